Source: an optimization exercise on an open RTL-to-GDS flow (aim: small area). Production flows keep margins and buffers that such runs may drop.
At most, simulation tests tie the RTL to the original design; equivalence was not proved.
Order is by start time. A run may have started before the one above it ended, and the first run may already hold edits.
Not every run is shown, and edits may drop behaviour that the tests do not exercise.
The RTL of run 1 was laid out without a check of its function.

==> design.v <==
`timescale 1ns/1ns
module LZA2(
    input [1:0] in,
    output valid, 
    output position
);
    assign valid = in[1]|in[0];
    assign position = ~in[1];
endmodule
`timescale 1ns/1ns
module LZA4(
    input [3:0] in,
    output valid,
    output [1:0] position
);
    wire u_valid;
    wire l_valid;
    wire u_position;
    wire l_position;
    LZA2 u1(in[3:2], u_valid, u_position);
    LZA2 u2(in[1:0], l_valid, l_position);
    assign valid = u_valid | l_valid;
    assign position[1] = ~u_valid;
    assign position[0] = u_valid ? u_position : l_position;
endmodule
`timescale 1ns/1ns
module LZA8(
    input [7:0] in,
    output valid,
    output [2:0] position
);
    wire u_valid;
    wire l_valid;
    wire[1:0] u_position;
    wire[1:0] l_position;
    LZA4 u1(in[7:4], u_valid, u_position);
    LZA4 u2(in[3:0], l_valid, l_position);
    assign valid = u_valid | l_valid;
    assign position[2] = ~u_valid;
    assign position[1:0] = u_valid ? u_position : l_position;
endmodule
`timescale 1ns/1ns
module LZA16(
    input [15:0] in,
    output valid,
    output [3:0] position
);
    wire u_valid;
    wire l_valid;
    wire[2:0] u_position;
    wire[2:0] l_position;
    LZA8 u1(in[15:8], u_valid, u_position);
    LZA8 u2(in[7:0], l_valid, l_position);
    assign valid = u_valid | l_valid;
    assign position[3] = ~u_valid;
    assign position[2:0] = u_valid ? u_position : l_position;
endmodule
`timescale 1ns/1ns
module FP_MUL(
    input [15:0] opA_i,
    input [15:0] opB_i,
    output [15:0] MUL_o
);
wire [4:0] a_exp = opA_i[14:10];
wire [9:0] a_mantissa = opA_i[9:0];
wire [4:0] b_exp = opB_i[14:10];
wire [9:0] b_mantissa = opB_i[9:0];
wire [5:0] r_exp = a_exp + b_exp;        
reg [21:0] r_mantissa;
wire [4:0] a_denorm_value;                    
wire [9:0] a_denorm_mantissa;
wire [4:0] b_denorm_value;        
wire [9:0] b_denorm_mantissa;
reg [4:0] o_exp;
reg [9:0] o_mantissa;
wire o_sign = opA_i[15] ^ opB_i[15];
wire a_valid;
wire[3:0] a_position;
wire b_valid;
wire[3:0] b_position;
always@(*) begin
    r_mantissa = 22'd0;
    o_exp = 5'd0;
    o_mantissa = 10'd0;
    if((a_exp == 5'b11111) || (b_exp == 5'b11111)) begin
        o_exp = 5'b11111;
        o_mantissa = 10'd0;
    end
    else if((a_exp == 5'd0) && (b_exp == 5'd0)) begin
        o_exp = 5'd0;
        o_mantissa = 10'd0;
    end
    else if((a_exp == 5'd0)) begin
        if(a_mantissa == 10'd0) begin
            o_exp = 5'd0;
            o_mantissa = 10'd0;
        end
        else begin
            r_mantissa = {1'b1, a_denorm_mantissa} * {1'b1, b_mantissa};    
            if((b_exp + r_mantissa[21] == a_denorm_value + 15) && r_mantissa[21]) begin
                o_exp = 1;    
                r_mantissa = r_mantissa >> 1;
            end
            else if(b_exp + r_mantissa[21] > a_denorm_value + 15) begin
                o_exp = b_exp + r_mantissa[21] - a_denorm_value - 14;    
                if(r_mantissa[21]) begin        
                    r_mantissa = r_mantissa >> 1;   
                end
                else                                                                         
                    r_mantissa = r_mantissa;
            end
            else begin
                o_exp = 5'd0;
                r_mantissa = (r_mantissa >> a_denorm_value - (b_exp) + 15);
            end   
            o_mantissa = r_mantissa[19:10];
        end
    end
    else if((b_exp == 5'd0)) begin
        if(b_mantissa == 10'd0) begin
            o_exp = 5'd0;
            o_mantissa = 10'd0;
        end
        else begin
            r_mantissa = {1'b1, b_denorm_mantissa} * {1'b1, a_mantissa};   
            if((a_exp + r_mantissa[21] == b_denorm_value + 15) && r_mantissa[21]) begin
                o_exp = 1;    
                r_mantissa = r_mantissa >> 1;
            end
            else if(a_exp + r_mantissa[21] > b_denorm_value + 15) begin
                o_exp = a_exp + r_mantissa[21] - b_denorm_value - 14;    
                if(r_mantissa[21]) begin       
                    r_mantissa = r_mantissa >> 1;   
                end
                else                                                                         
                    r_mantissa = r_mantissa;
            end
            else begin
                o_exp = 5'd0;
                r_mantissa = (r_mantissa >> b_denorm_value - (a_exp) + 15); 
            end   
            o_mantissa = r_mantissa[19:10];
        end
    end
    else begin
        r_mantissa = {1'b1, a_mantissa} * {1'b1, b_mantissa};
        if(r_exp < 15) begin
            if(r_exp == 14 && r_mantissa[21]) begin
                o_exp = 5'd0;
                r_mantissa = r_mantissa >> 2;
                o_mantissa = r_mantissa[19:10];
            end
            else begin
                o_exp = 5'd0;
                r_mantissa = r_mantissa >> (16-r_exp);    
                o_mantissa = r_mantissa[19:10];
            end
        end
        else if(r_exp == 15) begin
            if(r_mantissa[21]) begin  
                o_exp = 5'd1;
                r_mantissa = r_mantissa >> 1;
                o_mantissa = r_mantissa[19:10];
            end
            else begin
                o_exp = 5'd0;
                o_mantissa = r_mantissa[19:10];
            end
        end
        else if((r_exp + r_mantissa[21] >= 46) ) begin 
            o_exp = 5'b11111;
            o_mantissa = 10'd0;
        end
        else begin
            o_exp = a_exp + b_exp - 15;
            r_mantissa = {1'b1, a_mantissa} * {1'b1, b_mantissa};
            if(r_mantissa[21]) begin
                r_mantissa = r_mantissa >> 1;
                o_exp = o_exp + 1;
            end
            else 
                r_mantissa = r_mantissa;
            o_mantissa = r_mantissa[19:10];    
        end
    end
end
LZA16 u1(.in({a_mantissa,6'd0}), .valid(a_valid), .position(a_position));
LZA16 u2(.in({b_mantissa,6'd0}), .valid(b_valid), .position(b_position));
assign a_denorm_value = a_valid ? a_position + 1 : 0;
assign a_denorm_mantissa = a_valid ? (a_mantissa << (a_position + 1)) : a_mantissa;
assign b_denorm_value = b_valid ? b_position + 1 : 0;
assign b_denorm_mantissa = b_valid ? (b_mantissa << (b_position + 1)) : b_mantissa;
assign MUL_o = {o_sign,o_exp,o_mantissa};
endmodule
`timescale 1ns/1ns
module FP_ADD(opA_i, opB_i, ADD_o);
   input [15:0] opA_i;
   input [15:0] opB_i;
   output [15:0] ADD_o;
   reg   sign_A, sign_B, sign_out;
   reg   [4:0] exp_A, exp_B, exp_reg, exp_out;
   reg [20:0] man_A, man_B;  
   reg [21:0] man_reg, man_reg_2;    
   reg [19:0] man_out;  
   wire V_16, V_4;
   wire [3:0] P_16;
   wire [1:0] P_4;
   wire [4:0] norm_shift_num;
   always @(*) begin
      sign_out = 1'b0;
      exp_out = 5'd0;
      exp_reg = 5'd0;
      man_A = 21'd0;
      man_B = 21'd0;
      man_reg = 22'd0;
      man_reg_2 = 22'd0;
      man_out = 20'd0;
      sign_A = opA_i[15];
      sign_B = opB_i[15];
      exp_A = opA_i[14:10];
      exp_B = opB_i[14:10];
      if ((exp_A==5'b11111) || (exp_B==5'b11111)) begin
         exp_out = 5'b11111;
         man_out = 0;
         if ((exp_A==5'b11111) && (exp_B==5'b11111)) begin
            if (sign_A == sign_B)
               sign_out = sign_A;
            else 
               sign_out = 0;
         end
         else if (exp_A ==5'b11111)
            sign_out = sign_A;
         else if (exp_B==5'b11111)
            sign_out = sign_B;
      end
      else if ((exp_A==0 && opA_i[9:0]==0) && (exp_B==0 && opB_i[9:0]==0)) begin
         exp_out = 0;
         man_out = 0;
         sign_out = 0;
      end
      else if ((exp_A==0 && opA_i[9:0]==0)) begin
         exp_out = exp_B;
         man_out = {opB_i[9:0],{10{1'b0}}};
         sign_out = sign_B;
      end
      else if ((exp_B==0 && opB_i[9:0]==0)) begin
         exp_out = exp_A;
         man_out = {opA_i[9:0],{10{1'b0}}};
         sign_out = sign_A;
      end
      else if (exp_A == 0 && exp_B == 0) begin
         man_A = {1'b0, opA_i[9:0], {10{1'b0}}};   
         man_B = {1'b0, opB_i[9:0], {10{1'b0}}};     
         exp_reg = 0;
         if (sign_A == sign_B) begin
            man_reg = man_A + man_B;
            sign_out = sign_A;
         end
         else begin
            if (man_A > man_B) begin
               man_reg = man_A - man_B;
               sign_out = sign_A;
            end
            else if (man_A < man_B) begin
               man_reg = man_B - man_A;
               sign_out = sign_B;
            end
            else if (man_A == man_B) begin
               man_reg = 0;
               sign_out = sign_A;
            end
         end
         if (man_reg[20] == 1'b0) begin
            exp_out = 0;
            man_out = man_reg[19:0];
         end
         else if (man_reg[20] == 1'b1) begin
            exp_out = 1;
            man_out = man_reg[19:0];
         end
      end
      else if (exp_A == 0) begin
         man_A = {1'b0, opA_i[9:0], {10{1'b0}}};   
         man_B = {1'b1, opB_i[9:0], {10{1'b0}}};     
         man_A = man_A >> (exp_B - (exp_A + 1));
         if (sign_A == sign_B) begin
            man_reg = man_A + man_B;
				sign_out = sign_A;
				exp_reg = exp_B;
            if (man_reg[21] == 1) begin
               man_reg = man_reg >> 1;
               exp_reg = exp_reg + 1;
            end
            man_out = man_reg;
            exp_out = exp_reg;
         end
         else begin
            sign_out = sign_B;
            man_reg = man_B - man_A;
            if (man_reg[21:20] ==2'b01) begin
               exp_reg = exp_B;
               man_out = man_reg[19:0];
               exp_out = exp_reg;
            end
            else if (man_reg[21:20] ==2'b00) begin
               exp_reg = ((exp_B==5'b00001) ? 0 : exp_B);
               if (exp_reg < norm_shift_num) begin
               man_reg_2 = man_reg << (exp_reg);
               man_out = man_reg_2[19:0];
               exp_out = 0;
               end
               else if (exp_reg > norm_shift_num) begin
                  man_reg_2 = man_reg << (norm_shift_num);
                  man_out = man_reg_2[19:0];
                  exp_out = exp_reg - (norm_shift_num);
               end
               else if (exp_reg == norm_shift_num) begin
                  man_reg_2 = man_reg << (norm_shift_num);
                  man_out = man_reg_2[19:0];
                  exp_out = 1;
               end
            end   
         end
      end
      else if (exp_B == 0) begin
         man_A = {1'b1, opA_i[9:0], {10{1'b0}}};   
         man_B = {1'b0, opB_i[9:0], {10{1'b0}}};     
         man_B = man_B >> (exp_A - (exp_B + 1));
         if (sign_A == sign_B) begin
            man_reg = man_A + man_B;
            sign_out = sign_A;
            exp_reg = exp_A;
            if (man_reg[21] == 1) begin
               man_reg = man_reg >> 1;
               exp_reg = exp_reg + 1;
            end
            man_out = man_reg;
            exp_out = exp_reg;
         end
         else begin
            sign_out = sign_A;
            man_reg = man_A - man_B;
            if (man_reg[21:20] ==2'b01) begin
               exp_reg = exp_A;
               man_out = man_reg[19:0];
               exp_out = exp_reg;
            end
            else if (man_reg[21:20] ==2'b00) begin
               exp_reg = ((exp_A==5'b00001) ? 0 : exp_A);
               if (exp_reg < norm_shift_num) begin
               man_reg_2 = man_reg << (exp_reg);
               man_out = man_reg_2[19:0];
               exp_out = 0;
               end
               else if (exp_reg > norm_shift_num) begin
                  man_reg_2 = man_reg << (norm_shift_num);
                  man_out = man_reg_2[19:0];
                  exp_out = exp_reg - (norm_shift_num);
               end
               else if (exp_reg == norm_shift_num) begin
                  man_reg_2 = man_reg << (norm_shift_num);
                  man_out = man_reg_2[19:0];
                  exp_out = 1;
               end
            end   
         end
      end
      else begin
         man_A = {1'b1, opA_i[9:0], {10{1'b0}}};   
         man_B = {1'b1, opB_i[9:0], {10{1'b0}}};     
         if (exp_A > exp_B) begin
            man_B = man_B >> (exp_A - exp_B);
            exp_reg = exp_A;
         end
         else if (exp_A < exp_B) begin
            man_A = man_A >> (exp_B - exp_A);
            exp_reg = exp_B;
         end
         else if (exp_A == exp_B) begin
            exp_reg = exp_A;
         end
         if (sign_A == sign_B) begin
            man_reg = man_A + man_B;
            sign_out = sign_A;
            if (man_reg[21] == 1) begin
               man_reg = man_reg >> 1;
               exp_reg = exp_reg + 1;
            end   
            man_out = man_reg[19:0];
            exp_out = exp_reg;
            if (exp_reg ==5'b11111) begin
               exp_out = 5'b11111;
               man_out = 0;
            end
         end
         else begin
            if (man_A > man_B) begin
               man_reg = man_A - man_B;
               sign_out = sign_A;
            end
            else if (man_A < man_B) begin
               man_reg = man_B - man_A;
               sign_out = sign_B;
            end
            else begin 
               man_reg = 0;
               sign_out = 0;
            end
            if (man_reg[20] == 1'b1) begin  
               man_out = man_reg[19:0];
               exp_out = exp_reg;
            end
            else if ((exp_reg-1) > norm_shift_num) begin
               man_reg_2 = man_reg << (norm_shift_num);
               man_out = man_reg_2[19:0];
               exp_out = exp_reg - (norm_shift_num);
            end
            else if ((exp_reg-1) == norm_shift_num) begin
               man_reg_2 = man_reg << (norm_shift_num);
               man_out = man_reg_2[19:0];
               exp_out = 1;
            end
            else if ((exp_reg-1) < norm_shift_num) begin
               man_reg_2 = man_reg << (exp_reg - 1);
               man_out = man_reg_2[19:0];
               exp_out = 0;
            end
         end
      end
   end
   LZA16 u16 (man_reg[19:4], V_16, P_16);
   LZA4 u4 (man_reg[3:0], V_4, P_4);
   assign norm_shift_num = (V_16 ? P_16 : (V_4 ? (P_4 + 4'b1111) : 0)) + 1'b1;
   assign ADD_o = {sign_out, exp_out, man_out[19:10]};
endmodule
`timescale 1ns/1ns
module FP_MAC(
    input clk,
    input reset_n,
    input val_MAC,
    input enA,           
    input enB,           
    input [15:0] opA,   
    input [15:0] opB,
    input enADD,
    input [15:0] opADD,
    output [15:0] out_o
);
    reg[15:0] r_a, r_b;
    reg[15:0] r_add;
    reg[15:0] r_mul;
    wire[15:0] w_mul;
    reg [1:0] r_valid;
    always@(posedge clk, negedge reset_n) begin
        if(!reset_n) begin
            r_a <= 16'b0;
        end
        else if(enA)
            r_a <= opA;
        else
            r_a <= r_a;
    end
    always@(posedge clk, negedge reset_n) begin
        if(!reset_n) begin
            r_b <= 16'b0;
        end
        else if(enB)
            r_b <= opB;
        else
            r_b <= r_b;
    end
    always@(posedge clk, negedge reset_n) begin
        if(!reset_n) begin
            r_add <= 16'b0;
        end
        else if(enADD)
            r_add <= opADD;
        else
            r_add <= 16'b0;          
    end
    always@(posedge clk, negedge reset_n) begin
        if(!reset_n) begin
            r_mul <= 16'b0;
        end
        else
            r_mul <= w_mul;
    end
    always@(posedge clk, negedge reset_n) begin
        if(!reset_n)
            r_valid <= 2'b0;
        else begin
            r_valid <= {r_valid[0],val_MAC};
        end
    end
    FP_MUL u1(
        .opA_i(r_a),
        .opB_i(r_b),
        .MUL_o(w_mul)
    );
    FP_ADD u2(
        .opA_i(r_mul),
        .opB_i(r_add),
        .ADD_o(out_o)
    );
endmodule
`timescale 1ns/1ns
module macrow4(
    input clk,
    input reset_n,
    input enX,
    input[3:0] enW,
    input [15:0] X_i, 
    input [15:0] W_i,
    output valid_o,
    output [15:0] Y_o
);
reg [6:0] r_enX;
wire [15:0] w_out1, w_out2, w_out3;
reg [15:0] r_X_i;
    always@(posedge clk, negedge reset_n) begin
        if(!reset_n)
            r_enX <= 0;
        else
            r_enX <= {r_enX[5:0], enX};
    end
    always@(posedge clk, negedge reset_n) begin
        if(!reset_n)
            r_X_i <= 0;
        else
            r_X_i <= X_i;
    end
    FP_MAC mac_u1(
        .clk(clk),
        .reset_n(reset_n),
        .val_MAC(r_enX[0]),
        .enA(r_enX[0]),           
        .enB(enW[0]),           
        .opA(r_X_i),   
        .opB(W_i),
        .enADD(r_enX[1]),
        .opADD(16'b0),
        .out_o(w_out1)
    );
    FP_MAC mac_u2(
        .clk(clk),
        .reset_n(reset_n),
        .val_MAC(r_enX[1]),
        .enA(r_enX[1]),           
        .enB(enW[1]),           
        .opA(r_X_i),   
        .opB(W_i),
        .enADD(r_enX[2]),
        .opADD(w_out1),
        .out_o(w_out2)
    );
    FP_MAC mac_u3(
        .clk(clk),
        .reset_n(reset_n),
        .val_MAC(r_enX[2]),
        .enA(r_enX[2]),           
        .enB(enW[2]),           
        .opA(r_X_i),   
        .opB(W_i),
        .enADD(r_enX[3]),
        .opADD(w_out2),
        .out_o(w_out3)
    );
    FP_MAC mac_u4(
        .clk(clk),
        .reset_n(reset_n),
        .val_MAC(r_enX[3]),
        .enA(r_enX[3]),           
        .enB(enW[3]),           
        .opA(r_X_i),   
        .opB(W_i),
        .enADD(r_enX[4]),
        .opADD(w_out3),
        .out_o(Y_o)
    );
assign valid_o = enX ? r_enX[5] : r_enX[2];
endmodule
==> run.sh <==
#!/bin/bash
# synth_recipe.tcl (not shown) runs the flow's synth.tcl, then flattens the netlist and writes it again
# the make line also repeats each setting of config.mk as NAME=value (left out here)
make -C /OpenROAD-flow-scripts/flow DESIGN_CONFIG=/design/flow/config.mk WORK_HOME=/design/flow/orfs CLKGATE_MAP_FILE= SYNTH_SCRIPT=/design/flow/synth_recipe.tcl finish
==> config.mk <==
export PLATFORM = sky130hd
export DESIGN_NAME = macrow4
export DESIGN_NICKNAME = macrow4
export VERILOG_FILES = /design/flow/design.v
export SDC_FILE = /design/flow/constraint.sdc
export NUM_CORES = 4
export LEC_CHECK = 0
export CAP_MARGIN = 20
export CORE_MARGIN = 2
export CORE_UTILIZATION = 40
export SLEW_MARGIN = 20
==> constraint.sdc <==
create_clock -name core_clock -period 18.0 [get_ports {clk}]
set_input_delay 3.6000 -clock core_clock [delete_from_list [all_inputs] [get_ports {clk}]]
set_output_delay 3.6000 -clock core_clock [all_outputs]
set_load 0.01 [all_outputs]
==> results.sh, run 1 <==
export IMPL_status="complete, no violations"
export IMPL_max_slew_margin_pct=10.9
export IMPL_start_util_pct=40.1
export IMPL_track_usage_pct=33.8
export IMPL_grt_first_pass_wirelength_um=923000
export IMPL_num_fill_cells=36490
export IMPL_die_area_sq_um=354000
export IMPL_netlist_top_cells_area="fa_1 15%, ha_1 13%, nand2_1 5.8%"
export IMPL_reg2reg_slack_ns=2.53
export IMPL_die_w_um=595
export IMPL_yosys_area_top_type="fa_1"
export IMPL_insertion_delay_ns=0.69
export IMPL_worstHoldPathType="register to register"
export IMPL_drc=0
export IMPL_synth_warnings=4
export IMPL_cp_data_required_time_ns=14.40
export IMPL_hp_start="mac_u1.r_mul[15]"
export IMPL_final_util_pct=42.3
export IMPL_cts_tree="yes"
export IMPL_netlist_instances=19144
export IMPL_cts_buffer_depth=3
export IMPL_die_h_um=595
export IMPL_fin_tns_setup_ns=0
export IMPL_gp_congestion=1.07
export IMPL_syn2layout_area_growth_pct=5.58
export IMPL_row_count=217
export IMPL_rr_startpoint="mac_u3.r_mul[12]"
export IMPL_fin_crit_ns=16.94
export IMPL_syn_cell_area_sq_um=140000
export IMPL_crit_buf_inv=8
export IMPL_synth_most_common_cell="nand2_1"
export IMPL_synth_flop_cell="dfrtp_1"
export IMPL_grt_max_degree=68
export IMPL_dp_cells=23250
export IMPL_syn_area_per_cell_sq_um=7.30
export IMPL_synth_common_cells="2176 x nand2_1, 2004 x inv_1, 1722 x nor2_1"
export IMPL_cts_buffers_inserted=39
export IMPL_antenna_left=0
export IMPL_crit_start="mac_u4.r_add[10]"
export IMPL_htreeDepth=2
export IMPL_maxSlewViolCount=0
export IMPL_ys_seq_elements=262
export IMPL_start_kind="register"
export IMPL_first_iter_violations=18581
export IMPL_max_stage_delay_ns=0.79
export IMPL_rr_worst_depth=47
export IMPL_finalHoldViolCount=0
export IMPL_cap_violations=0
export IMPL_routedWlPerCell_um=26.7
export IMPL_io_buffers=55
export IMPL_rr_endpoint="mac_u4.r_add[13]"
export IMPL_synth_top_area_share_pct=14.6
export IMPL_first_global_vias=139489
export IMPL_path_delay_family="simple AND/OR/NAND/NOR gates"
export IMPL_antenna_found_initial=34
export IMPL_clockRootBuffer="clkbuf_16"
export IMPL_clk_pin_slew_ns=0.07
export IMPL_synth_distinct_cells=131
export IMPL_first_pass_iters=7
export IMPL_ios=56
export IMPL_yosysSeqAreaShare_pct=4.69
export IMPL_num_vias=148580
export IMPL_crit_arrival_ns=13.34
export IMPL_crit_path_top_delay_cell="ha_2"
export IMPL_seq_area_sq_um=6560
export IMPL_place_hpwl_um=495000
export IMPL_drt_total_wl_um=623000
export IMPL_path_depth=43
export IMPL_endpoint_kind="primary output"
export IMPL_worst_pin_slew_ns=1.33
export IMPL_cpMostUsedCell="a21oi_1"
export IMPL_synth_edff_count=0
export IMPL_endpoint="Y_o[9]"
export IMPL_crit_type="register to primary output"
export IMPL_core_area_sq_um=349000
export IMPL_finalCritPeriodShare_pct=94.1
export IMPL_worstPathMaxFanout=56
export IMPL_multi_input_area_sq_um=121000
export IMPL_fmax_ghz=0.0590
export IMPL_cts_hold_buffers_added=0
export IMPL_finalSetupViolCount=0
export IMPL_final_cells=23336
export IMPL_grt_ovfl_total=0
export IMPL_rsz0062_at_grt="no"
export IMPL_drive_gt1_share_pct=6.94
export IMPL_async_flop_share_pct=100
export IMPL_viasPerCell=6.37
export IMPL_nets=21194
export IMPL_post_cts_buffers=0
export IMPL_clock_skew_ns=0.0462
export IMPL_cts_repair_resized=0
export IMPL_final_hold_worst_slack_ns=0.446
export IMPL_cts_sinks=262
## stage by stage
step	setup WS, ns	cell area [sq um]
2_1_floorplan	2.61	140000
3_3_place_gp	2.21	146000
3_5_place_dp	2.15	146000
4_1_cts	1.33	147000
5_1_grt	0.343	147000
6_report	1.06	147000
## sequential cells by signal, summed over array words and instances (netlist names), 16 cells and up
| signal | cells |
|---|---|
| mac_u4.r_a | 16 |
| mac_u4.r_b | 16 |
| mac_u3.r_mul | 16 |
| mac_u4.r_add | 16 |
| mac_u1.r_b | 16 |
| mac_u3.r_a | 16 |
| mac_u2.r_a | 16 |
| mac_u2.r_b | 16 |
| r_X_i | 16 |
| mac_u4.r_mul | 16 |
| mac_u1.r_a | 16 |
| mac_u2.r_add | 16 |
| mac_u2.r_mul | 16 |
| mac_u3.r_add | 16 |
| mac_u3.r_b | 16 |
| mac_u1.r_mul | 16 |
## worst min path at each step
stage,endpoint,cells after the start
final,mac_u2.r_add[15],1
after global routing,mac_u3.r_mul[15],1
after CTS,mac_u2.r_add[15],1
after detailed placement,mac_u2.r_add[15],1
after global placement,mac_u2.r_add[15],1
after floorplan,r_enX[1],0
## per-layer routing
metal / part of all wire, % / track usage (%) / wire [um]
met5: 0.056 / 0 / 351
met4: 5.0 / 14.2 / 31200
met3: 10 / 7.51 / 65300
met2: 41 / 49.9 / 258000
met1: 43 / 47.3 / 268000
## logic make-up after synthesis
logic type	synth area share, %
multiplexers	8.77
AO/OA/AOI/OAI	25.0
flip-flops	4.69
buffers and inverters	8.70
AND/OR/NAND/NOR	21.1
XOR/XNOR	4.21
adder cells (fa/ha/maj)	27.5
other	0.00538
## area by class of cell
cell class                      instances  share of cell area (%)
Multi-Input combinational cell      15722                    82.2
Inverter                             2075                    5.28
Sequential cell                       262                    4.45
Tap cell                             4599                    3.90
Timing Repair Buffer                  595                    3.13
Clock buffer                           42                   0.676
Clock inverter                         26                   0.290
Antenna cell                           15                  0.0255
## placed cells by master (no fill, tap or decap), types with 117 or more instances in the layout
| cell type | netlist | layout |
|---|---|---|
| nand3_1 | 419 | 419 |
| dfrtp_1 | 262 | 262 |
| ha_1 | 1440 | 1431 |
| nand4_1 | 138 | 138 |
| or3_1 | 128 | 128 |
| buf_4 | 21 | 535 |
| o31ai_1 | 140 | 138 |
| nor2b_1 | 137 | 137 |
| a31oi_1 | 223 | 223 |
| and3_1 | 198 | 198 |
| inv_1 | 2004 | 2003 |
| a211oi_1 | 290 | 289 |
| mux4_2 | 193 | 193 |
| o22ai_1 | 159 | 159 |
| o21ai_0 | 1035 | 1029 |
| nand2_1 | 2176 | 2174 |
| fa_1 | 1020 | 1020 |
| nor2_1 | 1722 | 1721 |
| nand2b_1 | 160 | 160 |
| nor3_1 | 460 | 458 |
| xnor2_1 | 457 | 448 |
| a21o_1 | 316 | 316 |
| nor4_1 | 121 | 117 |
| a21oi_1 | 1293 | 1290 |
| mux2i_1 | 559 | 559 |
| and2_1 | 423 | 424 |
| o211ai_1 | 255 | 255 |
| xor2_1 | 207 | 205 |
| mux2_2 | 201 | 201 |
Power of run 1 is left out: the tool's default activity adds up to more than one toggle a clock period on the data nets, which glitch-free logic cannot reach.
==> inputs of run 2 (changes only) <==
==> design.v (replaced) <==
`timescale 1ns/1ns
module fp16_dec(
    input  [15:0] x,
    output        s,
    output        z,           
    output        inf,         
    output        dn,          
    output [5:0]  e,           
    output [9:0]  m
);
    wire [4:0] ex = x[14:10];
    wire [9:0] mx = x[9:0];
    wire       e0 = (ex == 5'd0);
    reg  [3:0] lz;
    integer i;
    always @(*) begin
        lz = 4'd0;
        for (i = 0; i <= 9; i = i + 1)
            if (mx[i]) lz = 4'd9 - i[3:0];
    end
    wire [9:0] mn = mx << (lz + 4'd1);
    assign s   = x[15];
    assign z   = e0 & ~|mx;
    assign inf = &ex;
    assign dn  = e0 & |mx;
    assign e   = e0 ? -{2'b00, lz} : {1'b0, ex};
    assign m   = e0 ? mn : mx;
endmodule
module fp16_mul(
    input        sa, za, ia, da, input [5:0] ea, input [9:0] ma,
    input        sb, zb, ib, db, input [5:0] eb, input [9:0] mb,
    output [15:0] y
);
    wire [21:0] p  = {1'b1, ma} * {1'b1, mb};
    wire        p1 = p[21];
    wire [6:0]  E    = {ea[5], ea} + {eb[5], eb};
    wire [6:0]  Eb   = E ^ 7'h40;
    wire [6:0]  Epb  = Eb + {6'd0, p1};
    wire        s    = sa ^ sb;
    wire        d    = da ^ db;
    wire        zero = za | zb | (da & db);
    wire        inf  = ia | ib;
    wire        ovf  = Epb >= 7'd110;             
    wire        q16  = (E == 7'd16) & ~p1 & d;
    wire        big  = (Epb >= 7'd80) & ~q16;     
    reg  [4:0]  sh;
    always @(*) begin
        if (big)                  sh = {4'd0, p1};
        else if (q16)             sh = 5'd0;
        else if (E == 7'd15)      sh = {4'd0, d};
        else if (Eb < 7'd68)      sh = 5'd12;     
        else                      sh = 5'd16 - E[4:0];
    end
    wire [11:0] pm  = p[21:10] >> sh;
    wire [6:0]  eo7 = E + {6'd0, p1} - 7'd15;
    wire [4:0]  eo  = big ? eo7[4:0] : 5'd0;
    assign y = inf  ? {s, 5'b11111, 10'd0} :
               zero ? {s, 15'd0} :
               ovf  ? {s, 5'b11111, 10'd0} :
                      {s, eo, pm[9:0]};
endmodule
`timescale 1ns/1ns
module fp16_add(
    input  [15:0] a,
    input  [15:0] b,
    output [15:0] y
);
    wire       sa = a[15], sb = b[15];
    wire [4:0] ea = a[14:10], eb = b[14:10];
    wire [9:0] ma = a[9:0], mb = b[9:0];
    wire       ia = &ea, ib = &eb;
    wire       zab = ~|a[14:0] & ~|b[14:0];
    wire       agb = a[14:0] >= b[14:0];
    wire       eq  = a[14:0] == b[14:0];
    wire [14:0] L = agb ? a[14:0] : b[14:0];
    wire [14:0] S = agb ? b[14:0] : a[14:0];
    wire       sL  = agb ? sa : sb;
    wire       hL = |L[14:10], hS = |S[14:10];
    wire [4:0] eL = hL ? L[14:10] : 5'd1;
    wire [4:0] eS = hS ? S[14:10] : 5'd1;
    wire [4:0] df = eL - eS;
    wire [20:0] S21 = {hS, S[9:0], 10'd0} >> df;
    wire       st  = |S21[8:0];
    wire       sub = sa ^ sb;
    wire [12:0] Lv = {1'b0, hL, L[9:0], 1'b0};
    wire [12:0] Sv = {1'b0, S21[20:9]};
    wire [12:0] V  = Lv + (sub ? ~Sv : Sv) + {12'd0, sub & ~st};
    reg  [3:0] lz;
    integer i;
    always @(*) begin
        lz = 4'd0;
        for (i = 0; i <= 10; i = i + 1)
            if (V[i]) lz = 4'd10 - i[3:0];
    end
    wire [3:0] n  = lz + 4'd1;           
    wire       gt = {1'b0, eL} > {1'b0, n};
    reg  [4:0] eo;
    reg  [3:0] k;
    always @(*) begin
        if (V[12])      begin eo = eL + 5'd1; k = 4'd0; end
        else if (V[11]) begin eo = eL;        k = 4'd1; end
        else if (gt)    begin eo = eL - {1'b0, n}; k = n + 4'd1; end
        else            begin eo = 5'd0;      k = eL[3:0]; end
    end
    wire [12:0] Vs = V << k;
    wire [9:0]  mo = (&eo) ? 10'd0 : Vs[11:2];
    wire        so = zab ? 1'b0 : (~sub ? sa : (eq ? (~|ea & sa) : sL));
    wire        si = (ia & ib) ? (sa == sb ? sa : 1'b0) : (ia ? sa : sb);
    assign y = (ia | ib) ? {si, 5'b11111, 10'd0} : {so, eo, mo};
endmodule
`timescale 1ns/1ns
module macrow4(
    input clk,
    input reset_n,
    input enX,
    input[3:0] enW,
    input [15:0] X_i,
    input [15:0] W_i,
    output valid_o,
    output [15:0] Y_o
);
    reg [5:0] r_en;
    always @(posedge clk, negedge reset_n) begin
        if (!reset_n)
            r_en <= 6'd0;
        else
            r_en <= {r_en[4:0], enX};
    end
    assign valid_o = r_en[2] & r_en[5];
    wire       wd_s, wd_z, wd_i, wd_d;
    wire [5:0] wd_e;
    wire [9:0] wd_m;
    fp16_dec wdec(.x(W_i), .s(wd_s), .z(wd_z), .inf(wd_i), .dn(wd_d), .e(wd_e), .m(wd_m));
    reg [3:0]  w_s, w_z, w_i, w_d;
    reg [23:0] w_e;
    reg [39:0] w_m;
    genvar k;
    generate for (k = 0; k < 4; k = k + 1) begin : tap
        always @(posedge clk, negedge reset_n) begin
            if (!reset_n) begin
                w_s[k] <= 1'b0;
                w_z[k] <= 1'b1;
                w_i[k] <= 1'b0;
            end else if (enW[k]) begin
                w_s[k] <= wd_s;
                w_z[k] <= wd_z;
                w_i[k] <= wd_i;
            end
        end
        always @(posedge clk) begin
            if (enW[k]) begin
                w_d[k] <= wd_d;
                w_e[6*k +: 6]  <= wd_e;
                w_m[10*k +: 10] <= wd_m;
            end
        end
    end endgenerate
    reg [15:0] x1, x2;
    always @(posedge clk) begin
        x1 <= X_i;
        x2 <= x1;
    end
    wire       xd_s, xd_z, xd_i, xd_d;
    wire [5:0] xd_e;
    wire [9:0] xd_m;
    fp16_dec xdec(.x(x2), .s(xd_s), .z(xd_z), .inf(xd_i), .dn(xd_d), .e(xd_e), .m(xd_m));
    wire [15:0] p0, p1, p2, p3;
    fp16_mul m0(xd_s, xd_z, xd_i, xd_d, xd_e, xd_m, w_s[0], w_z[0], w_i[0], w_d[0], w_e[0 +: 6], w_m[0 +: 10], p0);
    fp16_mul m1(xd_s, xd_z, xd_i, xd_d, xd_e, xd_m, w_s[1], w_z[1], w_i[1], w_d[1], w_e[6 +: 6], w_m[10 +: 10], p1);
    fp16_mul m2(xd_s, xd_z, xd_i, xd_d, xd_e, xd_m, w_s[2], w_z[2], w_i[2], w_d[2], w_e[12 +: 6], w_m[20 +: 10], p2);
    fp16_mul m3(xd_s, xd_z, xd_i, xd_d, xd_e, xd_m, w_s[3], w_z[3], w_i[3], w_d[3], w_e[18 +: 6], w_m[30 +: 10], p3);
    reg  [15:0] s0, s1, s2, y;
    wire [15:0] a1, a2, a3;
    fp16_add ad1(.a(p1), .b(s0), .y(a1));
    fp16_add ad2(.a(p2), .b(s1), .y(a2));
    fp16_add ad3(.a(p3), .b(s2), .y(a3));
    always @(posedge clk) begin
        s0 <= (p0[14:0] == 15'd0) ? 16'd0 : p0;
        s1 <= a1;
        s2 <= a2;
        y  <= a3;
    end
    assign Y_o = y;
endmodule
==> results.sh, run 2 <==
export IMPL_path_delay_family="compound AO/OA/AOI/OAI gates"
export IMPL_layout_common_cells="924 x buf_4, 549 x inv_1, 516 x nand2_1, 357 x ha_1, 347 x nor2_1"
export IMPL_worst_pin_slew_ns=1.12
export IMPL_worstHoldPathType="register to register"
export IMPL_track_usage_pct=26.3
export IMPL_worstPathMaxFanout=7
export IMPL_final_common_cell="buf_4"
export IMPL_start_kind="register"
export IMPL_grt_use_met3_pct=3.81
export IMPL_cts_buffer_depth=2
export IMPL_netlist_top_cells_area="fa_1 17%, ha_1 13%, inv_1 5.7%"
export IMPL_status="finished with violations"
export IMPL_netlist_instances=4799
export IMPL_reg2reg_slack_ns=-0.42
export IMPL_clk_pin_slew_ns=0.09
export IMPL_max_slew_margin_pct=25.1
export IMPL_nets=6459
export IMPL_seq_area_sq_um=4430
export IMPL_max_stage_delay_ns=0.66
export IMPL_synth_top_area_share_pct=17.3
export IMPL_rr_worst_depth=88
export IMPL_grt_first_pass_wirelength_um=206000
export IMPL_maxSlewViolCount=0
export IMPL_clock_skew_ns=0.0269
export IMPL_final_util_pct=53.7
export IMPL_synth_distinct_cells=118
export IMPL_grt_max_degree=32
export IMPL_insertion_delay_ns=0.53
export IMPL_finalHoldViolCount=0
export IMPL_die_h_um=312
export IMPL_cp_data_required_time_ns=18.44
export IMPL_row_count=113
export IMPL_grt_use_met2_pct=43.8
export IMPL_whs_path_depth=0
export IMPL_first_global_vias=38381
export IMPL_rsz0062_at_grt="yes"
export IMPL_top_usage_layer="met2"
export IMPL_viasPerCell=5.58
export IMPL_cts_buffers_inserted=17
export IMPL_crit_buf_inv=15
export IMPL_io_buffers=55
export IMPL_syn2layout_area_growth_pct=33.8
export IMPL_finalCritPeriodShare_pct=102
export IMPL_dp_cells=6747
export IMPL_fin_crit_ns=18.42
export IMPL_routedWlPerCell_um=18.8
export IMPL_cap_violations=0
export IMPL_syn_area_per_cell_sq_um=7.92
export IMPL_drt_total_wl_um=131000
export IMPL_hp_start="x1[4]"
export IMPL_first_pass_iters=6
export IMPL_multi_input_area_sq_um=33500
export IMPL_synth_flop_cell="dfxtp_1"
export IMPL_endpoint_kind="register"
export IMPL_synth_common_cells="576 x inv_1, 537 x nand2_1, 397 x ha_1"
export IMPL_core_area_sq_um=94600
export IMPL_start_util_pct=40.2
export IMPL_synth_warnings=4
export IMPL_largest_register_ffs=40
export IMPL_yosysSeqAreaShare_pct=11.6
export IMPL_antenna_left=0
export IMPL_place_hpwl_um=104000
export IMPL_fin_ws_ns=-0.422
export IMPL_crit_path_top_delay_cell="fa_2"
export IMPL_clockRootBuffer="clkbuf_16"
export IMPL_drive_gt1_share_pct=27.7
export IMPL_largest_register="w_m"
export IMPL_num_antenna_cells=0
export IMPL_ys_seq_elements=182
export IMPL_crit_type="register to register"
export IMPL_num_vias=38917
export IMPL_die_w_um=312
export IMPL_final_hold_worst_slack_ns=0.324
export IMPL_synth_edff_count=68
export IMPL_finalSetupViolCount=20
export IMPL_htreeDepth=4
export IMPL_ios=56
export IMPL_cts_hold_buffers_added=0
export IMPL_antenna_found_initial=8
export IMPL_die_area_sq_um=97500
export IMPL_cts_tree="yes"
export IMPL_crit_arrival_ns=18.87
export IMPL_hold_path_end="x2[4]"
export IMPL_synth_most_common_cell="inv_1"
export IMPL_num_fill_cells=8703
export IMPL_reg_top3="w_m (40), w_e (24)"
export IMPL_rr_startpoint="x2[5]"
export IMPL_cpMostUsedCell="ha_4"
export IMPL_syn_cell_area_sq_um=38000
export IMPL_dp_slack_ns=-1.22
export IMPL_async_flop_share_pct=9.89
export IMPL_gr_usage_met1_pct=35.2
export IMPL_final_cells=6972
export IMPL_first_iter_violations=3292
export IMPL_fmax_ghz=0.0543
export IMPL_so_faults="negative setup slack"
export IMPL_rr_endpoint="s1[8]"
export IMPL_drc=0
export IMPL_grt_ovfl_total=0
export IMPL_cts_sinks=182
export IMPL_yosys_area_top_type="fa_1"
export IMPL_gp_congestion=0.958
[run 2: cell types whose count changed in the layout (fill, tap and decap cells not counted), sizes merged, moves of 691 or more]
cell,previous run,this run
o21ai,1087,213
nor2,1724,372
ha,1440,397
a21oi,1297,252
fa,1020,329
inv,2030,586
nand2,2180,538
[run 2: per-stage QoR]
stage | area [sq um] | TNS [ns]
final | 50800 | -5.03
after global routing | 50800 | -28.85
after CTS | 48800 | -0.00121
after detailed placement | 46400 | -25.99
after global placement | 46400 | -15.31
after floorplan | 39000 | -3.28
[run 2: worst register-to-register path: cells and delay by family (launching register included)]
kind | cells | cell delay, ns
AND/OR/NAND/NOR | 14 | 2.95
multiplexers | 6 | 1.54
AO/OA/AOI/OAI | 36 | 6.39
adder cells (fa/ha/maj) | 15 | 5.13
XOR/XNOR | 2 | 0.35
flip-flops | 1 | 0.38
buffers and inverters | 15 | 1.60
[run 2: routing by layer]
layer	up-vias	share of wire (%)
met5	-	0.031
met4	6	2.9
met3	237	6.5
met2	1250	47
met1	18834	44
li1	18590	-
[run 2: layout make-up]
| type | instances | area share (%) |
|---|---|---|
| Sequential cell | 182 | 8.71 |
| Multi-Input combinational cell | 3853 | 65.9 |
| Inverter | 582 | 4.30 |
| Timing Repair Buffer | 1058 | 16.7 |
| Clock buffer | 17 | 0.837 |
| Tap cell | 1265 | 3.11 |
| Clock inverter | 15 | 0.399 |
[run 2: how the worst max path moves through the flow]
| stage | start | end | slack [ns] | cells past startpoint |
|---|---|---|---|---|
| after floorplan | x2[0] | s1[1] | -0.25 | 92 |
| after global placement | x2[5] | y[8] | -0.96 | 83 |
| after detailed placement | x2[2] | y[7] | -1.22 | 85 |
| after CTS | x2[2] | s1[8] | -0.001 | 86 |
| after global routing | x2[4] | s1[8] | -1.19 | 88 |
| final | x2[5] | s1[8] | -0.42 | 88 |
[run 2: kinds of logic (layout without fill, tap and decap cells)]
family	count (synthesis)	after routing	share of synthesized area [%]
muxes	172	172	4.75
DFF	182	182	11.6
adders and majority gates	727	727	30.4
and+or+nand+nor	1680	1680	21.3
xor gates and xnor gates	181	181	4.17
AOI/OAI and AO/OA	1093	1093	20.1
buffers and inverters	764	1672	7.65
[run 2: timing repair]
action                                  CTS  global route
endpoints found under the hold margin     0             0
pin swaps                               144           136
resized for setup                       193           315
gates cloned                              1             0
endpoints found under the setup margin   40            45
setup buffers                           121            78
Power of run 2 is left out for the same reason.
==> inputs of run 3 (changes only) <==
--- a/design.v
+++ b/design.v
@@ -32,5 +32,7 @@
     output [15:0] y
 );
-    wire [21:0] p  = {1'b1, ma} * {1'b1, mb};
+    wire [21:0] p;
+    mant_mul mm(.a(ma), .b(mb), .y(p[21:10]));
+    assign p[9:0] = 10'd0;
     wire        p1 = p[21];
     wire [6:0]  E    = {ea[5], ea} + {eb[5], eb};
@@ -60,4 +62,327 @@
                       {s, eo, pm[9:0]};
 endmodule
+module mant_mul(input [9:0] a, input [9:0] b, output [11:0] y);
+  wire n1 = a[0] & b[0];
+  wire n2 = a[0] & b[1];
+  wire n3 = a[0] & b[2];
+  wire n4 = a[0] & b[3];
+  wire n5 = a[0] & b[4];
+  wire n6 = a[0] & b[5];
+  wire n7 = a[0] & b[6];
+  wire n8 = a[0] & b[7];
+  wire n9 = a[0] & b[8];
+  wire n10 = a[0] & b[9];
+  wire n11 = a[1] & b[0];
+  wire n12 = a[1] & b[1];
+  wire n13 = a[1] & b[2];
+  wire n14 = a[1] & b[3];
+  wire n15 = a[1] & b[4];
+  wire n16 = a[1] & b[5];
+  wire n17 = a[1] & b[6];
+  wire n18 = a[1] & b[7];
+  wire n19 = a[1] & b[8];
+  wire n20 = a[1] & b[9];
+  wire n21 = a[2] & b[0];
+  wire n22 = a[2] & b[1];
+  wire n23 = a[2] & b[2];
+  wire n24 = a[2] & b[3];
+  wire n25 = a[2] & b[4];
+  wire n26 = a[2] & b[5];
+  wire n27 = a[2] & b[6];
+  wire n28 = a[2] & b[7];
+  wire n29 = a[2] & b[8];
+  wire n30 = a[2] & b[9];
+  wire n31 = a[3] & b[0];
+  wire n32 = a[3] & b[1];
+  wire n33 = a[3] & b[2];
+  wire n34 = a[3] & b[3];
+  wire n35 = a[3] & b[4];
+  wire n36 = a[3] & b[5];
+  wire n37 = a[3] & b[6];
+  wire n38 = a[3] & b[7];
+  wire n39 = a[3] & b[8];
+  wire n40 = a[3] & b[9];
+  wire n41 = a[4] & b[0];
+  wire n42 = a[4] & b[1];
+  wire n43 = a[4] & b[2];
+  wire n44 = a[4] & b[3];
+  wire n45 = a[4] & b[4];
+  wire n46 = a[4] & b[5];
+  wire n47 = a[4] & b[6];
+  wire n48 = a[4] & b[7];
+  wire n49 = a[4] & b[8];
+  wire n50 = a[4] & b[9];
+  wire n51 = a[5] & b[0];
+  wire n52 = a[5] & b[1];
+  wire n53 = a[5] & b[2];
+  wire n54 = a[5] & b[3];
+  wire n55 = a[5] & b[4];
+  wire n56 = a[5] & b[5];
+  wire n57 = a[5] & b[6];
+  wire n58 = a[5] & b[7];
+  wire n59 = a[5] & b[8];
+  wire n60 = a[5] & b[9];
+  wire n61 = a[6] & b[0];
+  wire n62 = a[6] & b[1];
+  wire n63 = a[6] & b[2];
+  wire n64 = a[6] & b[3];
+  wire n65 = a[6] & b[4];
+  wire n66 = a[6] & b[5];
+  wire n67 = a[6] & b[6];
+  wire n68 = a[6] & b[7];
+  wire n69 = a[6] & b[8];
+  wire n70 = a[6] & b[9];
+  wire n71 = a[7] & b[0];
+  wire n72 = a[7] & b[1];
+  wire n73 = a[7] & b[2];
+  wire n74 = a[7] & b[3];
+  wire n75 = a[7] & b[4];
+  wire n76 = a[7] & b[5];
+  wire n77 = a[7] & b[6];
+  wire n78 = a[7] & b[7];
+  wire n79 = a[7] & b[8];
+  wire n80 = a[7] & b[9];
+  wire n81 = a[8] & b[0];
+  wire n82 = a[8] & b[1];
+  wire n83 = a[8] & b[2];
+  wire n84 = a[8] & b[3];
+  wire n85 = a[8] & b[4];
+  wire n86 = a[8] & b[5];
+  wire n87 = a[8] & b[6];
+  wire n88 = a[8] & b[7];
+  wire n89 = a[8] & b[8];
+  wire n90 = a[8] & b[9];
+  wire n91 = a[9] & b[0];
+  wire n92 = a[9] & b[1];
+  wire n93 = a[9] & b[2];
+  wire n94 = a[9] & b[3];
+  wire n95 = a[9] & b[4];
+  wire n96 = a[9] & b[5];
+  wire n97 = a[9] & b[6];
+  wire n98 = a[9] & b[7];
+  wire n99 = a[9] & b[8];
+  wire n100 = a[9] & b[9];
+  wire n101 = n91 ^ n82;
+  wire n102 = n91 & n82;
+  wire n103 = b[0] ^ n92 ^ n83;
+  wire n104 = (b[0] & n92) | (b[0] & n83) | (n92 & n83);
+  wire n105 = n74 ^ n65;
+  wire n106 = n74 & n65;
+  wire n107 = b[1] ^ n93 ^ n84;
+  wire n108 = (b[1] & n93) | (b[1] & n84) | (n93 & n84);
+  wire n109 = n75 ^ n66;
+  wire n110 = n75 & n66;
+  wire n111 = b[2] ^ n94 ^ n85;
+  wire n112 = (b[2] & n94) | (b[2] & n85) | (n94 & n85);
+  wire n113 = n61 ^ n52;
+  wire n114 = n61 & n52;
+  wire n115 = n71 ^ n62 ^ n53;
+  wire n116 = (n71 & n62) | (n71 & n53) | (n62 & n53);
+  wire n117 = n44 ^ n35;
+  wire n118 = n44 & n35;
+  wire n119 = n81 ^ n72 ^ n63;
+  wire n120 = (n81 & n72) | (n81 & n63) | (n72 & n63);
+  wire n121 = n54 ^ n45 ^ n36;
+  wire n122 = (n54 & n45) | (n54 & n36) | (n45 & n36);
+  wire n123 = n27 ^ n18;
+  wire n124 = n27 & n18;
+  wire n125 = n73 ^ n64 ^ n55;
+  wire n126 = (n73 & n64) | (n73 & n55) | (n64 & n55);
+  wire n127 = n46 ^ n37 ^ n28;
+  wire n128 = (n46 & n37) | (n46 & n28) | (n37 & n28);
+  wire n129 = n19 ^ n10 ^ n101;
+  wire n130 = (n19 & n10) | (n19 & n101) | (n10 & n101);
+  wire n131 = n102 ^ n56 ^ n47;
+  wire n132 = (n102 & n56) | (n102 & n47) | (n56 & n47);
+  wire n133 = n38 ^ n29 ^ n20;
+  wire n134 = (n38 & n29) | (n38 & n20) | (n29 & n20);
+  wire n135 = a[0] ^ n103 ^ n105;
+  wire n136 = (a[0] & n103) | (a[0] & n105) | (n103 & n105);
+  wire n137 = n106 ^ n104 ^ n57;
+  wire n138 = (n106 & n104) | (n106 & n57) | (n104 & n57);
+  wire n139 = n48 ^ n39 ^ n30;
+  wire n140 = (n48 & n39) | (n48 & n30) | (n39 & n30);
+  wire n141 = a[1] ^ n107 ^ n109;
+  wire n142 = (a[1] & n107) | (a[1] & n109) | (n107 & n109);
+  wire n143 = n110 ^ n108 ^ n76;
+  wire n144 = (n110 & n108) | (n110 & n76) | (n108 & n76);
+  wire n145 = n67 ^ n58 ^ n49;
+  wire n146 = (n67 & n58) | (n67 & n49) | (n58 & n49);
+  wire n147 = n40 ^ a[2] ^ n111;
+  wire n148 = (n40 & a[2]) | (n40 & n111) | (a[2] & n111);
+  wire n149 = n112 ^ b[3] ^ n95;
+  wire n150 = (n112 & b[3]) | (n112 & n95) | (b[3] & n95);
+  wire n151 = n86 ^ n77 ^ n68;
+  wire n152 = (n86 & n77) | (n86 & n68) | (n77 & n68);
+  wire n153 = n59 ^ n50 ^ a[3];
+  wire n154 = (n59 & n50) | (n59 & a[3]) | (n50 & a[3]);
+  wire n155 = b[4] ^ n96 ^ n87;
+  wire n156 = (b[4] & n96) | (b[4] & n87) | (n96 & n87);
+  wire n157 = n78 ^ n69 ^ n60;
+  wire n158 = (n78 & n69) | (n78 & n60) | (n69 & n60);
+  wire n159 = b[5] ^ n97 ^ n88;
+  wire n160 = (b[5] & n97) | (b[5] & n88) | (n97 & n88);
+  wire n161 = n41 ^ n32;
+  wire n162 = n41 & n32;
+  wire n163 = n51 ^ n42 ^ n33;
+  wire n164 = (n51 & n42) | (n51 & n33) | (n42 & n33);
+  wire n165 = n24 ^ n15;
+  wire n166 = n24 & n15;
+  wire n167 = n43 ^ n34 ^ n25;
+  wire n168 = (n43 & n34) | (n43 & n25) | (n34 & n25);
+  wire n169 = n16 ^ n7 ^ n113;
+  wire n170 = (n16 & n7) | (n16 & n113) | (n7 & n113);
+  wire n171 = n114 ^ n26 ^ n17;
+  wire n172 = (n114 & n26) | (n114 & n17) | (n26 & n17);
+  wire n173 = n8 ^ n115 ^ n117;
+  wire n174 = (n8 & n115) | (n8 & n117) | (n115 & n117);
+  wire n175 = n118 ^ n116 ^ n9;
+  wire n176 = (n118 & n116) | (n118 & n9) | (n116 & n9);
+  wire n177 = n119 ^ n121 ^ n123;
+  wire n178 = (n119 & n121) | (n119 & n123) | (n121 & n123);
+  wire n179 = n124 ^ n122 ^ n120;
+  wire n180 = (n124 & n122) | (n124 & n120) | (n122 & n120);
+  wire n181 = n125 ^ n127 ^ n129;
+  wire n182 = (n125 & n127) | (n125 & n129) | (n127 & n129);
+  wire n183 = n130 ^ n128 ^ n126;
+  wire n184 = (n130 & n128) | (n130 & n126) | (n128 & n126);
+  wire n185 = n131 ^ n133 ^ n135;
+  wire n186 = (n131 & n133) | (n131 & n135) | (n133 & n135);
+  wire n187 = n136 ^ n134 ^ n132;
+  wire n188 = (n136 & n134) | (n136 & n132) | (n134 & n132);
+  wire n189 = n137 ^ n139 ^ n141;
+  wire n190 = (n137 & n139) | (n137 & n141) | (n139 & n141);
+  wire n191 = n142 ^ n140 ^ n138;
+  wire n192 = (n142 & n140) | (n142 & n138) | (n140 & n138);
+  wire n193 = n143 ^ n145 ^ n147;
+  wire n194 = (n143 & n145) | (n143 & n147) | (n145 & n147);
+  wire n195 = n148 ^ n146 ^ n144;
+  wire n196 = (n148 & n146) | (n148 & n144) | (n146 & n144);
+  wire n197 = n149 ^ n151 ^ n153;
+  wire n198 = (n149 & n151) | (n149 & n153) | (n151 & n153);
+  wire n199 = n154 ^ n152 ^ n150;
+  wire n200 = (n154 & n152) | (n154 & n150) | (n152 & n150);
+  wire n201 = a[4] ^ n155 ^ n157;
+  wire n202 = (a[4] & n155) | (a[4] & n157) | (n155 & n157);
+  wire n203 = n158 ^ n156 ^ n79;
+  wire n204 = (n158 & n156) | (n158 & n79) | (n156 & n79);
+  wire n205 = n70 ^ a[5] ^ n159;
+  wire n206 = (n70 & a[5]) | (n70 & n159) | (a[5] & n159);
+  wire n207 = n160 ^ b[6] ^ n98;
+  wire n208 = (n160 & b[6]) | (n160 & n98) | (b[6] & n98);
+  wire n209 = n89 ^ n80 ^ a[6];
+  wire n210 = (n89 & n80) | (n89 & a[6]) | (n80 & a[6]);
+  wire n211 = b[7] ^ n99 ^ n90;
+  wire n212 = (b[7] & n99) | (b[7] & n90) | (n99 & n90);
+  wire n213 = n31 ^ n22;
+  wire n214 = n31 & n22;
+  wire n215 = n23 ^ n14 ^ n5;
+  wire n216 = (n23 & n14) | (n23 & n5) | (n14 & n5);
+  wire n217 = n162 ^ n6 ^ n163;
+  wire n218 = (n162 & n6) | (n162 & n163) | (n6 & n163);
+  wire n219 = n166 ^ n164 ^ n167;
+  wire n220 = (n166 & n164) | (n166 & n167) | (n164 & n167);
+  wire n221 = n170 ^ n168 ^ n171;
+  wire n222 = (n170 & n168) | (n170 & n171) | (n168 & n171);
+  wire n223 = n174 ^ n172 ^ n175;
+  wire n224 = (n174 & n172) | (n174 & n175) | (n172 & n175);
+  wire n225 = n178 ^ n176 ^ n179;
+  wire n226 = (n178 & n176) | (n178 & n179) | (n176 & n179);
+  wire n227 = n182 ^ n180 ^ n183;
+  wire n228 = (n182 & n180) | (n182 & n183) | (n180 & n183);
+  wire n229 = n186 ^ n184 ^ n187;
+  wire n230 = (n186 & n184) | (n186 & n187) | (n184 & n187);
+  wire n231 = n190 ^ n188 ^ n191;
+  wire n232 = (n190 & n188) | (n190 & n191) | (n188 & n191);
+  wire n233 = n194 ^ n192 ^ n195;
+  wire n234 = (n194 & n192) | (n194 & n195) | (n192 & n195);
+  wire n235 = n198 ^ n196 ^ n199;
+  wire n236 = (n198 & n196) | (n198 & n199) | (n196 & n199);
+  wire n237 = n202 ^ n200 ^ n203;
+  wire n238 = (n202 & n200) | (n202 & n203) | (n200 & n203);
+  wire n239 = n206 ^ n204 ^ n207;
+  wire n240 = (n206 & n204) | (n206 & n207) | (n204 & n207);
+  wire n241 = n210 ^ n208 ^ a[7];
+  wire n242 = (n210 & n208) | (n210 & a[7]) | (n208 & a[7]);
+  wire n243 = n212 ^ b[8] ^ n100;
+  wire n244 = (n212 & b[8]) | (n212 & n100) | (b[8] & n100);
+  wire n245 = n21 ^ n12;
+  wire n246 = n21 & n12;
+  wire n247 = n13 ^ n4 ^ n213;
+  wire n248 = (n13 & n4) | (n13 & n213) | (n4 & n213);
+  wire n249 = n214 ^ n161 ^ n215;
+  wire n250 = (n214 & n161) | (n214 & n215) | (n161 & n215);
+  wire n251 = n216 ^ n165 ^ n217;
+  wire n252 = (n216 & n165) | (n216 & n217) | (n165 & n217);
+  wire n253 = n218 ^ n169 ^ n219;
+  wire n254 = (n218 & n169) | (n218 & n219) | (n169 & n219);
+  wire n255 = n220 ^ n173 ^ n221;
+  wire n256 = (n220 & n173) | (n220 & n221) | (n173 & n221);
+  wire n257 = n222 ^ n177 ^ n223;
+  wire n258 = (n222 & n177) | (n222 & n223) | (n177 & n223);
+  wire n259 = n224 ^ n181 ^ n225;
+  wire n260 = (n224 & n181) | (n224 & n225) | (n181 & n225);
+  wire n261 = n226 ^ n185 ^ n227;
+  wire n262 = (n226 & n185) | (n226 & n227) | (n185 & n227);
+  wire n263 = n228 ^ n189 ^ n229;
+  wire n264 = (n228 & n189) | (n228 & n229) | (n189 & n229);
+  wire n265 = n230 ^ n193 ^ n231;
+  wire n266 = (n230 & n193) | (n230 & n231) | (n193 & n231);
+  wire n267 = n232 ^ n197 ^ n233;
+  wire n268 = (n232 & n197) | (n232 & n233) | (n197 & n233);
+  wire n269 = n234 ^ n201 ^ n235;
+  wire n270 = (n234 & n201) | (n234 & n235) | (n201 & n235);
+  wire n271 = n236 ^ n205 ^ n237;
+  wire n272 = (n236 & n205) | (n236 & n237) | (n205 & n237);
+  wire n273 = n238 ^ n209 ^ n239;
+  wire n274 = (n238 & n209) | (n238 & n239) | (n209 & n239);
+  wire n275 = n240 ^ n211 ^ n241;
+  wire n276 = (n240 & n211) | (n240 & n241) | (n211 & n241);
+  wire n277 = n242 ^ a[8] ^ n243;
+  wire n278 = (n242 & a[8]) | (n242 & n243) | (a[8] & n243);
+  wire n279 = n244 ^ b[9] ^ a[9];
+  wire n280 = (n244 & b[9]) | (n244 & a[9]) | (b[9] & a[9]);
+  wire n281 = n2 ^ n11;
+  wire n282 = n2 & n11;
+  wire n283 = n245 ^ n3 ^ n282;
+  wire n284 = (n245 & n3) | (n245 & n282) | (n3 & n282);
+  wire n285 = n247 ^ n246 ^ n284;
+  wire n286 = (n247 & n246) | (n247 & n284) | (n246 & n284);
+  wire n287 = n249 ^ n248 ^ n286;
+  wire n288 = (n249 & n248) | (n249 & n286) | (n248 & n286);
+  wire n289 = n251 ^ n250 ^ n288;
+  wire n290 = (n251 & n250) | (n251 & n288) | (n250 & n288);
+  wire n291 = n253 ^ n252 ^ n290;
+  wire n292 = (n253 & n252) | (n253 & n290) | (n252 & n290);
+  wire n293 = n255 ^ n254 ^ n292;
+  wire n294 = (n255 & n254) | (n255 & n292) | (n254 & n292);
+  wire n295 = n257 ^ n256 ^ n294;
+  wire n296 = (n257 & n256) | (n257 & n294) | (n256 & n294);
+  wire n297 = n259 ^ n258 ^ n296;
+  wire n298 = (n259 & n258) | (n259 & n296) | (n258 & n296);
+  wire n299 = n261 ^ n260 ^ n298;
+  wire n300 = (n261 & n260) | (n261 & n298) | (n260 & n298);
+  wire n301 = n263 ^ n262 ^ n300;
+  wire n302 = (n263 & n262) | (n263 & n300) | (n262 & n300);
+  wire n303 = n265 ^ n264 ^ n302;
+  wire n304 = (n265 & n264) | (n265 & n302) | (n264 & n302);
+  wire n305 = n267 ^ n266 ^ n304;
+  wire n306 = (n267 & n266) | (n267 & n304) | (n266 & n304);
+  wire n307 = n269 ^ n268 ^ n306;
+  wire n308 = (n269 & n268) | (n269 & n306) | (n268 & n306);
+  wire n309 = n271 ^ n270 ^ n308;
+  wire n310 = (n271 & n270) | (n271 & n308) | (n270 & n308);
+  wire n311 = n273 ^ n272 ^ n310;
+  wire n312 = (n273 & n272) | (n273 & n310) | (n272 & n310);
+  wire n313 = n275 ^ n274 ^ n312;
+  wire n314 = (n275 & n274) | (n275 & n312) | (n274 & n312);
+  wire n315 = n277 ^ n276 ^ n314;
+  wire n316 = (n277 & n276) | (n277 & n314) | (n276 & n314);
+  wire n317 = n279 ^ n278 ^ n316;
+  wire n318 = (n279 & n278) | (n279 & n316) | (n278 & n316);
+  wire n319 = 1'b1 ^ n280 ^ n318;
+  wire n320 = (1'b1 & n280) | (1'b1 & n318) | (n280 & n318);
+  assign y = {n320, n319, n317, n315, n313, n311, n309, n307, n305, n303, n301, n299};
+endmodule
 `timescale 1ns/1ns
 module fp16_add(
@@ -156,25 +481,34 @@
         end
     end endgenerate
-    reg [15:0] x1, x2;
-    always @(posedge clk) begin
-        x1 <= X_i;
-        x2 <= x1;
-    end
     wire       xd_s, xd_z, xd_i, xd_d;
     wire [5:0] xd_e;
     wire [9:0] xd_m;
-    fp16_dec xdec(.x(x2), .s(xd_s), .z(xd_z), .inf(xd_i), .dn(xd_d), .e(xd_e), .m(xd_m));
+    fp16_dec xdec(.x(X_i), .s(xd_s), .z(xd_z), .inf(xd_i), .dn(xd_d), .e(xd_e), .m(xd_m));
+    reg        x_s, x_z, x_i, x_d;
+    reg [5:0]  x_e;
+    reg [9:0]  x_m;
+    always @(posedge clk) begin
+        x_s <= xd_s;  x_z <= xd_z;  x_i <= xd_i;  x_d <= xd_d;
+        x_e <= xd_e;  x_m <= xd_m;
+    end
     wire [15:0] p0, p1, p2, p3;
-    fp16_mul m0(xd_s, xd_z, xd_i, xd_d, xd_e, xd_m, w_s[0], w_z[0], w_i[0], w_d[0], w_e[0 +: 6], w_m[0 +: 10], p0);
-    fp16_mul m1(xd_s, xd_z, xd_i, xd_d, xd_e, xd_m, w_s[1], w_z[1], w_i[1], w_d[1], w_e[6 +: 6], w_m[10 +: 10], p1);
-    fp16_mul m2(xd_s, xd_z, xd_i, xd_d, xd_e, xd_m, w_s[2], w_z[2], w_i[2], w_d[2], w_e[12 +: 6], w_m[20 +: 10], p2);
-    fp16_mul m3(xd_s, xd_z, xd_i, xd_d, xd_e, xd_m, w_s[3], w_z[3], w_i[3], w_d[3], w_e[18 +: 6], w_m[30 +: 10], p3);
+    fp16_mul m0(x_s, x_z, x_i, x_d, x_e, x_m, w_s[0], w_z[0], w_i[0], w_d[0], w_e[0 +: 6], w_m[0 +: 10], p0);
+    fp16_mul m1(x_s, x_z, x_i, x_d, x_e, x_m, w_s[1], w_z[1], w_i[1], w_d[1], w_e[6 +: 6], w_m[10 +: 10], p1);
+    fp16_mul m2(x_s, x_z, x_i, x_d, x_e, x_m, w_s[2], w_z[2], w_i[2], w_d[2], w_e[12 +: 6], w_m[20 +: 10], p2);
+    fp16_mul m3(x_s, x_z, x_i, x_d, x_e, x_m, w_s[3], w_z[3], w_i[3], w_d[3], w_e[18 +: 6], w_m[30 +: 10], p3);
+    reg  [15:0] r_p0, r_p1, r_p2, r_p3;
+    always @(posedge clk) begin
+        r_p0 <= p0;
+        r_p1 <= p1;
+        r_p2 <= p2;
+        r_p3 <= p3;
+    end
     reg  [15:0] s0, s1, s2, y;
     wire [15:0] a1, a2, a3;
-    fp16_add ad1(.a(p1), .b(s0), .y(a1));
-    fp16_add ad2(.a(p2), .b(s1), .y(a2));
-    fp16_add ad3(.a(p3), .b(s2), .y(a3));
+    fp16_add ad1(.a(r_p1), .b(s0), .y(a1));
+    fp16_add ad2(.a(r_p2), .b(s1), .y(a2));
+    fp16_add ad3(.a(r_p3), .b(s2), .y(a3));
     always @(posedge clk) begin
-        s0 <= (p0[14:0] == 15'd0) ? 16'd0 : p0;
+        s0 <= (r_p0[14:0] == 15'd0) ? 16'd0 : r_p0;
         s1 <= a1;
         s2 <= a2;
==> results.sh, run 3 <==
export IMPL_status="complete, no violations"
export IMPL_rr_worst_depth=36
export IMPL_start_util_pct=40.2
export IMPL_rsz0062_at_grt="no"
export IMPL_cts_buffer_depth=3
export IMPL_fin_crit_ns=11.70
export IMPL_rr_endpoint="r_p3[1]"
export IMPL_layout_common_cells="549 x inv_1, 373 x fa_1, 323 x nand2_1, 315 x and2_1, 267 x nor2_1"
export IMPL_drt_total_wl_um=90200
export IMPL_synth_top_area_share_pct=21.5
export IMPL_worstPathMaxFanout=25
export IMPL_muxShareOfSynthArea_pct=8.30
export IMPL_first_pass_iters=5
export IMPL_die_h_um=299
export IMPL_synth_edff_count=68
export IMPL_syn_area_per_cell_sq_um=8.56
export IMPL_fin_ws_ns=6.30
export IMPL_synth_warnings=4
export IMPL_gr_usage_met1_pct=28.3
export IMPL_largest_register="w_m"
export IMPL_yosys_area_share_adder_pct=30.1
export IMPL_largest_register_ffs=40
export IMPL_drc=0
export IMPL_ys_seq_elements=234
export IMPL_crit_type="register to register"
export IMPL_synth_distinct_cells=126
export IMPL_cts_buffers_inserted=27
export IMPL_crit_arrival_ns=12.19
export IMPL_place_hpwl_um=71600
export IMPL_netlist_top_cells_area="fa_1 22%, dfxtp_1 8.5%, ha_1 7.8%"
export IMPL_clk_pin_slew_ns=0.06
export IMPL_finalCritPeriodShare_pct=65.0
export IMPL_die_w_um=299
export IMPL_rr_startpoint="x_m[0]"
export IMPL_endpoint_kind="register"
export IMPL_max_slew_margin_pct=26.4
export IMPL_ios=56
export IMPL_grt_use_met3_pct=2.12
export IMPL_grt_ovfl_total=0
export IMPL_syn2layout_area_growth_pct=7.27
export IMPL_die_area_sq_um=89200
export IMPL_crit_buf_inv=4
export IMPL_htreeDepth=1
export IMPL_clock_skew_ns=0.0241
export IMPL_synth_most_common_cell="inv_1"
export IMPL_yosys_area_share_simple_pct=19.9
export IMPL_cp_data_required_time_ns=18.50
export IMPL_cts_repair_resized=0
export IMPL_cap_violations=0
export IMPL_async_flop_share_pct=7.69
export IMPL_path_depth=36
export IMPL_top_usage_layer="met2"
export IMPL_synth_common_cells="549 x inv_1, 373 x fa_1, 323 x nand2_1"
export IMPL_syn_cell_area_sq_um=34700
export IMPL_cpMostUsedCell="fa_1"
export IMPL_cts_tree="yes"
export IMPL_netlist_instances=4057
export IMPL_gp_congestion=0.909
export IMPL_fin_tns_setup_ns=0
export IMPL_grt_use_met2_pct=33.0
export IMPL_core_area_sq_um=86300
export IMPL_drive_gt1_share_pct=5.23
export IMPL_antenna_left=0
export IMPL_insertion_delay_ns=0.58
export IMPL_final_common_cell="inv_1"
export IMPL_num_vias=27873
export IMPL_reg_top3="w_m (40), w_e (24)"
export IMPL_max_stage_delay_ns=0.56
export IMPL_synth_xor_area_share_pct=3.48
export IMPL_post_cts_buffers=0
export IMPL_worstHoldPathType="register to register"
export IMPL_crit_start="x_m[0]"
export IMPL_start_kind="register"
export IMPL_nets=4640
export IMPL_finalSetupViolCount=0
export IMPL_viasPerCell=5.37
export IMPL_cts_sinks=234
export IMPL_reg2reg_slack_ns=6.30
export IMPL_path_delay_family="adder cells"
export IMPL_yosysSeqAreaShare_pct=15.7
export IMPL_yosys_area_top_type="fa_1"
export IMPL_dp_slack_ns=6.23
export IMPL_track_usage_pct=20.0
export IMPL_row_count=108
export IMPL_first_iter_violations=1865
export IMPL_grt_first_pass_wirelength_um=147000
export IMPL_routedWlPerCell_um=17.4
export IMPL_worst_pin_slew_ns=1.09
export IMPL_clockRootBuffer="clkbuf_16"
export IMPL_io_buffers=55
export IMPL_first_global_vias=27812
export IMPL_synth_compound_area_share_pct=14.6
export IMPL_synth_flop_cell="dfxtp_1"
export IMPL_finalHoldViolCount=0
export IMPL_num_antenna_cells=0
export IMPL_crit_path_top_delay_cell="clkinv_1"
export IMPL_fmax_ghz=0.0855
export IMPL_cts_hold_buffers_added=0
export IMPL_grt_max_degree=47
export IMPL_endpoint="r_p3[1]"
export IMPL_synth_top_family_by_area="adder cells"
export IMPL_antenna_found_initial=1
export IMPL_maxSlewViolCount=0
-- run 3: per-stage QoR --
step / util [%] / instance area, sq um / hold WS [ns] / cells
4_1_cts: 43.1 / 37200 / 0.350 / 5186
2_1_floorplan: - / 34700 / 0.331 / 4057
3_3_place_gp: 42.0 / 36300 / 0.332 / 5136
3_5_place_dp: 42.0 / 36300 / 0.336 / 5136
6_report: 43.1 / 37200 / 0.347 / 5187
5_1_grt: 43.1 / 37200 / 0.355 / 5187
-- run 3: worst min-delay path by stage --
stage / start / endpoint / slack, ns / depth (start not counted)
floorplan: r_en[0] / r_en[1] / 0.33 / 0
global placement: r_en[1] / r_en[2] / 0.33 / 0
detailed placement: r_en[1] / r_en[2] / 0.34 / 0
CTS: r_en[1] / r_en[2] / 0.35 / 0
global route: r_p0[5] / s0[5] / 0.35 / 0
finish: r_en[1] / r_en[2] / 0.35 / 0
-- run 3: kinds of logic after synthesis --
kind of cell | after synthesis
AO/OA/AOI/OAI | 744
XOR/XNOR | 137
adder cells (fa/ha/maj) | 615
buffers and inverters | 717
flip-flops | 234
multiplexers | 271
AND/OR/NAND/NOR | 1339
-- run 3: area by class of cell --
type / instances / area, sq um
Multi-Input combinational cell: 3106 / 26500
Fill cell: 8541 / 49100
Inverter: 556 / 2090
Clock buffer: 37 / 774
Sequential cell: 234 / 5460
Tap cell: 1155 / 1450
Clock inverter: 13 / 170
Timing Repair Buffer: 86 / 783
-- run 3: worst register-to-register path: cells and delay by family, from the launching register on --
| family | cells | cell delay (ns) |
|---|---|---|
| AO/OA/AOI/OAI | 5 | 0.58 |
| adder cells (fa/ha/maj) | 18 | 7.16 |
| buffers and inverters | 4 | 1.14 |
| flip-flops | 1 | 0.30 |
| AND/OR/NAND/NOR | 9 | 2.44 |
-- run 3: metal layers --
metal	part of all wire (%)	vias up
met4	1.8	2
met2	46	559
met1	48	13551
met5	0.011	-
li1	-	13644
met3	4.1	117
Power of run 3 is left out for the same reason.
==> inputs of run 4 (changes only) <==
==> design.v (replaced) <==
`timescale 1ns/1ns
module mant_mul(
    input  [9:0]  a,
    input  [9:0]  b,
    output [11:0] y
);
    wire n1 = a[0] & b[0];
    wire n2 = a[0] & b[1];
    wire n3 = a[0] & b[2];
    wire n4 = a[0] & b[3];
    wire n5 = a[0] & b[4];
    wire n6 = a[0] & b[5];
    wire n7 = a[0] & b[6];
    wire n8 = a[0] & b[7];
    wire n9 = a[0] & b[8];
    wire n10 = a[0] & b[9];
    wire n11 = a[1] & b[0];
    wire n12 = a[1] & b[1];
    wire n13 = a[1] & b[2];
    wire n14 = a[1] & b[3];
    wire n15 = a[1] & b[4];
    wire n16 = a[1] & b[5];
    wire n17 = a[1] & b[6];
    wire n18 = a[1] & b[7];
    wire n19 = a[1] & b[8];
    wire n20 = a[1] & b[9];
    wire n21 = a[2] & b[0];
    wire n22 = a[2] & b[1];
    wire n23 = a[2] & b[2];
    wire n24 = a[2] & b[3];
    wire n25 = a[2] & b[4];
    wire n26 = a[2] & b[5];
    wire n27 = a[2] & b[6];
    wire n28 = a[2] & b[7];
    wire n29 = a[2] & b[8];
    wire n30 = a[2] & b[9];
    wire n31 = a[3] & b[0];
    wire n32 = a[3] & b[1];
    wire n33 = a[3] & b[2];
    wire n34 = a[3] & b[3];
    wire n35 = a[3] & b[4];
    wire n36 = a[3] & b[5];
    wire n37 = a[3] & b[6];
    wire n38 = a[3] & b[7];
    wire n39 = a[3] & b[8];
    wire n40 = a[3] & b[9];
    wire n41 = a[4] & b[0];
    wire n42 = a[4] & b[1];
    wire n43 = a[4] & b[2];
    wire n44 = a[4] & b[3];
    wire n45 = a[4] & b[4];
    wire n46 = a[4] & b[5];
    wire n47 = a[4] & b[6];
    wire n48 = a[4] & b[7];
    wire n49 = a[4] & b[8];
    wire n50 = a[4] & b[9];
    wire n51 = a[5] & b[0];
    wire n52 = a[5] & b[1];
    wire n53 = a[5] & b[2];
    wire n54 = a[5] & b[3];
    wire n55 = a[5] & b[4];
    wire n56 = a[5] & b[5];
    wire n57 = a[5] & b[6];
    wire n58 = a[5] & b[7];
    wire n59 = a[5] & b[8];
    wire n60 = a[5] & b[9];
    wire n61 = a[6] & b[0];
    wire n62 = a[6] & b[1];
    wire n63 = a[6] & b[2];
    wire n64 = a[6] & b[3];
    wire n65 = a[6] & b[4];
    wire n66 = a[6] & b[5];
    wire n67 = a[6] & b[6];
    wire n68 = a[6] & b[7];
    wire n69 = a[6] & b[8];
    wire n70 = a[6] & b[9];
    wire n71 = a[7] & b[0];
    wire n72 = a[7] & b[1];
    wire n73 = a[7] & b[2];
    wire n74 = a[7] & b[3];
    wire n75 = a[7] & b[4];
    wire n76 = a[7] & b[5];
    wire n77 = a[7] & b[6];
    wire n78 = a[7] & b[7];
    wire n79 = a[7] & b[8];
    wire n80 = a[7] & b[9];
    wire n81 = a[8] & b[0];
    wire n82 = a[8] & b[1];
    wire n83 = a[8] & b[2];
    wire n84 = a[8] & b[3];
    wire n85 = a[8] & b[4];
    wire n86 = a[8] & b[5];
    wire n87 = a[8] & b[6];
    wire n88 = a[8] & b[7];
    wire n89 = a[8] & b[8];
    wire n90 = a[8] & b[9];
    wire n91 = a[9] & b[0];
    wire n92 = a[9] & b[1];
    wire n93 = a[9] & b[2];
    wire n94 = a[9] & b[3];
    wire n95 = a[9] & b[4];
    wire n96 = a[9] & b[5];
    wire n97 = a[9] & b[6];
    wire n98 = a[9] & b[7];
    wire n99 = a[9] & b[8];
    wire n100 = a[9] & b[9];
    wire n101, n102;
    ha_c h0(.a(n91), .b(n82), .s(n101), .co(n102));
    wire n103, n104;
    fa_c f1(.a(b[0]), .b(n92), .c(n83), .s(n103), .co(n104));
    wire n105, n106;
    ha_c h2(.a(n74), .b(n65), .s(n105), .co(n106));
    wire n107, n108;
    fa_c f3(.a(b[1]), .b(n93), .c(n84), .s(n107), .co(n108));
    wire n109, n110;
    ha_c h4(.a(n75), .b(n66), .s(n109), .co(n110));
    wire n111, n112;
    fa_c f5(.a(b[2]), .b(n94), .c(n85), .s(n111), .co(n112));
    wire n113, n114;
    ha_c h6(.a(n61), .b(n52), .s(n113), .co(n114));
    wire n115, n116;
    fa_c f7(.a(n71), .b(n62), .c(n53), .s(n115), .co(n116));
    wire n117, n118;
    ha_c h8(.a(n44), .b(n35), .s(n117), .co(n118));
    wire n119, n120;
    fa_c f9(.a(n81), .b(n72), .c(n63), .s(n119), .co(n120));
    wire n121, n122;
    fa_c f10(.a(n54), .b(n45), .c(n36), .s(n121), .co(n122));
    wire n123, n124;
    ha_c h11(.a(n27), .b(n18), .s(n123), .co(n124));
    wire n125, n126;
    fa_c f12(.a(n73), .b(n64), .c(n55), .s(n125), .co(n126));
    wire n127, n128;
    fa_c f13(.a(n46), .b(n37), .c(n28), .s(n127), .co(n128));
    wire n129, n130;
    fa_c f14(.a(n19), .b(n10), .c(n101), .s(n129), .co(n130));
    wire n131, n132;
    fa_c f15(.a(n102), .b(n56), .c(n47), .s(n131), .co(n132));
    wire n133, n134;
    fa_c f16(.a(n38), .b(n29), .c(n20), .s(n133), .co(n134));
    wire n135, n136;
    fa_c f17(.a(a[0]), .b(n103), .c(n105), .s(n135), .co(n136));
    wire n137, n138;
    fa_c f18(.a(n106), .b(n104), .c(n57), .s(n137), .co(n138));
    wire n139, n140;
    fa_c f19(.a(n48), .b(n39), .c(n30), .s(n139), .co(n140));
    wire n141, n142;
    fa_c f20(.a(a[1]), .b(n107), .c(n109), .s(n141), .co(n142));
    wire n143, n144;
    fa_c f21(.a(n110), .b(n108), .c(n76), .s(n143), .co(n144));
    wire n145, n146;
    fa_c f22(.a(n67), .b(n58), .c(n49), .s(n145), .co(n146));
    wire n147, n148;
    fa_c f23(.a(n40), .b(a[2]), .c(n111), .s(n147), .co(n148));
    wire n149, n150;
    fa_c f24(.a(n112), .b(b[3]), .c(n95), .s(n149), .co(n150));
    wire n151, n152;
    fa_c f25(.a(n86), .b(n77), .c(n68), .s(n151), .co(n152));
    wire n153, n154;
    fa_c f26(.a(n59), .b(n50), .c(a[3]), .s(n153), .co(n154));
    wire n155, n156;
    fa_c f27(.a(b[4]), .b(n96), .c(n87), .s(n155), .co(n156));
    wire n157, n158;
    fa_c f28(.a(n78), .b(n69), .c(n60), .s(n157), .co(n158));
    wire n159, n160;
    fa_c f29(.a(b[5]), .b(n97), .c(n88), .s(n159), .co(n160));
    wire n161, n162;
    ha_c h30(.a(n41), .b(n32), .s(n161), .co(n162));
    wire n163, n164;
    fa_c f31(.a(n51), .b(n42), .c(n33), .s(n163), .co(n164));
    wire n165, n166;
    ha_c h32(.a(n24), .b(n15), .s(n165), .co(n166));
    wire n167, n168;
    fa_c f33(.a(n43), .b(n34), .c(n25), .s(n167), .co(n168));
    wire n169, n170;
    fa_c f34(.a(n16), .b(n7), .c(n113), .s(n169), .co(n170));
    wire n171, n172;
    fa_c f35(.a(n114), .b(n26), .c(n17), .s(n171), .co(n172));
    wire n173, n174;
    fa_c f36(.a(n8), .b(n115), .c(n117), .s(n173), .co(n174));
    wire n175, n176;
    fa_c f37(.a(n118), .b(n116), .c(n9), .s(n175), .co(n176));
    wire n177, n178;
    fa_c f38(.a(n119), .b(n121), .c(n123), .s(n177), .co(n178));
    wire n179, n180;
    fa_c f39(.a(n124), .b(n122), .c(n120), .s(n179), .co(n180));
    wire n181, n182;
    fa_c f40(.a(n125), .b(n127), .c(n129), .s(n181), .co(n182));
    wire n183, n184;
    fa_c f41(.a(n130), .b(n128), .c(n126), .s(n183), .co(n184));
    wire n185, n186;
    fa_c f42(.a(n131), .b(n133), .c(n135), .s(n185), .co(n186));
    wire n187, n188;
    fa_c f43(.a(n136), .b(n134), .c(n132), .s(n187), .co(n188));
    wire n189, n190;
    fa_c f44(.a(n137), .b(n139), .c(n141), .s(n189), .co(n190));
    wire n191, n192;
    fa_c f45(.a(n142), .b(n140), .c(n138), .s(n191), .co(n192));
    wire n193, n194;
    fa_c f46(.a(n143), .b(n145), .c(n147), .s(n193), .co(n194));
    wire n195, n196;
    fa_c f47(.a(n148), .b(n146), .c(n144), .s(n195), .co(n196));
    wire n197, n198;
    fa_c f48(.a(n149), .b(n151), .c(n153), .s(n197), .co(n198));
    wire n199, n200;
    fa_c f49(.a(n154), .b(n152), .c(n150), .s(n199), .co(n200));
    wire n201, n202;
    fa_c f50(.a(a[4]), .b(n155), .c(n157), .s(n201), .co(n202));
    wire n203, n204;
    fa_c f51(.a(n158), .b(n156), .c(n79), .s(n203), .co(n204));
    wire n205, n206;
    fa_c f52(.a(n70), .b(a[5]), .c(n159), .s(n205), .co(n206));
    wire n207, n208;
    fa_c f53(.a(n160), .b(b[6]), .c(n98), .s(n207), .co(n208));
    wire n209, n210;
    fa_c f54(.a(n89), .b(n80), .c(a[6]), .s(n209), .co(n210));
    wire n211, n212;
    fa_c f55(.a(b[7]), .b(n99), .c(n90), .s(n211), .co(n212));
    wire n213, n214;
    ha_c h56(.a(n31), .b(n22), .s(n213), .co(n214));
    wire n215, n216;
    fa_c f57(.a(n23), .b(n14), .c(n5), .s(n215), .co(n216));
    wire n217, n218;
    fa_c f58(.a(n162), .b(n6), .c(n163), .s(n217), .co(n218));
    wire n219, n220;
    fa_c f59(.a(n166), .b(n164), .c(n167), .s(n219), .co(n220));
    wire n221, n222;
    fa_c f60(.a(n170), .b(n168), .c(n171), .s(n221), .co(n222));
    wire n223, n224;
    fa_c f61(.a(n174), .b(n172), .c(n175), .s(n223), .co(n224));
    wire n225, n226;
    fa_c f62(.a(n178), .b(n176), .c(n179), .s(n225), .co(n226));
    wire n227, n228;
    fa_c f63(.a(n182), .b(n180), .c(n183), .s(n227), .co(n228));
    wire n229, n230;
    fa_c f64(.a(n186), .b(n184), .c(n187), .s(n229), .co(n230));
    wire n231, n232;
    fa_c f65(.a(n190), .b(n188), .c(n191), .s(n231), .co(n232));
    wire n233, n234;
    fa_c f66(.a(n194), .b(n192), .c(n195), .s(n233), .co(n234));
    wire n235, n236;
    fa_c f67(.a(n198), .b(n196), .c(n199), .s(n235), .co(n236));
    wire n237, n238;
    fa_c f68(.a(n202), .b(n200), .c(n203), .s(n237), .co(n238));
    wire n239, n240;
    fa_c f69(.a(n206), .b(n204), .c(n207), .s(n239), .co(n240));
    wire n241, n242;
    fa_c f70(.a(n210), .b(n208), .c(a[7]), .s(n241), .co(n242));
    wire n243, n244;
    fa_c f71(.a(n212), .b(b[8]), .c(n100), .s(n243), .co(n244));
    wire n245, n246;
    ha_c h72(.a(n21), .b(n12), .s(n245), .co(n246));
    wire n247, n248;
    fa_c f73(.a(n13), .b(n4), .c(n213), .s(n247), .co(n248));
    wire n249, n250;
    fa_c f74(.a(n214), .b(n161), .c(n215), .s(n249), .co(n250));
    wire n251, n252;
    fa_c f75(.a(n216), .b(n165), .c(n217), .s(n251), .co(n252));
    wire n253, n254;
    fa_c f76(.a(n218), .b(n169), .c(n219), .s(n253), .co(n254));
    wire n255, n256;
    fa_c f77(.a(n220), .b(n173), .c(n221), .s(n255), .co(n256));
    wire n257, n258;
    fa_c f78(.a(n222), .b(n177), .c(n223), .s(n257), .co(n258));
    wire n259, n260;
    fa_c f79(.a(n224), .b(n181), .c(n225), .s(n259), .co(n260));
    wire n261, n262;
    fa_c f80(.a(n226), .b(n185), .c(n227), .s(n261), .co(n262));
    wire n263, n264;
    fa_c f81(.a(n228), .b(n189), .c(n229), .s(n263), .co(n264));
    wire n265, n266;
    fa_c f82(.a(n230), .b(n193), .c(n231), .s(n265), .co(n266));
    wire n267, n268;
    fa_c f83(.a(n232), .b(n197), .c(n233), .s(n267), .co(n268));
    wire n269, n270;
    fa_c f84(.a(n234), .b(n201), .c(n235), .s(n269), .co(n270));
    wire n271, n272;
    fa_c f85(.a(n236), .b(n205), .c(n237), .s(n271), .co(n272));
    wire n273, n274;
    fa_c f86(.a(n238), .b(n209), .c(n239), .s(n273), .co(n274));
    wire n275, n276;
    fa_c f87(.a(n240), .b(n211), .c(n241), .s(n275), .co(n276));
    wire n277, n278;
    fa_c f88(.a(n242), .b(a[8]), .c(n243), .s(n277), .co(n278));
    wire n279, n280;
    fa_c f89(.a(n244), .b(b[9]), .c(a[9]), .s(n279), .co(n280));
    wire n282 = n2 & n11;
    wire n284;
    maj_c f91(.a(n245), .b(n3), .c(n282), .co(n284));
    wire n286;
    maj_c f92(.a(n247), .b(n246), .c(n284), .co(n286));
    wire n288;
    maj_c f93(.a(n249), .b(n248), .c(n286), .co(n288));
    wire n290;
    maj_c f94(.a(n251), .b(n250), .c(n288), .co(n290));
    wire n292;
    maj_c f95(.a(n253), .b(n252), .c(n290), .co(n292));
    wire n294;
    maj_c f96(.a(n255), .b(n254), .c(n292), .co(n294));
    wire n296;
    maj_c f97(.a(n257), .b(n256), .c(n294), .co(n296));
    wire n298;
    maj_c f98(.a(n259), .b(n258), .c(n296), .co(n298));
    wire n299, n300;
    fa_c f99(.a(n261), .b(n260), .c(n298), .s(n299), .co(n300));
    wire n301, n302;
    fa_c f100(.a(n263), .b(n262), .c(n300), .s(n301), .co(n302));
    wire n303, n304;
    fa_c f101(.a(n265), .b(n264), .c(n302), .s(n303), .co(n304));
    wire n305, n306;
    fa_c f102(.a(n267), .b(n266), .c(n304), .s(n305), .co(n306));
    wire n307, n308;
    fa_c f103(.a(n269), .b(n268), .c(n306), .s(n307), .co(n308));
    wire n309, n310;
    fa_c f104(.a(n271), .b(n270), .c(n308), .s(n309), .co(n310));
    wire n311, n312;
    fa_c f105(.a(n273), .b(n272), .c(n310), .s(n311), .co(n312));
    wire n313, n314;
    fa_c f106(.a(n275), .b(n274), .c(n312), .s(n313), .co(n314));
    wire n315, n316;
    fa_c f107(.a(n277), .b(n276), .c(n314), .s(n315), .co(n316));
    wire n317, n318;
    fa_c f108(.a(n279), .b(n278), .c(n316), .s(n317), .co(n318));
    wire n319, n320;
    fa_c f109(.a(1'b1), .b(n280), .c(n318), .s(n319), .co(n320));
    assign y = {n320, n319, n317, n315, n313, n311, n309, n307, n305, n303, n301, n299};
endmodule
module fa_c(input a, input b, input c, output s, output co);
    assign s  = a ^ b ^ c;
    assign co = (a & b) | (a & c) | (b & c);
endmodule
module ha_c(input a, input b, output s, output co);
    assign s  = a ^ b;
    assign co = a & b;
endmodule
module maj_c(input a, input b, input c, output co);
    assign co = (a & b) | (a & c) | (b & c);
endmodule
`timescale 1ns/1ns
module macrow4(
    input clk,
    input reset_n,
    input enX,
    input[3:0] enW,
    input [15:0] X_i,
    input [15:0] W_i,
    output valid_o,
    output [15:0] Y_o
);
    function [19:0] f_dec(input [15:0] x);
        reg [3:0] lz;
        reg [9:0] mn;
        reg       e0;
        integer i;
        begin
            e0 = (x[14:10] == 5'd0);
            lz = 4'd0;
            for (i = 0; i <= 9; i = i + 1)
                if (x[i]) lz = 4'd9 - i[3:0];
            mn = x[9:0] << (lz + 4'd1);
            f_dec = {x[15], e0 & ~|x[9:0], &x[14:10], e0 & |x[9:0],
                     e0 ? -{2'b00, lz} : {1'b0, x[14:10]},
                     e0 ? mn : x[9:0]};
        end
    endfunction
    function [15:0] f_post(input [9:0] xa, input [9:0] wb, input [11:0] p);
        reg       p1, s, d, zero, inf, ovf, q16, big;
        reg [6:0] E, Eb, Epb, eo7;
        reg [4:0] sh, eo;
        reg [11:0] pm;
        begin
            p1   = p[11];
            E    = {xa[5], xa[5:0]} + {wb[5], wb[5:0]};
            Eb   = E ^ 7'h40;
            Epb  = Eb + {6'd0, p1};
            s    = xa[9] ^ wb[9];
            d    = xa[6] ^ wb[6];
            zero = xa[8] | wb[8] | (xa[6] & wb[6]);
            inf  = xa[7] | wb[7];
            ovf  = Epb >= 7'd110;             
            q16  = (E == 7'd16) & ~p1 & d;
            big  = (Epb >= 7'd80) & ~q16;     
            if (big)                  sh = {4'd0, p1};
            else if (q16)             sh = 5'd0;
            else if (E == 7'd15)      sh = {4'd0, d};
            else if (Eb < 7'd68)      sh = 5'd12;     
            else                      sh = 5'd16 - E[4:0];
            pm   = p >> sh;
            eo7  = E + {6'd0, p1} - 7'd15;
            eo   = big ? eo7[4:0] : 5'd0;
            f_post = inf  ? {s, 5'b11111, 10'd0} :
                     zero ? {s, 15'd0} :
                     ovf  ? {s, 5'b11111, 10'd0} :
                            {s, eo, pm[9:0]};
        end
    endfunction
    function [15:0] f_add(input [15:0] a, input [15:0] b);
        reg        sa, sb, ia, ib, zab, sub, agb, sL, hL, hS, c, st, gt, vz, so, si;
        reg [4:0]  ea, eL, eS, df, eo;
        reg [14:0] L, S;
        reg [20:0] S21;
        reg [12:0] Lv, Sv, V, Vs;
        reg [3:0]  lz, n, k;
        reg [5:0]  dn;
        reg [9:0]  mo;
        reg        x, yy;
        integer i;
        begin
            sa = a[15]; sb = b[15];
            ea = a[14:10];
            ia = &a[14:10]; ib = &b[14:10];
            zab = ~|a[14:0] & ~|b[14:0];
            sub = sa ^ sb;
            agb = 1'b1;
            for (i = 0; i < 15; i = i + 1)
                agb = (a[i] & ~b[i]) | (agb & (a[i] | ~b[i]));
            L  = agb ? a[14:0] : b[14:0];
            S  = agb ? b[14:0] : a[14:0];
            sL = agb ? sa : sb;
            hL = |L[14:10]; hS = |S[14:10];
            eL = {L[14:11], L[10] | ~hL};       
            eS = {S[14:11], S[10] | ~hS};
            c = 1'b1;
            for (i = 0; i < 5; i = i + 1) begin
                df[i] = eL[i] ^ ~eS[i] ^ c;
                c = (eL[i] & ~eS[i]) | (c & (eL[i] | ~eS[i]));
            end
            S21 = {hS, S[9:0], 10'd0} >> df;
            st  = |S21[8:0];
            Lv = {1'b0, hL, L[9:0], 1'b0};
            Sv = {1'b0, S21[20:9]} ^ {13{sub}};
            c = sub & ~st;
            for (i = 0; i < 13; i = i + 1) begin
                V[i] = Lv[i] ^ Sv[i] ^ c;
                c = (Lv[i] & Sv[i]) | (c & (Lv[i] | Sv[i]));
            end
            lz = 4'd0;
            for (i = 0; i <= 10; i = i + 1)
                if (V[i]) lz = 4'd10 - i[3:0];
            n = lz + 4'd1;
            c = 1'b0;
            for (i = 0; i < 6; i = i + 1) begin
                x  = (i < 5) ? eL[i] : 1'b0;
                yy = ~((i < 4) ? n[i] : 1'b0);
                dn[i] = x ^ yy ^ c;
                c = (x & yy) | (c & (x | yy));
            end
            gt = ~dn[5];
            if (V[12])      begin eo = eL + 5'd1;      k = 4'd0;     end
            else if (V[11]) begin eo = eL;             k = 4'd1;     end
            else if (gt)    begin eo = dn[4:0] + 5'd1; k = n + 4'd1; end
            else            begin eo = 5'd0;           k = eL[3:0];  end
            Vs = V << k;
            mo = (&eo) ? 10'd0 : Vs[11:2];
            vz = ~|V;
            so = zab ? 1'b0 : (~sub ? sa : (vz ? (~|ea & sa) : sL));
            si = (ia & ib) ? (sa == sb ? sa : 1'b0) : (ia ? sa : sb);
            f_add = (ia | ib) ? {si, 5'b11111, 10'd0} : {so, eo, mo};
        end
    endfunction
    reg [5:0] r_en;
    always @(posedge clk, negedge reset_n) begin
        if (!reset_n)
            r_en <= 6'd0;
        else
            r_en <= {r_en[4:0], enX};
    end
    assign valid_o = r_en[2] & r_en[5];
    wire [19:0] wd = f_dec(W_i);
    reg  [3:0]  w_s, w_z, w_i, w_d;
    reg  [23:0] w_e;
    reg  [39:0] w_m;
    genvar k;
    generate for (k = 0; k < 4; k = k + 1) begin : tap
        always @(posedge clk, negedge reset_n) begin
            if (!reset_n) begin
                w_s[k] <= 1'b0;
                w_z[k] <= 1'b1;
                w_i[k] <= 1'b0;
            end else if (enW[k]) begin
                w_s[k] <= wd[19];
                w_z[k] <= wd[18];
                w_i[k] <= wd[17];
            end
        end
        always @(posedge clk) begin
            if (enW[k]) begin
                w_d[k] <= wd[16];
                w_e[6*k +: 6]   <= wd[15:10];
                w_m[10*k +: 10] <= wd[9:0];
            end
        end
    end endgenerate
    wire [19:0] xd = f_dec(X_i);
    reg  [9:0]  x_a;         
    reg  [9:0]  x_m;
    always @(posedge clk) begin
        x_a <= xd[19:10];
        x_m <= xd[9:0];
    end
    wire [11:0] pm0, pm1, pm2, pm3;
    mant_mul mm0(.a(x_m), .b(w_m[0 +: 10]),  .y(pm0));
    mant_mul mm1(.a(x_m), .b(w_m[10 +: 10]), .y(pm1));
    mant_mul mm2(.a(x_m), .b(w_m[20 +: 10]), .y(pm2));
    mant_mul mm3(.a(x_m), .b(w_m[30 +: 10]), .y(pm3));
    reg [15:0] r_p0, r_p1, r_p2, r_p3;
    always @(posedge clk) begin
        r_p0 <= f_post(x_a, {w_s[0], w_z[0], w_i[0], w_d[0], w_e[0 +: 6]},  pm0);
        r_p1 <= f_post(x_a, {w_s[1], w_z[1], w_i[1], w_d[1], w_e[6 +: 6]},  pm1);
        r_p2 <= f_post(x_a, {w_s[2], w_z[2], w_i[2], w_d[2], w_e[12 +: 6]}, pm2);
        r_p3 <= f_post(x_a, {w_s[3], w_z[3], w_i[3], w_d[3], w_e[18 +: 6]}, pm3);
    end
    reg [15:0] s0, s1, s2, y;
    always @(posedge clk) begin
        s0 <= (r_p0[14:0] == 15'd0) ? 16'd0 : r_p0;
        s1 <= f_add(r_p1, s0);
        s2 <= f_add(r_p2, s1);
        y  <= f_add(r_p3, s2);
    end
    assign Y_o = y;
endmodule
--- a/config.mk
+++ b/config.mk
@@ -10,2 +10,3 @@
 export CORE_UTILIZATION = 40
 export SLEW_MARGIN = 20
+export SYNTH_HIERARCHICAL = 1
==> results.sh, run 4 <==
export IMPL_largest_register_ffs=40
export IMPL_layout_common_cells="410 x fa_1, 372 x and2_1, 284 x nand2_1, 188 x nor2_1, 167 x mux2i_1"
export IMPL_grt_first_pass_wirelength_um=146000
export IMPL_synth_warnings=7
export IMPL_syn_cell_area_sq_um=33500
export IMPL_top_usage_layer="met2"
export IMPL_cts_buffer_depth=3
export IMPL_cts_buffers_inserted=30
export IMPL_num_fill_cells=8155
export IMPL_finalSetupViolCount=0
export IMPL_endpoint_kind="register"
export IMPL_drc=0
export IMPL_cts_repair_resized=0
export IMPL_post_cts_buffers=0
export IMPL_start_kind="register"
export IMPL_ys_seq_elements=234
export IMPL_grt_ovfl_total=0
export IMPL_syn2layout_area_growth_pct=6.96
export IMPL_die_area_sq_um=86000
export IMPL_antenna_found_initial=1
export IMPL_maxSlewViolCount=0
export IMPL_grt_use_met3_pct=2.07
export IMPL_synth_common_cells="410 x fa_1, 372 x and2_1, 284 x nand2_1"
export IMPL_synth_top_area_share_pct=24.5
export IMPL_largest_register="w_m"
export IMPL_first_global_vias=26576
export IMPL_start_util_pct=40.2
export IMPL_antenna_left=0
export IMPL_first_pass_iters=6
export IMPL_ios=56
export IMPL_worst_pin_slew_ns=1.10
export IMPL_fin_tns_setup_ns=0
export IMPL_cts_hold_buffers_added=0
export IMPL_track_usage_pct=20.8
export IMPL_yosys_area_top_type="fa_1"
export IMPL_core_area_sq_um=83300
export IMPL_synth_flop_cell="dfxtp_1"
export IMPL_drt_total_wl_um=88600
export IMPL_routedWlPerCell_um=19.1
export IMPL_worstPathMaxFanout=32
export IMPL_final_common_cell="fa_1"
export IMPL_num_antenna_cells=0
export IMPL_reg_top3="w_m (40), w_e (24)"
export IMPL_syn_area_per_cell_sq_um=9.38
export IMPL_cap_violations=0
export IMPL_cp_data_required_time_ns=18.44
export IMPL_netlist_top_cells_area="fa_1 25%, dfxtp_1 8.9%, and2_1 7.0%"
export IMPL_nets=4124
export IMPL_num_vias=26436
export IMPL_clk_pin_slew_ns=0.06
export IMPL_max_slew_margin_pct=26.1
export IMPL_final_hold_worst_slack_ns=0.342
export IMPL_first_iter_violations=1857
export IMPL_synth_most_common_cell="fa_1"
export IMPL_drive_gt1_share_pct=8.32
export IMPL_viasPerCell=5.71
export IMPL_netlist_instances=3567
export IMPL_crit_arrival_ns=15.01
export IMPL_insertion_delay_ns=0.63
export IMPL_multi_input_area_sq_um=26600
export IMPL_grt_use_met2_pct=35.9
export IMPL_row_count=106
export IMPL_clock_skew_ns=0.0669
export IMPL_io_buffers=55
export IMPL_fin_crit_ns=14.57
export IMPL_synth_edff_count=68
export IMPL_cts_tree="yes"
export IMPL_die_w_um=293
export IMPL_place_hpwl_um=68000
export IMPL_async_flop_share_pct=7.69
export IMPL_max_stage_delay_ns=0.80
export IMPL_finalHoldViolCount=0
export IMPL_clockRootBuffer="clkbuf_16"
export IMPL_die_h_um=293
export IMPL_rsz0062_at_grt="no"
export IMPL_htreeDepth=1
export IMPL_finalCritPeriodShare_pct=80.9
export IMPL_crit_path_top_delay_cell="nor2_1"
export IMPL_worstHoldPathType="register to register"
export IMPL_crit_type="register to register"
export IMPL_cpMostUsedCell="fa_1"
export IMPL_fmax_ghz=0.0686
export IMPL_gr_usage_met1_pct=28.5
export IMPL_status="complete, no violations"
export IMPL_cts_sinks=234
export IMPL_grt_max_degree=45
export IMPL_seq_area_sq_um=5460
export IMPL_gp_congestion=0.906
export IMPL_yosysSeqAreaShare_pct=16.3
export IMPL_synth_distinct_cells=122
==> run 4: changes by cell type in the layout (fill, tap and decap cells not counted), sizes merged, moves of 15 or more <==
cell   delta
a21o     -28
a21oi    -33
and2     +95
fa       +37
ha       -64
inv     -403
mux2i    -47
mux4     +15
nand2    -39
nand3    +20
nor2     -79
nor3     +34
o21ai    -29
xnor2    -19
==> run 4: routing by layer <==
| metal | part of all wire (%) | up-vias |
|---|---|---|
| met5 | 0 | - |
| met4 | 1.8 | 0 |
| met3 | 4.2 | 101 |
| met2 | 49 | 612 |
| met1 | 45 | 13177 |
| li1 | - | 12546 |
==> run 4: area by class of cell <==
type	instances	share of cell area (%)
multi-input combinational	3017	74.3
tap	1080	3.78
inverter	151	1.58
clock buffer	38	2.35
clock inverter	18	0.517
sequential	234	15.3
timing repair buffer	88	2.23
==> run 4: worst max-delay path, delay by kind of cell, from the launching register on <==
family	cells	cell delay [ns]
flops	1	0.60
compound gates	10	2.89
xor+xnor	1	0.57
mux	2	0.69
buf+inv	5	0.63
simple gates	10	2.79
fa+ha+maj	18	6.21
==> run 4: final timing paths <==
| kind | start | to | slack [ns] | cells after the start |
|---|---|---|---|---|
| hold reg to reg | r_en[2] | r_en[3] | 0.34 | 0 |
| hold / removal | r_en[2] | r_en[3] | 0.34 | 0 |
| setup / recovery | r_p1[11] | s1[9] | 3.43 | 46 |
| setup reg to reg | r_p1[11] | s1[9] | 3.43 | 46 |
| max in group asynchronous | reset_n | r_en[2] | 14.35 | 2 |
| min in group asynchronous | reset_n | w_i[0] | 3.33 | 2 |
==> run 4: logic make-up after synthesis <==
family	count (synthesis)	synth area share, %
buf+inv	316	4.31
xor+xnor	125	3.34
compound gates	671	13.9
simple gates	1365	21.9
other cells	4	0.0449
mux	251	8.65
fa+ha+maj	601	31.5
flops	234	16.3
==> run 4: per-module statistics from Yosys (local to each module, per instance) <==
module	cells	times used	area, sq um	flip-flops and latches
mant_mul	111	4	721	0
fa_c	1	364	20.0	0
macrow4	2687	1	22400	234
ha_c	1	40	12.5	0
maj_c	1	32	11.3	0
==> run 4: through the flow <==
step / utilization [%] / area (sq um) / cells / setup slack [ns]
finish: 43.0 / 35800 / 4626 / 3.43
detailed placement: 41.7 / 34700 / 4570 / 3.46
CTS: 42.9 / 35800 / 4626 / 3.41
floorplan: - / 33500 / 3567 / 5.52
global placement: 41.7 / 34700 / 4570 / 3.70
global route: 43.0 / 35800 / 4626 / 2.34
Power of run 4 is left out for the same reason.
==> inputs of run 5 (changes only) <==
==> design.v (replaced) <==
`timescale 1ns/1ns
module mant_mul(
    input  [9:0]  a,         
    input  [12:0] x3,        
    input  [9:0]  b,         
    output [11:0] y
);
    wire [4:0] s1, s2, s3;
    genvar r;
    generate for (r = 0; r < 5; r = r + 1) begin : dig
        assign s1[r] =  b[2*r] & ~b[2*r+1];
        assign s2[r] = ~b[2*r] &  b[2*r+1];
        assign s3[r] =  b[2*r] &  b[2*r+1];
    end endgenerate
    wire n1, n2, n3, n4, n5, n6, n7, n8, n9, n10, n11, n12;
    wire n13, n14, n15, n16, n17, n18, n19, n20, n21, n22, n23, n24;
    wire n25, n26, n27, n28, n29, n30, n31, n32, n33, n34, n35, n36;
    wire n37, n38, n39, n40, n41, n42, n43, n44, n45, n46, n47, n48;
    wire n49, n50, n51, n52, n53, n54, n55, n56, n57, n58, n59, n60;
    wire n61, n62, n63, n64, n65, n66, n67, n68, n69, n70, n71, n72;
    wire n73, n74, n75, n76, n77, n78, n79, n80, n81, n82, n83, n84;
    wire n85, n86, n87, n88, n89, n90, n91, n92, n93, n94, n95, n96;
    wire n97, n98, n99, n100, n101, n102, n103, n104, n105, n106, n107, n108;
    wire n109, n110, n111, n112, n113, n114, n115, n116, n117, n118, n119, n120;
    wire n121, n122, n123, n124, n125, n126, n127, n128, n129, n130, n131, n132;
    wire n133, n134, n135, n136, n137, n138, n139, n140, n141, n142, n143, n144;
    wire n145, n146, n147, n148, n149, n150, n151, n153, n155, n157, n159, n161;
    wire n163, n165, n167, n168, n169, n170, n171, n172, n173, n174, n175, n176;
    wire n177, n178, n179, n180, n181, n182, n183, n184, n185, n186, n187, n188;
    wire n189, n190, n191;
    assign n1 = (s1[0] & a[0]) | (s3[0] & x3[0]);
    assign n2 = (s1[0] & a[1]) | (s2[0] & a[0]) | (s3[0] & x3[1]);
    assign n3 = (s1[0] & a[2]) | (s2[0] & a[1]) | (s3[0] & x3[2]);
    assign n4 = (s1[0] & a[3]) | (s2[0] & a[2]) | (s3[0] & x3[3]);
    assign n5 = (s1[0] & a[4]) | (s2[0] & a[3]) | (s3[0] & x3[4]);
    assign n6 = (s1[0] & a[5]) | (s2[0] & a[4]) | (s3[0] & x3[5]);
    assign n7 = (s1[0] & a[6]) | (s2[0] & a[5]) | (s3[0] & x3[6]);
    assign n8 = (s1[0] & a[7]) | (s2[0] & a[6]) | (s3[0] & x3[7]);
    assign n9 = (s1[0] & a[8]) | (s2[0] & a[7]) | (s3[0] & x3[8]);
    assign n10 = (s1[0] & a[9]) | (s2[0] & a[8]) | (s3[0] & x3[9]);
    assign n11 = s1[0] | (s2[0] & a[9]) | (s3[0] & x3[10]);
    assign n12 = s2[0] | (s3[0] & x3[11]);
    assign n13 = (s3[0] & x3[12]);
    assign n14 = (s1[1] & a[0]) | (s3[1] & x3[0]);
    assign n15 = (s1[1] & a[1]) | (s2[1] & a[0]) | (s3[1] & x3[1]);
    assign n16 = (s1[1] & a[2]) | (s2[1] & a[1]) | (s3[1] & x3[2]);
    assign n17 = (s1[1] & a[3]) | (s2[1] & a[2]) | (s3[1] & x3[3]);
    assign n18 = (s1[1] & a[4]) | (s2[1] & a[3]) | (s3[1] & x3[4]);
    assign n19 = (s1[1] & a[5]) | (s2[1] & a[4]) | (s3[1] & x3[5]);
    assign n20 = (s1[1] & a[6]) | (s2[1] & a[5]) | (s3[1] & x3[6]);
    assign n21 = (s1[1] & a[7]) | (s2[1] & a[6]) | (s3[1] & x3[7]);
    assign n22 = (s1[1] & a[8]) | (s2[1] & a[7]) | (s3[1] & x3[8]);
    assign n23 = (s1[1] & a[9]) | (s2[1] & a[8]) | (s3[1] & x3[9]);
    assign n24 = s1[1] | (s2[1] & a[9]) | (s3[1] & x3[10]);
    assign n25 = s2[1] | (s3[1] & x3[11]);
    assign n26 = (s3[1] & x3[12]);
    assign n27 = (s1[2] & a[0]) | (s3[2] & x3[0]);
    assign n28 = (s1[2] & a[1]) | (s2[2] & a[0]) | (s3[2] & x3[1]);
    assign n29 = (s1[2] & a[2]) | (s2[2] & a[1]) | (s3[2] & x3[2]);
    assign n30 = (s1[2] & a[3]) | (s2[2] & a[2]) | (s3[2] & x3[3]);
    assign n31 = (s1[2] & a[4]) | (s2[2] & a[3]) | (s3[2] & x3[4]);
    assign n32 = (s1[2] & a[5]) | (s2[2] & a[4]) | (s3[2] & x3[5]);
    assign n33 = (s1[2] & a[6]) | (s2[2] & a[5]) | (s3[2] & x3[6]);
    assign n34 = (s1[2] & a[7]) | (s2[2] & a[6]) | (s3[2] & x3[7]);
    assign n35 = (s1[2] & a[8]) | (s2[2] & a[7]) | (s3[2] & x3[8]);
    assign n36 = (s1[2] & a[9]) | (s2[2] & a[8]) | (s3[2] & x3[9]);
    assign n37 = s1[2] | (s2[2] & a[9]) | (s3[2] & x3[10]);
    assign n38 = s2[2] | (s3[2] & x3[11]);
    assign n39 = (s3[2] & x3[12]);
    assign n40 = (s1[3] & a[0]) | (s3[3] & x3[0]);
    assign n41 = (s1[3] & a[1]) | (s2[3] & a[0]) | (s3[3] & x3[1]);
    assign n42 = (s1[3] & a[2]) | (s2[3] & a[1]) | (s3[3] & x3[2]);
    assign n43 = (s1[3] & a[3]) | (s2[3] & a[2]) | (s3[3] & x3[3]);
    assign n44 = (s1[3] & a[4]) | (s2[3] & a[3]) | (s3[3] & x3[4]);
    assign n45 = (s1[3] & a[5]) | (s2[3] & a[4]) | (s3[3] & x3[5]);
    assign n46 = (s1[3] & a[6]) | (s2[3] & a[5]) | (s3[3] & x3[6]);
    assign n47 = (s1[3] & a[7]) | (s2[3] & a[6]) | (s3[3] & x3[7]);
    assign n48 = (s1[3] & a[8]) | (s2[3] & a[7]) | (s3[3] & x3[8]);
    assign n49 = (s1[3] & a[9]) | (s2[3] & a[8]) | (s3[3] & x3[9]);
    assign n50 = s1[3] | (s2[3] & a[9]) | (s3[3] & x3[10]);
    assign n51 = s2[3] | (s3[3] & x3[11]);
    assign n52 = (s3[3] & x3[12]);
    assign n53 = (s1[4] & a[0]) | (s3[4] & x3[0]);
    assign n54 = (s1[4] & a[1]) | (s2[4] & a[0]) | (s3[4] & x3[1]);
    assign n55 = (s1[4] & a[2]) | (s2[4] & a[1]) | (s3[4] & x3[2]);
    assign n56 = (s1[4] & a[3]) | (s2[4] & a[2]) | (s3[4] & x3[3]);
    assign n57 = (s1[4] & a[4]) | (s2[4] & a[3]) | (s3[4] & x3[4]);
    assign n58 = (s1[4] & a[5]) | (s2[4] & a[4]) | (s3[4] & x3[5]);
    assign n59 = (s1[4] & a[6]) | (s2[4] & a[5]) | (s3[4] & x3[6]);
    assign n60 = (s1[4] & a[7]) | (s2[4] & a[6]) | (s3[4] & x3[7]);
    assign n61 = (s1[4] & a[8]) | (s2[4] & a[7]) | (s3[4] & x3[8]);
    assign n62 = (s1[4] & a[9]) | (s2[4] & a[8]) | (s3[4] & x3[9]);
    assign n63 = s1[4] | (s2[4] & a[9]) | (s3[4] & x3[10]);
    assign n64 = s2[4] | (s3[4] & x3[11]);
    assign n65 = (s3[4] & x3[12]);
    assign n190 = ~n188;
    assign n191 = n189 ^ n188;
    ha_c u0(.a(n53), .b(n42), .s(n66), .co(n67));
    fa_c u1(.a(n54), .b(n43), .c(n32), .s(n68), .co(n69));
    fa_c u2(.a(a[0]), .b(n55), .c(n44), .s(n70), .co(n71));
    ha_c u3(.a(n33), .b(n22), .s(n72), .co(n73));
    fa_c u4(.a(a[1]), .b(n56), .c(n45), .s(n74), .co(n75));
    fa_c u5(.a(n34), .b(n23), .c(n12), .s(n76), .co(n77));
    fa_c u6(.a(a[2]), .b(n57), .c(n46), .s(n78), .co(n79));
    fa_c u7(.a(n35), .b(n24), .c(n13), .s(n80), .co(n81));
    fa_c u8(.a(a[3]), .b(n58), .c(n47), .s(n82), .co(n83));
    ha_c u9(.a(n36), .b(n25), .s(n84), .co(n85));
    fa_c u10(.a(a[4]), .b(n59), .c(n48), .s(n86), .co(n87));
    ha_c u11(.a(n37), .b(n26), .s(n88), .co(n89));
    fa_c u12(.a(a[5]), .b(n60), .c(n49), .s(n90), .co(n91));
    ha_c u13(.a(a[6]), .b(n61), .s(n92), .co(n93));
    ha_c u14(.a(n40), .b(n29), .s(n94), .co(n95));
    fa_c u15(.a(n41), .b(n30), .c(n19), .s(n96), .co(n97));
    fa_c u16(.a(n31), .b(n20), .c(n9), .s(n98), .co(n99));
    fa_c u17(.a(n67), .b(n21), .c(n10), .s(n100), .co(n101));
    fa_c u18(.a(n69), .b(n11), .c(n70), .s(n102), .co(n103));
    fa_c u19(.a(n73), .b(n71), .c(n74), .s(n104), .co(n105));
    fa_c u20(.a(n77), .b(n75), .c(n78), .s(n106), .co(n107));
    fa_c u21(.a(n81), .b(n79), .c(n82), .s(n108), .co(n109));
    fa_c u22(.a(n85), .b(n83), .c(n86), .s(n110), .co(n111));
    fa_c u23(.a(n89), .b(n87), .c(n38), .s(n112), .co(n113));
    fa_c u24(.a(n91), .b(n50), .c(n39), .s(n114), .co(n115));
    fa_c u25(.a(n93), .b(a[7]), .c(n62), .s(n116), .co(n117));
    ha_c u26(.a(a[8]), .b(n63), .s(n118), .co(n119));
    ha_c u27(.a(n27), .b(n16), .s(n120), .co(n121));
    fa_c u28(.a(n28), .b(n17), .c(n6), .s(n122), .co(n123));
    fa_c u29(.a(n18), .b(n7), .c(n94), .s(n124), .co(n125));
    fa_c u30(.a(n95), .b(n8), .c(n96), .s(n126), .co(n127));
    fa_c u31(.a(n97), .b(n66), .c(n98), .s(n128), .co(n129));
    fa_c u32(.a(n99), .b(n68), .c(n100), .s(n130), .co(n131));
    fa_c u33(.a(n101), .b(n72), .c(n102), .s(n132), .co(n133));
    fa_c u34(.a(n103), .b(n76), .c(n104), .s(n134), .co(n135));
    fa_c u35(.a(n105), .b(n80), .c(n106), .s(n136), .co(n137));
    fa_c u36(.a(n107), .b(n84), .c(n108), .s(n138), .co(n139));
    fa_c u37(.a(n109), .b(n88), .c(n110), .s(n140), .co(n141));
    fa_c u38(.a(n111), .b(n90), .c(n112), .s(n142), .co(n143));
    fa_c u39(.a(n113), .b(n92), .c(n114), .s(n144), .co(n145));
    fa_c u40(.a(n115), .b(n51), .c(n116), .s(n146), .co(n147));
    fa_c u41(.a(n117), .b(n52), .c(n118), .s(n148), .co(n149));
    fa_c u42(.a(n119), .b(a[9]), .c(n64), .s(n150), .co(n151));
    assign n153 = n3 & n14;
    maj_c u44(.a(n4), .b(n15), .c(n153), .co(n155));
    maj_c u45(.a(n120), .b(n5), .c(n155), .co(n157));
    maj_c u46(.a(n122), .b(n121), .c(n157), .co(n159));
    maj_c u47(.a(n124), .b(n123), .c(n159), .co(n161));
    maj_c u48(.a(n126), .b(n125), .c(n161), .co(n163));
    maj_c u49(.a(n128), .b(n127), .c(n163), .co(n165));
    maj_c u50(.a(n130), .b(n129), .c(n165), .co(n167));
    fa_c u51(.a(n132), .b(n131), .c(n167), .s(n168), .co(n169));
    fa_c u52(.a(n134), .b(n133), .c(n169), .s(n170), .co(n171));
    fa_c u53(.a(n136), .b(n135), .c(n171), .s(n172), .co(n173));
    fa_c u54(.a(n138), .b(n137), .c(n173), .s(n174), .co(n175));
    fa_c u55(.a(n140), .b(n139), .c(n175), .s(n176), .co(n177));
    fa_c u56(.a(n142), .b(n141), .c(n177), .s(n178), .co(n179));
    fa_c u57(.a(n144), .b(n143), .c(n179), .s(n180), .co(n181));
    fa_c u58(.a(n146), .b(n145), .c(n181), .s(n182), .co(n183));
    fa_c u59(.a(n148), .b(n147), .c(n183), .s(n184), .co(n185));
    fa_c u60(.a(n150), .b(n149), .c(n185), .s(n186), .co(n187));
    fa_c u61(.a(n65), .b(n151), .c(n187), .s(n188), .co(n189));
    assign y = {n191, n190, n186, n184, n182, n180, n178, n176, n174, n172, n170, n168};
endmodule
module fa_c(input a, input b, input c, output s, output co);
    assign s  = a ^ b ^ c;
    assign co = (a & b) | (a & c) | (b & c);
endmodule
module maj_c(input a, input b, input c, output co);
    assign co = (a & b) | (a & c) | (b & c);
endmodule
module ha_c(input a, input b, output s, output co);
    assign s  = a ^ b;
    assign co = a & b;
endmodule
`timescale 1ns/1ns
module macrow4(
    input clk,
    input reset_n,
    input enX,
    input[3:0] enW,
    input [15:0] X_i,
    input [15:0] W_i,
    output valid_o,
    output [15:0] Y_o
);
    function [19:0] f_dec(input [15:0] x);
        reg [3:0] lz;
        reg [9:0] mn;
        reg       e0;
        integer i;
        begin
            e0 = (x[14:10] == 5'd0);
            lz = 4'd0;
            for (i = 0; i <= 9; i = i + 1)
                if (x[i]) lz = 4'd9 - i[3:0];
            mn = x[9:0] << (lz + 4'd1);
            f_dec = {x[15], e0 & ~|x[9:0], &x[14:10], e0 & |x[9:0],
                     e0 ? -{2'b00, lz} : {1'b0, x[14:10]},
                     e0 ? mn : x[9:0]};
        end
    endfunction
    function [15:0] f_post(input [9:0] xa, input [9:0] wb, input [11:0] p);
        reg       p1, s, d, zero, inf, ovf, q16, big;
        reg [6:0] E, Eb, Epb, eo7;
        reg [4:0] sh, eo;
        reg [11:0] pm;
        begin
            p1   = p[11];
            E    = {xa[5], xa[5:0]} + {wb[5], wb[5:0]};
            Eb   = E ^ 7'h40;
            Epb  = Eb + {6'd0, p1};
            s    = xa[9] ^ wb[9];
            d    = xa[6] ^ wb[6];
            zero = xa[8] | wb[8] | (xa[6] & wb[6]);
            inf  = xa[7] | wb[7];
            ovf  = Epb >= 7'd110;             
            q16  = (E == 7'd16) & ~p1 & d;
            big  = (Epb >= 7'd80) & ~q16;     
            if (big)                  sh = {4'd0, p1};
            else if (q16)             sh = 5'd0;
            else if (E == 7'd15)      sh = {4'd0, d};
            else if (Eb < 7'd68)      sh = 5'd12;     
            else                      sh = 5'd16 - E[4:0];
            pm   = p >> sh;
            eo7  = E + {6'd0, p1} - 7'd15;
            eo   = big ? eo7[4:0] : 5'd0;
            f_post = inf  ? {s, 5'b11111, 10'd0} :
                     zero ? {s, 15'd0} :
                     ovf  ? {s, 5'b11111, 10'd0} :
                            {s, eo, pm[9:0]};
        end
    endfunction
    function [15:0] f_add(input [15:0] a, input [15:0] b);
        reg        sa, sb, ia, ib, zab, sub, agb, sL, hL, hS, c, st, gt, vz, so, si;
        reg [4:0]  ea, eL, eS, df, eo;
        reg [14:0] L, S;
        reg [20:0] S21;
        reg [12:0] Lv, Sv, V, Vs;
        reg [3:0]  lz, n, k;
        reg [5:0]  dn;
        reg [9:0]  mo;
        reg        x, yy;
        integer i;
        begin
            sa = a[15]; sb = b[15];
            ea = a[14:10];
            ia = &a[14:10]; ib = &b[14:10];
            zab = ~|a[14:0] & ~|b[14:0];
            sub = sa ^ sb;
            agb = 1'b1;
            for (i = 0; i < 15; i = i + 1)
                agb = (a[i] & ~b[i]) | (agb & (a[i] | ~b[i]));
            L  = agb ? a[14:0] : b[14:0];
            S  = agb ? b[14:0] : a[14:0];
            sL = agb ? sa : sb;
            hL = |L[14:10]; hS = |S[14:10];
            eL = {L[14:11], L[10] | ~hL};       
            eS = {S[14:11], S[10] | ~hS};
            c = 1'b1;
            for (i = 0; i < 5; i = i + 1) begin
                df[i] = eL[i] ^ ~eS[i] ^ c;
                c = (eL[i] & ~eS[i]) | (c & (eL[i] | ~eS[i]));
            end
            S21 = {hS, S[9:0], 10'd0} >> df;
            st  = |S21[8:0];
            Lv = {1'b0, hL, L[9:0], 1'b0};
            Sv = {1'b0, S21[20:9]} ^ {13{sub}};
            c = sub & ~st;
            for (i = 0; i < 13; i = i + 1) begin
                V[i] = Lv[i] ^ Sv[i] ^ c;
                c = (Lv[i] & Sv[i]) | (c & (Lv[i] | Sv[i]));
            end
            lz = 4'd0;
            for (i = 0; i <= 10; i = i + 1)
                if (V[i]) lz = 4'd10 - i[3:0];
            n = lz + 4'd1;
            c = 1'b0;
            for (i = 0; i < 6; i = i + 1) begin
                x  = (i < 5) ? eL[i] : 1'b0;
                yy = ~((i < 4) ? n[i] : 1'b0);
                dn[i] = x ^ yy ^ c;
                c = (x & yy) | (c & (x | yy));
            end
            gt = ~dn[5];
            if (V[12])      begin eo = eL + 5'd1;      k = 4'd0;     end
            else if (V[11]) begin eo = eL;             k = 4'd1;     end
            else if (gt)    begin eo = dn[4:0] + 5'd1; k = n + 4'd1; end
            else            begin eo = 5'd0;           k = eL[3:0];  end
            Vs = V << k;
            mo = (&eo) ? 10'd0 : Vs[11:2];
            vz = ~|V;
            so = zab ? 1'b0 : (~sub ? sa : (vz ? (~|ea & sa) : sL));
            si = (ia & ib) ? (sa == sb ? sa : 1'b0) : (ia ? sa : sb);
            f_add = (ia | ib) ? {si, 5'b11111, 10'd0} : {so, eo, mo};
        end
    endfunction
    reg [5:0] r_en;
    always @(posedge clk, negedge reset_n) begin
        if (!reset_n)
            r_en <= 6'd0;
        else
            r_en <= {r_en[4:0], enX};
    end
    assign valid_o = r_en[2] & r_en[5];
    wire [19:0] wd = f_dec(W_i);
    reg  [3:0]  w_s, w_z;
    reg  [23:0] w_e;
    reg  [39:0] w_m;
    genvar k;
    generate for (k = 0; k < 4; k = k + 1) begin : tap
        always @(posedge clk, negedge reset_n) begin
            if (!reset_n) begin
                w_s[k] <= 1'b0;
                w_z[k] <= 1'b1;
            end else if (enW[k]) begin
                w_s[k] <= wd[19];
                w_z[k] <= wd[18];
            end
        end
        always @(posedge clk) begin
            if (enW[k]) begin
                w_e[6*k +: 6]   <= wd[15:10];
                w_m[10*k +: 10] <= wd[9:0];
            end
        end
    end endgenerate
    function [9:0] f_wa(input s, input z, input [5:0] e);
        f_wa = {s, z, ~z & (e == 6'd31), e[5] | (e == 6'd0), e};
    endfunction
    wire [19:0] xd = f_dec(X_i);
    reg         x_s, x_z;
    reg  [5:0]  x_e;
    reg  [9:0]  x_m;
    always @(posedge clk) begin
        x_s <= xd[19];
        x_z <= xd[18];
        x_e <= xd[15:10];
        x_m <= xd[9:0];
    end
    wire [9:0]  x_a = {x_s, x_z, x_e == 6'd31, x_e[5] | (x_e == 6'd0), x_e};
    wire [12:0] x3  = {2'b01, x_m, 1'b0} + {3'b001, x_m};      
    wire [11:0] pm0, pm1, pm2, pm3;
    mant_mul mm0(.a(x_m), .x3(x3), .b(w_m[0 +: 10]),  .y(pm0));
    mant_mul mm1(.a(x_m), .x3(x3), .b(w_m[10 +: 10]), .y(pm1));
    mant_mul mm2(.a(x_m), .x3(x3), .b(w_m[20 +: 10]), .y(pm2));
    mant_mul mm3(.a(x_m), .x3(x3), .b(w_m[30 +: 10]), .y(pm3));
    reg [15:0] r_p0, r_p1, r_p2, r_p3;
    always @(posedge clk) begin
        r_p0 <= f_post(x_a, f_wa(w_s[0], w_z[0], w_e[0 +: 6]),  pm0);
        r_p1 <= f_post(x_a, f_wa(w_s[1], w_z[1], w_e[6 +: 6]),  pm1);
        r_p2 <= f_post(x_a, f_wa(w_s[2], w_z[2], w_e[12 +: 6]), pm2);
        r_p3 <= f_post(x_a, f_wa(w_s[3], w_z[3], w_e[18 +: 6]), pm3);
    end
    reg [15:0] s0, s1, s2, y;
    always @(posedge clk) begin
        s0 <= (r_p0[14:0] == 15'd0) ? 16'd0 : r_p0;
        s1 <= f_add(r_p1, s0);
        s2 <= f_add(r_p2, s1);
        y  <= f_add(r_p3, s2);
    end
    assign Y_o = y;
endmodule
--- a/config.mk
+++ b/config.mk
@@ -6,4 +6,5 @@
 export NUM_CORES = 4
 export LEC_CHECK = 0
+export ABC_AREA = 1
 export CAP_MARGIN = 20
 export CORE_MARGIN = 2
==> results.sh, run 5 <==
export IMPL_fmax_ghz=0.0793
export IMPL_syn_area_per_cell_sq_um=6.54
export IMPL_netlist_instances=4682
export IMPL_place_hpwl_um=70300
export IMPL_first_iter_violations=2821
export IMPL_cts_repair_resized=0
export IMPL_clk_pin_slew_ns=0.06
export IMPL_reg2reg_slack_ns=5.39
export IMPL_start_util_pct=40.4
export IMPL_cts_sinks=224
export IMPL_final_cells=5613
export IMPL_core_area_sq_um=75800
export IMPL_fin_tns_setup_ns=0
export IMPL_cts_buffers_inserted=26
export IMPL_ys_seq_elements=224
export IMPL_antenna_found_initial=3
export IMPL_synth_compound_area_share_pct=11.5
export IMPL_yosys_area_top_type="nand2_1"
export IMPL_crit_type="register to register"
export IMPL_status="complete, no violations"
export IMPL_largest_register="w_m"
export IMPL_max_slew_margin_pct=28.4
export IMPL_drc=0
export IMPL_nets=5041
export IMPL_start_kind="register"
export IMPL_cts_tree="yes"
export IMPL_muxShareOfSynthArea_pct=0.212
export IMPL_synth_distinct_cells=70
export IMPL_layout_common_cells="1582 x nand2_1, 536 x inv_1, 507 x nand3_1, 286 x o21ai_0, 231 x fa_1"
export IMPL_fin_crit_ns=12.61
export IMPL_synth_most_common_cell="nand2_1"
export IMPL_first_global_vias=27729
export IMPL_die_area_sq_um=78800
export IMPL_synth_top_family_by_area="simple AND/OR/NAND/NOR gates"
export IMPL_yosysSeqAreaShare_pct=17.0
export IMPL_syn2layout_area_growth_pct=6.48
export IMPL_track_usage_pct=22.7
export IMPL_cap_violations=0
export IMPL_finalHoldViolCount=0
export IMPL_finalSetupViolCount=0
export IMPL_cpMostUsedCell="fa_1"
export IMPL_finalCritPeriodShare_pct=70.1
export IMPL_grt_max_degree=54
export IMPL_die_w_um=281
export IMPL_drt_total_wl_um=89800
export IMPL_grt_ovfl_total=0
export IMPL_netlist_top_cells_area="nand2_1 19%, fa_1 15%, dfxtp_1 9.5%"
export IMPL_viasPerCell=5.25
export IMPL_synth_common_cells="1582 x nand2_1, 536 x inv_1, 507 x nand3_1"
export IMPL_first_pass_iters=6
export IMPL_insertion_delay_ns=0.57
export IMPL_async_flop_share_pct=6.25
export IMPL_cts_hold_buffers_added=0
export IMPL_yosys_area_share_simple_pct=36.3
export IMPL_reg_top3="w_m (40), w_e (24)"
export IMPL_seq_area_sq_um=5210
export IMPL_clock_skew_ns=0.0254
export IMPL_dp_cells=5566
export IMPL_post_cts_buffers=0
export IMPL_multi_input_area_sq_um=22300
export IMPL_io_buffers=55
export IMPL_worstPathMaxFanout=43
export IMPL_maxSlewViolCount=0
export IMPL_num_fill_cells=8077
export IMPL_rsz0062_at_grt="no"
export IMPL_worstHoldPathType="register to register"
export IMPL_endpoint_kind="register"
export IMPL_synth_warnings=7
export IMPL_syn_cell_area_sq_um=30600
export IMPL_antenna_left=0
export IMPL_gp_congestion=0.921
export IMPL_synth_xor_area_share_pct=3.22
export IMPL_synth_top_area_share_pct=19.4
export IMPL_ios=56
export IMPL_worst_pin_slew_ns=1.07
export IMPL_cp_data_required_time_ns=18.44
export IMPL_grt_first_pass_wirelength_um=147000
export IMPL_die_h_um=281
export IMPL_synth_flop_cell="dfxtp_1"
export IMPL_max_stage_delay_ns=0.55
export IMPL_final_common_cell="nand2_1"
export IMPL_clockRootBuffer="clkbuf_16"
export IMPL_num_vias=29477
export IMPL_htreeDepth=1
export IMPL_routedWlPerCell_um=16.0
export IMPL_crit_path_top_delay_cell="o21ai_0"
export IMPL_drive_gt1_share_pct=5.61
export IMPL_yosys_area_share_adder_pct=21.4
export IMPL_largest_register_ffs=40
export IMPL_crit_arrival_ns=13.05
export IMPL_row_count=101
export IMPL_cts_buffer_depth=3
export IMPL_synth_edff_count=64
[run 5: cell types whose count changed after synthesis, sizes merged, moves of 41 or more]
cell    change
inv       +432
nand2b     -46
o21ai     +213
a211oi     -41
nand3     +437
nor2       +54
and2      -406
fa        -179
mux2i     -168
mux2       -54
xnor2      -55
nand2    +1326
[run 5: final timing paths]
kind | start | end | cells after the start
max | x_m[1] | r_p3[3] | 51
min | r_en[0] | r_en[1] | 0
max reg2reg | x_m[1] | r_p3[3] | 51
min reg2reg | r_en[0] | r_en[1] | 0
max in group asynchronous | reset_n | w_s[2] | 1
min in group asynchronous | reset_n | r_en[1] | 1
[run 5: worst max-delay path: cells and delay by family, from the launching register on]
family | cells | cell delay, ns
fa+ha+maj | 17 | 6.51
simple gates | 14 | 1.80
xor+xnor | 3 | 0.86
buf+inv | 9 | 1.41
flops | 1 | 0.31
compound gates | 8 | 1.52
[run 5: logic make-up after synthesis]
kind of cell             Yosys count
flip-flops                       224
buffers and inverters            767
AND/OR/NAND/NOR                 2574
AO/OA/AOI/OAI                    618
adder cells (fa/ha/maj)          386
multiplexers                       6
XOR/XNOR                         107
[run 5: layer usage]
layer | global-route usage (%) | part of all wire (%)
met1 | 32.2 | 47
met2 | 37.2 | 45
met3 | 2.49 | 6.1
met4 | 4.74 | 2.2
met5 | 0 | 0.030
[run 5: per-stage QoR]
| step | utilization (%) | instance area (sq um) | hold slack, ns | worst slack (ns) |
|---|---|---|---|---|
| floorplan | - | 30600 | 0.331 | 6.85 |
| global placement | 41.8 | 31700 | 0.332 | 5.77 |
| detailed placement | 41.8 | 31700 | 0.339 | 5.60 |
| CTS | 43.0 | 32600 | 0.351 | 5.57 |
| global route | 43.0 | 32600 | 0.350 | 4.48 |
| finish | 43.0 | 32600 | 0.349 | 5.39 |
[run 5: final cells by class]
type                    instances  area share, %
multi-input cells            3691           68.5
flip-flops and latches        224           16.0
inverters                     598           6.88
well taps                     978           3.75
clock buffers                  36           2.37
repair buffers                 75           2.15
clock inverters                10          0.395
diodes                          1        0.00767
[run 5: per-module statistics from Yosys, one instance, submodules excluded]
module,cells,times used
fa_c,1,184
ha_c,1,32
macrow4,3294,1
maj_c,4,28
mant_mul,265,4
Power of run 5 is left out for the same reason.
==> inputs of run 6 (changes only) <==
--- a/config.mk
+++ b/config.mk
@@ -10,4 +10,5 @@
 export CORE_MARGIN = 2
 export CORE_UTILIZATION = 40
+export CTS_BUF_LIST = sky130_fd_sc_hd__clkbuf_4 sky130_fd_sc_hd__clkbuf_8
 export SLEW_MARGIN = 20
 export SYNTH_HIERARCHICAL = 1
==> results.sh, run 6 <==
export IMPL_track_usage_pct=22.9
export IMPL_finalCritPeriodShare_pct=69.9
export IMPL_worstHoldPathType="register to register"
export IMPL_drive_gt1_share_pct=6.26
export IMPL_status="complete, no violations"
export IMPL_dp_slack_ns=5.60
export IMPL_cts_sinks=224
export IMPL_crit_type="register to register"
export IMPL_syn_area_per_cell_sq_um=6.54
export IMPL_max_slew_margin_pct=28.7
export IMPL_worstPathMaxFanout=43
export IMPL_cts_hold_buffers_added=0
export IMPL_hp_start="r_en[1]"
export IMPL_cts_buffers_inserted=43
export IMPL_largest_register="w_m"
export IMPL_fin_tns_setup_ns=0
export IMPL_cts_repair_resized=0
export IMPL_layout_common_cells="1582 x nand2_1, 536 x inv_1, 507 x nand3_1, 286 x o21ai_0, 231 x fa_1"
export IMPL_antenna_left=0
export IMPL_cts_tree="yes"
export IMPL_insertion_delay_ns=0.62
export IMPL_grt_use_met2_pct=37.2
export IMPL_start_util_pct=40.4
export IMPL_htreeDepth=2
export IMPL_synth_flop_cell="dfxtp_1"
export IMPL_drt_total_wl_um=90400
export IMPL_worst_pin_slew_ns=1.07
export IMPL_fin_ws_ns=5.42
export IMPL_gp_congestion=0.921
export IMPL_synth_top_area_share_pct=19.4
export IMPL_gr_usage_met1_pct=32.2
export IMPL_core_area_sq_um=75800
export IMPL_clk_pin_slew_ns=0.06
export IMPL_row_count=101
export IMPL_synth_edff_count=64
export IMPL_clockRootBuffer="clkbuf_8"
export IMPL_viasPerCell=5.26
export IMPL_ios=56
export IMPL_rsz0062_at_grt="no"
export IMPL_top_usage_layer="met2"
export IMPL_start_kind="register"
export IMPL_num_vias=29715
export IMPL_grt_use_met3_pct=2.84
export IMPL_finalHoldViolCount=0
export IMPL_finalSetupViolCount=0
export IMPL_yosysSeqAreaShare_pct=17.0
export IMPL_grt_ovfl_total=0
export IMPL_ys_seq_elements=224
export IMPL_die_h_um=281
export IMPL_antenna_found_initial=3
export IMPL_syn_cell_area_sq_um=30600
export IMPL_grt_first_pass_wirelength_um=147000
export IMPL_fmax_ghz=0.0795
export IMPL_yosys_area_top_type="nand2_1"
export IMPL_synth_warnings=7
export IMPL_synth_most_common_cell="nand2_1"
export IMPL_crit_start="x_m[1]"
export IMPL_multi_input_area_sq_um=22300
export IMPL_cts_buffer_depth=3
export IMPL_first_pass_iters=6
export IMPL_max_stage_delay_ns=0.54
export IMPL_endpoint_kind="register"
export IMPL_netlist_instances=4682
export IMPL_rr_startpoint="x_m[1]"
export IMPL_die_area_sq_um=78800
export IMPL_first_global_vias=27873
export IMPL_reg_top3="w_m (40), w_e (24)"
export IMPL_cap_violations=0
export IMPL_maxSlewViolCount=0
export IMPL_die_w_um=281
export IMPL_io_buffers=55
export IMPL_place_hpwl_um=70300
export IMPL_drc=0
export IMPL_netlist_top_cells_area="nand2_1 19%, fa_1 15%, dfxtp_1 9.5%"
export IMPL_crit_arrival_ns=13.07
export IMPL_largest_register_ffs=40
export IMPL_post_cts_buffers=0
export IMPL_seq_area_sq_um=5210
export IMPL_cp_data_required_time_ns=18.50
export IMPL_syn2layout_area_growth_pct=6.51
export IMPL_first_iter_violations=2774
export IMPL_place_area_sq_um=31700
export IMPL_grt_max_degree=54
export IMPL_clock_skew_ns=0.0426
export IMPL_crit_path_top_delay_cell="o21ai_0"
export IMPL_final_area_sq_um=32600
export IMPL_async_flop_share_pct=6.25
export IMPL_synth_common_cells="1582 x nand2_1, 536 x inv_1, 507 x nand3_1"
export IMPL_routedWlPerCell_um=16.0
export IMPL_synth_distinct_cells=70
export IMPL_final_common_cell="nand2_1"
export IMPL_cpMostUsedCell="fa_1"
export IMPL_nets=5058
export IMPL_fin_crit_ns=12.58
export IMPL_num_fill_cells=8069
run 6: changes by cell type in the layout (fill, tap and decap cells not counted), moves of 3 or more:
cell        delta
clkbuf_1       -4
clkbuf_16     -29
clkbuf_4       +8
clkbuf_8      +49
clkinv_2       +3
clkinvlp_4     +3
run 6: cell families after synthesis:
kind of cell | count (synthesis) | share of synthesized area (%)
compound gates | 618 | 11.5
xor+xnor | 107 | 3.22
fa+ha+maj | 386 | 21.4
buf+inv | 767 | 10.4
flops | 224 | 17.0
mux | 6 | 0.212
simple gates | 2574 | 36.3
run 6: worst paths after layout:
check | end | slack, ns | depth (start not counted)
hold reg to reg | r_en[2] | 0.35 | 0
hold / removal | r_en[2] | 0.35 | 0
min in group asynchronous | r_en[5] | 3.43 | 1
setup reg to reg | r_p3[3] | 5.42 | 51
max in group asynchronous | w_s[2] | 14.09 | 1
setup / recovery | r_p3[3] | 5.42 | 51
run 6: final cells by class:
class / instances / area share (%)
Multi-Input combinational cell: 3691 / 68.5
Timing Repair Buffer: 75 / 2.15
Tap cell: 978 / 3.75
Sequential cell: 224 / 16.0
Clock buffer: 59 / 2.34
Clock inverter: 17 / 0.449
Inverter: 598 / 6.88
Antenna cell: 2 / 0.0153
run 6: stage by stage:
stage,hold WS (ns),utilization [%],instances
floorplan,0.331,-,4682
global placement,0.332,41.8,5566
detailed placement,0.339,41.8,5566
CTS,0.346,43.0,5642
global route,0.357,43.0,5643
finish,0.345,43.0,5644
run 6: critical path: cells and delay by family (launching register included):
| kind | cells | cell delay (ns) |
|---|---|---|
| DFF | 1 | 0.31 |
| xor gates and xnor gates | 3 | 0.86 |
| AOI/OAI and AO/OA | 8 | 1.49 |
| and+or+nand+nor | 14 | 1.82 |
| buffers and inverters | 9 | 1.39 |
| adders and majority gates | 17 | 6.52 |
run 6: layer usage:
layer  up-vias  part of all wire, %
li1      15004                    -
met1     13693                   47
met2       865                   45
met3       151                  6.0
met4         2                  2.3
met5         -                0.014
run 6: Yosys stat by module, one instance, submodules excluded:
module	cell area [sq um]	cells inside	times used	flops+latches
fa_c	20.0	1	184	0
maj_c	21.3	4	28	0
mant_mul	1160	265	4	0
macrow4	21300	3294	1	224
ha_c	12.5	1	32	0
Power of run 6 is left out for the same reason.
==> inputs of run 7 (changes only) <==
--- a/design.v
+++ b/design.v
@@ -165,5 +165,5 @@
 endmodule
 module maj_c(input a, input b, input c, output co);
-    assign co = (a & b) | (a & c) | (b & c);
+    assign co = (a & b) | (c & (a | b));
 endmodule
 module ha_c(input a, input b, output s, output co);
@@ -199,32 +199,28 @@
     endfunction
     function [15:0] f_post(input [9:0] xa, input [9:0] wb, input [11:0] p);
-        reg       p1, s, d, zero, inf, ovf, q16, big;
-        reg [6:0] E, Eb, Epb, eo7;
-        reg [4:0] sh, eo;
+        reg       p1, s, d, zero, inf, pos, ovf, q16, big;
+        reg [6:0] Ep, F;
+        reg [3:0] sh;
         reg [11:0] pm;
         begin
             p1   = p[11];
-            E    = {xa[5], xa[5:0]} + {wb[5], wb[5:0]};
-            Eb   = E ^ 7'h40;
-            Epb  = Eb + {6'd0, p1};
+            Ep   = {xa[5], xa[5:0]} + {wb[5], wb[5:0]};    
+            F    = Ep + {6'd0, p1};                         
             s    = xa[9] ^ wb[9];
             d    = xa[6] ^ wb[6];
             zero = xa[8] | wb[8] | (xa[6] & wb[6]);
             inf  = xa[7] | wb[7];
-            ovf  = Epb >= 7'd110;             
-            q16  = (E == 7'd16) & ~p1 & d;
-            big  = (Epb >= 7'd80) & ~q16;     
-            if (big)                  sh = {4'd0, p1};
-            else if (q16)             sh = 5'd0;
-            else if (E == 7'd15)      sh = {4'd0, d};
-            else if (Eb < 7'd68)      sh = 5'd12;     
-            else                      sh = 5'd16 - E[4:0];
+            pos  = ~F[6] & |F[5:0];                         
+            ovf  = ~F[6] & (F[5] | &F[4:0]);                
+            q16  = (Ep == 7'd1) & ~p1 & d;
+            big  = pos & ~q16;
+            if (big)                      sh = {3'd0, p1};
+            else if (q16)                 sh = 4'd0;
+            else if (Ep == 7'd0)          sh = {3'd0, d};
+            else if (Ep[6:2] < 5'b11101)  sh = 4'd12;       
+            else                          sh = 4'd1 - Ep[3:0];
             pm   = p >> sh;
-            eo7  = E + {6'd0, p1} - 7'd15;
-            eo   = big ? eo7[4:0] : 5'd0;
-            f_post = inf  ? {s, 5'b11111, 10'd0} :
-                     zero ? {s, 15'd0} :
-                     ovf  ? {s, 5'b11111, 10'd0} :
-                            {s, eo, pm[9:0]};
+            f_post = {s, {5{inf | (~zero & ovf)}} | ((big & ~(inf | zero | ovf)) ? F[4:0] : 5'd0),
+                      (inf | zero | ovf) ? 10'd0 : pm[9:0]};
         end
     endfunction
@@ -336,5 +332,6 @@
         x_m <= xd[9:0];
     end
-    wire [9:0]  x_a = {x_s, x_z, x_e == 6'd31, x_e[5] | (x_e == 6'd0), x_e};
+    wire [5:0]  x_e15 = x_e - 6'd15;
+    wire [9:0]  x_a = {x_s, x_z, x_e == 6'd31, x_e[5] | (x_e == 6'd0), x_e15};
     wire [12:0] x3  = {2'b01, x_m, 1'b0} + {3'b001, x_m};      
     wire [11:0] pm0, pm1, pm2, pm3;
--- a/config.mk
+++ b/config.mk
@@ -10,5 +10,4 @@
 export CORE_MARGIN = 2
 export CORE_UTILIZATION = 40
-export CTS_BUF_LIST = sky130_fd_sc_hd__clkbuf_4 sky130_fd_sc_hd__clkbuf_8
 export SLEW_MARGIN = 20
 export SYNTH_HIERARCHICAL = 1
==> results.sh, run 7 <==
export IMPL_max_slew_margin_pct=27.2
export IMPL_synth_most_common_cell="nand2_1"
export IMPL_first_global_vias=27738
export IMPL_cap_violations=0
export IMPL_cts_buffers_inserted=26
export IMPL_cp_data_required_time_ns=18.50
export IMPL_finalHoldViolCount=0
export IMPL_worstPathMaxFanout=47
export IMPL_core_area_sq_um=74700
export IMPL_status="complete, no violations"
export IMPL_yosysSeqAreaShare_pct=17.2
export IMPL_syn_area_per_cell_sq_um=6.62
export IMPL_grt_first_pass_wirelength_um=146000
export IMPL_worstHoldPathType="register to register"
export IMPL_drc=0
export IMPL_crit_start="s0[1]"
export IMPL_largest_register_ffs=40
export IMPL_start_kind="register"
export IMPL_netlist_instances=4570
export IMPL_start_util_pct=40.5
export IMPL_clockRootBuffer="clkbuf_16"
export IMPL_endpoint_kind="register"
export IMPL_drt_total_wl_um=89400
export IMPL_grt_max_degree=53
export IMPL_synth_common_cells="1433 x nand2_1, 537 x inv_1, 536 x nand3_1"
export IMPL_rr_startpoint="s0[1]"
export IMPL_num_vias=29154
export IMPL_largest_register="w_m"
export IMPL_fmax_ghz=0.0773
export IMPL_die_w_um=279
export IMPL_layout_common_cells="1433 x nand2_1, 537 x inv_1, 536 x nand3_1, 266 x nor2_1, 250 x o21ai_0"
export IMPL_clk_pin_slew_ns=0.06
export IMPL_place_hpwl_um=70500
export IMPL_final_common_cell="nand2_1"
export IMPL_reg_top3="w_m (40), w_e (24)"
export IMPL_cpMostUsedCell="nand2_1"
export IMPL_ios=56
export IMPL_synth_top_area_share_pct=17.8
export IMPL_synth_distinct_cells=75
export IMPL_clock_skew_ns=0.0142
export IMPL_crit_path_top_delay_cell="xor2_1"
export IMPL_insertion_delay_ns=0.56
export IMPL_cts_tree="yes"
export IMPL_worst_pin_slew_ns=1.09
export IMPL_finalCritPeriodShare_pct=71.9
export IMPL_cts_buffer_depth=3
export IMPL_grt_ovfl_total=0
export IMPL_cts_repair_resized=0
export IMPL_antenna_left=0
export IMPL_synth_edff_count=64
export IMPL_htreeDepth=1
export IMPL_finalSetupViolCount=0
export IMPL_gp_congestion=0.945
export IMPL_die_area_sq_um=77900
export IMPL_antenna_found_initial=1
export IMPL_maxSlewViolCount=0
export IMPL_track_usage_pct=22.9
export IMPL_rsz0062_at_grt="no"
export IMPL_fin_crit_ns=12.93
export IMPL_netlist_top_cells_area="nand2_1 18%, fa_1 15%, dfxtp_1 9.7%"
export IMPL_yosys_area_top_type="nand2_1"
export IMPL_post_cts_buffers=0
export IMPL_async_flop_share_pct=6.25
export IMPL_cts_sinks=224
export IMPL_ys_seq_elements=224
export IMPL_die_h_um=279
export IMPL_crit_type="register to register"
export IMPL_drive_gt1_share_pct=6.05
export IMPL_syn_cell_area_sq_um=30300
export IMPL_nets=4930
export IMPL_fin_tns_setup_ns=0
export IMPL_cts_hold_buffers_added=0
export IMPL_syn2layout_area_growth_pct=6.45
export IMPL_max_stage_delay_ns=0.72
export IMPL_synth_warnings=7
export IMPL_io_buffers=55
export IMPL_first_pass_iters=6
export IMPL_crit_arrival_ns=13.43
export IMPL_viasPerCell=5.30
export IMPL_synth_flop_cell="dfxtp_1"
export IMPL_row_count=100
export IMPL_first_iter_violations=2308
export IMPL_hp_start="r_p0[10]"
export IMPL_routedWlPerCell_um=16.3
==> run 7: changes by cell type after synthesis, moves of 14 or more <==
cell and change:
nor3_1 -14, nand2_1 -149, nand3_2 -25, mux2i_1 +16
a31oi_1 +19, nor2_1 +50, nand4_1 -18, nand3_1 +29
o21ai_0 -35, o21ai_1 -23, a21oi_1 +27
==> run 7: final timing paths <==
kind                                 to  slack [ns]  cells after the start
worst max-delay path              s1[7]        5.07                     74
worst min-delay path             s0[10]        0.35                      0
worst min register to register   s0[10]        0.35                      0
worst max register to register    s1[7]        5.07                     74
max in group asynchronous        w_s[2]       13.97                      1
min in group asynchronous       r_en[1]        3.51                      1
==> run 7: kinds of logic (layout without fill, tap and decap cells) <==
family / Yosys count / count (layout) / share of synthesized area (%)
adder cells (fa/ha/maj): 380 / 380 / 21.4
flip-flops: 224 / 224 / 17.2
AO/OA/AOI/OAI: 610 / 610 / 11.6
AND/OR/NAND/NOR: 2463 / 2463 / 35.1
other: 0 / 1 / 0
buffers and inverters: 763 / 724 / 10.6
multiplexers: 22 / 22 / 0.744
XOR/XNOR: 108 / 108 / 3.34
==> run 7: per-module statistics from Yosys (local to each module, per instance) <==
module / flip-flops and latches / cells
mant_mul: 0 / 265
macrow4: 224 / 3182
ha_c: 0 / 1
maj_c: 0 / 4
fa_c: 0 / 1
==> run 7: metal layers <==
layer / wire (um) / GRT usage, % / vias up
met1: 40700 / 31.0 / 13581
met2: 42000 / 39.4 / 779
met3: 4440 / 2.17 / 159
met4: 2210 / 5.54 / 2
met5: 13 / 0 / -
li1: - / - / 14633
==> run 7: metrics by stage <==
| stage | setup WS, ns | std cells | cell area, sq um | hold slack [ns] | utilization, % |
|---|---|---|---|---|---|
| floorplan | 6.91 | 4570 | 30300 | 0.331 | - |
| global placement | 5.31 | 5452 | 31300 | 0.336 | 41.9 |
| detailed placement | 5.15 | 5452 | 31300 | 0.340 | 41.9 |
| CTS | 5.12 | 5500 | 32200 | 0.347 | 43.1 |
| global route | 3.82 | 5500 | 32200 | 0.354 | 43.1 |
| finish | 5.07 | 5501 | 32200 | 0.349 | 43.1 |
==> run 7: worst max-delay path, delay by kind of cell, from the launching register on <==
family	cells	cell delay, ns
XOR/XNOR	1	0.72
adder cells (fa/ha/maj)	17	5.58
buffers and inverters	12	1.46
flip-flops	1	0.38
AO/OA/AOI/OAI	4	0.95
AND/OR/NAND/NOR	40	3.72
==> run 7: layout make-up <==
cell class	count	area, sq um
tap	969	1210
timing repair buffer	81	746
antenna	1	2.50
clock inverter	10	66.3
clock buffer	38	808
inverter	595	2240
multi-input combinational	3583	21900
sequential	224	5210
fill	7797	42500
Power of run 7 is left out for the same reason.
==> inputs of run 8 (changes only) <==
==> flow/run.sh (new file) <==
#!/bin/bash
# Own layout flow: the standard flow (standard.sh) with one change. Synthesis
# maps the combinational logic with an area-oriented ABC script
# (flow/abc_area.script: choice computation, then ABC's area mapper amap) in
# place of ORFS's abc_area.script. The synthesis script itself, the registers,
# floorplan, placement, CTS and routing are the standard flow's.
set -euo pipefail
W=$(pwd)
rm -rf "$W/scripts_abc"
mkdir -p "$W/scripts_abc"
cp -r "$FLOW_HOME/scripts/." "$W/scripts_abc/"
cp "$W/flow/abc_area.script" "$W/scripts_abc/abc_area.script"
# the standard make command, for the synth target, with the copied scripts
sed -e 's|"${@:-finish}"|SCRIPTS_DIR='"$W"'/scripts_abc synth|' standard.sh > synth_abc.sh
grep -q "scripts_abc synth" synth_abc.sh
bash synth_abc.sh > synth.log 2>&1
# the rest of the standard flow, up to the final DEF
bash standard.sh > layout.log 2>&1
==> flow/abc_area.script (new file) <==
strash
dch -f
amap
topo
stime -c
==> standard.sh (new file) <==
#!/bin/bash
# synth_recipe.tcl (not shown) runs the flow's synth.tcl, then flattens the netlist and writes it again
# the make line also repeats each setting of config.mk as NAME=value (left out here)
make -C /OpenROAD-flow-scripts/flow DESIGN_CONFIG=/design/flow/config.mk WORK_HOME=/design/flow/orfs CLKGATE_MAP_FILE= SYNTH_SCRIPT=/design/flow/synth_recipe.tcl "${@:-finish}"
removed: run.sh
==> results.sh, run 8 <==
export IMPL_cp_data_required_time_ns=18.46
export IMPL_max_stage_delay_ns=0.65
export IMPL_finalCritPeriodShare_pct=89.8
export IMPL_whs_path_depth=0
export IMPL_clk_pin_slew_ns=0.06
export IMPL_worst_pin_slew_ns=1.01
export IMPL_rsz0062_at_grt="no"
export IMPL_cts_buffer_depth=3
export IMPL_syn_cell_area_sq_um=26600
export IMPL_hp_start="r_en[3]"
export IMPL_grt_first_pass_wirelength_um=130000
export IMPL_yosysSeqAreaShare_pct=19.5
export IMPL_final_common_cell="clkinv_1"
export IMPL_synth_most_common_cell="clkinv_1"
export IMPL_first_pass_iters=15
export IMPL_die_w_um=262
export IMPL_ys_seq_elements=224
export IMPL_antenna_found_initial=2
export IMPL_final_hold_worst_slack_ns=0.347
export IMPL_fin_tns_setup_ns=0
export IMPL_hold_path_end="r_en[4]"
export IMPL_layout_common_cells="589 x clkinv_1, 453 x nor2_1, 309 x nand2_1, 236 x o21ai_0, 231 x fa_1"
export IMPL_synth_edff_count=64
export IMPL_fin_crit_ns=16.17
export IMPL_row_count=94
export IMPL_nets=3906
export IMPL_place_hpwl_um=62400
export IMPL_synth_top_area_share_pct=17.4
export IMPL_track_usage_pct=23.4
export IMPL_cts_hold_buffers_added=0
export IMPL_largest_register_ffs=40
export IMPL_reg_top3="w_m (40), w_e (24)"
export IMPL_start_util_pct=40.5
export IMPL_htreeDepth=1
export IMPL_core_area_sq_um=65700
export IMPL_worstPathMaxFanout=32
export IMPL_max_slew_margin_pct=32.1
export IMPL_grt_ovfl_total=0
export IMPL_dp_slack_ns=1.61
export IMPL_cts_buffers_inserted=27
export IMPL_status="complete, no violations"
export IMPL_rr_endpoint="y[7]"
export IMPL_yosys_area_top_type="fa_1"
export IMPL_first_iter_violations=3218
export IMPL_crit_arrival_ns=16.63
export IMPL_syn2layout_area_growth_pct=9.55
export IMPL_final_util_pct=44.3
export IMPL_clockRootBuffer="clkbuf_16"
export IMPL_synth_flop_cell="dfxtp_1"
export IMPL_rr_startpoint="s2[1]"
export IMPL_cts_sinks=224
export IMPL_viasPerCell=5.91
export IMPL_cap_violations=0
export IMPL_first_global_vias=23841
export IMPL_start_kind="register"
export IMPL_largest_register="w_m"
export IMPL_drc=0
export IMPL_reg2reg_slack_ns=1.83
export IMPL_fin_ws_ns=1.83
export IMPL_clock_skew_ns=0.0162
export IMPL_num_antenna_cells=0
export IMPL_crit_path_top_delay_cell="a31oi_1"
export IMPL_synth_distinct_cells=60
export IMPL_crit_type="register to register"
export IMPL_rr_worst_depth=79
export IMPL_drive_gt1_share_pct=3.22
export IMPL_endpoint_kind="register"
export IMPL_routedWlPerCell_um=18.6
export IMPL_die_h_um=262
export IMPL_synth_warnings=7
export IMPL_grt_max_degree=47
export IMPL_insertion_delay_ns=0.57
export IMPL_netlist_top_cells_area="fa_1 17%, dfxtp_1 11%, clkinv_1 8.3%"
export IMPL_gp_congestion=0.942
export IMPL_die_area_sq_um=68600
export IMPL_worstHoldPathType="register to register"
export IMPL_cts_tree="yes"
export IMPL_ios=56
export IMPL_num_vias=25859
export IMPL_drt_total_wl_um=81200
export IMPL_io_buffers=55
export IMPL_netlist_instances=3423
export IMPL_fmax_ghz=0.0618
export IMPL_syn_area_per_cell_sq_um=7.77
export IMPL_antenna_left=0
export IMPL_finalSetupViolCount=0
export IMPL_async_flop_share_pct=6.25
export IMPL_maxSlewViolCount=0
export IMPL_synth_common_cells="589 x clkinv_1, 454 x nor2_1, 309 x nand2_1"
export IMPL_finalHoldViolCount=0
[run 8: critical path, delay by kind of cell, from the launching register on]
kind	cells	cell delay (ns)
buf+inv	14	2.88
compound gates	29	5.73
flops	1	0.42
fa+ha+maj	15	4.09
simple gates	21	2.88
[run 8: area by class of cell]
class | instances | area (sq um)
Timing Repair Buffer | 98 | 871
Inverter | 589 | 2210
Sequential cell | 224 | 5210
Fill cell | 6628 | 36600
Multi-Input combinational cell | 2547 | 18800
Clock inverter | 18 | 220
Tap cell | 864 | 1080
Clock buffer | 32 | 724
[run 8: timing repair]
action	in CTS	in global routing
resized for setup	0	3
setup buffers	0	0
endpoints found under the setup margin	0	14
[run 8: how the worst max path moves through the flow]
stage,start,to,slack (ns),cells past startpoint
CTS,s2[1],y[7],1.52,79
detailed placement,s2[1],y[6],1.61,76
floorplan,s0[1],s1[6],2.13,74
global placement,s2[1],y[6],1.64,76
global route,s2[1],y[7],0.13,79
finish,s2[1],y[7],1.83,79
[run 8: cells by family after synthesis]
group           synth area share, %
fa+ha+maj                      24.4
compound gates                 29.8
simple gates                   16.3
flops                          19.5
xor+xnor                     0.0329
buf+inv                        9.88
[run 8: routing by layer]
metal | part of all wire [%] | wire length (um) | global-route usage (%) | vias up
met1 | 45 | 36900 | 33.4 | 12001
met5 | 0.016 | 13 | 0 | -
met3 | 7.3 | 5970 | 3.24 | 160
met4 | 3.2 | 2610 | 6.68 | 2
met2 | 44 | 35700 | 36.7 | 977
li1 | - | - | - | 12719
[run 8: per-stage QoR]
step	std cells	cell area (sq um)
floorplan	3423	26600
global placement	4321	28200
detailed placement	4321	28200
CTS	4371	29100
global route	4372	29100
finish	4372	29100
[run 8: modules after synthesis, one instance, submodules excluded]
module	cells inside	flip-flops and latches
macrow4	2443	224
mant_mul	170	0
fa_c	1	0
ha_c	1	0
maj_c	3	0
Power of run 8 is left out for the same reason.
==> inputs of run 9 (changes only) <==
==> run.sh (new file) <==
#!/bin/bash
# synth_recipe.tcl (not shown) runs the flow's synth.tcl, then flattens the netlist and writes it again
# the make line also repeats each setting of config.mk as NAME=value (left out here)
make -C /OpenROAD-flow-scripts/flow DESIGN_CONFIG=/design/flow/config.mk WORK_HOME=/design/flow/orfs CLKGATE_MAP_FILE= SYNTH_SCRIPT=/design/flow/synth_recipe.tcl finish
--- a/config.mk
+++ b/config.mk
@@ -10,4 +10,6 @@
 export CORE_MARGIN = 2
 export CORE_UTILIZATION = 40
+export CTS_CLUSTER_DIAMETER = 100
+export CTS_CLUSTER_SIZE = 30
 export SLEW_MARGIN = 20
 export SYNTH_HIERARCHICAL = 1
removed: flow/run.sh
removed: flow/abc_area.script
removed: standard.sh
==> results.sh, run 9 <==
export IMPL_io_buffers=55
export IMPL_nets=4920
export IMPL_num_vias=29018
export IMPL_place_hpwl_um=70500
export IMPL_synth_most_common_cell="nand2_1"
export IMPL_clk_pin_slew_ns=0.10
export IMPL_core_area_sq_um=74700
export IMPL_async_flop_share_pct=6.25
export IMPL_synth_common_cells="1433 x nand2_1, 537 x inv_1, 536 x nand3_1"
export IMPL_ios=56
export IMPL_syn2layout_area_growth_pct=5.50
export IMPL_rsz0062_at_grt="no"
export IMPL_crit_arrival_ns=13.43
export IMPL_largest_register="w_m"
export IMPL_die_h_um=279
export IMPL_cts_buffers_inserted=16
export IMPL_reg_top3="w_m (40), w_e (24)"
export IMPL_grt_ovfl_total=0
export IMPL_cts_buffer_depth=3
export IMPL_clockRootBuffer="clkbuf_16"
export IMPL_fin_crit_ns=12.96
export IMPL_yosysSeqAreaShare_pct=17.2
export IMPL_start_util_pct=40.5
export IMPL_first_pass_iters=6
export IMPL_track_usage_pct=22.8
export IMPL_post_cts_buffers=0
export IMPL_first_iter_violations=2225
export IMPL_maxSlewViolCount=0
export IMPL_final_cells=5481
export IMPL_fin_tns_setup_ns=0
export IMPL_grt_use_met3_pct=1.97
export IMPL_max_slew_margin_pct=27.0
export IMPL_largest_register_ffs=40
export IMPL_grt_first_pass_wirelength_um=146000
export IMPL_viasPerCell=5.29
export IMPL_netlist_top_cells_area="nand2_1 18%, fa_1 15%, dfxtp_1 9.7%"
export IMPL_final_area_sq_um=31900
export IMPL_layout_common_cells="1433 x nand2_1, 537 x inv_1, 536 x nand3_1, 266 x nor2_1, 250 x o21ai_0"
export IMPL_worstPathMaxFanout=47
export IMPL_grt_use_met2_pct=39.5
export IMPL_final_util_pct=42.7
export IMPL_insertion_delay_ns=0.53
export IMPL_htreeDepth=1
export IMPL_ys_seq_elements=224
export IMPL_synth_edff_count=64
export IMPL_yosys_area_top_type="nand2_1"
export IMPL_cp_data_required_time_ns=18.47
export IMPL_grt_max_degree=53
export IMPL_status="complete, no violations"
export IMPL_syn_cell_area_sq_um=30300
export IMPL_gr_usage_met1_pct=31.0
export IMPL_endpoint_kind="register"
export IMPL_worstHoldPathType="register to register"
export IMPL_first_global_vias=27591
export IMPL_cts_repair_resized=0
export IMPL_die_w_um=279
export IMPL_antenna_found_initial=1
export IMPL_final_common_cell="nand2_1"
export IMPL_fmax_ghz=0.0772
export IMPL_start_kind="register"
export IMPL_cts_hold_buffers_added=0
export IMPL_finalHoldViolCount=0
export IMPL_finalSetupViolCount=0
export IMPL_cts_sinks=224
export IMPL_place_area_sq_um=31300
export IMPL_max_stage_delay_ns=0.73
export IMPL_cpMostUsedCell="nand2_1"
export IMPL_drive_gt1_share_pct=5.70
export IMPL_synth_top_area_share_pct=17.8
export IMPL_top_usage_layer="met2"
export IMPL_synth_warnings=7
export IMPL_crit_path_top_delay_cell="xor2_1"
export IMPL_cap_violations=0
export IMPL_drc=0
export IMPL_gp_congestion=0.945
export IMPL_synth_flop_cell="dfxtp_1"
export IMPL_routedWlPerCell_um=16.3
export IMPL_die_area_sq_um=77900
export IMPL_row_count=100
export IMPL_drt_total_wl_um=89200
export IMPL_clock_skew_ns=0.0150
export IMPL_finalCritPeriodShare_pct=72.0
export IMPL_worst_pin_slew_ns=1.09
export IMPL_syn_area_per_cell_sq_um=6.62
export IMPL_crit_type="register to register"
export IMPL_dp_cells=5452
export IMPL_synth_distinct_cells=75
export IMPL_netlist_instances=4570
export IMPL_antenna_left=0
export IMPL_cts_tree="yes"
run 9: cell count changes in the layout (fill, tap and decap cells not counted), sizes merged, moves of 39 or more:
| cell | change |
|---|---|
| a222oi | -156 |
| o22ai | -195 |
| nand3 | +504 |
| inv | +583 |
| clkinv | -578 |
| nor3 | -44 |
| o211ai | +39 |
| o21ai | +67 |
| nand2 | +1167 |
| o22a | -89 |
| nor2 | -157 |
| xor2 | +82 |
run 9: cell type report:
class                      instances  area [sq um]
tap                              969          1210
inverter                         595          2240
timing repair buffer              81           746
antenna                            1          2.50
sequential                       224          5210
clock inverter                    11           163
multi-input combinational       3583         21900
clock buffer                      17           425
fill                            7814         42800
run 9: metal layers:
metal	wire length (um)	vias up
li1	-	14599
met4	2050	2
met5	13	-
met3	4680	132
met2	42100	818
met1	40400	13467
run 9: final timing paths:
path                       startpoint      to  slack [ns]  depth (start not counted)
min in group asynchronous     reset_n  w_s[0]        3.53                          1
min                           r_p0[7]   s0[7]        0.35                          0
max reg2reg                     s0[1]   s1[7]        5.04                         74
max in group asynchronous     reset_n  w_s[3]       13.96                          1
min reg2reg                   r_p0[7]   s0[7]        0.35                          0
max                             s0[1]   s1[7]        5.04                         74
run 9: Yosys stat by module (local to each module, per instance):
module	copies in the design	flip-flops and latches	cells inside
macrow4	1	224	3182
fa_c	184	0	1
ha_c	32	0	1
mant_mul	4	0	265
maj_c	28	0	4
run 9: kinds of logic after synthesis:
kind of cell | share of synthesized area (%)
buffers and inverters | 10.6
xor gates and xnor gates | 3.34
muxes | 0.744
DFF | 17.2
adders and majority gates | 21.4
and+or+nand+nor | 35.1
AOI/OAI and AO/OA | 11.6
run 9: through the flow:
step / hold slack [ns] / setup WS, ns
after floorplan: 0.331 / 6.91
after global placement: 0.336 / 5.31
after detailed placement: 0.340 / 5.15
after CTS: 0.349 / 5.12
after global routing: 0.362 / 3.83
final: 0.350 / 5.04
run 9: critical path, delay by kind of cell (launching register included):
| kind | cells | cell delay (ns) |
|---|---|---|
| adder cells (fa/ha/maj) | 17 | 5.57 |
| AND/OR/NAND/NOR | 40 | 3.72 |
| buffers and inverters | 12 | 1.46 |
| AO/OA/AOI/OAI | 4 | 0.96 |
| XOR/XNOR | 1 | 0.73 |
| flip-flops | 1 | 0.39 |
Power of run 9 is left out for the same reason.
==> inputs of run 10 (changes only) <==
==> flow/run.sh (new file) <==
#!/bin/bash
# Own layout flow: the standard flow (standard.sh) with one change. Synthesis
# maps the combinational logic with an area-oriented ABC script
# (flow/abc_area.script: choice computation, then ABC's area mapper amap) in
# place of ORFS's abc_area.script. The synthesis script itself, the registers,
# floorplan, placement, CTS and routing are the standard flow's.
set -euo pipefail
W=$(pwd)
rm -rf "$W/scripts_abc"
mkdir -p "$W/scripts_abc"
cp -r "$FLOW_HOME/scripts/." "$W/scripts_abc/"
cp "$W/flow/abc_area.script" "$W/scripts_abc/abc_area.script"
# the standard make command, for the synth target, with the copied scripts
sed -e 's|"${@:-finish}"|SCRIPTS_DIR='"$W"'/scripts_abc synth|' standard.sh > synth_abc.sh
grep -q "scripts_abc synth" synth_abc.sh
bash synth_abc.sh > synth.log 2>&1
# the rest of the standard flow, up to the final DEF
bash standard.sh > layout.log 2>&1
==> flow/abc_area.script (new file) <==
strash
dch -f
amap
topo
stime -c
==> standard.sh (new file) <==
#!/bin/bash
# synth_recipe.tcl (not shown) runs the flow's synth.tcl, then flattens the netlist and writes it again
# the make line also repeats each setting of config.mk as NAME=value (left out here)
make -C /OpenROAD-flow-scripts/flow DESIGN_CONFIG=/design/flow/config.mk WORK_HOME=/design/flow/orfs CLKGATE_MAP_FILE= SYNTH_SCRIPT=/design/flow/synth_recipe.tcl "${@:-finish}"
--- a/config.mk
+++ b/config.mk
@@ -9,5 +9,5 @@
 export CAP_MARGIN = 20
 export CORE_MARGIN = 2
-export CORE_UTILIZATION = 40
+export CORE_UTILIZATION = 30
 export CTS_CLUSTER_DIAMETER = 100
 export CTS_CLUSTER_SIZE = 30
removed: run.sh
==> results.sh, run 10 <==
export IMPL_worst_pin_slew_ns=1.13
export IMPL_crit_arrival_ns=16.45
export IMPL_crit_type="register to register"
export IMPL_multi_input_area_sq_um=18800
export IMPL_layout_common_cells="589 x clkinv_1, 453 x nor2_1, 309 x nand2_1, 236 x o21ai_0, 231 x fa_1"
export IMPL_grt_max_degree=48
export IMPL_die_w_um=302
export IMPL_crit_path_top_delay_cell="o21ai_0"
export IMPL_final_area_sq_um=29100
export IMPL_cts_tree="yes"
export IMPL_drt_total_wl_um=81500
export IMPL_syn_cell_area_sq_um=26600
export IMPL_rr_endpoint="y[6]"
export IMPL_cp_data_required_time_ns=18.45
export IMPL_clock_skew_ns=0.0389
export IMPL_drc=0
export IMPL_routedWlPerCell_um=17.5
export IMPL_max_slew_margin_pct=24.5
export IMPL_syn2layout_area_growth_pct=9.47
export IMPL_die_area_sq_um=91100
export IMPL_num_vias=25900
export IMPL_row_count=109
export IMPL_rsz0062_at_grt="no"
export IMPL_dp_slack_ns=1.96
export IMPL_fin_crit_ns=16.00
export IMPL_first_iter_violations=3312
export IMPL_track_usage_pct=17.4
export IMPL_status="complete, no violations"
export IMPL_whs_path_depth=0
export IMPL_antenna_found_initial=0
export IMPL_worstHoldPathType="register to register"
export IMPL_start_kind="register"
export IMPL_clk_pin_slew_ns=0.11
export IMPL_yosys_area_top_type="fa_1"
export IMPL_antenna_left=0
export IMPL_clockRootBuffer="clkbuf_16"
export IMPL_netlist_instances=3423
export IMPL_synth_most_common_cell="clkinv_1"
export IMPL_synth_top_area_share_pct=17.4
export IMPL_synth_common_cells="589 x clkinv_1, 454 x nor2_1, 309 x nand2_1"
export IMPL_cts_buffers_inserted=15
export IMPL_worstPathMaxFanout=32
export IMPL_final_common_cell="clkinv_1"
export IMPL_place_area_sq_um=28500
export IMPL_io_buffers=55
export IMPL_ios=56
export IMPL_finalSetupViolCount=0
export IMPL_synth_distinct_cells=60
export IMPL_grt_first_pass_wirelength_um=131000
export IMPL_drive_gt1_share_pct=2.50
export IMPL_async_flop_share_pct=6.25
export IMPL_maxSlewViolCount=0
export IMPL_syn_area_per_cell_sq_um=7.77
export IMPL_endpoint="y[6]"
export IMPL_nets=3891
export IMPL_start_util_pct=30.2
export IMPL_core_area_sq_um=88100
export IMPL_ys_seq_elements=224
export IMPL_synth_warnings=7
export IMPL_insertion_delay_ns=0.54
export IMPL_cts_hold_buffers_added=0
export IMPL_rr_worst_depth=73
export IMPL_endpoint_kind="register"
export IMPL_grt_ovfl_total=0
export IMPL_finalHoldViolCount=0
export IMPL_cts_buffer_depth=3
export IMPL_synth_edff_count=64
export IMPL_max_stage_delay_ns=0.68
export IMPL_die_h_um=302
export IMPL_first_global_vias=24073
export IMPL_fin_tns_setup_ns=0
export IMPL_synth_flop_cell="dfxtp_1"
export IMPL_place_hpwl_um=62900
export IMPL_reg_top3="w_m (40), w_e (24)"
export IMPL_yosysSeqAreaShare_pct=19.5
export IMPL_crit_start="s2[1]"
export IMPL_netlist_top_cells_area="fa_1 17%, dfxtp_1 11%, clkinv_1 8.3%"
export IMPL_first_pass_iters=14
export IMPL_largest_register_ffs=40
export IMPL_num_antenna_cells=0
export IMPL_cap_violations=0
export IMPL_viasPerCell=5.57
export IMPL_num_fill_cells=9355
export IMPL_gp_congestion=0.946
export IMPL_finalCritPeriodShare_pct=88.9
export IMPL_cts_sinks=224
export IMPL_rr_startpoint="s2[1]"
export IMPL_largest_register="w_m"
export IMPL_htreeDepth=1
export IMPL_seq_area_sq_um=5210
export IMPL_reg2reg_slack_ns=2.00
export IMPL_fin_ws_ns=2.00
export IMPL_fmax_ghz=0.0625
## run 10: cell types whose count changed after synthesis, moves of 156 or more
| cell | before | now |
|---|---|---|
| nor2_1 | 266 | 454 |
| clkinv_1 | 17 | 589 |
| nand2_1 | 1433 | 309 |
| inv_1 | 537 | 0 |
| o22ai_1 | 21 | 216 |
| nand3_1 | 536 | 42 |
| a222oi_1 | 0 | 156 |
## run 10: worst min-delay path by stage
stage,startpoint,to,slack (ns)
final,r_en[1],r_en[2],0.35
after global routing,r_p0[8],s0[8],0.37
after CTS,r_p0[14],s0[14],0.36
after detailed placement,r_en[1],r_en[2],0.34
after global placement,r_en[4],r_en[5],0.33
after floorplan,r_en[0],r_en[1],0.33
## run 10: per-module statistics from Yosys, one instance, submodules excluded
module,flops+latches,cells inside,times used
ha_c,0,1,32
maj_c,0,3,28
fa_c,0,1,184
mant_mul,0,170,4
macrow4,224,2443,1
## run 10: area by class of cell
type | instances | share of cell area, %
flip-flops and latches | 224 | 17.9
well taps | 1165 | 5.01
repair buffers | 95 | 2.92
clock inverters | 11 | 0.644
multi-input cells | 2547 | 64.7
inverters | 589 | 7.59
clock buffers | 15 | 1.29
## run 10: what timing repair did
item,CTS,global route
buffers inserted,0,0
gates resized for setup,0,1
endpoints found under the setup margin,0,3
## run 10: logic make-up after synthesis
logic type / Yosys count / synth area share (%)
buffers and inverters: 652 / 9.88
DFF: 224 / 19.5
adders and majority gates: 380 / 24.4
and+or+nand+nor: 1021 / 16.3
xor gates and xnor gates: 1 / 0.0329
AOI/OAI and AO/OA: 1145 / 29.8
## run 10: worst max-delay path: cells and delay by family (launching register included)
kind                     cells  cell delay, ns
AO/OA/AOI/OAI               24            4.98
buffers and inverters       13            2.94
adder cells (fa/ha/maj)     17            5.11
flip-flops                   1            0.42
AND/OR/NAND/NOR             19            2.46
## run 10: per-stage QoR
step | cells | hold WS (ns) | util (%)
2_1_floorplan | 3423 | 0.331 | -
3_3_place_gp | 4619 | 0.333 | 32.4
3_5_place_dp | 4619 | 0.337 | 32.4
4_1_cts | 4645 | 0.357 | 33.0
5_1_grt | 4646 | 0.365 | 33.1
6_report | 4646 | 0.354 | 33.1
## run 10: per-layer routing
| metal | up-vias | part of all wire [%] | GRT usage [%] |
|---|---|---|---|
| met1 | 12032 | 47 | 25.2 |
| met3 | 129 | 7.0 | 1.74 |
| li1 | 12671 | - | - |
| met4 | 0 | 2.5 | 4.44 |
| met5 | - | 0 | 0 |
| met2 | 1068 | 44 | 27.7 |
Power of run 10 is left out for the same reason.
==> inputs of run 11 (changes only) <==
==> design.v (replaced) <==
`timescale 1ns/1ns
module mant_mul(
    input  [9:0]  a,         
    input  [12:0] x3,        
    input  [9:0]  b,         
    output [11:0] y
);
    wire [4:0] s1, s2, s3;
    genvar r;
    generate for (r = 0; r < 5; r = r + 1) begin : dig
        assign s1[r] =  b[2*r] & ~b[2*r+1];
        assign s2[r] = ~b[2*r] &  b[2*r+1];
        assign s3[r] =  b[2*r] &  b[2*r+1];
    end endgenerate
    wire n1, n2, n3, n4, n5, n6, n7, n8, n9, n10, n11, n12;
    wire n13, n14, n15, n16, n17, n18, n19, n20, n21, n22, n23, n24;
    wire n25, n26, n27, n28, n29, n30, n31, n32, n33, n34, n35, n36;
    wire n37, n38, n39, n40, n41, n42, n43, n44, n45, n46, n47, n48;
    wire n49, n50, n51, n52, n53, n54, n55, n56, n57, n58, n59, n60;
    wire n61, n62, n63, n64, n65, n66, n67, n68, n69, n70, n71, n72;
    wire n73, n74, n75, n76, n77, n78, n79, n80, n81, n82, n83, n84;
    wire n85, n86, n87, n88, n89, n90, n91, n92, n93, n94, n95, n96;
    wire n97, n98, n99, n100, n101, n102, n103, n104, n105, n106, n107, n108;
    wire n109, n110, n111, n112, n113, n114, n115, n116, n117, n118, n119, n120;
    wire n121, n122, n123, n124, n125, n126, n127, n128, n129, n130, n131, n132;
    wire n133, n134, n135, n136, n137, n138, n139, n140, n141, n142, n143, n144;
    wire n145, n146, n147, n148, n149, n150, n151, n152, n153, n154, n155, n156;
    wire n157, n158, n159, n160, n161, n162, n163, n164, n165, n166, n167, n168;
    wire n169, n170, n171, n172, n173, n174, n176, n177, n179, n180, n182, n184;
    wire n186, n188, n190, n191, n192, n193, n194, n195, n196, n197, n198, n199;
    wire n200, n201, n202, n203, n204, n205, n206, n207, n208, n209, n210, n211;
    wire n212, n213, n214, n215, n216, n217, n218;
    assign n1 = ~((s1[0] & a[0]) | (s3[0] & x3[0]));
    assign n2 = ~((s1[0] & a[1]) | (s2[0] & a[0]) | (s3[0] & x3[1]));
    assign n3 = ~((s1[0] & a[2]) | (s2[0] & a[1]) | (s3[0] & x3[2]));
    assign n4 = ~((s1[0] & a[3]) | (s2[0] & a[2]) | (s3[0] & x3[3]));
    assign n5 = ~((s1[0] & a[4]) | (s2[0] & a[3]) | (s3[0] & x3[4]));
    assign n6 = ~((s1[0] & a[5]) | (s2[0] & a[4]) | (s3[0] & x3[5]));
    assign n7 = ~((s1[0] & a[6]) | (s2[0] & a[5]) | (s3[0] & x3[6]));
    assign n8 = ~((s1[0] & a[7]) | (s2[0] & a[6]) | (s3[0] & x3[7]));
    assign n9 = ~((s1[0] & a[8]) | (s2[0] & a[7]) | (s3[0] & x3[8]));
    assign n10 = ~((s1[0] & a[9]) | (s2[0] & a[8]) | (s3[0] & x3[9]));
    assign n11 = ~(s1[0] | (s2[0] & a[9]) | (s3[0] & x3[10]));
    assign n12 = ~(s2[0] | (s3[0] & x3[11]));
    assign n13 = ~((s3[0] & x3[12]));
    assign n14 = ~((s1[1] & a[0]) | (s3[1] & x3[0]));
    assign n15 = ~((s1[1] & a[1]) | (s2[1] & a[0]) | (s3[1] & x3[1]));
    assign n16 = ~((s1[1] & a[2]) | (s2[1] & a[1]) | (s3[1] & x3[2]));
    assign n17 = ~((s1[1] & a[3]) | (s2[1] & a[2]) | (s3[1] & x3[3]));
    assign n18 = ~((s1[1] & a[4]) | (s2[1] & a[3]) | (s3[1] & x3[4]));
    assign n19 = ~((s1[1] & a[5]) | (s2[1] & a[4]) | (s3[1] & x3[5]));
    assign n20 = ~((s1[1] & a[6]) | (s2[1] & a[5]) | (s3[1] & x3[6]));
    assign n21 = ~((s1[1] & a[7]) | (s2[1] & a[6]) | (s3[1] & x3[7]));
    assign n22 = ~((s1[1] & a[8]) | (s2[1] & a[7]) | (s3[1] & x3[8]));
    assign n23 = ~((s1[1] & a[9]) | (s2[1] & a[8]) | (s3[1] & x3[9]));
    assign n24 = ~(s1[1] | (s2[1] & a[9]) | (s3[1] & x3[10]));
    assign n25 = ~(s2[1] | (s3[1] & x3[11]));
    assign n26 = ~((s3[1] & x3[12]));
    assign n27 = ~((s1[2] & a[0]) | (s3[2] & x3[0]));
    assign n28 = ~((s1[2] & a[1]) | (s2[2] & a[0]) | (s3[2] & x3[1]));
    assign n29 = ~((s1[2] & a[2]) | (s2[2] & a[1]) | (s3[2] & x3[2]));
    assign n30 = ~((s1[2] & a[3]) | (s2[2] & a[2]) | (s3[2] & x3[3]));
    assign n31 = ~((s1[2] & a[4]) | (s2[2] & a[3]) | (s3[2] & x3[4]));
    assign n32 = ~((s1[2] & a[5]) | (s2[2] & a[4]) | (s3[2] & x3[5]));
    assign n33 = ~((s1[2] & a[6]) | (s2[2] & a[5]) | (s3[2] & x3[6]));
    assign n34 = ~((s1[2] & a[7]) | (s2[2] & a[6]) | (s3[2] & x3[7]));
    assign n35 = ~((s1[2] & a[8]) | (s2[2] & a[7]) | (s3[2] & x3[8]));
    assign n36 = ~((s1[2] & a[9]) | (s2[2] & a[8]) | (s3[2] & x3[9]));
    assign n37 = ~(s1[2] | (s2[2] & a[9]) | (s3[2] & x3[10]));
    assign n38 = ~(s2[2] | (s3[2] & x3[11]));
    assign n39 = ~((s3[2] & x3[12]));
    assign n40 = ~((s1[3] & a[0]) | (s3[3] & x3[0]));
    assign n41 = ~((s1[3] & a[1]) | (s2[3] & a[0]) | (s3[3] & x3[1]));
    assign n42 = ~((s1[3] & a[2]) | (s2[3] & a[1]) | (s3[3] & x3[2]));
    assign n43 = ~((s1[3] & a[3]) | (s2[3] & a[2]) | (s3[3] & x3[3]));
    assign n44 = ~((s1[3] & a[4]) | (s2[3] & a[3]) | (s3[3] & x3[4]));
    assign n45 = ~((s1[3] & a[5]) | (s2[3] & a[4]) | (s3[3] & x3[5]));
    assign n46 = ~((s1[3] & a[6]) | (s2[3] & a[5]) | (s3[3] & x3[6]));
    assign n47 = ~((s1[3] & a[7]) | (s2[3] & a[6]) | (s3[3] & x3[7]));
    assign n48 = ~((s1[3] & a[8]) | (s2[3] & a[7]) | (s3[3] & x3[8]));
    assign n49 = ~((s1[3] & a[9]) | (s2[3] & a[8]) | (s3[3] & x3[9]));
    assign n50 = ~(s1[3] | (s2[3] & a[9]) | (s3[3] & x3[10]));
    assign n51 = ~(s2[3] | (s3[3] & x3[11]));
    assign n52 = ~((s3[3] & x3[12]));
    assign n53 = ~((s1[4] & a[0]) | (s3[4] & x3[0]));
    assign n54 = ~((s1[4] & a[1]) | (s2[4] & a[0]) | (s3[4] & x3[1]));
    assign n55 = ~((s1[4] & a[2]) | (s2[4] & a[1]) | (s3[4] & x3[2]));
    assign n56 = ~((s1[4] & a[3]) | (s2[4] & a[2]) | (s3[4] & x3[3]));
    assign n57 = ~((s1[4] & a[4]) | (s2[4] & a[3]) | (s3[4] & x3[4]));
    assign n58 = ~((s1[4] & a[5]) | (s2[4] & a[4]) | (s3[4] & x3[5]));
    assign n59 = ~((s1[4] & a[6]) | (s2[4] & a[5]) | (s3[4] & x3[6]));
    assign n60 = ~((s1[4] & a[7]) | (s2[4] & a[6]) | (s3[4] & x3[7]));
    assign n61 = ~((s1[4] & a[8]) | (s2[4] & a[7]) | (s3[4] & x3[8]));
    assign n62 = ~((s1[4] & a[9]) | (s2[4] & a[8]) | (s3[4] & x3[9]));
    assign n63 = ~(s1[4] | (s2[4] & a[9]) | (s3[4] & x3[10]));
    assign n64 = ~(s2[4] | (s3[4] & x3[11]));
    assign n65 = ~((s3[4] & x3[12]));
    assign n66 = n9 ^ n20;
    assign n67 = ~(n9 | n20);
    assign n72 = n70 ^ n44;
    assign n73 = ~(n70 | n44);
    assign n84 = n82 ^ n58;
    assign n85 = ~(n82 | n58);
    assign n88 = n86 ^ n59;
    assign n89 = ~(n86 | n59);
    assign n92 = n39 ^ n50;
    assign n93 = ~(n39 | n50);
    assign n94 = n7 ^ n18;
    assign n95 = ~(n7 | n18);
    assign n102 = ~n72;
    assign n105 = ~a[1];
    assign n110 = ~n84;
    assign n115 = ~a[5];
    assign n118 = ~n92;
    assign n121 = ~a[7];
    assign n124 = n52 ^ n63;
    assign n125 = ~(n52 | n63);
    assign n126 = n5 ^ n16;
    assign n127 = ~(n5 | n16);
    assign n130 = ~n94;
    assign n133 = ~n95;
    assign n136 = ~n66;
    assign n139 = ~n67;
    assign n142 = ~a[0];
    assign n145 = ~n73;
    assign n148 = ~a[2];
    assign n151 = ~a[3];
    assign n154 = ~n113;
    assign n157 = ~n116;
    assign n160 = ~a[6];
    assign n163 = ~n93;
    assign n166 = ~n123;
    assign n169 = ~n64;
    assign n172 = n3 ^ n14;
    assign n173 = ~(n3 | n14);
    assign n174 = ~n173;
    assign n177 = ~n126;
    assign n180 = ~n127;
    assign n201 = ~n158;
    assign n204 = ~n159;
    assign n209 = ~n167;
    assign n212 = ~n211;
    assign n215 = ~n65;
    assign n218 = n217 ^ n216;
    fa_c u0(.a(n10), .b(n21), .c(n32), .s(n68), .co(n69));
    fa_c u1(.a(n11), .b(n22), .c(n33), .s(n70), .co(n71));
    fa_c u2(.a(n12), .b(n23), .c(n34), .s(n74), .co(n75));
    fa_c u3(.a(n74), .b(n45), .c(n56), .s(n76), .co(n77));
    fa_c u4(.a(n13), .b(n24), .c(n35), .s(n78), .co(n79));
    fa_c u5(.a(n78), .b(n46), .c(n57), .s(n80), .co(n81));
    fa_c u6(.a(n25), .b(n36), .c(n47), .s(n82), .co(n83));
    fa_c u7(.a(n26), .b(n37), .c(n48), .s(n86), .co(n87));
    fa_c u8(.a(n38), .b(n49), .c(n60), .s(n90), .co(n91));
    fa_c u9(.a(n8), .b(n19), .c(n30), .s(n96), .co(n97));
    fa_c u10(.a(n31), .b(n42), .c(n53), .s(n98), .co(n99));
    fa_c u11(.a(n68), .b(n43), .c(n54), .s(n100), .co(n101));
    fa_c u12(.a(n55), .b(n69), .c(n102), .s(n103), .co(n104));
    fa_c u13(.a(n76), .b(n71), .c(n105), .s(n106), .co(n107));
    fa_c u14(.a(n80), .b(n75), .c(n77), .s(n108), .co(n109));
    fa_c u15(.a(n79), .b(n81), .c(n110), .s(n111), .co(n112));
    fa_c u16(.a(n88), .b(a[4]), .c(n85), .s(n113), .co(n114));
    fa_c u17(.a(n90), .b(n87), .c(n115), .s(n116), .co(n117));
    fa_c u18(.a(n61), .b(n91), .c(n118), .s(n119), .co(n120));
    fa_c u19(.a(n51), .b(n62), .c(n121), .s(n122), .co(n123));
    fa_c u20(.a(n6), .b(n17), .c(n28), .s(n128), .co(n129));
    fa_c u21(.a(n29), .b(n40), .c(n130), .s(n131), .co(n132));
    fa_c u22(.a(n96), .b(n41), .c(n133), .s(n134), .co(n135));
    fa_c u23(.a(n98), .b(n97), .c(n136), .s(n137), .co(n138));
    fa_c u24(.a(n100), .b(n99), .c(n139), .s(n140), .co(n141));
    fa_c u25(.a(n103), .b(n101), .c(n142), .s(n143), .co(n144));
    fa_c u26(.a(n106), .b(n104), .c(n145), .s(n146), .co(n147));
    fa_c u27(.a(n108), .b(n107), .c(n148), .s(n149), .co(n150));
    fa_c u28(.a(n111), .b(n109), .c(n151), .s(n152), .co(n153));
    fa_c u29(.a(n83), .b(n112), .c(n154), .s(n155), .co(n156));
    fa_c u30(.a(n89), .b(n114), .c(n157), .s(n158), .co(n159));
    fa_c u31(.a(n119), .b(n117), .c(n160), .s(n161), .co(n162));
    fa_c u32(.a(n122), .b(n120), .c(n163), .s(n164), .co(n165));
    fa_c u33(.a(n124), .b(a[8]), .c(n166), .s(n167), .co(n168));
    fa_c u34(.a(a[9]), .b(n125), .c(n169), .s(n170), .co(n171));
    maj_c u35(.a(n4), .b(n15), .c(n174), .co(n176));
    maj_c u36(.a(n27), .b(n176), .c(n177), .co(n179));
    maj_c u37(.a(n128), .b(n179), .c(n180), .co(n182));
    maj_c u38(.a(n131), .b(n129), .c(n182), .co(n184));
    maj_c u39(.a(n134), .b(n132), .c(n184), .co(n186));
    maj_c u40(.a(n137), .b(n135), .c(n186), .co(n188));
    maj_c u41(.a(n140), .b(n138), .c(n188), .co(n190));
    fa_c u42(.a(n143), .b(n141), .c(n190), .s(n191), .co(n192));
    fa_c u43(.a(n146), .b(n144), .c(n192), .s(n193), .co(n194));
    fa_c u44(.a(n149), .b(n147), .c(n194), .s(n195), .co(n196));
    fa_c u45(.a(n152), .b(n150), .c(n196), .s(n197), .co(n198));
    fa_c u46(.a(n155), .b(n153), .c(n198), .s(n199), .co(n200));
    fa_c u47(.a(n156), .b(n200), .c(n201), .s(n202), .co(n203));
    fa_c u48(.a(n161), .b(n203), .c(n204), .s(n205), .co(n206));
    fa_c u49(.a(n164), .b(n162), .c(n206), .s(n207), .co(n208));
    fa_c u50(.a(n165), .b(n208), .c(n209), .s(n210), .co(n211));
    fa_c u51(.a(n170), .b(n168), .c(n212), .s(n213), .co(n214));
    fa_c u52(.a(n171), .b(n214), .c(n215), .s(n216), .co(n217));
    assign y = {n218, ~n216, n213, ~n210, ~n207, ~n205, ~n202, ~n199, ~n197, ~n195, ~n193, ~n191};
endmodule
module fa_c(input a, input b, input c, output s, output co);
    assign s  = a ^ b ^ c;
    assign co = (a & b) | (a & c) | (b & c);
endmodule
module maj_c(input a, input b, input c, output co);
    assign co = (a & b) | (c & (a | b));
endmodule
`timescale 1ns/1ns
module macrow4(
    input clk,
    input reset_n,
    input enX,
    input[3:0] enW,
    input [15:0] X_i,
    input [15:0] W_i,
    output valid_o,
    output [15:0] Y_o
);
    function [19:0] f_dec(input [15:0] x);
        reg [3:0] lz;
        reg [9:0] mn;
        reg       e0;
        integer i;
        begin
            e0 = (x[14:10] == 5'd0);
            lz = 4'd0;
            for (i = 0; i <= 9; i = i + 1)
                if (x[i]) lz = 4'd9 - i[3:0];
            mn = x[9:0] << (lz + 4'd1);
            f_dec = {x[15], e0 & ~|x[9:0], &x[14:10], e0 & |x[9:0],
                     e0 ? -{2'b00, lz} : {1'b0, x[14:10]},
                     e0 ? mn : x[9:0]};
        end
    endfunction
    function [15:0] f_post(input [9:0] xa, input [9:0] wb, input [11:0] p);
        reg       p1, s, d, zero, inf, pos, ovf, q16, big;
        reg [6:0] Ep, F;
        reg [3:0] sh;
        reg [11:0] pm;
        begin
            p1   = p[11];
            Ep   = {xa[5], xa[5:0]} + {wb[5], wb[5:0]};    
            F    = Ep + {6'd0, p1};                         
            s    = xa[9] ^ wb[9];
            d    = xa[6] ^ wb[6];
            zero = xa[8] | wb[8] | (xa[6] & wb[6]);
            inf  = xa[7] | wb[7];
            pos  = ~F[6] & |F[5:0];                         
            ovf  = ~F[6] & (F[5] | &F[4:0]);                
            q16  = (Ep == 7'd1) & ~p1 & d;
            big  = pos & ~q16;
            if (big)                      sh = {3'd0, p1};
            else if (q16)                 sh = 4'd0;
            else if (Ep == 7'd0)          sh = {3'd0, d};
            else if (Ep[6:2] < 5'b11101)  sh = 4'd12;       
            else                          sh = 4'd1 - Ep[3:0];
            pm   = p >> sh;
            f_post = {s, {5{inf | (~zero & ovf)}} | ((big & ~(inf | zero | ovf)) ? F[4:0] : 5'd0),
                      (inf | zero | ovf) ? 10'd0 : pm[9:0]};
        end
    endfunction
    function [15:0] f_add(input [15:0] a, input [15:0] b);
        reg        sa, sb, ia, ib, zab, sub, agb, sL, hL, hS, c, st, gt, vz, so, si;
        reg [4:0]  ea, eL, eS, df, eo;
        reg [14:0] L, S;
        reg [20:0] S21;
        reg [12:0] Lv, Sv, V, Vs;
        reg [3:0]  lz, n, k;
        reg [5:0]  dn;
        reg [9:0]  mo;
        reg        x, yy;
        integer i;
        begin
            sa = a[15]; sb = b[15];
            ea = a[14:10];
            ia = &a[14:10]; ib = &b[14:10];
            zab = ~|a[14:0] & ~|b[14:0];
            sub = sa ^ sb;
            agb = 1'b1;
            for (i = 0; i < 15; i = i + 1)
                agb = (a[i] & ~b[i]) | (agb & (a[i] | ~b[i]));
            L  = agb ? a[14:0] : b[14:0];
            S  = agb ? b[14:0] : a[14:0];
            sL = agb ? sa : sb;
            hL = |L[14:10]; hS = |S[14:10];
            eL = {L[14:11], L[10] | ~hL};       
            eS = {S[14:11], S[10] | ~hS};
            c = 1'b1;
            for (i = 0; i < 5; i = i + 1) begin
                df[i] = eL[i] ^ ~eS[i] ^ c;
                c = (eL[i] & ~eS[i]) | (c & (eL[i] | ~eS[i]));
            end
            S21 = {hS, S[9:0], 10'd0} >> df;
            st  = |S21[8:0];
            Lv = {1'b0, hL, L[9:0], 1'b0};
            Sv = {1'b0, S21[20:9]} ^ {13{sub}};
            c = sub & ~st;
            for (i = 0; i < 13; i = i + 1) begin
                V[i] = Lv[i] ^ Sv[i] ^ c;
                c = (Lv[i] & Sv[i]) | (c & (Lv[i] | Sv[i]));
            end
            lz = 4'd0;
            for (i = 0; i <= 10; i = i + 1)
                if (V[i]) lz = 4'd10 - i[3:0];
            n = lz + 4'd1;
            c = 1'b0;
            for (i = 0; i < 6; i = i + 1) begin
                x  = (i < 5) ? eL[i] : 1'b0;
                yy = ~((i < 4) ? n[i] : 1'b0);
                dn[i] = x ^ yy ^ c;
                c = (x & yy) | (c & (x | yy));
            end
            gt = ~dn[5];
            if (V[12])      begin eo = eL + 5'd1;      k = 4'd0;     end
            else if (V[11]) begin eo = eL;             k = 4'd1;     end
            else if (gt)    begin eo = dn[4:0] + 5'd1; k = n + 4'd1; end
            else            begin eo = 5'd0;           k = eL[3:0];  end
            Vs = V << k;
            mo = (&eo) ? 10'd0 : Vs[11:2];
            vz = ~|V;
            so = zab ? 1'b0 : (~sub ? sa : (vz ? (~|ea & sa) : sL));
            si = (ia & ib) ? (sa == sb ? sa : 1'b0) : (ia ? sa : sb);
            f_add = (ia | ib) ? {si, 5'b11111, 10'd0} : {so, eo, mo};
        end
    endfunction
    reg [5:0] r_en;
    always @(posedge clk, negedge reset_n) begin
        if (!reset_n)
            r_en <= 6'd0;
        else
            r_en <= {r_en[4:0], enX};
    end
    assign valid_o = r_en[2] & r_en[5];
    wire [19:0] wd = f_dec(W_i);
    reg  [3:0]  w_s, w_z;
    reg  [23:0] w_e;
    reg  [39:0] w_m;
    genvar k;
    generate for (k = 0; k < 4; k = k + 1) begin : tap
        always @(posedge clk, negedge reset_n) begin
            if (!reset_n) begin
                w_s[k] <= 1'b0;
                w_z[k] <= 1'b1;
            end else if (enW[k]) begin
                w_s[k] <= wd[19];
                w_z[k] <= wd[18];
            end
        end
        always @(posedge clk) begin
            if (enW[k]) begin
                w_e[6*k +: 6]   <= wd[15:10];
                w_m[10*k +: 10] <= wd[9:0];
            end
        end
    end endgenerate
    function [9:0] f_wa(input s, input z, input [5:0] e);
        f_wa = {s, z, ~z & (e == 6'd31), e[5] | (e == 6'd0), e};
    endfunction
    wire [19:0] xd = f_dec(X_i);
    reg         x_s, x_z;
    reg  [5:0]  x_e;
    reg  [9:0]  x_m;
    always @(posedge clk) begin
        x_s <= xd[19];
        x_z <= xd[18];
        x_e <= xd[15:10];
        x_m <= xd[9:0];
    end
    wire [5:0]  x_e15 = x_e - 6'd15;
    wire [9:0]  x_a = {x_s, x_z, x_e == 6'd31, x_e[5] | (x_e == 6'd0), x_e15};
    wire [12:0] x3  = {2'b01, x_m, 1'b0} + {3'b001, x_m};      
    wire [11:0] pm0, pm1, pm2, pm3;
    mant_mul mm0(.a(x_m), .x3(x3), .b(w_m[0 +: 10]),  .y(pm0));
    mant_mul mm1(.a(x_m), .x3(x3), .b(w_m[10 +: 10]), .y(pm1));
    mant_mul mm2(.a(x_m), .x3(x3), .b(w_m[20 +: 10]), .y(pm2));
    mant_mul mm3(.a(x_m), .x3(x3), .b(w_m[30 +: 10]), .y(pm3));
    reg [15:0] r_p0, r_p1, r_p2, r_p3;
    always @(posedge clk) begin
        r_p0 <= f_post(x_a, f_wa(w_s[0], w_z[0], w_e[0 +: 6]),  pm0);
        r_p1 <= f_post(x_a, f_wa(w_s[1], w_z[1], w_e[6 +: 6]),  pm1);
        r_p2 <= f_post(x_a, f_wa(w_s[2], w_z[2], w_e[12 +: 6]), pm2);
        r_p3 <= f_post(x_a, f_wa(w_s[3], w_z[3], w_e[18 +: 6]), pm3);
    end
    reg [15:0] s0, s1, s2, y;
    always @(posedge clk) begin
        s0 <= (r_p0[14:0] == 15'd0) ? 16'd0 : r_p0;
        s1 <= f_add(r_p1, s0);
        s2 <= f_add(r_p2, s1);
        y  <= f_add(r_p3, s2);
    end
    assign Y_o = y;
endmodule
==> flow/run.sh (replaced) <==
#!/bin/bash
# Own layout flow: the standard flow (standard.sh) with a different
# mapping of the combinational logic in synthesis. A copy of ORFS's scripts
# is used for the synth target, with three changes:
#   - abc_area.script is flow/abc_area.script: choice computation and ABC's
#     area mapper (amap), twice;
#   - extract_fa looks for full adders only (half adders are left to ABC);
#   - Yosys's synth skips its quick generic ABC pass (-noabc) before that.
# The synthesis script itself (synth_recipe.tcl), and so the registers, and
# floorplan, placement, CTS and routing are the standard flow's.
# Each tool's output goes to a log file here: synth.log and layout.log (make),
# and ORFS's own logs under orfs/logs.
set -euo pipefail
W=$(pwd)
S=$W/scripts_abc
rm -rf "$S"
mkdir -p "$S"
cp -r "$FLOW_HOME/scripts/." "$S/"
cp "$W/flow/abc_area.script" "$S/abc_area.script"
sed -i -e 's/^  extract_fa {\*}\[dont_use_extract_fa_args\]$/  extract_fa -fa/' \
       -e 's/^  synth -top \$::env(DESIGN_NAME) -run fine: {\*}\$synth_full_args$/  synth -top $::env(DESIGN_NAME) -run fine: -noabc {*}$synth_full_args/' \
       "$S/synth.tcl"
grep -q '^  extract_fa -fa$' "$S/synth.tcl"
grep -q -- '-run fine: -noabc' "$S/synth.tcl"
# the standard make command, for the synth target, with the copied scripts
sed -e 's|"${@:-finish}"|SCRIPTS_DIR='"$S"' synth|' standard.sh > synth_abc.sh
grep -q "scripts_abc synth" synth_abc.sh
bash synth_abc.sh > synth.log 2>&1
# the rest of the standard flow, up to the final DEF
bash standard.sh > layout.log 2>&1
==> flow/abc_area.script (replaced) <==
strash
dch -f
amap -m
strash
dch -f
amap -m
topo
stime -c
--- a/config.mk
+++ b/config.mk
@@ -9,5 +9,5 @@
 export CAP_MARGIN = 20
 export CORE_MARGIN = 2
-export CORE_UTILIZATION = 30
+export CORE_UTILIZATION = 40
 export CTS_CLUSTER_DIAMETER = 100
 export CTS_CLUSTER_SIZE = 30
==> results.sh, run 11 <==
export IMPL_netlist_top_cells_area="fa_1 20%, dfxtp_1 12%, edfxtp_1 7.9%"
export IMPL_num_antenna_cells=0
export IMPL_drc=0
export IMPL_cp_data_required_time_ns=18.37
export IMPL_gp_congestion=0.967
export IMPL_crit_arrival_ns=16.54
export IMPL_endpoint="s2[9]"
export IMPL_ios=56
export IMPL_die_area_sq_um=62900
export IMPL_track_usage_pct=24.4
export IMPL_drt_total_wl_um=78600
export IMPL_antenna_found_initial=1
export IMPL_rr_worst_depth=65
export IMPL_synth_flop_cell="dfxtp_1"
export IMPL_status="complete, no violations"
export IMPL_fin_crit_ns=16.17
export IMPL_io_buffers=55
export IMPL_cts_buffers_inserted=14
export IMPL_routedWlPerCell_um=19.6
export IMPL_grt_max_degree=55
export IMPL_drive_gt1_share_pct=2.67
export IMPL_place_hpwl_um=59800
export IMPL_grt_ovfl_total=0
export IMPL_die_w_um=251
export IMPL_reg2reg_slack_ns=1.83
export IMPL_largest_register="w_m"
export IMPL_worstPathMaxFanout=32
export IMPL_crit_path_top_delay_cell="a31oi_1"
export IMPL_async_flop_share_pct=6.25
export IMPL_final_common_cell="clkinv_1"
export IMPL_endpoint_kind="register"
export IMPL_start_kind="register"
export IMPL_rr_endpoint="s2[9]"
export IMPL_nets=3496
export IMPL_maxSlewViolCount=0
export IMPL_largest_register_ffs=40
export IMPL_synth_common_cells="473 x clkinv_1, 392 x nor2_1, 319 x nand2_1"
export IMPL_yosysSeqAreaShare_pct=21.3
export IMPL_netlist_instances=3119
export IMPL_finalHoldViolCount=0
export IMPL_fin_ws_ns=1.83
export IMPL_crit_type="register to register"
export IMPL_cts_sinks=224
export IMPL_reg_top3="w_m (40), w_e (24)"
export IMPL_synth_distinct_cells=58
export IMPL_synth_top_area_share_pct=19.7
export IMPL_viasPerCell=6.29
export IMPL_first_global_vias=24131
export IMPL_dp_slack_ns=2.10
export IMPL_cap_violations=0
export IMPL_fmax_ghz=0.0618
export IMPL_antenna_left=0
export IMPL_cts_tree="yes"
export IMPL_synth_warnings=7
export IMPL_syn_area_per_cell_sq_um=7.82
export IMPL_die_h_um=251
export IMPL_insertion_delay_ns=0.55
export IMPL_cts_hold_buffers_added=0
export IMPL_num_vias=25195
export IMPL_syn_cell_area_sq_um=24400
export IMPL_htreeDepth=1
export IMPL_first_pass_iters=15
export IMPL_post_cts_buffers=0
export IMPL_synth_edff_count=64
export IMPL_cts_repair_resized=0
export IMPL_finalSetupViolCount=0
export IMPL_cts_buffer_depth=3
export IMPL_ys_seq_elements=224
export IMPL_core_area_sq_um=60400
export IMPL_clock_skew_ns=0.0598
export IMPL_crit_start="s1[1]"
export IMPL_yosys_area_top_type="fa_1"
export IMPL_clk_pin_slew_ns=0.10
export IMPL_start_util_pct=40.4
export IMPL_worst_pin_slew_ns=1.15
export IMPL_worstHoldPathType="register to register"
export IMPL_max_stage_delay_ns=0.82
export IMPL_finalCritPeriodShare_pct=89.8
export IMPL_synth_most_common_cell="clkinv_1"
export IMPL_cpMostUsedCell="fa_1"
export IMPL_max_slew_margin_pct=23.2
export IMPL_grt_first_pass_wirelength_um=126000
export IMPL_rr_startpoint="s1[1]"
export IMPL_rsz0062_at_grt="no"
export IMPL_row_count=90
export IMPL_clockRootBuffer="clkbuf_16"
export IMPL_first_iter_violations=3756
export IMPL_fin_tns_setup_ns=0
export IMPL_syn2layout_area_growth_pct=9.51
export IMPL_layout_common_cells="473 x clkinv_1, 391 x nor2_1, 319 x nand2_1, 264 x o22ai_1, 258 x o21ai_0"
==> run 11: Yosys stat by module (local to each module, per instance) <==
module,cells,flops+latches,area (sq um),copies in the design
macrow4,2271,224,16800,1
mant_mul,145,0,892,4
maj_c,3,0,12.5,28
fa_c,1,0,20.0,184
==> run 11: area by class of cell <==
type                       instances  area [sq um]
clock inverter                     9           153
timing repair buffer             105           926
sequential                       224          5200
inverter                         473          1780
fill                            5980         33700
multi-input combinational       2399         17300
clock buffer                      15           354
tap                              782           978
==> run 11: cell families after synthesis <==
kind of cell | count (synthesis) | share of synthesized area (%)
compound gates | 1206 | 34.5
flops | 224 | 21.3
simple gates | 953 | 16.7
buf+inv | 496 | 7.76
fa+ha+maj | 240 | 19.7
==> run 11: stage by stage <==
step	hold WS (ns)	instance area, sq um	util (%)	std cells
finish	0.358	26700	44.2	4007
global route	0.366	26700	44.2	4007
CTS	0.359	26700	44.2	4007
detailed placement	0.336	26200	43.4	3983
global placement	0.335	26200	43.4	3983
floorplan	0.331	24400	-	3119
==> run 11: worst min-delay path by stage <==
stage | from | end | cells past startpoint
floorplan | r_en[0] | r_en[1] | 0
global placement | r_en[4] | r_en[5] | 0
detailed placement | r_en[1] | r_en[2] | 0
finish | r_en[1] | r_en[2] | 0
global route | r_en[4] | r_en[5] | 0
CTS | r_en[1] | r_en[2] | 0
==> run 11: routing by layer <==
| metal | up-vias | wire length, um | track usage (%) |
|---|---|---|---|
| li1 | 12018 | - | - |
| met1 | 11787 | 33300 | 32.3 |
| met2 | 1209 | 36500 | 41.4 |
| met3 | 181 | 6040 | 3.02 |
| met4 | 0 | 2750 | 8.44 |
| met5 | - | 0 | 0 |
==> run 11: critical path, delay by kind of cell, from the launching register on <==
kind,cells,cell delay (ns)
compound gates,35,6.44
fa+ha+maj,13,5.24
buf+inv,8,2.76
simple gates,9,1.23
flops,1,0.38
Power of run 11 is left out for the same reason.
==> inputs of run 12 (changes only) <==
--- a/design.v
+++ b/design.v
@@ -226,5 +226,5 @@
             for (i = 0; i <= 9; i = i + 1)
                 if (x[i]) lz = 4'd9 - i[3:0];
-            mn = x[9:0] << (lz + 4'd1);
+            mn = {x[8:0], 1'b0} << lz;
             f_dec = {x[15], e0 & ~|x[9:0], &x[14:10], e0 & |x[9:0],
                      e0 ? -{2'b00, lz} : {1'b0, x[14:10]},
@@ -232,4 +232,15 @@
         end
     endfunction
+    function [6:0] f_add7(input [6:0] u, input [6:0] v, input ci);
+        reg       c;
+        integer i;
+        begin
+            c = ci;
+            for (i = 0; i < 7; i = i + 1) begin
+                f_add7[i] = u[i] ^ v[i] ^ c;
+                c = (u[i] & v[i]) | (c & (u[i] | v[i]));
+            end
+        end
+    endfunction
     function [15:0] f_post(input [9:0] xa, input [9:0] wb, input [11:0] p);
         reg       p1, s, d, zero, inf, pos, ovf, q16, big;
@@ -239,6 +250,6 @@
         begin
             p1   = p[11];
-            Ep   = {xa[5], xa[5:0]} + {wb[5], wb[5:0]};    
-            F    = Ep + {6'd0, p1};                         
+            Ep   = f_add7({xa[5], xa[5:0]}, {wb[5], wb[5:0]}, 1'b0);    
+            F    = f_add7(Ep, 7'd0, p1);                              
             s    = xa[9] ^ wb[9];
             d    = xa[6] ^ wb[6];
@@ -265,5 +276,5 @@
         reg [20:0] S21;
         reg [12:0] Lv, Sv, V, Vs;
-        reg [3:0]  lz, n, k;
+        reg [3:0]  lz, k;
         reg [5:0]  dn;
         reg [9:0]  mo;
@@ -302,17 +313,16 @@
             for (i = 0; i <= 10; i = i + 1)
                 if (V[i]) lz = 4'd10 - i[3:0];
-            n = lz + 4'd1;
             c = 1'b0;
             for (i = 0; i < 6; i = i + 1) begin
                 x  = (i < 5) ? eL[i] : 1'b0;
-                yy = ~((i < 4) ? n[i] : 1'b0);
+                yy = (i < 4) ? ~lz[i] : 1'b1;
                 dn[i] = x ^ yy ^ c;
                 c = (x & yy) | (c & (x | yy));
             end
-            gt = ~dn[5];
-            if (V[12])      begin eo = eL + 5'd1;      k = 4'd0;     end
-            else if (V[11]) begin eo = eL;             k = 4'd1;     end
-            else if (gt)    begin eo = dn[4:0] + 5'd1; k = n + 4'd1; end
-            else            begin eo = 5'd0;           k = eL[3:0];  end
+            gt = ~dn[5] & |dn[4:0];
+            if (V[12])      begin eo = eL + 5'd1; k = 4'd0;        end
+            else if (V[11]) begin eo = eL;        k = 4'd1;        end
+            else if (gt)    begin eo = dn[4:0];   k = lz + 4'd2;   end
+            else            begin eo = 5'd0;      k = eL[3:0];     end
             Vs = V << k;
             mo = (&eo) ? 10'd0 : Vs[11:2];
@@ -368,5 +378,20 @@
     wire [5:0]  x_e15 = x_e - 6'd15;
     wire [9:0]  x_a = {x_s, x_z, x_e == 6'd31, x_e[5] | (x_e == 6'd0), x_e15};
-    wire [12:0] x3  = {2'b01, x_m, 1'b0} + {3'b001, x_m};      
+    function [12:0] f_x3(input [9:0] m);
+        reg [12:0] u, v, r;
+        reg        c;
+        integer i;
+        begin
+            u = {2'b01, m, 1'b0};
+            v = {3'b001, m};
+            c = 1'b0;
+            for (i = 0; i < 13; i = i + 1) begin
+                r[i] = u[i] ^ v[i] ^ c;
+                c = (u[i] & v[i]) | (c & (u[i] | v[i]));
+            end
+            f_x3 = r;
+        end
+    endfunction
+    wire [12:0] x3  = f_x3(x_m);
     wire [11:0] pm0, pm1, pm2, pm3;
     mant_mul mm0(.a(x_m), .x3(x3), .b(w_m[0 +: 10]),  .y(pm0));
--- a/config.mk
+++ b/config.mk
@@ -12,4 +12,5 @@
 export CTS_CLUSTER_DIAMETER = 100
 export CTS_CLUSTER_SIZE = 30
+export PLACE_DENSITY = 0.45
 export SLEW_MARGIN = 20
 export SYNTH_HIERARCHICAL = 1
==> results.sh, run 12 <==
export IMPL_start_kind="register"
export IMPL_nets=3333
export IMPL_insertion_delay_ns=0.54
export IMPL_finalSetupViolCount=0
export IMPL_max_stage_delay_ns=0.83
export IMPL_num_antenna_cells=0
export IMPL_clockRootBuffer="clkbuf_16"
export IMPL_place_hpwl_um=60800
export IMPL_netlist_instances=2928
export IMPL_viasPerCell=6.27
export IMPL_post_cts_buffers=0
export IMPL_start_util_pct=40.4
export IMPL_crit_path_top_delay_cell="o22ai_1"
export IMPL_endpoint_kind="register"
export IMPL_drive_gt1_share_pct=3.29
export IMPL_row_count=89
export IMPL_worstPathMaxFanout=30
export IMPL_num_vias=23920
export IMPL_gp_congestion=0.936
export IMPL_die_h_um=248
export IMPL_grt_max_degree=53
export IMPL_htreeDepth=1
export IMPL_antenna_left=0
export IMPL_synth_top_area_share_pct=22.1
export IMPL_cpMostUsedCell="fa_1"
export IMPL_crit_type="register to register"
export IMPL_maxSlewViolCount=0
export IMPL_synth_warnings=7
export IMPL_cts_buffers_inserted=17
export IMPL_rr_worst_depth=62
export IMPL_hold_path_end="r_en[1]"
export IMPL_grt_ovfl_total=0
export IMPL_reg_top3="w_m (40), w_e (24)"
export IMPL_syn2layout_area_growth_pct=10.4
export IMPL_yosysSeqAreaShare_pct=21.8
export IMPL_syn_cell_area_sq_um=23900
export IMPL_ios=56
export IMPL_worst_pin_slew_ns=1.11
export IMPL_drt_total_wl_um=79500
export IMPL_first_global_vias=22677
export IMPL_whs_path_depth=0
export IMPL_clk_pin_slew_ns=0.09
export IMPL_synth_distinct_cells=55
export IMPL_yosys_area_top_type="fa_1"
export IMPL_cp_data_required_time_ns=18.37
export IMPL_track_usage_pct=25.6
export IMPL_synth_common_cells="441 x clkinv_1, 368 x nor2_1, 263 x fa_1"
export IMPL_largest_register_ffs=40
export IMPL_cts_repair_resized=0
export IMPL_crit_arrival_ns=16.68
export IMPL_fin_crit_ns=16.30
export IMPL_reg2reg_slack_ns=1.70
export IMPL_grt_first_pass_wirelength_um=126000
export IMPL_synth_edff_count=64
export IMPL_first_iter_violations=2867
export IMPL_cts_hold_buffers_added=0
export IMPL_synth_most_common_cell="clkinv_1"
export IMPL_finalCritPeriodShare_pct=90.6
export IMPL_async_flop_share_pct=6.25
export IMPL_cts_sinks=224
export IMPL_worstHoldPathType="register to register"
export IMPL_fmax_ghz=0.0613
export IMPL_core_area_sq_um=59000
export IMPL_rr_endpoint="s2[8]"
export IMPL_netlist_top_cells_area="fa_1 22%, dfxtp_1 12%, edfxtp_1 8.1%"
export IMPL_die_w_um=248
export IMPL_cts_tree="yes"
export IMPL_die_area_sq_um=61600
export IMPL_fin_tns_setup_ns=0
export IMPL_antenna_found_initial=2
export IMPL_status="complete, no violations"
export IMPL_synth_flop_cell="dfxtp_1"
export IMPL_max_slew_margin_pct=25.7
export IMPL_routedWlPerCell_um=20.8
export IMPL_rsz0062_at_grt="no"
export IMPL_syn_area_per_cell_sq_um=8.15
export IMPL_drc=0
export IMPL_cap_violations=0
export IMPL_cts_buffer_depth=3
export IMPL_first_pass_iters=22
export IMPL_finalHoldViolCount=0
export IMPL_clock_skew_ns=0.0210
export IMPL_ys_seq_elements=224
export IMPL_rr_startpoint="s1[0]"
export IMPL_io_buffers=55
export IMPL_hp_start="r_en[0]"
export IMPL_layout_common_cells="441 x clkinv_1, 368 x nor2_1, 263 x fa_1, 261 x o22ai_1, 259 x nand2_1"
export IMPL_largest_register="w_m"
export IMPL_final_common_cell="clkinv_1"
## run 12: cell count changes after synthesis, moves of 8 or more
cell | previous run | this run
a32oi_1 | 13 | 3
nand2_1 | 319 | 259
o21a_1 | 24 | 11
nor2_1 | 392 | 368
clkinv_1 | 473 | 441
fa_1 | 240 | 263
nand3_1 | 38 | 47
a21oi_1 | 153 | 145
o21ai_0 | 261 | 186
a22oi_1 | 34 | 26
## run 12: per-module statistics from Yosys (local to each module, per instance)
| module | cells inside | times used | cell area [sq um] |
|---|---|---|---|
| macrow4 | 2080 | 1 | 16200 |
| fa_c | 1 | 184 | 20.0 |
| mant_mul | 145 | 4 | 892 |
| maj_c | 3 | 28 | 12.5 |
## run 12: cell families after synthesis
group | share of synthesized area (%)
buffers and inverters | 7.43
flip-flops | 21.8
adder cells (fa/ha/maj) | 22.1
AND/OR/NAND/NOR | 16.2
AO/OA/AOI/OAI | 32.5
## run 12: critical path, delay by kind of cell, from the launching register on
family | cells | cell delay [ns]
adder cells (fa/ha/maj) | 16 | 6.79
AND/OR/NAND/NOR | 9 | 1.41
flip-flops | 1 | 0.35
AO/OA/AOI/OAI | 31 | 5.84
buffers and inverters | 6 | 1.69
## run 12: final cells by class
type                    instances  area, sq um
flip-flops and latches        224         5210
repair buffers                107          933
well taps                     773          967
multi-input cells            2240        16900
clock buffers                  17          425
fillers                      5849        32700
clock inverters                13          228
inverters                     441         1660
## run 12: stage by stage
step	cell area [sq um]	hold slack (ns)	setup WS [ns]	utilization, %	cells
6_report	26300	0.357	1.70	44.6	3815
5_1_grt	26300	0.371	0.0997	44.6	3815
4_1_cts	26300	0.363	1.78	44.6	3815
3_5_place_dp	25700	0.340	1.83	43.5	3785
3_3_place_gp	25700	0.335	2.08	43.5	3784
2_1_floorplan	23900	0.331	1.41	-	2928
## run 12: worst max-delay path by stage
stage,start,end
2_1_floorplan,r_p3[2],y[9]
3_3_place_gp,r_p1[2],s1[8]
3_5_place_dp,s1[0],s2[9]
4_1_cts,s1[0],s2[9]
5_1_grt,s1[0],s2[9]
6_report,s1[0],s2[8]
## run 12: metal layers
metal | vias up | global-route usage [%] | share of wire [%]
li1 | 11332 | - | -
met2 | 1072 | 39.6 | 44
met1 | 11366 | 36.5 | 45
met4 | 2 | 9.05 | 3.6
met5 | - | 0 | 0.018
met3 | 148 | 3.50 | 7.5
Power of run 12 is left out for the same reason.
==> inputs of run 13 (changes only) <==
--- a/design.v
+++ b/design.v
@@ -30,5 +30,5 @@
     wire n186, n188, n190, n191, n192, n193, n194, n195, n196, n197, n198, n199;
     wire n200, n201, n202, n203, n204, n205, n206, n207, n208, n209, n210, n211;
-    wire n212, n213, n214, n215, n216, n217, n218;
+    wire n212, n214, n215, n216, n217;
     assign n1 = ~((s1[0] & a[0]) | (s3[0] & x3[0]));
     assign n2 = ~((s1[0] & a[1]) | (s2[0] & a[0]) | (s3[0] & x3[1]));
@@ -142,5 +142,5 @@
     assign n212 = ~n211;
     assign n215 = ~n65;
-    assign n218 = n217 ^ n216;
+    assign y[11] = n217 ^ n216;
     fa_c u0(.a(n10), .b(n21), .c(n32), .s(n68), .co(n69));
     fa_c u1(.a(n11), .b(n22), .c(n33), .s(n70), .co(n71));
@@ -194,7 +194,16 @@
     fa_c u49(.a(n164), .b(n162), .c(n206), .s(n207), .co(n208));
     fa_c u50(.a(n165), .b(n208), .c(n209), .s(n210), .co(n211));
-    fa_c u51(.a(n170), .b(n168), .c(n212), .s(n213), .co(n214));
+    fa_c u51(.a(n170), .b(n168), .c(n212), .s(y[9]), .co(n214));
     fa_c u52(.a(n171), .b(n214), .c(n215), .s(n216), .co(n217));
-    assign y = {n218, ~n216, n213, ~n210, ~n207, ~n205, ~n202, ~n199, ~n197, ~n195, ~n193, ~n191};
+    assign y[0] = ~n191;
+    assign y[1] = ~n193;
+    assign y[2] = ~n195;
+    assign y[3] = ~n197;
+    assign y[4] = ~n199;
+    assign y[5] = ~n202;
+    assign y[6] = ~n205;
+    assign y[7] = ~n207;
+    assign y[8] = ~n210;
+    assign y[10] = ~n216;
 endmodule
 module fa_c(input a, input b, input c, output s, output co);
==> results.sh, run 13 <==
export IMPL_crit_type="register to register"
export IMPL_crit_arrival_ns=17.03
export IMPL_finalSetupViolCount=0
export IMPL_async_flop_share_pct=6.25
export IMPL_core_area_sq_um=58900
export IMPL_worstHoldPathType="register to register"
export IMPL_fin_tns_setup_ns=0
export IMPL_endpoint="y[0]"
export IMPL_maxSlewViolCount=0
export IMPL_drc=0
export IMPL_fmax_ghz=0.0603
export IMPL_rsz0062_at_grt="no"
export IMPL_first_global_vias=22621
export IMPL_synth_edff_count=64
export IMPL_final_cells=3811
export IMPL_num_fill_cells=5810
export IMPL_yosys_area_top_type="fa_1"
export IMPL_status="complete, no violations"
export IMPL_syn_area_per_cell_sq_um=8.15
export IMPL_htreeDepth=1
export IMPL_clock_skew_ns=0.0292
export IMPL_rr_startpoint="r_p3[2]"
export IMPL_ys_seq_elements=224
export IMPL_largest_register="w_m"
export IMPL_clockRootBuffer="clkbuf_16"
export IMPL_max_slew_margin_pct=15.6
export IMPL_cp_data_required_time_ns=18.46
export IMPL_synth_top_family_by_area="compound AO/OA/AOI/OAI gates"
export IMPL_viasPerCell=6.26
export IMPL_finalCritPeriodShare_pct=92.1
export IMPL_worst_pin_slew_ns=1.26
export IMPL_largest_register_ffs=40
export IMPL_synth_flop_cell="dfxtp_1"
export IMPL_endpoint_kind="register"
export IMPL_muxShareOfSynthArea_pct=0
export IMPL_rr_endpoint="y[0]"
export IMPL_grt_first_pass_wirelength_um=126000
export IMPL_syn_cell_area_sq_um=23800
export IMPL_synth_distinct_cells=54
export IMPL_antenna_left=0
export IMPL_hp_start="r_en[1]"
export IMPL_synth_most_common_cell="clkinv_1"
export IMPL_layout_common_cells="441 x clkinv_1, 368 x nor2_1, 262 x fa_1, 261 x o22ai_1, 259 x nand2_1"
export IMPL_seq_area_sq_um=5210
export IMPL_yosysSeqAreaShare_pct=21.9
export IMPL_clk_pin_slew_ns=0.10
export IMPL_synth_xor_area_share_pct=0
export IMPL_num_vias=23854
export IMPL_yosys_area_share_simple_pct=16.3
export IMPL_insertion_delay_ns=0.53
export IMPL_fin_crit_ns=16.57
export IMPL_cts_sinks=224
export IMPL_gp_congestion=0.923
export IMPL_first_pass_iters=14
export IMPL_die_w_um=248
export IMPL_max_stage_delay_ns=0.68
export IMPL_cpMostUsedCell="a21oi_1"
export IMPL_drt_total_wl_um=80200
export IMPL_dp_cells=3781
export IMPL_reg_top3="w_m (40), w_e (24)"
export IMPL_track_usage_pct=25.5
export IMPL_netlist_instances=2920
export IMPL_drive_gt1_share_pct=3.10
export IMPL_final_common_cell="clkinv_1"
export IMPL_crit_start="r_p3[2]"
export IMPL_nets=3329
export IMPL_cts_buffers_inserted=17
export IMPL_syn2layout_area_growth_pct=10.4
export IMPL_die_h_um=248
export IMPL_row_count=89
export IMPL_grt_max_degree=53
export IMPL_die_area_sq_um=61400
export IMPL_ios=56
export IMPL_worstPathMaxFanout=31
export IMPL_multi_input_area_sq_um=16900
export IMPL_synth_top_area_share_pct=22.1
export IMPL_grt_ovfl_total=0
export IMPL_antenna_found_initial=0
export IMPL_finalHoldViolCount=0
export IMPL_reg2reg_slack_ns=1.43
export IMPL_start_kind="register"
export IMPL_cts_tree="yes"
export IMPL_cap_violations=0
export IMPL_cts_buffer_depth=3
export IMPL_synth_compound_area_share_pct=32.6
export IMPL_yosys_area_share_adder_pct=22.1
export IMPL_netlist_top_cells_area="fa_1 22%, dfxtp_1 12%, edfxtp_1 8.1%"
export IMPL_first_iter_violations=2673
export IMPL_start_util_pct=40.4
export IMPL_synth_warnings=7
export IMPL_place_hpwl_um=60400
export IMPL_routedWlPerCell_um=21.0
export IMPL_rr_worst_depth=69
export IMPL_crit_path_top_delay_cell="clkinv_1"
export IMPL_synth_common_cells="441 x clkinv_1, 368 x nor2_1, 263 x fa_1"
export IMPL_io_buffers=55
run 13: stage by stage:
step | hold slack [ns] | cell area [sq um] | setup slack [ns] | utilization, %
finish | 0.355 | 26300 | 1.43 | 44.6
global route | 0.359 | 26300 | 0.0113 | 44.6
CTS | 0.356 | 26200 | 1.40 | 44.6
detailed placement | 0.337 | 25600 | 1.50 | 43.5
global placement | 0.333 | 25600 | 1.58 | 43.5
floorplan | 0.331 | 23800 | 1.41 | -
run 13: modules after synthesis, one instance, submodules excluded:
module / flops+latches / cells
fa_c: 0 / 1
macrow4: 224 / 2080
mant_mul: 0 / 143
maj_c: 0 / 3
run 13: how the worst min path moves through the flow:
stage	depth (start not counted)	to	slack (ns)
final	0	r_en[2]	0.36
after global routing	0	s0[3]	0.36
after CTS	0	s0[3]	0.36
after detailed placement	0	s0[3]	0.34
after global placement	0	r_en[4]	0.33
after floorplan	0	r_en[1]	0.33
run 13: final cells by class:
cell class,count,area share (%)
inverter,441,6.30
sequential,224,19.8
clock buffer,17,1.62
antenna,1,0.00953
clock inverter,12,0.686
tap,773,3.68
timing repair buffer,103,3.45
multi-input combinational,2240,64.4
run 13: logic make-up after synthesis:
family	Yosys count
DFF	224
and+or+nand+nor	890
buffers and inverters	456
adders and majority gates	263
AOI/OAI and AO/OA	1087
run 13: routing by layer:
layer | part of all wire [%] | vias to the layer above | global-route usage (%)
met5 | 0 | - | 0
li1 | - | 11330 | -
met3 | 6.7 | 128 | 3.05
met4 | 3.0 | 0 | 7.03
met1 | 45 | 11461 | 35.9
met2 | 46 | 935 | 41.3
run 13: what timing repair did:
action                                  CTS  global route
buffers inserted                          0             0
resized for setup                         0             1
hold buffers                              0             0
endpoints found under the setup margin    0            10
hold endpoints to repair                  0             0
run 13: critical path: cells and delay by family, from the launching register on:
kind / cells / cell delay (ns)
AND/OR/NAND/NOR: 12 / 1.93
AO/OA/AOI/OAI: 33 / 5.30
adder cells (fa/ha/maj): 15 / 6.24
flip-flops: 1 / 0.36
buffers and inverters: 9 / 2.59
Power of run 13 is left out for the same reason.
==> inputs of run 14 (changes only) <==
--- a/flow/run.sh
+++ b/flow/run.sh
@@ -8,5 +8,7 @@
 #   - Yosys's synth skips its quick generic ABC pass (-noabc) before that.
 # The synthesis script itself (synth_recipe.tcl), and so the registers, and
-# floorplan, placement, CTS and routing are the standard flow's.
+# floorplan, placement, CTS and routing are the standard flow's, except that
+# the buffer that placement puts on every input and output port is the
+# smallest buffer, sky130_fd_sc_hd__buf_1 (BUFFER_PORTS_ARGS).
 # Each tool's output goes to a log file here: synth.log and layout.log (make),
 # and ORFS's own logs under orfs/logs.
@@ -28,3 +30,3 @@
 bash synth_abc.sh > synth.log 2>&1
 # the rest of the standard flow, up to the final DEF
-bash standard.sh > layout.log 2>&1
+bash standard.sh BUFFER_PORTS_ARGS="-buffer_cell sky130_fd_sc_hd__buf_1" finish > layout.log 2>&1
==> results.sh, run 14 <==
export IMPL_status="complete, no violations"
export IMPL_grt_first_pass_wirelength_um=126000
export IMPL_cts_buffers_inserted=17
export IMPL_synth_edff_count=64
export IMPL_htreeDepth=1
export IMPL_routedWlPerCell_um=20.9
export IMPL_syn_area_per_cell_sq_um=8.15
export IMPL_grt_ovfl_total=0
export IMPL_max_slew_margin_pct=17.4
export IMPL_yosysSeqAreaShare_pct=21.9
export IMPL_track_usage_pct=25.6
export IMPL_fin_crit_ns=16.55
export IMPL_syn_cell_area_sq_um=23800
export IMPL_cap_violations=0
export IMPL_syn2layout_area_growth_pct=9.05
export IMPL_reg_top3="w_m (40), w_e (24)"
export IMPL_netlist_top_cells_area="fa_1 22%, dfxtp_1 12%, edfxtp_1 8.1%"
export IMPL_finalHoldViolCount=0
export IMPL_clk_pin_slew_ns=0.11
export IMPL_crit_path_top_delay_cell="o22ai_1"
export IMPL_ios=56
export IMPL_crit_arrival_ns=16.94
export IMPL_cts_buffer_depth=3
export IMPL_die_w_um=248
export IMPL_grt_max_degree=53
export IMPL_start_util_pct=40.4
export IMPL_ys_seq_elements=224
export IMPL_gp_congestion=0.892
export IMPL_yosys_area_top_type="fa_1"
export IMPL_core_area_sq_um=58900
export IMPL_worstPathMaxFanout=30
export IMPL_antenna_found_initial=1
export IMPL_fin_tns_setup_ns=0
export IMPL_clockRootBuffer="clkbuf_16"
export IMPL_worst_pin_slew_ns=1.24
export IMPL_synth_common_cells="441 x clkinv_1, 368 x nor2_1, 263 x fa_1"
export IMPL_place_hpwl_um=60300
export IMPL_insertion_delay_ns=0.54
export IMPL_final_common_cell="clkinv_1"
export IMPL_drive_gt1_share_pct=3.22
export IMPL_layout_common_cells="440 x clkinv_1, 368 x nor2_1, 263 x fa_1, 261 x o22ai_1, 259 x nand2_1"
export IMPL_final_hold_worst_slack_ns=0.358
export IMPL_largest_register="w_m"
export IMPL_synth_top_area_share_pct=22.1
export IMPL_synth_most_common_cell="clkinv_1"
export IMPL_synth_flop_cell="dfxtp_1"
export IMPL_endpoint_kind="register"
export IMPL_cts_tree="yes"
export IMPL_cts_sinks=224
export IMPL_maxSlewViolCount=0
export IMPL_cp_data_required_time_ns=18.39
export IMPL_worstHoldPathType="register to register"
export IMPL_fmax_ghz=0.0604
export IMPL_first_iter_violations=2801
export IMPL_num_antenna_cells=0
export IMPL_first_pass_iters=14
export IMPL_max_stage_delay_ns=0.85
export IMPL_nets=3334
export IMPL_largest_register_ffs=40
export IMPL_netlist_instances=2920
export IMPL_finalCritPeriodShare_pct=92.0
export IMPL_antenna_left=0
export IMPL_finalSetupViolCount=0
export IMPL_io_buffers=55
export IMPL_crit_type="register to register"
export IMPL_drc=0
export IMPL_async_flop_share_pct=6.25
export IMPL_die_area_sq_um=61400
export IMPL_num_vias=23707
export IMPL_synth_warnings=7
export IMPL_die_h_um=248
export IMPL_start_kind="register"
export IMPL_cpMostUsedCell="fa_1"
export IMPL_drt_total_wl_um=79800
export IMPL_synth_distinct_cells=54
export IMPL_clock_skew_ns=0.0315
export IMPL_row_count=89
export IMPL_cts_hold_buffers_added=0
export IMPL_first_global_vias=22372
export IMPL_rsz0062_at_grt="no"
export IMPL_viasPerCell=6.21
==> run 14: path summary, 6_finish.rpt <==
path	start	endpoint	slack, ns	depth (start not counted)
min in group asynchronous	reset_n	w_s[1]	3.12	1
setup reg to reg	s1[0]	s2[8]	1.45	62
hold reg to reg	r_en[4]	r_en[5]	0.36	0
max in group asynchronous	reset_n	r_en[1]	14.37	1
hold / removal	r_en[4]	r_en[5]	0.36	0
setup / recovery	s1[0]	s2[8]	1.45	62
==> run 14: cells by family (layout without fill, tap and decap cells) <==
family,count (synthesis),in the layout,share of synthesized area [%]
AND/OR/NAND/NOR,890,890,16.3
adder cells (fa/ha/maj),263,263,22.1
flip-flops,224,224,21.9
AO/OA/AOI/OAI,1087,1087,32.6
buffers and inverters,456,578,7.19
==> run 14: metal layers <==
metal  vias to the layer above  share of wire (%)  global-route usage [%]  routed length (um)
li1                      11353                  -                       -                   -
met1                     11306                 45                    35.9               35800
met2                       947                 46                    41.9               36900
met3                       101                6.5                    3.33                5160
met4                         0                2.4                    5.78                1900
met5                         -                  0                   0.159                   0
==> run 14: area by class of cell <==
type                    instances  area (sq um)
clock buffers                  20           458
clock inverters                 9           129
fillers                      5834         33000
inverters                     441          1660
multi-input cells            2240         16900
flip-flops and latches        224          5210
well taps                     773           967
repair buffers                108           617
==> run 14: critical path: cells and delay by family, from the launching register on <==
family,cells,cell delay [ns]
adder cells (fa/ha/maj),16,6.84
AO/OA/AOI/OAI,31,5.99
flip-flops,1,0.35
AND/OR/NAND/NOR,9,1.47
buffers and inverters,6,1.75
==> run 14: per-stage QoR <==
step | instances | util, % | area [sq um] | setup slack [ns]
2_1_floorplan | 2920 | - | 23800 | 1.41
3_3_place_gp | 3784 | 43.0 | 25300 | 1.57
3_5_place_dp | 3785 | 43.0 | 25300 | 1.53
4_1_cts | 3814 | 44.0 | 25900 | 1.52
5_1_grt | 3815 | 44.0 | 25900 | 0.236
6_report | 3815 | 44.0 | 25900 | 1.45
==> run 14: modules after synthesis (local to each module, per instance) <==
module    area [sq um]  flip-flops and latches
macrow4          16200                     224
mant_mul           877                       0
fa_c              20.0                       0
maj_c             12.5                       0
==> run 14: repair_timing <==
item,CTS,global route
gates resized for setup,0,2
endpoints found under the setup margin,0,11
buffers inserted,0,0
Power of run 14 is left out for the same reason.
==> inputs of run 15 (changes only) <==
--- a/config.mk
+++ b/config.mk
@@ -12,4 +12,5 @@
 export CTS_CLUSTER_DIAMETER = 100
 export CTS_CLUSTER_SIZE = 30
+export GPL_TIMING_DRIVEN = 0
 export PLACE_DENSITY = 0.45
 export SLEW_MARGIN = 20
==> results.sh, run 15 <==
export IMPL_track_usage_pct=25.2
export IMPL_first_iter_violations=2861
export IMPL_worstPathMaxFanout=16
export IMPL_cts_sinks=224
export IMPL_syn_area_per_cell_sq_um=8.15
export IMPL_yosys_area_top_type="fa_1"
export IMPL_io_buffers=55
export IMPL_clockRootBuffer="clkbuf_16"
export IMPL_highest_layer="met5"
export IMPL_clock_skew_ns=0.0330
export IMPL_drive_gt1_share_pct=3.53
export IMPL_first_global_vias=22324
export IMPL_largest_register_ffs=40
export IMPL_async_flop_share_pct=6.25
export IMPL_finalSetupViolCount=0
export IMPL_cp_data_required_time_ns=18.37
export IMPL_cts_tree="yes"
export IMPL_grt_first_pass_wirelength_um=124000
export IMPL_start_kind="register"
export IMPL_seq_area_sq_um=5210
export IMPL_start_util_pct=40.4
export IMPL_synth_distinct_cells=54
export IMPL_viasPerCell=6.25
export IMPL_ios=56
export IMPL_antenna_found_initial=2
export IMPL_dp_slack_ns=-0.00250
export IMPL_cap_violations=0
export IMPL_status="complete, no violations"
export IMPL_grt_max_degree=35
export IMPL_ys_seq_elements=224
export IMPL_wl_met1_um=36300
export IMPL_layout_common_cells="438 x clkinv_1, 367 x nor2_1, 258 x nand2_1, 257 x o22ai_1, 257 x fa_1"
export IMPL_fin_crit_ns=16.81
export IMPL_syn_cell_area_sq_um=23800
export IMPL_netlist_instances=2920
export IMPL_first_pass_iters=14
export IMPL_place_hpwl_um=60000
export IMPL_drt_total_wl_um=79300
export IMPL_largest_register="w_m"
export IMPL_synth_top_area_share_pct=22.1
export IMPL_cts_hold_buffers_added=0
export IMPL_netlist_top_cells_area="fa_1 22%, dfxtp_1 12%, edfxtp_1 8.1%"
export IMPL_wl_met3_um=5330
export IMPL_finalHoldViolCount=0
export IMPL_cpMostUsedCell="fa_1"
export IMPL_antenna_left=0
export IMPL_nets=3322
export IMPL_num_antenna_cells=0
export IMPL_yosysSeqAreaShare_pct=21.9
export IMPL_cts_buffers_inserted=18
export IMPL_endpoint_kind="register"
export IMPL_grt_ovfl_total=0
export IMPL_htreeDepth=1
export IMPL_clk_pin_slew_ns=0.10
export IMPL_reg_top3="w_m (40), w_e (24)"
export IMPL_final_common_cell="clkinv_1"
export IMPL_cts_buffer_depth=3
export IMPL_fin_tns_setup_ns=0
export IMPL_num_vias=23793
export IMPL_num_fill_cells=5900
export IMPL_gp_congestion=0.877
export IMPL_crit_path_top_delay_cell="a2111oi_0"
export IMPL_die_w_um=248
export IMPL_synth_most_common_cell="clkinv_1"
export IMPL_crit_type="register to register"
export IMPL_fmax_ghz=0.0595
export IMPL_synth_edff_count=64
export IMPL_worst_pin_slew_ns=1.18
export IMPL_multi_input_area_sq_um=17100
export IMPL_die_area_sq_um=61400
export IMPL_fin_ws_ns=1.19
export IMPL_synth_flop_cell="dfxtp_1"
export IMPL_max_slew_margin_pct=21.0
export IMPL_synth_warnings=7
export IMPL_rsz0062_at_grt="no"
export IMPL_max_stage_delay_ns=0.62
export IMPL_finalCritPeriodShare_pct=93.4
export IMPL_core_area_sq_um=58900
export IMPL_synth_common_cells="441 x clkinv_1, 368 x nor2_1, 263 x fa_1"
export IMPL_maxSlewViolCount=0
export IMPL_worstHoldPathType="register to register"
export IMPL_syn2layout_area_growth_pct=10.1
export IMPL_die_h_um=248
export IMPL_drc=0
export IMPL_row_count=89
export IMPL_crit_arrival_ns=17.18
export IMPL_insertion_delay_ns=0.54
export IMPL_routedWlPerCell_um=20.8
export IMPL_dr_wl_met2_um=36300
run 15: cell count changes in the layout (fill, tap and decap cells not counted), sizes merged:
cell and change:
clkbuf +1, clkinvlp +3, buf -17, clkinv +3, a21oi +2, inv -2
run 15: what timing repair did:
| item | CTS | global route |
|---|---|---|
| gates resized for setup | 0 | 19 |
| endpoints found under the setup margin | 0 | 70 |
| setup buffers | 0 | 4 |
run 15: per-module statistics from Yosys, one instance, submodules excluded:
module    area, sq um  flip-flops and latches  cells inside  times used
macrow4         16200                     224          2080           1
mant_mul          877                       0           143           4
maj_c            12.5                       0             3          28
fa_c             20.0                       0             1         184
run 15: path summary, 6_finish.rpt:
kind,from,cells after the start,endpoint,slack (ns)
worst max-delay path,s1[0],63,s2[9],1.19
worst min-delay path,r_en[4],0,r_en[5],0.33
worst max register to register,s1[0],63,s2[9],1.19
worst min register to register,r_en[4],0,r_en[5],0.33
max in group asynchronous,reset_n,1,w_z[1],14.60
min in group asynchronous,reset_n,1,w_s[2],3.01
run 15: cells by family after synthesis:
family                   count (synthesis)  share of synthesized area [%]
AO/OA/AOI/OAI                         1087                           32.6
AND/OR/NAND/NOR                        890                           16.3
buffers and inverters                  456                           7.19
adder cells (fa/ha/maj)                263                           22.1
flip-flops                             224                           21.9
run 15: routing by layer:
layer,up-vias,track usage (%)
met5,-,0.397
met4,2,5.35
met3,106,3.55
met2,909,40.4
met1,11441,36.0
li1,11335,-
run 15: layout make-up:
cell class / instances / area share, %
timing repair inverter: 2 / 0.0382
clock inverter: 11 / 0.688
tap: 773 / 3.69
clock buffer: 21 / 1.93
multi-input combinational: 2242 / 65.2
timing repair buffer: 76 / 1.97
inverter: 441 / 6.36
buffer: 15 / 0.215
sequential: 224 / 19.9
run 15: critical path: cells and delay by family, from the launching register on:
family	cells	cell delay, ns
adder cells (fa/ha/maj)	16	6.82
flip-flops	1	0.36
AO/OA/AOI/OAI	29	6.02
AND/OR/NAND/NOR	9	1.44
buffers and inverters	9	1.97
run 15: per-stage QoR:
stage,cell area (sq um),cells,utilization [%],hold WS [ns]
2_1_floorplan,23800,2920,-,0.331
6_report,26200,3805,44.5,0.333
5_1_grt,26200,3805,44.5,0.341
3_3_place_gp,25000,3748,42.4,0.334
3_5_place_dp,25300,3763,43.0,0.337
4_1_cts,26000,3795,44.1,0.336
Power of run 15 is left out for the same reason.
==> inputs of run 16 (changes only) <==
--- a/config.mk
+++ b/config.mk
@@ -7,11 +7,10 @@
 export LEC_CHECK = 0
 export ABC_AREA = 1
-export CAP_MARGIN = 20
+export CAP_MARGIN = 10
 export CORE_MARGIN = 2
 export CORE_UTILIZATION = 40
 export CTS_CLUSTER_DIAMETER = 100
 export CTS_CLUSTER_SIZE = 30
-export GPL_TIMING_DRIVEN = 0
 export PLACE_DENSITY = 0.45
-export SLEW_MARGIN = 20
+export SLEW_MARGIN = 10
 export SYNTH_HIERARCHICAL = 1
==> results.sh, run 16 <==
export IMPL_status="complete, no violations"
export IMPL_drc=0
export IMPL_crit_type="register to register"
export IMPL_async_flop_share_pct=6.25
export IMPL_grt_max_degree=53
export IMPL_place_area_sq_um=25300
export IMPL_reg_top3="w_m (40), w_e (24)"
export IMPL_maxSlewViolCount=0
export IMPL_yosysSeqAreaShare_pct=21.9
export IMPL_first_pass_iters=14
export IMPL_die_area_sq_um=61400
export IMPL_syn_cell_area_sq_um=23800
export IMPL_place_hpwl_um=60200
export IMPL_worstHoldPathType="register to register"
export IMPL_fin_crit_ns=16.38
export IMPL_antenna_found_initial=1
export IMPL_antenna_left=0
export IMPL_finalCritPeriodShare_pct=91.0
export IMPL_yosys_area_share_simple_pct=16.3
export IMPL_synth_warnings=7
export IMPL_die_h_um=248
export IMPL_routedWlPerCell_um=20.9
export IMPL_synth_xor_area_share_pct=0
export IMPL_muxShareOfSynthArea_pct=0
export IMPL_gp_congestion=0.892
export IMPL_synth_top_family_by_area="compound AO/OA/AOI/OAI gates"
export IMPL_insertion_delay_ns=0.55
export IMPL_synth_most_common_cell="clkinv_1"
export IMPL_synth_common_cells="441 x clkinv_1, 368 x nor2_1, 263 x fa_1"
export IMPL_fin_ws_ns=1.62
export IMPL_largest_register="w_m"
export IMPL_yosys_area_share_adder_pct=22.1
export IMPL_yosys_area_top_type="fa_1"
export IMPL_drive_gt1_share_pct=3.32
export IMPL_die_w_um=248
export IMPL_track_usage_pct=25.6
export IMPL_start_util_pct=40.4
export IMPL_synth_top_area_share_pct=22.1
export IMPL_fmax_ghz=0.0611
export IMPL_viasPerCell=6.21
export IMPL_io_buffers=55
export IMPL_dp_slack_ns=1.54
export IMPL_ys_seq_elements=224
export IMPL_cts_sinks=224
export IMPL_ios=56
export IMPL_cp_data_required_time_ns=18.40
export IMPL_first_iter_violations=2784
export IMPL_crit_path_top_delay_cell="o22ai_1"
export IMPL_start_kind="register"
export IMPL_clock_skew_ns=0.0411
export IMPL_worst_pin_slew_ns=1.22
export IMPL_clk_pin_slew_ns=0.11
export IMPL_finalHoldViolCount=0
export IMPL_num_fill_cells=5802
export IMPL_worstPathMaxFanout=30
export IMPL_grt_ovfl_total=0
export IMPL_finalSetupViolCount=0
export IMPL_htreeDepth=1
export IMPL_fin_tns_setup_ns=0
export IMPL_synth_compound_area_share_pct=32.6
export IMPL_final_area_sq_um=26000
export IMPL_syn2layout_area_growth_pct=9.21
export IMPL_grt_first_pass_wirelength_um=126000
export IMPL_rsz0062_at_grt="no"
export IMPL_dp_cells=3784
export IMPL_num_vias=23694
export IMPL_final_cells=3816
export IMPL_cts_tree="yes"
export IMPL_cts_buffer_depth=3
export IMPL_netlist_instances=2920
export IMPL_cpMostUsedCell="fa_1"
export IMPL_synth_flop_cell="dfxtp_1"
export IMPL_core_area_sq_um=58900
export IMPL_layout_common_cells="440 x clkinv_1, 368 x nor2_1, 263 x fa_1, 261 x o22ai_1, 259 x nand2_1"
export IMPL_first_global_vias=22369
export IMPL_syn_area_per_cell_sq_um=8.15
export IMPL_final_common_cell="clkinv_1"
export IMPL_drt_total_wl_um=79800
export IMPL_clockRootBuffer="clkbuf_16"
export IMPL_synth_edff_count=64
export IMPL_endpoint_kind="register"
export IMPL_cts_buffers_inserted=18
export IMPL_cap_violations=0
export IMPL_reg2reg_slack_ns=1.62
export IMPL_max_slew_margin_pct=18.9
export IMPL_crit_arrival_ns=16.78
export IMPL_nets=3333
export IMPL_post_cts_buffers=0
export IMPL_largest_register_ffs=40
export IMPL_netlist_top_cells_area="fa_1 22%, dfxtp_1 12%, edfxtp_1 8.1%"
export IMPL_row_count=89
export IMPL_num_antenna_cells=0
export IMPL_cts_hold_buffers_added=0
export IMPL_max_stage_delay_ns=0.85
export IMPL_synth_distinct_cells=54
-- run 16: cell types whose count changed in the layout (fill, tap and decap cells not counted), sizes merged --
| cell | change |
|---|---|
| buf | +15 |
| clkinvlp | -4 |
| a21oi | -2 |
| clkbuf | +1 |
| clkinv | +1 |
-- run 16: cell type report --
class	count	area [sq um]	share of cell area, %
inverters	441	1660	6.39
repair buffers	106	591	2.27
multi-input cells	2240	16900	65.1
clock inverters	10	135	0.520
well taps	773	967	3.72
clock buffers	22	517	1.99
flip-flops and latches	224	5210	20.0
-- run 16: worst max-delay path, delay by kind of cell, from the launching register on --
family | cells | cell delay [ns]
adders and majority gates | 16 | 6.66
AOI/OAI and AO/OA | 31 | 5.77
buffers and inverters | 7 | 1.82
and+or+nand+nor | 10 | 1.64
DFF | 1 | 0.35
-- run 16: metrics by stage --
| step | hold slack, ns | util [%] |
|---|---|---|
| after floorplan | 0.331 | - |
| after global placement | 0.337 | 43.0 |
| after detailed placement | 0.337 | 43.0 |
| after CTS | 0.357 | 44.1 |
| after global routing | 0.365 | 44.1 |
| final | 0.355 | 44.1 |
-- run 16: timing repair --
action                                 in CTS  in global routing
endpoints found under the hold margin       0                  0
gates resized for setup                     0                  2
setup endpoints to repair                   0                 14
-- run 16: kinds of logic (layout without fill, tap and decap cells) --
kind of cell	Yosys count	after routing
DFF	224	224
buffers and inverters	456	579
adders and majority gates	263	263
AOI/OAI and AO/OA	1087	1087
and+or+nand+nor	890	890
-- run 16: final timing paths --
check | startpoint | end | cells past startpoint
min reg2reg | r_en[1] | r_en[2] | 0
min in group asynchronous | reset_n | w_s[0] | 1
max reg2reg | s1[0] | s2[8] | 64
max in group asynchronous | reset_n | w_s[3] | 1
max | s1[0] | s2[8] | 64
min | r_en[1] | r_en[2] | 0
-- run 16: per-module statistics from Yosys, one instance, submodules excluded --
| module | cells | cell area, sq um |
|---|---|---|
| fa_c | 1 | 20.0 |
| macrow4 | 2080 | 16200 |
| maj_c | 3 | 12.5 |
| mant_mul | 143 | 877 |
-- run 16: routing by layer --
metal	part of all wire (%)	routed length (um)	GRT usage, %	up-vias
met5	0	0	0.318	-
met4	2.3	1810	5.74	0
met3	6.2	4940	3.25	103
met2	47	37100	41.7	925
met1	45	35900	36.0	11311
li1	-	-	-	11355
Power of run 16 is left out for the same reason.

[static timing again, ports no longer ideal]
The results above use ideal ports. As a check the final layouts listed here were re-extracted and re-timed, cells and wires unchanged.
Step 1: set_driving_cell puts a clkbuf_16 on clk and a buf_2 on each other input, an assumption about the parent block.
Step 2 also shifts input and output timing later by t, the mid clock arrival at the registers, as if the neighbouring blocks saw the same clock.
Slacks: no drivers / after step 1 / after step 2; pairs: no drivers / after step 1.
run | t, ns | setup slack, ns | worst setup path at the end | worst data-port slew with drivers (ns) | cell pins on the clock port's net
run 1 | 0.766 | 1.065 / 0.962 / 1.728 | register to output | 0.05 | 1
run 2 | 0.583 | -0.422 / -0.422 / -0.422 | register to register | 0.16 | 1
run 3 | 0.635 | 6.304 / 6.304 / 6.304 | register to register | 0.10 | 1
run 4 | 0.660 | 3.431 / 3.431 / 3.431 | register to register | 0.06 | 1
run 5 | 0.621 | 5.388 / 5.388 / 5.388 | register to register | 0.12 | 1
run 6 | 0.659 | 5.424 / 5.424 / 5.424 | register to register | 0.11 | 1
run 7 | 0.618 | 5.066 / 5.066 / 5.066 | register to register | 0.11 | 1
run 8 | 0.615 | 1.827 / 1.827 / 1.827 | register to register | 0.10 | 1
run 9 | 0.590 | 5.042 / 5.042 / 5.042 | register to register | 0.10 | 1
run 10 | 0.582 | 2.001 / 2.001 / 2.001 | register to register | 0.12 | 1
run 11 | 0.582 | 1.827 / 1.827 / 1.827 | register to register | 0.03 | 1
run 12 | 0.597 | 1.695 / 1.695 / 1.695 | register to register | 0.04 | 1
run 13 | 0.579 | 1.430 / 1.430 / 1.430 | register to register | 0.05 | 1
run 14 | 0.587 | 1.446 / 1.446 / 1.446 | register to register | 0.05 | 1
run 15 | 0.590 | 1.193 / 1.193 / 1.193 | register to register | 0.05 | 1
run 16 | 0.595 | 1.623 / 1.623 / 1.623 | register to register | 0.05 | 1
